From an optimization exercise on the open Yosys and OpenROAD flow, aimed at small area and a short achievable clock period; shortcuts taken in it are not production practice.
Where RTL was checked, it was by simulation tests only, not by an equivalence proof against the original.
Order is by start time. A run may have started before the one above it ended, and the first run may already hold edits.
Some runs may be left out. An edit can pass the tests and still lose a function that they never use.
No functional check of the RTL was part of run 2.
Power figures rest on the tool's default switching activity, not on a simulated workload.

===== design/flow/config.mk =====
export PLATFORM = sky130hd
export DESIGN_NAME = riscv_ppu
export DESIGN_NICKNAME = riscv_ppu
export VERILOG_FILES = /design/flow/design.v
export SDC_FILE = /design/flow/constraint.sdc
export NUM_CORES = 4
export LEC_CHECK = 0
export CAP_MARGIN = 20
export CORE_MARGIN = 2
export CORE_UTILIZATION = 30
export PLACE_DENSITY = 0.5
export SLEW_MARGIN = 20

===== design/flow/constraint.sdc =====
create_clock -name core_clock -period 9.0 [get_ports {clk}]
set_input_delay 1.8000 -clock core_clock [delete_from_list [all_inputs] [get_ports {clk}]]
set_output_delay 1.8000 -clock core_clock [all_outputs]
set_load 0.01 [all_outputs]

===== design/flow/design.v =====
module PC (
    output reg [31:0] pc_out,
    input [31:0] pc_in,
    input clk, LE, reset
);
    always @(posedge clk) begin
        if (reset) begin
            pc_out  <= 32'b0;
        end
        else begin
            if(LE) begin
                pc_out <= pc_in;
            end
        end
    end
endmodule
module CONTROL_UNIT_MUX (
    output reg[22:0] out_id_signal,
    input[22:0] in_id_signal,
    input wire nop_signal
);
    always @(*) begin
        if (nop_signal) begin
            out_id_signal = 23'b0;
        end
        else begin
            out_id_signal = in_id_signal;
        end
    end
endmodule
module CONTROL_UNIT (
    output reg[22:0] id_signal,
    input[31:0] instruction
);
    reg[1:0] ID_source_registers; 
    reg[3:0] ID_ALU_op;
    reg ID_load_instr;
    reg ID_RF_enable;
    reg ID_S2;
    reg ID_S1;
    reg ID_S0;
    reg[2:0] ID_branchType;
    reg[1:0] ID_Size;
    reg ID_E;
    reg ID_SE;
    reg ID_RW;
    reg ID_dataMemAddressInput;
    reg ID_AUIPC;
    reg ID_JALR;
    reg ID_JAL;
    always@(instruction) begin
        ID_source_registers = 0;
        ID_ALU_op = 0;
        ID_load_instr = 0;
        ID_RF_enable = 0;
        ID_S2 = 0;
        ID_S1 = 0;
        ID_S0 = 0;
        ID_branchType = 0;
        ID_Size = 0;
        ID_E = 0;
        ID_SE = 0;
        ID_RW = 0;
        ID_dataMemAddressInput = 0;
        ID_AUIPC = 0;
        ID_JALR = 0;
        ID_JAL = 0;
        case (instruction[6:0])
            7'b0010011: begin
                            if(instruction[14:12] == 3'b000) begin
                                    ID_load_instr = 0;
                                    ID_ALU_op = 4'b0010;     
                                    ID_RF_enable = 1;        
                                    ID_S2 = 0;
                                    ID_S1 = 0;
                                    ID_S0 = 1;
                                    ID_source_registers = 2'b01;
                            end
                            else if(instruction[14:12] == 3'b010) begin
                                    ID_load_instr = 0;
                                    ID_ALU_op = 4'b1000;     
                                    ID_RF_enable = 1;        
                                    ID_S2 = 0;
                                    ID_S1 = 0;
                                    ID_S0 = 1;
                                    ID_source_registers = 2'b01;
                            end
                            else if(instruction[14:12] == 3'b011) begin
                                    ID_load_instr = 0;
                                    ID_ALU_op = 4'b1001;     
                                    ID_RF_enable = 1;        
                                    ID_S2 = 0;
                                    ID_S1 = 0;
                                    ID_S0 = 1;
                                    ID_source_registers = 2'b01;
                            end
                            else if(instruction[14:12] == 3'b111) begin
                                    ID_load_instr = 0;
                                    ID_ALU_op = 4'b1010;     
                                    ID_RF_enable = 1;        
                                    ID_S2 = 0;
                                    ID_S1 = 0;
                                    ID_S0 = 1;
                                    ID_source_registers = 2'b01;
                            end
                            else if(instruction[14:12] == 3'b110) begin
                                    ID_load_instr = 0;
                                    ID_ALU_op = 4'b1011;     
                                    ID_RF_enable = 1;        
                                    ID_S2 = 0;
                                    ID_S1 = 0;
                                    ID_S0 = 1;
                                    ID_source_registers = 2'b01;
                            end
                            else if(instruction[14:12] == 3'b100) begin
                                    ID_load_instr = 0;
                                    ID_ALU_op = 4'b1100;     
                                    ID_RF_enable = 1;        
                                    ID_S2 = 0;
                                    ID_S1 = 0;
                                    ID_S0 = 1;
                                    ID_source_registers = 2'b01;
                            end
                            else if(instruction[14:12] == 3'b100) begin
                                    ID_load_instr = 0;
                                    ID_ALU_op = 4'b0101;     
                                    ID_RF_enable = 1;        
                                    ID_S2 = 0;
                                    ID_S1 = 0;
                                    ID_S0 = 1;
                                    ID_source_registers = 2'b01;
                            end
                            else if(instruction[14:12] == 3'b101 && instruction[31:25] == 7'b0000000) begin
                                    ID_load_instr = 0;
                                    ID_ALU_op = 4'b0110;     
                                    ID_RF_enable = 1;        
                                    ID_S2 = 0;
                                    ID_S1 = 0;
                                    ID_S0 = 1;
                                    ID_source_registers = 2'b01;
                            end
                            else if(instruction[14:12] == 3'b101 && instruction[31:25] == 7'b0100000) begin
                                    ID_load_instr = 0;
                                    ID_ALU_op = 4'b0111;     
                                    ID_RF_enable = 1;        
                                    ID_S2 = 0;
                                    ID_S1 = 0;
                                    ID_S0 = 1;
                                    ID_source_registers = 2'b01;
                            end
                        end
            7'b0110111: begin
                            ID_S2 = 0;
                            ID_S1 = 1;
                            ID_S0 = 1;
                            ID_ALU_op = 4'b0000;    
                            ID_RF_enable = 1;        
                            ID_source_registers = 2'b00;
                        end
            7'b0010111: begin
                            ID_S2 = 0;
                            ID_S1 = 1;
                            ID_S0 = 1;
                            ID_ALU_op = 4'b0010;    
                            ID_RF_enable = 1;        
                            ID_source_registers = 2'b00;
                            ID_AUIPC = 1;
                        end
            7'b0110011: begin
                            if(instruction[14:12] == 3'b000 && instruction[31:25] == 7'b0000000) begin
                                ID_load_instr = 0;
                                ID_ALU_op = 4'b0010;     
                                ID_RF_enable = 1;        
                                ID_S2 = 0;
                                ID_S1 = 0;
                                ID_S0 = 0;
                                ID_source_registers = 2'b10;
                            end
                            else if(instruction[14:12] == 3'b000 && instruction[31:25] == 7'b0100000) begin
                                ID_load_instr = 0;
                                ID_ALU_op = 4'b0011;     
                                ID_RF_enable = 1;        
                                ID_S2 = 0;
                                ID_S1 = 0;
                                ID_S0 = 0;
                                ID_source_registers = 2'b10;
                            end
                            else if(instruction[14:12] == 3'b010) begin
                                ID_load_instr = 0;
                                ID_ALU_op = 4'b1000;     
                                ID_RF_enable = 1;        
                                ID_S2 = 0;
                                ID_S1 = 0;
                                ID_S0 = 0;
                                ID_source_registers = 2'b10;
                            end
                            else if(instruction[14:12] == 3'b011) begin
                                ID_load_instr = 0;
                                ID_ALU_op = 4'b1001;     
                                ID_RF_enable = 1;        
                                ID_S2 = 0;
                                ID_S1 = 0;
                                ID_S0 = 0;
                                ID_source_registers = 2'b10;
                            end
                            else if(instruction[14:12] == 3'b111) begin
                                ID_load_instr = 0;
                                ID_ALU_op = 4'b1010;     
                                ID_RF_enable = 1;        
                                ID_S2 = 0;
                                ID_S1 = 0;
                                ID_S0 = 0;
                                ID_source_registers = 2'b10;
                            end
                            else if(instruction[14:12] == 3'b110) begin
                                ID_load_instr = 0;
                                ID_ALU_op = 4'b1011;     
                                ID_RF_enable = 1;        
                                ID_S2 = 0;
                                ID_S1 = 0;
                                ID_S0 = 0;
                                ID_source_registers = 2'b10;
                            end
                            else if(instruction[14:12] == 3'b100) begin
                                ID_load_instr = 0;
                                ID_ALU_op = 4'b1100;     
                                ID_RF_enable = 1;        
                                ID_S2 = 0;
                                ID_S1 = 0;
                                ID_S0 = 0;
                                ID_source_registers = 2'b10;
                            end
                            else if(instruction[14:12] == 3'b001) begin
                                ID_load_instr = 0;
                                ID_ALU_op = 4'b0101;     
                                ID_RF_enable = 1;        
                                ID_S2 = 0;
                                ID_S1 = 0;
                                ID_S0 = 0;
                                ID_source_registers = 2'b10;
                            end
                            else if(instruction[14:12] == 3'b101 && instruction[31:25] == 7'b0000000) begin
                                ID_load_instr = 0;
                                ID_ALU_op = 4'b0110;     
                                ID_RF_enable = 1;        
                                ID_S2 = 0;
                                ID_S1 = 0;
                                ID_S0 = 0;
                                ID_source_registers = 2'b10;
                            end
                            else if(instruction[14:12] == 3'b101 && instruction[31:25] == 7'b0100000) begin
                                ID_load_instr = 0;
                                ID_ALU_op = 4'b0111;     
                                ID_RF_enable = 1;        
                                ID_S2 = 0;
                                ID_S1 = 0;
                                ID_S0 = 0;
                                ID_source_registers = 2'b10;
                            end
                        end
            7'b0000011: begin
                            if(instruction[14:12] == 3'b010) begin
                                ID_load_instr = 1;           
                                ID_RF_enable = 1;            
                                ID_Size  = 2'b10;             
                                ID_SE = 0;          
                                ID_E = 1;      
                                ID_S2 = 0;
                                ID_S1 = 0;
                                ID_S0 = 1;
                                ID_ALU_op = 4'b0010;
                                ID_source_registers = 2'b01;
                            end
                            else if(instruction[14:12] == 3'b001) begin
                                ID_load_instr = 1;           
                                ID_RF_enable = 1;            
                                ID_Size  = 2'b01;             
                                ID_SE = 1;          
                                ID_E = 1;      
                                ID_S2 = 0;
                                ID_S1 = 0;
                                ID_S0 = 1;
                                ID_ALU_op = 4'b0010;
                                ID_source_registers = 2'b01;
                            end
                            else if(instruction[14:12] == 3'b101) begin
                                ID_load_instr = 1;           
                                ID_RF_enable = 1;            
                                ID_Size  = 2'b01;             
                                ID_SE = 0;          
                                ID_E = 1;      
                                ID_S2 = 0;
                                ID_S1 = 0;
                                ID_S0 = 1;
                                ID_ALU_op = 4'b0010;
                                ID_source_registers = 2'b01;
                            end
                            else if(instruction[14:12] == 3'b000) begin
                                ID_load_instr = 1;           
                                ID_RF_enable = 1;            
                                ID_Size  = 2'b00;             
                                ID_SE = 1;          
                                ID_E = 1;      
                                ID_S2 = 0;
                                ID_S1 = 0;
                                ID_S0 = 1;
                                ID_ALU_op = 4'b0010;
                                ID_source_registers = 2'b01;
                            end
                            else if(instruction[14:12] == 3'b100) begin
                                ID_load_instr = 1;           
                                ID_RF_enable = 1;            
                                ID_Size  = 2'b00;             
                                ID_SE = 0;          
                                ID_E = 1;      
                                ID_S2 = 0;
                                ID_S1 = 0;
                                ID_S0 = 1;
                                ID_ALU_op = 4'b0010;
                                ID_source_registers = 2'b01;
                            end
                        end
            7'b0100011: begin
                            if(instruction[14:12] == 3'b010) begin
                                ID_load_instr = 0;                 
                                ID_Size = 2'b10;             
                                ID_SE = 0;         
                                ID_E = 1;      
                                ID_RW = 1;
                                ID_S2 = 0;
                                ID_S1 = 1;
                                ID_S0 = 0;
                                ID_ALU_op = 4'b0010;
                                ID_source_registers = 2'b10;
                            end
                            else if(instruction[14:12] == 3'b001) begin
                                ID_load_instr = 0;                 
                                ID_Size = 2'b01;             
                                ID_SE = 0;         
                                ID_E = 1;      
                                ID_RW = 1;
                                ID_S2 = 0;
                                ID_S1 = 1;
                                ID_S0 = 0;
                                ID_ALU_op = 4'b0010;
                                ID_source_registers = 2'b01;
                            end
                            else if(instruction[14:12] == 3'b000) begin
                                ID_load_instr = 0;                 
                                ID_Size = 2'b00;             
                                ID_SE = 0;         
                                ID_E = 1;      
                                ID_RW = 1;
                                ID_S2 = 0;
                                ID_S1 = 1;
                                ID_S0 = 0;
                                ID_ALU_op = 4'b0010;
                                ID_source_registers = 2'b10;
                            end
                        end
            7'b1100011: begin
                            if(instruction[14:12] == 3'b000) begin
                                ID_ALU_op = 4'b0011;
                                ID_RF_enable = 0;                    
                                ID_branchType = 3'b010;                
                                ID_source_registers = 2'b10;
                            end
                            else begin
                                    ID_ALU_op = 4'b0011;
                                    ID_RF_enable = 0; 
                                    ID_branchType = instruction[14:12];  
                                    ID_source_registers = 2'b10;
                                end
                        end
            7'b1101111: begin
                            ID_load_instr = 0;
                            ID_RF_enable = 1;
                            ID_JAL = 1;
                            ID_dataMemAddressInput = 1;
                            ID_source_registers = 2'b00;
                        end
            7'b1100111: begin
                            ID_ALU_op = 4'b0100;
                            ID_load_instr = 0;
                            ID_RF_enable = 1;
                            ID_JALR = 1;
                            ID_dataMemAddressInput = 1;
                            ID_source_registers = 2'b01;
                            ID_S2 = 0;
                            ID_S1 = 0;
                            ID_S0 = 1;
                        end
        endcase
        id_signal = {
                    ID_source_registers,      
                    ID_ALU_op,                  
                    ID_load_instr,                
                    ID_RF_enable,                 
                    ID_S2,                        
                    ID_S1,                        
                    ID_S0,                        
                    ID_branchType,                
                    ID_Size,                      
                    ID_E,                         
                    ID_SE,                        
                    ID_RW,                       
                    ID_dataMemAddressInput,       
                    ID_AUIPC,                     
                    ID_JALR,                      
                    ID_JAL };                     
    end
endmodule
module PC_ADDER (
    output reg[31:0] adder_out,
    input[31:0] adder_in
);
    always @(adder_in) begin
        adder_out = adder_in + 32'b100;
    end
endmodule
module ALU(
    output reg [31:0] Out,
    output reg Z,
    output reg N,
    output reg C,
    output reg V,
    input [31:0] A,
    input [31:0] B,
    input [3:0] Op
);
reg [32:0] temp;  
always @(A, B, Op)
begin
    temp = {1'b1, A} - {1'b0, B};
    Z = (temp[31:0] == 32'b0);
    N = temp[31];
    C = ~temp[32];
    V = (A[31] ^ B[31]) & (A[31] ^ temp[31]);
    Out = 32'b0;
    case (Op)
        4'b0000: Out = B;
        4'b0001: Out = B+4;
        4'b0010: Out = A+B;
        4'b0011:
        begin
            Out = A - B;
            temp = {1'b1, A} - {1'b0, B};
            Out = temp[31:0];
            if (Out == 32'b0) Z = 1;  
            else Z = 0;
            N = Out[31];  
            C = ~temp[32];
            V = (A[31] ^ B[31]) & (A[31] ^ Out[31]);
        end
        4'b0100: Out = (A + B) & 32'b11111111111111111111111111111110; 
        4'b0101: Out = A << B[4:0]; 
        4'b0110: Out = A >> B[4:0];  
        4'b0111: Out = $signed(A) >>> B[4:0];  
        4'b1000:
            begin
            temp = {1'b1, A} - {1'b0, B};
            Out = temp[31:0];
            if (Out == 32'b0) Z = 1;  
            else Z = 0;
            N = Out[31];  
            C = ~temp[32];
            V = (A[31] ^ B[31]) & (A[31] ^ Out[31]);
            if(~(N)&V) Out =1;
            else Out =0;
        end
        4'b1001:
        begin
            temp = {1'b1, A} - {1'b0, B};
            Out = temp[31:0];
            if (Out == 32'b0) Z = 1;  
            else Z = 0;
            N = Out[31];  
            C = ~temp[32];
            V = (A[31] ^ B[31]) & (A[31] ^ Out[31]);
            if(C == 1) Out =1;
            else Out =0;
        end
        4'b1010: Out = A&B;
        4'b1011: Out = A|B;
        4'b1100: Out = A ^ B;
    endcase
end
endmodule
module SecondOperandHandler(
    output reg [31:0] N, 
    input [31:0] PB, 
    input [2:0] Si,
    input [11:0] imm12_I,
    input [11:0] imm12_S,
    input [19:0] imm20,
    input [31:0] PC
);
always @(PB, Si, imm12_I, imm12_S, imm20, PC)
begin
    case(Si)
        3'b000: N = PB; 
        3'b001: N = {{20{imm12_I[11]}}, imm12_I};
        3'b010: N = {{20{imm12_S[11]}}, imm12_S};
        3'b011:  N = {imm20,  12'b0}; 
        3'b100: N = PC;
        default: N = 32'b0;
    endcase
end
endmodule
module PIPELINE_IF_ID (
    output reg [31:0] instruction_out,
    output reg [31:0] pc_out,
    output reg [31:0] id_pc_plus4,
    input[31:0] instruction, pc, if_pc_plus4,
    input reset, clk, load_enable, hazard_reset
);
    always@(posedge clk) begin
       if(reset || hazard_reset) begin
            instruction_out <= 32'b0;
            pc_out          <= 32'b0;
            id_pc_plus4     <= 32'b0;
        end
       else if (load_enable) begin
            instruction_out <= instruction;
            pc_out          <= pc;
            id_pc_plus4     <= if_pc_plus4;
       end
    end
endmodule
module PIPELINE_ID_EX (
    output reg[22:0] EX_CONTROL_SIGNAL,
    output reg[31:0] EX_INSTRUCTION,
    output reg[31:0] PA, PB,
    output reg[4:0] RW, 
    output reg[31:0] PC,  
    output reg[31:0] ex_pc_plus4,      
    output reg[31:0] TA,         
    input[22:0] ID_CONTROL_SIGNAL,
    input[31:0] ID_INSTRUCTION,
    input[31:0] PA_OUT, PB_OUT,
    input[4:0] RW_DATA,
    input[31:0] PC_DATA,
    input[31:0] id_pc_plus4,
    input[31:0] TA_DATA,
    input wire reset, clk, hazard_reset
);
    always@(posedge clk) begin
       if(reset || hazard_reset) begin
            EX_CONTROL_SIGNAL   <= 23'b0;
            EX_INSTRUCTION      <= 32'b0;
            PA                  <= 32'b0;  
            PB                  <= 32'b0;
            RW                  <= 5'b0;
            PC                  <= 32'b0;
            ex_pc_plus4         <= 32'b0;
       end
       else begin
            EX_CONTROL_SIGNAL   <= ID_CONTROL_SIGNAL;
            EX_INSTRUCTION      <= ID_INSTRUCTION;
            PA                  <= PA_OUT;
            PB                  <= PB_OUT;
            RW                  <= RW_DATA;
            PC                  <= PC_DATA;
            ex_pc_plus4         <= id_pc_plus4;
            TA                  <= TA_DATA;
       end    
    end
endmodule
module PIPELINE_EX_MEM (
    output reg[22:0] MEM_CONTROL_SIGNAL,
    output reg[31:0] PB,
    output reg[4:0] RW,
    output reg[31:0] ALU_RESULT,
    input[22:0] EX_CONTROL_SIGNAL,
    input[31:0] PB_DATA,
    input[4:0] RW_DATA,
    input[31:0] ALU_RESULT_DATA,
    input reset, clk 
);
    always@(posedge clk) begin
        if(reset) begin
            MEM_CONTROL_SIGNAL  <= 23'b0;
            PB                  <= 32'b0;
            RW                  <= 5'b0;
            ALU_RESULT          <= 32'b0;
        end
        else begin
            MEM_CONTROL_SIGNAL  <= EX_CONTROL_SIGNAL;
            PB                  <= PB_DATA;
            RW                  <= RW_DATA;
            ALU_RESULT          <= ALU_RESULT_DATA;
        end
    end
endmodule
module PIPELINE_MEM_WB (
    output reg[22:0] WB_CONTROL_SIGNAL,
    output reg[4:0] RW,
    output reg[31:0] PW,
    input[22:0] MEM_CONTROL_SIGNAL,
    input[4:0] RW_DATA,
    input[31:0] PW_DATA,
    input reset, clk
);
    always@(posedge clk) begin
        if(reset) begin
            WB_CONTROL_SIGNAL   <= 23'b0;
            RW                  <= 5'b0;
            PW                  <= 32'b0;    
        end
        else begin
            WB_CONTROL_SIGNAL   <= MEM_CONTROL_SIGNAL;
            RW                  <= RW_DATA;
            PW                  <= PW_DATA;
        end
    end
endmodule
module multiPlexer(
    output reg [31:0] P, 
    input [31:0] R0,R1,R2,R3,R4,R5,R6,R7,R8,R9,R10,R11,R12,
                R13,R14,R15,R16,R17,R18,R19,R20,R21,R22,R23,
                R24,R25,R26,R27,R28,R29,R30,R31,
    input [4:0] S
    );
always @ (*)
    begin
        case (S)
            5'b00000: P = R0;
            5'b00001: P = R1;  
            5'b00010: P = R2;
            5'b00011: P = R3;
            5'b00100: P = R4;
            5'b00101: P = R5;
            5'b00110: P = R6;
            5'b00111: P = R7;
            5'b01000: P = R8;
            5'b01001: P = R9;
            5'b01010: P = R10;
            5'b01011: P = R11;
            5'b01100: P = R12;
            5'b01101: P = R13;
            5'b01110: P = R14;
            5'b01111: P = R15;
            5'b10000: P = R16;
            5'b10001: P = R17;
            5'b10010: P = R18;
            5'b10011: P = R19;
            5'b10100: P = R20;
            5'b10101: P = R21;
            5'b10110: P = R22;
            5'b10111: P = R23;
            5'b11000: P = R24;
            5'b11001: P = R25;
            5'b11010: P = R26;
            5'b11011: P = R27;
            5'b11100: P = R28;
            5'b11101: P = R29;
            5'b11110: P = R30;
            5'b11111: P = R31;
        endcase 
    end
endmodule 
module binaryDecoder (
        output reg [31:0] O, input [4:0] D, input E
);
        always @ (*) begin 
                if(E == 0)
                        O =  32'b00000000000000000000000000000000;
                else   
                    begin
                        case (D)
                                5'b00000: O = 32'b00000000000000000000000000000001;
                                5'b00001: O = 32'b00000000000000000000000000000010;  
                                5'b00010: O = 32'b00000000000000000000000000000100;
                                5'b00011: O = 32'b00000000000000000000000000001000;
                                5'b00100: O = 32'b00000000000000000000000000010000;
                                5'b00101: O = 32'b00000000000000000000000000100000;
                                5'b00110: O = 32'b00000000000000000000000001000000;
                                5'b00111: O = 32'b00000000000000000000000010000000;
                                5'b01000: O = 32'b00000000000000000000000100000000;
                                5'b01001: O = 32'b00000000000000000000001000000000;
                                5'b01010: O = 32'b00000000000000000000010000000000;
                                5'b01011: O = 32'b00000000000000000000100000000000;
                                5'b01100: O = 32'b00000000000000000001000000000000;
                                5'b01101: O = 32'b00000000000000000010000000000000;
                                5'b01110: O = 32'b00000000000000000100000000000000;
                                5'b01111: O = 32'b00000000000000001000000000000000;
                                5'b10000: O = 32'b00000000000000010000000000000000;
                                5'b10001: O = 32'b00000000000000100000000000000000;
                                5'b10010: O = 32'b00000000000001000000000000000000;
                                5'b10011: O = 32'b00000000000010000000000000000000;
                                5'b10100: O = 32'b00000000000100000000000000000000;
                                5'b10101: O = 32'b00000000001000000000000000000000;
                                5'b10110: O = 32'b00000000010000000000000000000000;
                                5'b10111: O = 32'b00000000100000000000000000000000;
                                5'b11000: O = 32'b00000001000000000000000000000000;
                                5'b11001: O = 32'b00000010000000000000000000000000;
                                5'b11010: O = 32'b00000100000000000000000000000000;
                                5'b11011: O = 32'b00001000000000000000000000000000;
                                5'b11100: O = 32'b00010000000000000000000000000000;
                                5'b11101: O = 32'b00100000000000000000000000000000;
                                5'b11110: O = 32'b01000000000000000000000000000000;
                                5'b11111: O = 32'b10000000000000000000000000000000;
                        endcase 
                end
        end
endmodule
module register32 (
    output reg [31:0] Qs,
    input clk, Ld, 
    input [31:0] Ds
);
    reg[31:0] PW;
    always @  (posedge clk)  
        if(Ld) begin
            PW <= Ds;       
            Qs <= Ds;
        end
endmodule
module RegisterFile (output [31:0] PA, PB, input [31:0] PW, input [4:0] RA, RB, RW, input Clk, LE);
    wire [31:0] Qs0,Qs1,Qs2,Qs3,Qs4,Qs5,Qs6,Qs7,Qs8,Qs9,Qs10,Qs11,Qs12,Qs13,Qs14,Qs15,Qs16,Qs17,Qs18,Qs19,Qs20,Qs21,Qs22,Qs23,Qs24,Qs25,Qs26,Qs27,Qs28,Qs29,Qs30,Qs31;
    wire [31:0] O;
    binaryDecoder BD1 (O,RW,LE);
    register32 R0 (Qs0,Clk,O[0] ,PW);
    register32 R1 (Qs1,Clk,O[1] ,PW);
    register32 R2 (Qs2,Clk,O[2] ,PW);
    register32 R3 (Qs3,Clk,O[3] ,PW);
    register32 R4 (Qs4,Clk,O[4] ,PW);
    register32 R5 (Qs5,Clk,O[5] ,PW);
    register32 R6 (Qs6,Clk,O[6] ,PW);
    register32 R7 (Qs7,Clk,O[7] ,PW);
    register32 R8 (Qs8,Clk,O[8] ,PW);
    register32 R9 (Qs9,Clk,O[9] ,PW);
    register32 R10 (Qs10,Clk,O[10] ,PW);
    register32 R11 (Qs11,Clk,O[11] ,PW);
    register32 R12 (Qs12,Clk,O[12] ,PW);
    register32 R13 (Qs13,Clk,O[13] ,PW);
    register32 R14 (Qs14,Clk,O[14] ,PW);
    register32 R15 (Qs15,Clk,O[15] ,PW);
    register32 R16 (Qs16,Clk,O[16] ,PW);
    register32 R17 (Qs17,Clk,O[17] ,PW);
    register32 R18 (Qs18,Clk,O[18] ,PW);
    register32 R19 (Qs19,Clk,O[19] ,PW);
    register32 R20 (Qs20,Clk,O[20] ,PW);
    register32 R21 (Qs21,Clk,O[21] ,PW);
    register32 R22 (Qs22,Clk,O[22] ,PW);
    register32 R23 (Qs23,Clk,O[23] ,PW);
    register32 R24 (Qs24,Clk,O[24] ,PW);
    register32 R25 (Qs25,Clk,O[25] ,PW);
    register32 R26 (Qs26,Clk,O[26] ,PW);
    register32 R27 (Qs27,Clk,O[27] ,PW);
    register32 R28 (Qs28,Clk,O[28] ,PW);
    register32 R29 (Qs29,Clk,O[29] ,PW);
    register32 R30 (Qs30,Clk,O[30] ,PW);
    register32 R31 (Qs31,Clk,O[31] ,PW);
    multiPlexer mpPA (PA, 32'h00000000,Qs1,Qs2,Qs3,Qs4,Qs5,Qs6,Qs7,Qs8,Qs9,Qs10,Qs11,Qs12,Qs13,Qs14,Qs15,
        Qs16,Qs17,Qs18,Qs19,Qs20,Qs21,Qs22,Qs23,Qs24,Qs25,Qs26,Qs27,Qs28,Qs29,Qs30,Qs31, RA);
    multiPlexer mpPB (PB, 32'h00000000,Qs1,Qs2,Qs3,Qs4,Qs5,Qs6,Qs7,Qs8,Qs9,Qs10,Qs11,Qs12,Qs13,Qs14,Qs15,
        Qs16,Qs17,Qs18,Qs19,Qs20,Qs21,Qs22,Qs23,Qs24,Qs25,Qs26,Qs27,Qs28,Qs29,Qs30,Qs31, RB);
endmodule 
module PA_MUX(
    output reg [31:0] pa_out,
    input wire [1:0] pa_selector,
    input wire [31:0] Ex_Rd, Mem_Rd, Wb_Rd, pa_in
);
    always @(*) begin
        case (pa_selector)
            2'b00: pa_out = pa_in;
            2'b01: pa_out = Ex_Rd;
            2'b10: pa_out = Mem_Rd;
            2'b11: pa_out = Wb_Rd;
        endcase
    end
endmodule
module PB_MUX(
    output reg [31:0] pb_out,
    input wire [1:0] pb_selector,
    input wire [31:0] Ex_Rd, Mem_Rd, Wb_Rd, pb_in
);
    always @(*) begin
        case (pb_selector)
            2'b00: pb_out = pb_in;
            2'b01: pb_out = Ex_Rd;
            2'b10: pb_out = Mem_Rd;
            2'b11: pb_out = Wb_Rd;
        endcase
    end
endmodule
module Concatenate_imm12_s(
    output reg [11:0] conc_result,
    input wire [6:0] value_one,
    input wire [4:0] value_two
);
    always @(*) begin
        conc_result = {value_one, value_two};
    end
endmodule
module GEN_MUX(
    output reg[31:0] selected,
    input wire[31:0] option_one, option_two,
    input wire signal
);
    always @(*) begin
        if(signal) selected <=option_two;
        else 
        selected <=option_one;
    end
endmodule
module PW_SELECTOR(
    output reg[31:0] pw_in,
    input wire[31:0] alu_out, ram_out,
    input wire load_instr
    );
    always @(*) begin
        if (load_instr) begin
            pw_in = ram_out;
        end
        else pw_in = alu_out;
    end
endmodule
module CONDITION_HANDLER(
    output reg control_hazard,
    input Z,
    input N,
    input C,
    input V,
    input wire[2:0] branch_type
);
    always @(*) begin
        if (branch_type == 3'b000) begin
            control_hazard <= 1'b0;
        end
        else if ((branch_type == 3'b010) && (Z == 1'b1)) begin
            control_hazard <= 1'b1;
        end
        else if ((branch_type == 3'b001) && (Z == 1'b0)) begin
            control_hazard <= 1'b1;
        end
        else if ((branch_type == 3'b100) && (Z == 1'b0) && (N == 1'b1)) begin
            control_hazard <= 1'b1;
        end
        else if ((branch_type == 3'b101) && ((Z == 1'b1) || (N == 1'b0))) begin
            control_hazard <= 1'b1;
        end
        else if ((branch_type == 3'b110) && (Z == 1'b0) && (N == 1'b1)) begin
            control_hazard <= 1'b1;
        end
        else if (branch_type == 3'b111 && ((Z == 1'b1) || (N == 1'b0))) begin
                control_hazard <= 1'b1;
        end
            else control_hazard <= 1'b0;
    end 
endmodule
module LOGIC_BOX(
    output reg [2:0] decision_output,
    output reg if_id_reset, 
    output reg id_ex_reset,
    input cond_hand_out,
    input wire Jal,
    input wire JalR
    );
    always @(*) begin
        decision_output = 3'b000;
        if_id_reset = 0;
        id_ex_reset = 0;
        if (cond_hand_out) begin
            decision_output = 3'b001;  
            if_id_reset = 1;
            id_ex_reset = 1;
        end
        else if (Jal == 1'b1) begin
            decision_output = 3'b010;  
            if_id_reset = 1;
            id_ex_reset = 0;
        end
        else if (JalR == 1'b1) begin
            decision_output = 3'b011;  
            if_id_reset = 1;
            id_ex_reset = 1;
        end 
    end
endmodule
module IF_MUX(
    output reg[31:0] pc_in,
    input wire[31:0] ex_TA,
    input wire[31:0] ex_alu,
    input wire[31:0] id_TA,
    input wire[31:0] adder_out,
    input [2:0] decision_output
    );
    always @(*) begin
        if (decision_output == 3'b001) begin
            pc_in = ex_TA;
        end
        else if (decision_output == 3'b010) begin
            pc_in = id_TA;
        end
        else if (decision_output == 3'b011) begin
            pc_in = ex_alu;
        end
        else pc_in = adder_out;
    end
endmodule
module HAZARD_FORWARDING_UNIT (
    output reg[1:0] pa_selector, pb_selector,
    output reg load_enable, pc_enable, nop_signal,  
    input wire[4:0] ex_destination, mem_destination, wb_destination,
    input wire[4:0] id_rs1, id_rs2,
    input wire ex_rf_enable, mem_rf_enable, wb_rf_enable, ex_load_instruction,
    input wire[1:0] source_registers_signal
);
    reg[1:0] pa_selector_val;
    reg[1:0] pb_selector_val;
    reg load_enable_val;
    reg pc_enable_val;
    reg nop_signal_val;
    always @(*) begin
            pa_selector_val = 2'b00;
            pb_selector_val = 2'b00;
            load_enable_val = 1'b1;
            pc_enable_val = 1'b1;
            nop_signal_val = 1'b0;
        case (source_registers_signal)
        2'b00: begin  
            if (ex_load_instruction && (id_rs1 == ex_destination || id_rs2 == ex_destination)) begin
                load_enable_val = 1'b0;
                pc_enable_val = 1'b0;
                nop_signal_val = 1'b1;
            end
        end
        2'b01: begin  
            if (ex_load_instruction && (id_rs1 == ex_destination)) begin
                load_enable_val = 1'b0;
                pc_enable_val = 1'b0;
                nop_signal_val = 1'b1;
            end 
            else begin
                if (ex_rf_enable && (id_rs1 == ex_destination))
                    pa_selector_val = 2'b01;
                else if (mem_rf_enable && (id_rs1 == mem_destination))
                    pa_selector_val = 2'b10;
                else if (wb_rf_enable && (id_rs1 == wb_destination))
                    pa_selector_val = 2'b11;
                else
                    pa_selector_val = 2'b00;
            end
        end
        2'b10: begin  
            if (ex_load_instruction && (id_rs1 == ex_destination || id_rs2 == ex_destination)) begin
                load_enable_val = 1'b0;
                pc_enable_val = 1'b0;
                nop_signal_val = 1'b1;
            end 
            else begin
                if (ex_rf_enable && (id_rs1 == ex_destination))
                    pa_selector_val = 2'b01;
                else if (mem_rf_enable && (id_rs1 == mem_destination))
                    pa_selector_val = 2'b10;
                else if (wb_rf_enable && (id_rs1 == wb_destination))
                    pa_selector_val = 2'b11;
                else
                    pa_selector_val = 2'b00;
                if (ex_rf_enable && (id_rs2 == ex_destination))
                    pb_selector_val = 2'b01;
                else if (mem_rf_enable && (id_rs2 == mem_destination))
                    pb_selector_val = 2'b10;
                else if (wb_rf_enable && (id_rs2 == wb_destination))
                    pb_selector_val = 2'b11;
                else
                    pb_selector_val = 2'b00;
            end
        end
    endcase
    pa_selector <= pa_selector_val;
    pb_selector <= pb_selector_val;
    load_enable <= load_enable_val;
    pc_enable <= pc_enable_val; 
    nop_signal <= nop_signal_val;
    end
endmodule
module IMM_HANDLER(
    output reg [31:0] imm_out,
    input wire Jal,
    input wire[31:0] instr
    );
    always @(*) begin
        if (Jal) begin
            imm_out = {{12{instr[31]}}, instr[31], instr[19:12], instr[20], instr[30:21], 1'b0};
        end
        else begin
            imm_out = {{19{instr[31]}}, instr[31], instr[7], instr[30:25], instr[11:8], 1'b0};
        end
    end
endmodule
module ADDER(
    output reg [31:0] addition,
    input wire [31:0] value_one,
    input wire [31:0] value_two
);
    always @(*) begin
        addition = value_one + value_two;
    end
endmodule
module Concatenate_si(
    output reg [2:0] conc_result,
    input wire value_one,
    input wire value_two,
    input wire value_three
);
    always @(*) begin
        conc_result = {value_one, value_two, value_three};
    end
endmodule
module riscv_ppu (
    input             clk,
    input             reset,
    output [31:0]     imem_addr,
    input  [31:0]     imem_data,
    output            dmem_en,
    output            dmem_rw,
    output            dmem_se,
    output [1:0]      dmem_size,
    output [31:0]     dmem_addr,
    output [31:0]     dmem_wdata,
    input  [31:0]     dmem_rdata
);
    wire [31:0] adder_out, pc_out, if_instruction_out;
    wire [31:0] id_instruction_out;
    wire [22:0] id_control_signal, id_control_signal_mux;
    wire [22:0] ex_control_signal;
    wire [22:0] mem_control_signal;
    wire [22:0] wb_control_signal;
    wire [31:0] id_pa, id_pb, id_pa_mux, id_pb_mux;
    wire [31:0] ex_second_operand, ex_alu;
    wire Z, N, C, V;
    wire nop_signal, load_enable, pc_enable;
    wire [31:0] alu_A_input;
    wire [31:0] alu_mux_output;
    wire [1:0] pa_selector, pb_selector;
    wire [31:0] mem_pb, mem_alu;
    wire [4:0]  mem_rw;
    wire [31:0] mem_ram, mem_pw;
    wire [11:0] imm12_s;
    wire [31:0] wb_pw;
    wire [4:0]  wb_rw;
    wire if_id_reset_hazard;
    wire id_ex_reset_hazard;
    wire cond_hand_out;
    wire [2:0] decision_output;
    wire [31:0] pc_in;
    wire [31:0] id_TA, ex_TA;
    wire [31:0] imm_handler_out;
    wire [31:0] ex_instruction, ex_pa, ex_pb;
    wire [4:0]  ex_rw;
    wire [31:0] id_pc, ex_pc;
    wire [2:0]  si;
    wire [31:0] id_pc_plus4, ex_pc_plus4;
    CONTROL_UNIT my_ctrl_unit (id_control_signal, id_instruction_out);
    CONTROL_UNIT_MUX my_ctrl_mux (id_control_signal_mux, id_control_signal, nop_signal);
    HAZARD_FORWARDING_UNIT my_forwarding_unit (pa_selector, pb_selector, load_enable, pc_enable, nop_signal,
        ex_rw, mem_rw, wb_rw, id_instruction_out[19:15], id_instruction_out[24:20],
        ex_control_signal[15], mem_control_signal[15], wb_control_signal[15], ex_control_signal[16],
        id_control_signal[22:21]);
    IF_MUX my_if_mux (pc_in, ex_TA, ex_alu, id_TA, adder_out, decision_output);
    PC my_pc (pc_out, pc_in, clk, load_enable, reset);
    PC_ADDER my_pc_adder (adder_out, pc_out);
    assign imem_addr = pc_out;
    assign if_instruction_out = imem_data;
    PIPELINE_IF_ID my_if_id (id_instruction_out, id_pc, id_pc_plus4, if_instruction_out, pc_out, adder_out,
        reset, clk, load_enable, if_id_reset_hazard);
    RegisterFile my_reg_file (id_pa, id_pb, wb_pw, id_instruction_out[19:15], id_instruction_out[24:20],
        wb_rw, clk, wb_control_signal[15]);
    PA_MUX my_pa_mux (id_pa_mux, pa_selector, ex_alu, mem_pw, wb_pw, id_pa);
    PB_MUX my_pb_mux (id_pb_mux, pb_selector, ex_alu, mem_pw, wb_pw, id_pb);
    IMM_HANDLER my_imm_hanlder (imm_handler_out, id_control_signal_mux[0], id_instruction_out[31:0]);
    ADDER my_TA_adder (id_TA, imm_handler_out, id_pc);
    PIPELINE_ID_EX my_id_ex (ex_control_signal, ex_instruction, ex_pa, ex_pb, ex_rw, ex_pc, ex_pc_plus4, ex_TA,
        id_control_signal_mux, id_instruction_out, id_pa_mux, id_pb_mux, id_instruction_out[11:7], id_pc,
        id_pc_plus4, id_TA, reset, clk, id_ex_reset_hazard);
    Concatenate_imm12_s my_imm12_s_conc (imm12_s, ex_instruction[31:25], ex_instruction[11:7]);
    Concatenate_si my_si (si, ex_control_signal[14], ex_control_signal[13], ex_control_signal[12]);
    SecondOperandHandler my_second_operand (ex_second_operand, ex_pb, si, ex_instruction[31:20], imm12_s,
        ex_instruction[31:12], ex_pc);
    GEN_MUX my_alu_A_input (alu_A_input, ex_pa, ex_pc, ex_control_signal[2]);
    ALU my_alu (ex_alu, Z, N, C, V, alu_A_input, ex_second_operand, ex_control_signal[20:17]);
    CONDITION_HANDLER my_condition_handler (cond_hand_out, Z, N, C, V, ex_control_signal[11:9]);
    GEN_MUX my_alu_mux (alu_mux_output, ex_alu, ex_pc_plus4, ex_control_signal[3]);
    LOGIC_BOX my_logic_box (decision_output, if_id_reset_hazard, id_ex_reset_hazard, cond_hand_out,
        id_control_signal_mux[0], ex_control_signal[1]);
    PIPELINE_EX_MEM my_ex_mem (mem_control_signal, mem_pb, mem_rw, mem_alu, ex_control_signal, ex_pb, ex_rw,
        alu_mux_output, reset, clk);
    assign dmem_en    = mem_control_signal[6];
    assign dmem_rw    = mem_control_signal[4];
    assign dmem_se    = mem_control_signal[5];
    assign dmem_size  = mem_control_signal[8:7];
    assign dmem_addr  = mem_alu;
    assign dmem_wdata = mem_pb;
    assign mem_ram    = dmem_rdata;
    PW_SELECTOR my_mem_mux (mem_pw, mem_alu, mem_ram, mem_control_signal[16]);
    PIPELINE_MEM_WB my_mem_wb (wb_control_signal, wb_rw, wb_pw, mem_control_signal, mem_rw, mem_pw, reset, clk);
endmodule

===== design/flow/run.sh =====
#!/bin/bash
# synth_recipe.tcl (not shown) runs the flow's synth.tcl, then flattens the netlist and writes it again
# the make line also repeats each setting of config.mk as NAME=value (left out here)
make -C /OpenROAD-flow-scripts/flow DESIGN_CONFIG=/design/flow/config.mk WORK_HOME=/design/flow/orfs CLKGATE_MAP_FILE= SYNTH_SCRIPT=/design/flow/synth_recipe.tcl finish

==> reports/summary.txt, run 1 <==
Final setup vio count: 0
Placed cells: 9,573
Synth Register Bits: 1,465
Pint: 11,600 µW
Most common cell after layout, fill and taps aside: edfxtp_1
Critical path endpoint: my_id_ex.TA[14]$_DFFE_PN_
Post-CTS Setup Inserts: 0
Tot Pwr: 16,500 µW
Core ar.: 237,000 µm²
Avg WL per Cell: 40.1 µm
Gr usage total: 31.3%
Detailed placement HPWL: 251 mm
Sequential area share after synthesis: 55.4%
WS Path Type: flop to flop
Switching fraction of total power: 29.6%
H-tree depth: 4
Worst EP required: 9.50 ns
Final Non-Filler Cells: 9,877
Distinct cell type count after synthesis: 93
FMAX: 129 MHz
Worst rel slew slack: 8.53%
Hold path startpoint: my_id_ex.EX_CONTROL_SIGNAL[6]$_SDFF_PP0_
Routed WL: 397 mm
Io pins: 167
RSZ-0062 raised after global routing: no
First-pass DRT Iterations: 8
Comb pwr share: 15.3%
Initial DRC count: 11,700
RR Endpoint: my_id_ex.TA[14]$_DFFE_PN_
Cell Rows: 179
Routability Congestion: 1.02
CTS Root Cell: clkbuf_16
Slowest stage cell, crit path: mux2i_1
PortBufs: 166
Status: finished clean
Crit share post-route: 85.9%
Max VDD drop: 0.000180 V
Final #Nets: 6,769
Clock Sink Count: 1,465
GRT overflow: 0
Sequential share of power: 45.2%
Max FO, Critical Path: 72
Initial antenna violation count: 24
Vias post-DR: 65,400
Slew of the pin with the lowest slew margin: 1.36 ns
Chip width: 492 µm
Max Root-Sink Buffers: 3
TritonCTS clock tree: built
Starting Density: 30.1%
CP Capture Type: flop
Lkg Pwr: 0.0284 µW
Post-synth top flop: edfxtp_1
CTS Hold Bufs: 0
WHS: 0.441 ns
Max incr delay on CP: 0.93 ns
DP Worst Slack: 1.36 ns
Fraction of registers with async set/reset: 0%
Post-Synthesis Mean Instance Area: 11.1 µm²
Largest net degree at the start of global routing: 92
Post-Synthesis Cell Area: 71,400 µm²
Setup TNS: 0 ns
TritonCTS Buffers: 159
Clock-pin slew on the worst setup and hold paths: 0.06 ns
Post-route ant nets: 0
Number of flops mapped to enable cells by yosys: 1,024
Critical Path Start Type: flop
Max-cap violation count: 0
Dominant cells by area after synthesis: edfxtp_1, dfxtp_1, a22oi_1
Synth area leader: edfxtp_1
Fin Clk Skew: 0.0764 ns
Share of layout cells above drive strength 1: 10.8%
First-pass GRT wire length: 527 mm
Worst Setup Slack, final: 1.27 ns
Final Hold Fails: 0
Crit-path cells: buf_12 -> mux2i_1 -> inv_1 -> ha_1 -> nor2b_1 -> o21ai_0 -> o21ai_0 -> or4_1 -> a2111o_1 -> nor4_1 -> and4bb_1 -> o2111ai_1 -> nor4_4 -> o311ai_2 -> nand2_4 -> nand2_4 -> inv_4 -> buf_12
Share of the synthesized area in the top cell type: 43.1%
Yosys warns: 25
Cell Pwr Density: 199 nW/µm²
Switching power: 4890 µW
R2R depth: 18
Vias per cell: 6.62
Cells after synthesis: 6,456
Commonest non-fill, non-tap cells in the layout: edfxtp_1, nor2_1, dfxtp_1, a22oi_1, nand2_1
Reg2reg start: my_id_ex.EX_CONTROL_SIGNAL[2]$_SDFF_PP0_
Hold Path Class: flop to flop
Die H: 492 µm
CP startpoint: my_id_ex.EX_CONTROL_SIGNAL[2]$_SDFF_PP0_
Remaining DRCs: 0
Clock network power share: 39.5%
Syn Nets: 6,655
Worst reg2reg setup slack: 1.27 ns
Resized cells post-CTS: 0
Clock latency on the worst-skew pair: 0.84 ns
Final Max Tran Viols: 0
Vias in the first global route: 60,800
Minimum clock period: 7.73 ns
Synth-to-layout area growth: 16.4%
Die ar.: 242,000 µm²
Critical path arrival: 8.23 ns
==> worst min path at each step <==
stage	endpoint	slack, ns	cells after the start
floorplan	my_ex_mem.MEM_CONTROL_SIGNAL[4]$_SDFF_PP0_	0.41	1
global placement	my_ex_mem.MEM_CONTROL_SIGNAL[6]$_SDFF_PP0_	0.43	1
detailed placement	my_ex_mem.MEM_CONTROL_SIGNAL[6]$_SDFF_PP0_	0.43	1
CTS	my_ex_mem.MEM_CONTROL_SIGNAL[6]$_SDFF_PP0_	0.45	1
global route	my_ex_mem.MEM_CONTROL_SIGNAL[6]$_SDFF_PP0_	0.46	1
finish	my_ex_mem.MEM_CONTROL_SIGNAL[6]$_SDFF_PP0_	0.44	1
==> logic make-up after synthesis <==
| logic type | share of synthesized area (%) |
|---|---|
| adder cells (fa/ha/maj) | 2.34 |
| buffers and inverters | 3.42 |
| XOR/XNOR | 1.58 |
| AND/OR/NAND/NOR | 11.7 |
| AO/OA/AOI/OAI | 21.7 |
| flip-flops | 55.4 |
| multiplexers | 3.78 |
==> critical path: cells and delay by family, from the launching register on <==
family / cells / cell delay (ns)
and+or+nand+nor: 7 / 2.28
AOI/OAI and AO/OA: 5 / 1.44
adders and majority gates: 1 / 0.38
DFF: 1 / 0.78
muxes: 1 / 0.93
buffers and inverters: 4 / 1.53
==> through the flow <==
step | instance area (µm²) | utilization (%)
6_report | 83100 | 35.0
5_1_grt | 83100 | 35.0
4_1_cts | 82900 | 35.0
3_5_place_dp | 77900 | 32.8
3_3_place_gp | 77800 | 32.8
2_1_floorplan | 71400 | -
==> per-layer routing <==
layer / wire length (µm) / global-route usage [%] / vias to the layer above
li1: - / - / 25600
met1: 146000 / 39.4 / 32600
met2: 167000 / 46.3 / 5754
met3: 54100 / 11.0 / 1395
met4: 29700 / 18.3 / 18
met5: 119 / 0 / -
==> power by group through the flow <==
stage	clock network [µW]	registers [µW]	logic (µW)
6_report	6520	7460	2520
4_1_cts	6550	7450	2400
3_3_place_gp	0	7590	2400
2_1_floorplan	0	7510	1280
3_5_place_dp	0	7590	2390
5_1_grt	6810	7460	2600
==> cell usage after synthesis (80+ instances only) <==
master    count
nor3_1      127
xnor2_1      88
o21ai_0     226
and2_1      152
clkbuf_1    381
nand4_1     104
nand2_1     359
nand3_1     245
dfxtp_1     441
edfxtp_1   1024
ha_1        132
a22o_1      270
a22oi_1     415
a221oi_1    295
nor2_1      516
inv_1       133
mux2i_1     226
nor2b_1      80
a21oi_1     331
==> cell type report <==
class | instances | area, µm²
Fill cell | 23500 | 154000
Sequential cell | 1465 | 39600
Multi-Input combinational cell | 4374 | 30200
Clock buffer | 211 | 4320
Tap cell | 3167 | 3960
Timing Repair Buffer | 431 | 3710
Clock inverter | 72 | 748
Inverter | 139 | 524
Antenna cell | 18 | 45.0
==> run 2, diff against run 1 <==
==> design/flow/design.v (replaced) <==
module riscv_ppu (
    input             clk,
    input             reset,
    output [31:0]     imem_addr,
    input  [31:0]     imem_data,
    output            dmem_en,
    output            dmem_rw,
    output            dmem_se,
    output [1:0]      dmem_size,
    output [31:0]     dmem_addr,
    output [31:0]     dmem_wdata,
    input  [31:0]     dmem_rdata
);
    reg  [31:0] pc;
    reg  [31:0] id_ir;
    reg  [31:0] id_pc;
    reg  [31:0] ex_a;        
    reg  [31:0] ex_b;        
    reg  [31:0] ex_t;        
    reg  [4:0]  ex_rd;
    reg         ex_rf;       
    reg         ex_ld;       
    reg         ex_en;       
    reg         ex_st;       
    reg         ex_se;
    reg  [1:0]  ex_size;
    reg  [2:0]  ex_bt;       
    reg         ex_jalr;
    reg         ex_link;     
    reg         ex_sub;
    reg         ex_sra;
    reg  [2:0]  ex_fn;
    reg  [31:0] mem_res;
    reg  [31:0] mem_sd;
    reg  [4:0]  mem_rd;
    reg         mem_rf, mem_ld, mem_en, mem_st, mem_se;
    reg  [1:0]  mem_size;
    reg  [31:0] wb_pw;
    reg  [4:0]  wb_rd;
    reg         wb_rf;
    reg  [31:0] rf [1:31];
    wire [6:0] op  = id_ir[6:0];
    wire [2:0] f3  = id_ir[14:12];
    wire [6:0] f7  = id_ir[31:25];
    wire [4:0] rs1 = id_ir[19:15];
    wire [4:0] rs2 = id_ir[24:20];
    wire [4:0] rd  = id_ir[11:7];
    wire f7z = (f7 == 7'b0000000);
    wire f7s = (f7 == 7'b0100000);
    wire o_opimm = (op == 7'b0010011);
    wire o_op    = (op == 7'b0110011);
    wire o_lui   = (op == 7'b0110111);
    wire o_auipc = (op == 7'b0010111);
    wire o_load  = (op == 7'b0000011);
    wire o_store = (op == 7'b0100011);
    wire o_br    = (op == 7'b1100011);
    wire o_jal   = (op == 7'b1101111);
    wire o_jalr  = (op == 7'b1100111);
    wire v_opimm = o_opimm & (f3 != 3'b001) & ((f3 != 3'b101) | f7z | f7s);
    wire v_op    = o_op & (((f3 != 3'b000) & (f3 != 3'b101)) | f7z | f7s);
    wire v_load  = o_load & (f3 != 3'b011) & (f3 != 3'b110) & (f3 != 3'b111);
    wire v_store = o_store & (f3[2] == 1'b0) & (f3[1:0] != 2'b11);
    wire is_sh   = o_store & (f3 == 3'b001);
    wire src1 = v_opimm | v_load | is_sh | o_jalr;           
    wire src2 = v_op | (v_store & ~is_sh) | o_br;            
    wire id_rf = v_opimm | v_op | o_lui | o_auipc | v_load | o_jal | o_jalr;
    wire stall = ex_ld & ((rs1 == ex_rd) | (~src1 & (rs2 == ex_rd)));
    wire [31:0] imm_i = {{20{id_ir[31]}}, id_ir[31:20]};
    wire [31:0] imm_s = {{20{id_ir[31]}}, id_ir[31:25], id_ir[11:7]};
    wire [31:0] imm_u = {id_ir[31:12], 12'b0};
    wire [31:0] imm_b = {{20{id_ir[31]}}, id_ir[7], id_ir[30:25], id_ir[11:8], 1'b0};
    wire [31:0] imm_j = {{12{id_ir[31]}}, id_ir[19:12], id_ir[20], id_ir[30:21], 1'b0};
    wire [31:0] id_ta = id_pc + (o_jal ? imm_j : imm_b);
    reg [31:0] rf_a, rf_b;
    integer k;
    always @(*) begin
        rf_a = 32'b0;
        rf_b = 32'b0;
        for (k = 1; k < 32; k = k + 1) begin
            if (rs1 == k) rf_a = rf[k];
            if (rs2 == k) rf_b = rf[k];
        end
    end
    wire [31:0] ex_alu;
    wire [31:0] mem_pw = mem_ld ? dmem_rdata : mem_res;
    wire src12 = src1 | src2;
    wire a_ex  = src12 & ex_rf  & (rs1 == ex_rd);
    wire a_mem = src12 & mem_rf & (rs1 == mem_rd);
    wire a_wb  = src12 & wb_rf  & (rs1 == wb_rd);
    wire b_ex  = src2  & ex_rf  & (rs2 == ex_rd);
    wire b_mem = src2  & mem_rf & (rs2 == mem_rd);
    wire b_wb  = src2  & wb_rf  & (rs2 == wb_rd);
    wire [31:0] fwd_a = a_ex ? ex_alu : a_mem ? mem_pw : a_wb ? wb_pw : rf_a;
    wire [31:0] fwd_b = b_ex ? ex_alu : b_mem ? mem_pw : b_wb ? wb_pw : rf_b;
    wire use_imm_i = o_opimm | o_load | o_jalr;
    wire [31:0] id_a = o_auipc ? id_pc : o_lui ? 32'b0 : fwd_a;
    wire [31:0] id_b = use_imm_i ? imm_i : o_store ? imm_s : (o_lui | o_auipc) ? imm_u : fwd_b;
    wire [31:0] id_t = o_br ? id_ta : fwd_b;
    wire [31:0] b_in = ex_b ^ {32{ex_sub}};
    wire [32:0] sum  = {1'b0, ex_a} + {1'b0, b_in} + {32'b0, ex_sub};
    wire eq   = (ex_a == ex_b);
    wire neg  = sum[31];
    wire slt  = ex_a[31] & ~ex_b[31] & ~sum[31];
    wire sltu = ~sum[32];
    wire        left = (ex_fn == 3'b001);
    reg  [31:0] sh_in, sh_rev;
    integer j;
    always @(*) begin
        for (j = 0; j < 32; j = j + 1) begin
            sh_in[j] = left ? ex_a[31-j] : ex_a[j];
        end
    end
    wire        fill   = ex_sra & ex_a[31] & ~left;
    wire [63:0] sh_ext = {{32{fill}}, sh_in};
    wire [31:0] sh_out = sh_ext >> ex_b[4:0];
    always @(*) begin
        for (j = 0; j < 32; j = j + 1) begin
            sh_rev[j] = sh_out[31-j];
        end
    end
    reg [31:0] alu_r;
    always @(*) begin
        case (ex_fn)
            3'b000: alu_r = sum[31:0];
            3'b001: alu_r = sh_rev;
            3'b010: alu_r = {31'b0, slt};
            3'b011: alu_r = {31'b0, sltu};
            3'b100: alu_r = ex_a ^ ex_b;
            3'b101: alu_r = sh_out;
            3'b110: alu_r = ex_a | ex_b;
            default: alu_r = ex_a & ex_b;
        endcase
    end
    assign ex_alu = alu_r;
    wire cond = ((ex_bt == 3'b010) & eq) |
                ((ex_bt == 3'b001) & ~eq) |
                (ex_bt[2] & ~ex_bt[0] & ~eq & neg) |
                (ex_bt[2] &  ex_bt[0] & (eq | ~neg));
    wire [31:0] pc_in = cond ? ex_t :
                        o_jal ? id_ta :
                        ex_jalr ? {sum[31:1], 1'b0} :
                        pc + 32'd4;
    wire flush_if = cond | (o_jal & ~stall) | ex_jalr;
    wire flush_ex = cond | (ex_jalr & ~o_jal);
    always @(posedge clk) begin
        if (reset)
            pc <= 32'b0;
        else if (!stall)
            pc <= pc_in;
    end
    always @(posedge clk) begin
        if (reset | flush_if) begin
            id_ir[1:0]   <= 2'b0;
            id_ir[19:15] <= 5'b0;
            id_ir[24:20] <= 5'b0;
        end else if (!stall) begin
            id_ir[1:0]   <= imem_data[1:0];
            id_ir[19:15] <= imem_data[19:15];
            id_ir[24:20] <= imem_data[24:20];
        end
        if (!stall) begin
            id_ir[14:2]  <= imem_data[14:2];
            id_ir[31:25] <= imem_data[31:25];
            id_pc        <= pc;
        end
    end
    always @(posedge clk) begin
        if (reset | flush_ex | stall) begin
            ex_rf   <= 1'b0;
            ex_ld   <= 1'b0;
            ex_en   <= 1'b0;
            ex_bt   <= 3'b0;
            ex_jalr <= 1'b0;
        end else begin
            ex_rf   <= id_rf;
            ex_ld   <= v_load;
            ex_en   <= v_load | v_store;
            ex_bt   <= o_br ? ((f3 == 3'b000) ? 3'b010 : f3) : 3'b000;
            ex_jalr <= o_jalr;
        end
        ex_a    <= id_a;
        ex_b    <= id_b;
        ex_t    <= id_t;
        ex_rd   <= rd;
        ex_st   <= o_store;
        ex_se   <= ~f3[2] & ~f3[1];
        ex_size <= f3[1:0];
        ex_link <= o_jal | o_jalr;
        ex_sub  <= o_br | ((v_op | v_opimm) & (f3[2:1] == 2'b01)) | (o_op & (f3 == 3'b000) & f7s);
        ex_sra  <= f7s;
        ex_fn   <= (o_op | o_opimm) ? f3 : 3'b000;
    end
    always @(posedge clk) begin
        if (reset) begin
            mem_rf <= 1'b0;
            mem_en <= 1'b0;
        end else begin
            mem_rf <= ex_rf;
            mem_en <= ex_en;
        end
        mem_res  <= ex_link ? id_pc : ex_alu;
        mem_sd   <= ex_t;
        mem_rd   <= ex_rd;
        mem_ld   <= ex_ld;
        mem_st   <= ex_st;
        mem_se   <= ex_se;
        mem_size <= ex_size;
    end
    always @(posedge clk) begin
        if (reset)
            wb_rf <= 1'b0;
        else
            wb_rf <= mem_rf;
        wb_pw <= mem_pw;
        wb_rd <= mem_rd;
    end
    genvar g;
    generate
        for (g = 1; g < 32; g = g + 1) begin : rfw
            always @(posedge clk)
                if (wb_rf && wb_rd == g)
                    rf[g] <= wb_pw;
        end
    endgenerate
    assign imem_addr  = pc;
    assign dmem_en    = mem_en;
    assign dmem_rw    = mem_st;
    assign dmem_se    = mem_se;
    assign dmem_size  = mem_size;
    assign dmem_addr  = mem_res;
    assign dmem_wdata = mem_sd;
endmodule
==> design/flow/config.mk (replaced) <==
export PLATFORM = sky130hd
export DESIGN_NAME = riscv_ppu
export DESIGN_NICKNAME = riscv_ppu
export VERILOG_FILES = /design/flow/design.v
export SDC_FILE = /design/flow/constraint.sdc
export NUM_CORES = 4
export LEC_CHECK = 0
export ABC_CLOCK_PERIOD_IN_PS = 4000
export CAP_MARGIN = 20
export CORE_MARGIN = 2
export CORE_UTILIZATION = 40
export PLACE_DENSITY = 0.6
export SETUP_SLACK_MARGIN = 4.5
export SLEW_MARGIN = 20
==> run 2 against run 1 <==
  * Die area is 31% lower
  * Synthesized cell count down 11%
  * Critical path type unchanged
  * Via count decreased by 3.8%
  * Hold slack worse by 0.12 ns
  * Highest routed layer unchanged
==> reports/summary.txt, run 2 <==
Reg2reg start: id_ir[22]$_SDFFE_PP0N_
Clock network power share: 33.8% (-5.7 points)
Setup TNS: 0 ns (unchanged)
TritonCTS Buffers: 146 (-8.2%)
WHS Path Cells: 0 (-1)
Comb pwr share: 23.3% (+8.0 points)
Lkg Pwr: 0.0264 µW (-7.0%)
First-pass GRT wire length: 528 mm (+0.12%)
Slew of the pin with the lowest slew margin: 1.25 ns (-0.110 ns)
Dominant cells by area after synthesis: edfxtp_1, dfxtp_1, a22oi_1
Initial DRC count: 13,400 (+15%)
Tot Pwr: 18,700 µW (+13%)
Met3 usage: 20.2% (+9.2 points)
TritonCTS clock tree: built
Max incr delay on CP: 0.62 ns (-0.31 ns)
Vias in the first global route: 57,400 (-5.7%)
Routed WL: 400 mm (+0.80%)
Clock latency on the worst-skew pair: 0.85 ns (about the same)
Max VDD drop: 0.000220 V (+23%)
H-tree depth: 4 (unchanged)
Max reg flops: 992
Final setup vio count: 0 (unchanged)
Routability Congestion: 1.13 (+11%)
R2R depth: 12 (-6)
Fin Clk Skew: 0.0448 ns (-0.0316 ns)
Hold Path Class: flop to flop
Final Max Tran Viols: 0 (unchanged)
PortBufs: 166 (unchanged)
Avg WL per Cell: 48.1 µm (+20%)
Final #Nets: 6,191 (-8.5%)
Syn Nets: 5,960 (-10%)
GRT overflow: 0 (unchanged)
Share of layout cells above drive strength 1: 15.7% (+4.9 points)
Fillers: 14,700 (-37%)
Clock Sink Count: 1,320 (-9.9%)
Top reg by flops: rf
Chip width: 408 µm (-17%)
Synth Register Bits: 1,320 (-9.9%)
DP Worst Slack: 2.39 ns (+1.03 ns)
Max Root-Sink Buffers: 3 (unchanged)
Yosys warns: 2 (-92%)
CTS Root Cell: clkbuf_16
Cells after synthesis: 5,765 (-11%)
Switching fraction of total power: 34.4% (+4.8 points)
Sequential share of power: 42.9% (-2.3 points)
Minimum clock period: 4.85 ns (-2.88 ns)
Clock-pin slew on the worst setup and hold paths: 0.06 ns (about the same)
Initial antenna violation count: 42 (+75%)
First-pass DRT Iterations: 10 (+2)
Vias per cell: 7.56 (+14%)
Crit-path cells: buf_8 -> nand3b_1 -> nor2_2 -> buf_4 -> a22oi_1 -> nand4_1 -> a211oi_1 -> nor4_4 -> o21ai_0 -> a31oi_1 -> a211o_1 -> a31o_2
FMAX: 206 MHz (+59%)
Hold path startpoint: ex_size[1]$_DFF_P_
Worst reg2reg setup slack: 4.15 ns (+2.88 ns)
Worst Setup Slack, final: 4.15 ns (+2.88 ns)
Io pins: 167 (unchanged)
Most frequent cell after synthesis: edfxtp_1
Status: finished clean
Met1 Track Usage GR: 53.3% (+14 points)
Max FO, Critical Path: 34 (-53%)
Critical Path Start Type: flop
Crit share post-route: 53.9% (-32 points)
Starting Density: 40.2% (+10 points)
RR Endpoint: ex_b[22]$_DFF_P_
Cell Rows: 148 (-17%)
Fraction of registers with async set/reset: 0% (unchanged)
Distinct cell type count after synthesis: 103 (+11%)
Hold endpoint: mem_size[1]$_DFF_P_
Final Hold Fails: 0 (unchanged)
WHS: 0.321 ns (-0.120 ns)
Critical path arrival: 5.62 ns (-2.61 ns)
Die ar.: 167,000 µm² (-31%)
Post-route ant nets: 0 (unchanged)
Share of the synthesized area in the top cell type: 48.0% (+4.9 points)
Worst rel slew slack: 16.5% (+7.9 points)
Slowest stage cell, crit path: a31oi_1
Synth area leader: edfxtp_1
Gr usage total: 46.7% (+15 points)
Core ar.: 162,000 µm² (-32%)
Final Non-Filler Cells: 8,317 (-16%)
Worst EP required: 9.76 ns (+0.26 ns)
Commonest non-fill, non-tap cells in the layout: edfxtp_1, a22oi_1, nand2_1, nor2_1, buf_4
RSZ-0062 raised after global routing: yes
Global-route met2 utilization: 67.4% (+21 points)
Switching power: 6420 µW (+31%)
Number of flops mapped to enable cells by yosys: 1,044 (+2.0%)
Post-Synthesis Cell Area: 65,300 µm² (-8.5%)
CTS Hold Bufs: 0 (unchanged)
Cell Pwr Density: 242 nW/µm² (+22%)
WS Path Type: flop to flop
CP Capture Type: flop
Synth-to-layout area growth: 18.3%
Placed cells: 7,977 (-17%)
Largest net degree at the start of global routing: 53 (-42%)
Vias post-DR: 62,900 (-3.8%)
Pint: 12,200 µW (+5.5%)
Max-cap violation count: 0 (unchanged)
Die H: 408 µm (-17%)
Detailed placement HPWL: 273 mm (+8.8%)
Post-synth top flop: edfxtp_1
Most frequent cells after synthesis: edfxtp_1, a22oi_1, nand2_1
Post-Synthesis Mean Instance Area: 11.3 µm² (+2.4%)
Grt peak-use layer: met2
Most common cell after layout, fill and taps aside: edfxtp_1
Remaining DRCs: 0 (unchanged)
Sequential area share after synthesis: 56.5% (+1.0 points)
## run 2: cell count changes after synthesis, sizes merged, moves of 61 or more
cell and change:
a221oi -215, a22o -234, a22oi +79, and2 -130, clkbuf -61, dfxtp -165, mux2i -176, nand2 +71
nand3 -66, nor2 -113, o22ai +111
## run 2: kinds of logic after synthesis
| kind of cell | after synthesis | share of synthesized area [%] |
|---|---|---|
| AOI/OAI and AO/OA | 1995 | 21.6 |
| and+or+nand+nor | 1500 | 11.0 |
| DFF | 1320 | 56.5 |
| buffers and inverters | 527 | 3.17 |
| muxes | 156 | 3.50 |
| xor gates and xnor gates | 138 | 1.85 |
| adders and majority gates | 129 | 2.49 |
## run 2: how the worst max path moves through the flow
stage	start	end	slack, ns	cells past startpoint
4_1_cts	ex_b[0]$_DFF_P_	ex_b[8]$_DFF_P_	4.33	12
3_5_place_dp	id_ir[20]$_SDFFE_PP0N_	ex_b[2]$_DFF_P_	2.39	11
6_report	id_ir[22]$_SDFFE_PP0N_	ex_b[22]$_DFF_P_	4.15	12
2_1_floorplan	id_ir[5]$_DFFE_PN_	pc[24]$_SDFFE_PP0N_	4.52	19
5_1_grt	id_ir[24]$_SDFFE_PP0N_	ex_b[2]$_DFF_P_	4.45	12
3_3_place_gp	id_ir[20]$_SDFFE_PP0N_	ex_b[2]$_DFF_P_	1.96	11
## run 2: per-layer routing
layer,part of all wire [%],routed length (µm),up-vias
met2,41,164000,6651
met1,32,128000,30700
li1,-,-,23500
met3,15,60800,2009
met4,12,46700,42
met5,0.14,563,-
## run 2: critical path: cells and delay by family, from the launching register on
family | cells | cell delay (ns)
compound gates | 6 | 1.87
simple gates | 4 | 1.45
flops | 1 | 0.51
buf+inv | 2 | 0.88
## run 2: power by group through the flow
stage | logic [µW] | clock network, µW | registers (µW)
4_1_cts | 4030 | 6270 | 7980
3_5_place_dp | 3950 | 0 | 8100
3_3_place_gp | 3970 | 0 | 8110
5_1_grt | 4350 | 6490 | 8010
6_report | 4350 | 6300 | 8020
2_1_floorplan | 1450 | 0 | 8160
## run 2: metrics by stage
step / utilization [%] / cell area (µm²)
2_1_floorplan: - / 65300
3_3_place_gp: 43.6 / 70800
3_5_place_dp: 43.6 / 70800
4_1_cts: 47.1 / 76500
5_1_grt: 47.5 / 77200
6_report: 47.6 / 77300
## run 2: layout make-up
cell class,instances,area [µm²],share of cell area (%)
diodes,26,65.1,0.0842
clock buffers,179,3880,5.02
clock inverters,89,1040,1.35
inverters,119,462,0.598
multi-input cells,3918,27800,36.0
flip-flops and latches,1320,36900,47.8
well taps,2175,2720,3.52
repair buffers,491,4360,5.64
## run 2: what timing repair did
| item | 4_1_cts | 5_1_grt |
|---|---|---|
| setup buffers | 23 | 11 |
| cloned | 1 | 1 |
| pin swaps | 13 | 10 |
| setup endpoints to repair | 144 | 106 |
| resized for setup | 132 | 97 |
==> run 3, diff against run 2 <==
--- a/design/flow/design.v
+++ b/design/flow/design.v
@@ -30,6 +30,7 @@
     reg         ex_sub;
     reg         ex_sra;
     reg  [2:0]  ex_fn;
+    reg         ex_left;     
     reg  [31:0] mem_res;
     reg  [31:0] mem_sd;
     reg  [4:0]  mem_rd;
@@ -71,18 +72,20 @@
     wire [31:0] imm_b = {{20{id_ir[31]}}, id_ir[7], id_ir[30:25], id_ir[11:8], 1'b0};
     wire [31:0] imm_j = {{12{id_ir[31]}}, id_ir[19:12], id_ir[20], id_ir[30:21], 1'b0};
     wire [31:0] id_ta = id_pc + (o_jal ? imm_j : imm_b);
-    reg [31:0] rf_a, rf_b;
-    integer k;
-    always @(*) begin
-        rf_a = 32'b0;
-        rf_b = 32'b0;
-        for (k = 1; k < 32; k = k + 1) begin
-            if (rs1 == k) rf_a = rf[k];
-            if (rs2 == k) rf_b = rf[k];
-        end
-    end
+    wire [31:0] dec_a = 32'b1 << rs1;
+    wire [31:0] dec_b = 32'b1 << rs2;
+    wire [31:0] rf_a, rf_b;
+    wire [1023:0] rf_q;
+    assign rf_q[31:0] = 32'b0;
+    genvar gq;
+    generate
+        for (gq = 1; gq < 32; gq = gq + 1) begin : rfq
+            assign rf_q[32*gq +: 32] = rf[gq];
+        end
+    endgenerate
+    rf_read rda (.q(rf_q), .sel(dec_a), .y(rf_a));
+    rf_read rdb (.q(rf_q), .sel(dec_b), .y(rf_b));
     wire [31:0] ex_alu;
-    wire [31:0] mem_pw = mem_ld ? dmem_rdata : mem_res;
     wire src12 = src1 | src2;
     wire a_ex  = src12 & ex_rf  & (rs1 == ex_rd);
     wire a_mem = src12 & mem_rf & (rs1 == mem_rd);
@@ -90,29 +93,60 @@
     wire b_ex  = src2  & ex_rf  & (rs2 == ex_rd);
     wire b_mem = src2  & mem_rf & (rs2 == mem_rd);
     wire b_wb  = src2  & wb_rf  & (rs2 == wb_rd);
-    wire [31:0] fwd_a = a_ex ? ex_alu : a_mem ? mem_pw : a_wb ? wb_pw : rf_a;
-    wire [31:0] fwd_b = b_ex ? ex_alu : b_mem ? mem_pw : b_wb ? wb_pw : rf_b;
-    wire use_imm_i = o_opimm | o_load | o_jalr;
-    wire [31:0] id_a = o_auipc ? id_pc : o_lui ? 32'b0 : fwd_a;
-    wire [31:0] id_b = use_imm_i ? imm_i : o_store ? imm_s : (o_lui | o_auipc) ? imm_u : fwd_b;
-    wire [31:0] id_t = o_br ? id_ta : fwd_b;
-    wire [31:0] b_in = ex_b ^ {32{ex_sub}};
-    wire [32:0] sum  = {1'b0, ex_a} + {1'b0, b_in} + {32'b0, ex_sub};
+    wire fa_ex  = a_ex;
+    wire fa_mem = ~a_ex & a_mem;
+    wire fa_wb  = ~a_ex & ~a_mem & a_wb;
+    wire fa_rf  = ~a_ex & ~a_mem & ~a_wb;
+    wire fb_ex  = b_ex;
+    wire fb_mem = ~b_ex & b_mem;
+    wire fb_wb  = ~b_ex & ~b_mem & b_wb;
+    wire fb_rf  = ~b_ex & ~b_mem & ~b_wb;
+    wire use_imm = o_opimm | o_load | o_jalr | o_store | o_lui | o_auipc;
+    wire [31:0] imm = o_store ? imm_s : (o_lui | o_auipc) ? imm_u : imm_i;
+    wire sa_pc  = o_auipc;
+    wire sa_on  = ~o_auipc & ~o_lui;
+    wire sa_ex  = sa_on & fa_ex;
+    wire sa_mem = sa_on & fa_mem;
+    wire sa_wb  = sa_on & fa_wb;
+    wire sa_rf  = sa_on & fa_rf;
+    wire sb_imm = use_imm;
+    wire sb_ex  = ~use_imm & fb_ex;
+    wire sb_mem = ~use_imm & fb_mem;
+    wire sb_wb  = ~use_imm & fb_wb;
+    wire sb_rf  = ~use_imm & fb_rf;
+    wire st_ta  = o_br;
+    wire st_ex  = ~o_br & fb_ex;
+    wire st_mem = ~o_br & fb_mem;
+    wire st_wb  = ~o_br & fb_wb;
+    wire st_rf  = ~o_br & fb_rf;
+    wire mem_pl = mem_ld;    
+    wire [31:0] id_a = ({32{sa_ex}} & ex_alu) |
+                       ({32{sa_mem & mem_pl}} & dmem_rdata) | ({32{sa_mem & ~mem_pl}} & mem_res) |
+                       ({32{sa_wb}} & wb_pw) | ({32{sa_rf}} & rf_a) | ({32{sa_pc}} & id_pc);
+    wire [31:0] id_b = ({32{sb_ex}} & ex_alu) |
+                       ({32{sb_mem & mem_pl}} & dmem_rdata) | ({32{sb_mem & ~mem_pl}} & mem_res) |
+                       ({32{sb_wb}} & wb_pw) | ({32{sb_rf}} & rf_b) | ({32{sb_imm}} & imm);
+    wire [31:0] id_t = ({32{st_ex}} & ex_alu) |
+                       ({32{st_mem & mem_pl}} & dmem_rdata) | ({32{st_mem & ~mem_pl}} & mem_res) |
+                       ({32{st_wb}} & wb_pw) | ({32{st_rf}} & rf_b) | ({32{st_ta}} & id_ta);
+    wire [31:0] mem_pw = mem_ld ? dmem_rdata : mem_res;
+    wire [31:0] b_in  = ex_b ^ {32{ex_sub}};
+    wire [33:0] sum_x = {1'b0, ex_a, 1'b1} + {1'b0, b_in, ex_sub};
+    wire [31:0] sum   = sum_x[32:1];
     wire eq   = (ex_a == ex_b);
     wire neg  = sum[31];
     wire slt  = ex_a[31] & ~ex_b[31] & ~sum[31];
-    wire sltu = ~sum[32];
-    wire        left = (ex_fn == 3'b001);
+    wire sltu = ~sum_x[33];
     reg  [31:0] sh_in, sh_rev;
     integer j;
     always @(*) begin
         for (j = 0; j < 32; j = j + 1) begin
-            sh_in[j] = left ? ex_a[31-j] : ex_a[j];
-        end
-    end
-    wire        fill   = ex_sra & ex_a[31] & ~left;
-    wire [63:0] sh_ext = {{32{fill}}, sh_in};
-    wire [31:0] sh_out = sh_ext >> ex_b[4:0];
+            sh_in[j] = ex_left ? ex_a[31-j] : ex_a[j];
+        end
+    end
+    wire        fill   = ex_sra & ex_a[31];
+    wire [32:0] sh_x   = $signed({fill, sh_in}) >>> ex_b[4:0];
+    wire [31:0] sh_out = sh_x[31:0];
     always @(*) begin
         for (j = 0; j < 32; j = j + 1) begin
             sh_rev[j] = sh_out[31-j];
@@ -121,7 +155,7 @@
     reg [31:0] alu_r;
     always @(*) begin
         case (ex_fn)
-            3'b000: alu_r = sum[31:0];
+            3'b000: alu_r = sum;
             3'b001: alu_r = sh_rev;
             3'b010: alu_r = {31'b0, slt};
             3'b011: alu_r = {31'b0, sltu};
@@ -187,7 +221,8 @@
         ex_size <= f3[1:0];
         ex_link <= o_jal | o_jalr;
         ex_sub  <= o_br | ((v_op | v_opimm) & (f3[2:1] == 2'b01)) | (o_op & (f3 == 3'b000) & f7s);
-        ex_sra  <= f7s;
+        ex_sra  <= f7s & (f3 == 3'b101);
+        ex_left <= f3 == 3'b001;
         ex_fn   <= (o_op | o_opimm) ? f3 : 3'b000;
     end
     always @(posedge clk) begin
@@ -230,3 +265,31 @@
     assign dmem_addr  = mem_res;
     assign dmem_wdata = mem_sd;
 endmodule
+module rf_read (
+    input  [1023:0] q,
+    input  [31:0]   sel,
+    output [31:0]   y
+);
+    genvar b, k;
+    generate
+        for (b = 0; b < 32; b = b + 1) begin : bits
+            wire [10:0] n;
+            for (k = 0; k < 10; k = k + 1) begin : g
+                rf_aoi3 u (.a(q[32*(3*k+1)+b]), .sa(sel[3*k+1]),
+                           .b(q[32*(3*k+2)+b]), .sb(sel[3*k+2]),
+                           .c(q[32*(3*k+3)+b]), .sc(sel[3*k+3]), .y(n[k]));
+            end
+            rf_nand2 u31 (.a(q[32*31+b]), .b(sel[31]), .y(n[10]));
+            rf_nand11 uo (.x(n), .y(y[b]));
+        end
+    endgenerate
+endmodule
+module rf_aoi3 (input a, input sa, input b, input sb, input c, input sc, output y);
+    assign y = ~((a & sa) | (b & sb) | (c & sc));
+endmodule
+module rf_nand2 (input a, input b, output y);
+    assign y = ~(a & b);
+endmodule
+module rf_nand11 (input [10:0] x, output y);
+    assign y = ~&x;
+endmodule
--- a/design/flow/config.mk
+++ b/design/flow/config.mk
@@ -12,3 +12,4 @@
 export PLACE_DENSITY = 0.6
 export SETUP_SLACK_MARGIN = 4.5
 export SLEW_MARGIN = 20
+export SYNTH_HIERARCHICAL = 1
==> run 3 against run 2 <==
  * Clock-buffer cell count up 9
  * Maximum frequency up 4.9%
  * First-iteration DRC count down 8.1%
  * Total power down 6.6%
  * Clock skew down 0.013 ns
  * Cell count down 14%
  * Sequential share of layout area up 4.2 points
  * Critical path type unchanged
  * Critical endpoint is now ex_t[1]$_DFF_P_
  * Largest power group unchanged
==> reports/summary.txt, run 3 <==
Global-route met2 utilization: 52.4% (-15 points)
Detailed placement HPWL: 188 mm (-31%)
Final #Nets: 5,147 (-17%)
Max VDD drop: 0.000178 V (-19%)
Largest net degree at the start of global routing: 70 (+32%)
Routability Congestion: 1.03 (-8.6%)
Io pins: 167 (unchanged)
Grt peak-use layer: met2
WHS: 0.327 ns (+0.00574 ns)
GRT overflow: 0 (unchanged)
WS Path Type: flop to flop
Remaining DRCs: 0 (unchanged)
Crit share post-route: 51.4% (-2.5 points)
Crit-path cells: nand2_1 -> nor2_4 -> buf_4 -> a222oi_1 -> nand4_1 -> or3_1 -> mux2i_1 -> o22ai_1 -> a21oi_1 -> a21oi_1
Tot Pwr: 17,400 µW (-6.6%)
Chip width: 394 µm (-3.5%)
Top reg by flops: rf
H-tree depth: 4 (unchanged)
DP Worst Slack: 3.61 ns (+1.22 ns)
Die H: 394 µm (-3.5%)
Slew of the pin with the lowest slew margin: 1.20 ns (-0.0485 ns)
Fillers: 13,500 (-8.2%)
Synth-to-layout area growth: 16.8%
First-pass DRT Iterations: 13 (+3)
Worst reg2reg setup slack: 4.38 ns (+0.23 ns)
Max Root-Sink Buffers: 3 (unchanged)
Core ar.: 151,000 µm² (-6.8%)
Starting Density: 40.2% (-0.059 points)
Die ar.: 155,000 µm² (-6.9%)
Syn Nets: 4,852 (-19%)
CTS Hold Bufs: 0 (unchanged)
Reg2reg start: id_ir[23]$_SDFFE_PP0N_
Share of layout cells above drive strength 1: 13.1% (-2.7 points)
Final Max Tran Viols: 0 (unchanged)
Gr usage total: 34.8% (-12 points)
Commonest non-fill, non-tap cells in the layout: edfxtp_1, a222oi_1, nand2_1, dfxtp_1, a21oi_1
Final Hold Fails: 0 (unchanged)
Max incr delay on CP: 0.73 ns (+0.11 ns)
Initial DRC count: 12,400 (-8.1%)
Fin Clk Skew: 0.0320 ns (-0.0128 ns)
TritonCTS Buffers: 142 (-2.7%)
Post-Synthesis Mean Instance Area: 13.1 µm² (+15%)
TritonCTS clock tree: built
Critical Path Start Type: flop
Vias per cell: 7.20 (-4.7%)
Worst Path Buf+Inv: 1 (-1)
Max-cap violation count: 0 (unchanged)
Setup TNS: 0 ns (unchanged)
Vias post-DR: 51,300 (-18%)
Met3 usage: 9.73% (-10 points)
FMAX: 216 MHz (+4.9%)
Slowest stage cell, crit path: nor2_4
Pint: 11,800 µW (-3.8%)
Critical path depth in cells: 10 (-2)
Worst rel slew slack: 19.6% (+3.2 points)
Minimum clock period: 4.62 ns (-0.229 ns)
Max reg flops: 992 (unchanged)
Area after DPL: 66,100 µm² (-6.7%)
Max FO, Critical Path: 18 (-47%)
Cell Rows: 143 (-3.4%)
Post-route ant nets: 0 (unchanged)
Comb pwr share: 21.3% (-2.0 points)
RR Endpoint: ex_t[1]$_DFF_P_
Final setup vio count: 0 (unchanged)
Clock latency on the worst-skew pair: 0.80 ns (-0.05 ns)
Vias in the first global route: 47,300 (-18%)
R2R depth: 10 (-2)
Cell Pwr Density: 246 nW/µm² (+1.6%)
Critical path endpoint: ex_t[1]$_DFF_P_
RSZ-0062 raised after global routing: yes
Final Instance Area: 71,000 µm² (-8.1%)
Clock Sink Count: 1,321 (+0.076%)
Most frequent CP cell: a21oi_1
Yosys warns: 8 (+6)
Clock-pin slew on the worst setup and hold paths: 0.06 ns (about the same)
Avg WL per Cell: 39.4 µm (-18%)
Worst Setup Slack, final: 4.38 ns (+0.229 ns)
Sequential share of power: 45.3% (+2.4 points)
Lkg Pwr: 0.0246 µW (-7.0%)
Most common cell after layout, fill and taps aside: edfxtp_1
Routed WL: 281 mm (-30%)
First-pass GRT wire length: 382 mm (-28%)
Switching power: 5650 µW (-12%)
Met1 Track Usage GR: 44.7% (-8.6 points)
CTS Root Cell: clkbuf_16
Clock network power share: 33.3% (-0.5 points)
Worst EP required: 9.59 ns (-0.17 ns)
CP startpoint: id_ir[23]$_SDFFE_PP0N_
Critical path arrival: 5.22 ns (-0.40 ns)
Status: finished clean
Switching fraction of total power: 32.4% (-2.0 points)
Initial antenna violation count: 30 (-29%)
Hold Path Class: flop to flop
Post-Synthesis Cell Area: 60,800 µm² (-6.9%)
Cell family with most CP delay: simple AND/OR/NAND/NOR gates
CP Capture Type: flop
Cells after synthesis: 4,656 (-19%)
PortBufs: 166 (unchanged)
-- run 3: changes by cell type in the layout (fill, tap and decap cells not counted), sizes merged, moves of 43 or more --
cell	previous run	this run
a222oi	56	642
nand4	76	148
buf	321	182
a21oi	295	187
nand2	433	288
nor2	403	272
mux2i	50	99
a221oi	80	20
nor3	89	25
nand3	179	115
a22oi	494	56
or3	28	71
o22ai	156	40
o21ai	279	189
-- run 3: repair_timing --
item                                    in CTS  in global routing
gates resized for setup                     23                 34
pin swaps                                    4                  8
setup buffers                                1                  5
endpoints found under the setup margin      98                 98
-- run 3: worst register-to-register path: stages (launching register included) --
cell and delay (ns):
dfxtp_1 0.66, nand2_1 0.57, nor2_4 0.74, buf_4 0.45, a222oi_1 0.21, nand4_1 0.38
or3_1 0.27, mux2i_1 0.20, o22ai_1 0.20, a21oi_1 0.07, a21oi_1 0.69
-- run 3: worst min path at each step --
stage / start / endpoint / slack [ns] / cells past startpoint
after floorplan: ex_se$_DFF_P_ / mem_se$_DFF_P_ / 0.31 / 0
after detailed placement: ex_se$_DFF_P_ / mem_se$_DFF_P_ / 0.31 / 0
after global routing: ex_se$_DFF_P_ / mem_se$_DFF_P_ / 0.33 / 0
after global placement: ex_size[1]$_DFF_P_ / mem_size[1]$_DFF_P_ / 0.31 / 0
final: ex_se$_DFF_P_ / mem_se$_DFF_P_ / 0.33 / 0
after CTS: ex_se$_DFF_P_ / mem_se$_DFF_P_ / 0.33 / 0
-- run 3: final cells by class --
class,instances,area (µm²),area share [%]
clock inverter,70,623,0.878
multi-input combinational,3015,23400,32.9
inverter,123,463,0.652
tap,2030,2540,3.58
clock buffer,188,3960,5.58
sequential,1321,36900,52.0
antenna,22,55.1,0.0775
timing repair buffer,348,3080,4.34
-- run 3: per-layer routing --
metal	part of all wire, %	wire, µm	vias up
met4	7.3	20400	20
met2	43	121000	4593
met5	0.052	145	-
met1	35	99200	25300
li1	-	-	20500
met3	14	39500	858
-- run 3: power groups by stage --
stage                     clock network [µW]  logic, µW  registers, µW
final                                   5810       3720           7910
after detailed placement                   0       3480           8000
after global placement                     0       3460           8000
after floorplan                            0       1300           8120
after CTS                               5840       3500           7870
after global routing                    6080       3780           7900
-- run 3: stage by stage --
step	cells	util [%]
floorplan	4656	-
global placement	6831	43.6
detailed placement	6831	43.6
CTS	7090	46.7
global route	7096	46.9
finish	7117	46.9
==> run 4, diff against run 3 <==
--- a/design/flow/design.v
+++ b/design/flow/design.v
@@ -14,6 +14,7 @@
     reg  [31:0] pc;
     reg  [31:0] id_ir;
     reg  [31:0] id_pc;
+    reg         id_v;        
     reg  [31:0] ex_a;        
     reg  [31:0] ex_b;        
     reg  [31:0] ex_t;        
@@ -48,15 +49,15 @@
     wire [4:0] rd  = id_ir[11:7];
     wire f7z = (f7 == 7'b0000000);
     wire f7s = (f7 == 7'b0100000);
-    wire o_opimm = (op == 7'b0010011);
-    wire o_op    = (op == 7'b0110011);
-    wire o_lui   = (op == 7'b0110111);
-    wire o_auipc = (op == 7'b0010111);
-    wire o_load  = (op == 7'b0000011);
-    wire o_store = (op == 7'b0100011);
-    wire o_br    = (op == 7'b1100011);
-    wire o_jal   = (op == 7'b1101111);
-    wire o_jalr  = (op == 7'b1100111);
+    wire o_opimm = id_v & (op == 7'b0010011);
+    wire o_op    = id_v & (op == 7'b0110011);
+    wire o_lui   = id_v & (op == 7'b0110111);
+    wire o_auipc = id_v & (op == 7'b0010111);
+    wire o_load  = id_v & (op == 7'b0000011);
+    wire o_store = id_v & (op == 7'b0100011);
+    wire o_br    = id_v & (op == 7'b1100011);
+    wire o_jal   = id_v & (op == 7'b1101111);
+    wire o_jalr  = id_v & (op == 7'b1100111);
     wire v_opimm = o_opimm & (f3 != 3'b001) & ((f3 != 3'b101) | f7z | f7s);
     wire v_op    = o_op & (((f3 != 3'b000) & (f3 != 3'b101)) | f7z | f7s);
     wire v_load  = o_load & (f3 != 3'b011) & (f3 != 3'b110) & (f3 != 3'b111);
@@ -65,13 +66,14 @@
     wire src1 = v_opimm | v_load | is_sh | o_jalr;           
     wire src2 = v_op | (v_store & ~is_sh) | o_br;            
     wire id_rf = v_opimm | v_op | o_lui | o_auipc | v_load | o_jal | o_jalr;
-    wire stall = ex_ld & ((rs1 == ex_rd) | (~src1 & (rs2 == ex_rd)));
+    wire stall = ex_ld & (id_v ? ((rs1 == ex_rd) | (~src1 & (rs2 == ex_rd)))
+                               : (ex_rd == 5'd0));
     wire [31:0] imm_i = {{20{id_ir[31]}}, id_ir[31:20]};
     wire [31:0] imm_s = {{20{id_ir[31]}}, id_ir[31:25], id_ir[11:7]};
     wire [31:0] imm_u = {id_ir[31:12], 12'b0};
     wire [31:0] imm_b = {{20{id_ir[31]}}, id_ir[7], id_ir[30:25], id_ir[11:8], 1'b0};
     wire [31:0] imm_j = {{12{id_ir[31]}}, id_ir[19:12], id_ir[20], id_ir[30:21], 1'b0};
-    wire [31:0] id_ta = id_pc + (o_jal ? imm_j : imm_b);
+    wire [31:0] id_ta = id_pc + (id_ir[3] ? imm_j : imm_b);
     wire [31:0] dec_a = 32'b1 << rs1;
     wire [31:0] dec_b = 32'b1 << rs2;
     wire [31:0] rf_a, rf_b;
@@ -101,10 +103,13 @@
     wire fb_mem = ~b_ex & b_mem;
     wire fb_wb  = ~b_ex & ~b_mem & b_wb;
     wire fb_rf  = ~b_ex & ~b_mem & ~b_wb;
-    wire use_imm = o_opimm | o_load | o_jalr | o_store | o_lui | o_auipc;
-    wire [31:0] imm = o_store ? imm_s : (o_lui | o_auipc) ? imm_u : imm_i;
-    wire sa_pc  = o_auipc;
-    wire sa_on  = ~o_auipc & ~o_lui;
+    wire use_rs2 = id_ir[5] & ~id_ir[2] & (id_ir[4] | id_ir[6]);
+    wire use_imm = ~use_rs2;
+    wire is_u    = id_ir[2] & ~id_ir[6];            
+    wire [31:0] imm = id_ir[2] ? (id_ir[6] ? imm_i : imm_u) : (id_ir[5] ? imm_s : imm_i);
+    wire id_sub = o_br | ((v_op | v_opimm) & (f3[2:1] == 2'b01)) | (o_op & (f3 == 3'b000) & f7s);
+    wire sa_pc  = is_u & ~id_ir[5];
+    wire sa_on  = ~is_u;
     wire sa_ex  = sa_on & fa_ex;
     wire sa_mem = sa_on & fa_mem;
     wire sa_wb  = sa_on & fa_wb;
@@ -123,19 +128,19 @@
     wire [31:0] id_a = ({32{sa_ex}} & ex_alu) |
                        ({32{sa_mem & mem_pl}} & dmem_rdata) | ({32{sa_mem & ~mem_pl}} & mem_res) |
                        ({32{sa_wb}} & wb_pw) | ({32{sa_rf}} & rf_a) | ({32{sa_pc}} & id_pc);
-    wire [31:0] id_b = ({32{sb_ex}} & ex_alu) |
-                       ({32{sb_mem & mem_pl}} & dmem_rdata) | ({32{sb_mem & ~mem_pl}} & mem_res) |
-                       ({32{sb_wb}} & wb_pw) | ({32{sb_rf}} & rf_b) | ({32{sb_imm}} & imm);
+    wire [31:0] b_oth = ({32{sb_mem & mem_pl}} & dmem_rdata) | ({32{sb_mem & ~mem_pl}} & mem_res) |
+                        ({32{sb_wb}} & wb_pw) | ({32{sb_rf}} & rf_b) | ({32{sb_imm}} & imm);
+    wire [31:0] id_b = ({32{sb_ex & ~id_sub}} & ex_alu) | ({32{sb_ex & id_sub}} & ~ex_alu) |
+                       ({32{~sb_ex}} & (b_oth ^ {32{id_sub}}));
     wire [31:0] id_t = ({32{st_ex}} & ex_alu) |
                        ({32{st_mem & mem_pl}} & dmem_rdata) | ({32{st_mem & ~mem_pl}} & mem_res) |
                        ({32{st_wb}} & wb_pw) | ({32{st_rf}} & rf_b) | ({32{st_ta}} & id_ta);
     wire [31:0] mem_pw = mem_ld ? dmem_rdata : mem_res;
-    wire [31:0] b_in  = ex_b ^ {32{ex_sub}};
-    wire [33:0] sum_x = {1'b0, ex_a, 1'b1} + {1'b0, b_in, ex_sub};
+    wire [33:0] sum_x = {1'b0, ex_a, 1'b1} + {1'b0, ex_b, ex_sub};
     wire [31:0] sum   = sum_x[32:1];
-    wire eq   = (ex_a == ex_b);
+    wire eq   = &(ex_a ^ ex_b);           
     wire neg  = sum[31];
-    wire slt  = ex_a[31] & ~ex_b[31] & ~sum[31];
+    wire slt  = ex_a[31] & ex_b[31] & ~sum[31];
     wire sltu = ~sum_x[33];
     reg  [31:0] sh_in, sh_rev;
     integer j;
@@ -170,10 +175,8 @@
                 ((ex_bt == 3'b001) & ~eq) |
                 (ex_bt[2] & ~ex_bt[0] & ~eq & neg) |
                 (ex_bt[2] &  ex_bt[0] & (eq | ~neg));
-    wire [31:0] pc_in = cond ? ex_t :
-                        o_jal ? id_ta :
-                        ex_jalr ? {sum[31:1], 1'b0} :
-                        pc + 32'd4;
+    wire [31:0] pc_nb = o_jal ? id_ta : ex_jalr ? {sum[31:1], 1'b0} : pc + 32'd4;
+    wire [31:0] pc_in = cond ? ex_t : pc_nb;
     wire flush_if = cond | (o_jal & ~stall) | ex_jalr;
     wire flush_ex = cond | (ex_jalr & ~o_jal);
     always @(posedge clk) begin
@@ -183,19 +186,13 @@
             pc <= pc_in;
     end
     always @(posedge clk) begin
-        if (reset | flush_if) begin
-            id_ir[1:0]   <= 2'b0;
-            id_ir[19:15] <= 5'b0;
-            id_ir[24:20] <= 5'b0;
-        end else if (!stall) begin
-            id_ir[1:0]   <= imem_data[1:0];
-            id_ir[19:15] <= imem_data[19:15];
-            id_ir[24:20] <= imem_data[24:20];
-        end
+        if (reset | flush_if)
+            id_v <= 1'b0;
+        else if (!stall)
+            id_v <= 1'b1;
         if (!stall) begin
-            id_ir[14:2]  <= imem_data[14:2];
-            id_ir[31:25] <= imem_data[31:25];
-            id_pc        <= pc;
+            id_ir <= imem_data;
+            id_pc <= pc;
         end
     end
     always @(posedge clk) begin
@@ -220,7 +217,7 @@
         ex_se   <= ~f3[2] & ~f3[1];
         ex_size <= f3[1:0];
         ex_link <= o_jal | o_jalr;
-        ex_sub  <= o_br | ((v_op | v_opimm) & (f3[2:1] == 2'b01)) | (o_op & (f3 == 3'b000) & f7s);
+        ex_sub  <= id_sub;
         ex_sra  <= f7s & (f3 == 3'b101);
         ex_left <= f3 == 3'b001;
         ex_fn   <= (o_op | o_opimm) ? f3 : 3'b000;
==> design/flow/config.mk (replaced) <==
export PLATFORM = sky130hd
export DESIGN_NAME = riscv_ppu
export DESIGN_NICKNAME = riscv_ppu
export VERILOG_FILES = /design/flow/design.v
export SDC_FILE = /design/flow/constraint.sdc
export NUM_CORES = 4
export LEC_CHECK = 0
export ABC_CLOCK_PERIOD_IN_PS = 3000
export CAP_MARGIN = 20
export CORE_MARGIN = 2
export CORE_UTILIZATION = 40
export PLACE_DENSITY = 0.6
export SETUP_SLACK_MARGIN = 5
export SLEW_MARGIN = 20
export SYNTH_HIERARCHICAL = 1
==> run 4 against run 3 <==
  * Largest power group unchanged
  * Routed wire length rose by 2.5%
  * Critical endpoint is now ex_t[5]$_DFF_P_
  * Combinational power is 5% lower
  * Largest cell class unchanged
  * Sequential share of layout area decreased by 0.48 points
  * Via count is 1.0% higher
  * Non-clock buffer count grew 50
  * Clock power down 2%
  * Hold slack got worse by 0.0016 ns
  * First-iteration DRC count shrank 4.3%
==> reports/summary.txt, run 4 <==
Status: finished clean
Max Root-Sink Buffers: 3 (unchanged)
Worst Setup Slack, final: 4.85 ns (+0.474 ns)
Gr usage total: 35.5% (+0.75 points)
Detailed placement HPWL: 190 mm (+0.92%)
Cells after synthesis: 4,746 (+1.9%)
Worst rel slew slack: 29.3% (+9.7 points)
Core ar.: 152,000 µm² (+0.24%)
Die ar.: 156,000 µm² (+0.36%)
CP Capture Type: flop
Cell Pwr Density: 235 nW/µm² (-4.2%)
CP startpoint: ex_left$_DFF_P_
Final Hold Fails: 0 (unchanged)
Avg WL per Cell: 39.8 µm (+1.0%)
Tot Pwr: 16,900 µW (-2.9%)
Syn Nets: 4,909 (+1.2%)
Hold Path Class: flop to flop
RR Endpoint: ex_t[5]$_DFF_P_
Share of layout cells above drive strength 1: 15.1% (+2.0 points)
Final setup vio count: 0 (unchanged)
Synth-to-layout area growth: 18.0%
TritonCTS clock tree: built
Most common cell after layout, fill and taps aside: edfxtp_1
Vias post-DR: 51,800 (+1.0%)
Clock latency on the worst-skew pair: 0.82 ns (+0.02 ns)
Critical path endpoint: ex_t[5]$_DFF_P_
Final #Nets: 5,240 (+1.8%)
H-tree depth: 4 (unchanged)
GRT overflow: 0 (unchanged)
Max FO, Critical Path: 43 (+25)
Critical Path Start Type: flop
FMAX: 241 MHz (+11%)
Chip width: 395 µm (+0.18%)
Slew of the pin with the lowest slew margin: 1.05 ns (-0.150 ns)
Max VDD drop: 0.000178 V (about the same)
Post-Synthesis Mean Instance Area: 12.9 µm² (-1.5%)
Die H: 395 µm (+0.18%)
DP Worst Slack: 3.50 ns (-0.104 ns)
Top reg by flops: rf
PortBufs: 166 (unchanged)
CTS Root Cell: clkbuf_16
Routed WL: 288 mm (+2.5%)
Post-route ant nets: 0 (unchanged)
Largest net degree at the start of global routing: 56 (-20%)
Worst EP required: 9.64 ns (+0.05 ns)
Vias per cell: 7.17 (-0.46%)
Post-Synthesis Cell Area: 61,000 µm² (+0.37%)
Commonest non-fill, non-tap cells in the layout: edfxtp_1, a222oi_1, nand2_1, dfxtp_1, buf_4
Max-cap violation count: 0 (unchanged)
First-pass GRT wire length: 388 mm (+1.8%)
Setup TNS: 0 ns (unchanged)
Remaining DRCs: 0 (unchanged)
WS Path Type: flop to flop
Io pins: 167 (unchanged)
CTS Hold Bufs: 0 (unchanged)
RSZ-0062 raised after global routing: yes
Clock-pin slew on the worst setup and hold paths: 0.06 ns (about the same)
Worst reg2reg setup slack: 4.85 ns (+0.47 ns)
Critical path arrival: 4.79 ns (-0.43 ns)
Max reg flops: 992 (unchanged)
First-pass DRT Iterations: 14 (+1)
Routability Congestion: 1.04 (+0.95%)
WHS: 0.326 ns (-0.00159 ns)
Clock Sink Count: 1,322 (+0.076%)
Yosys warns: 8 (unchanged)
Vias in the first global route: 47,700 (+0.79%)
R2R depth: 10 (unchanged)
Final Max Tran Viols: 0 (unchanged)
Fin Clk Skew: 0.0405 ns (+0.00854 ns)
Minimum clock period: 4.15 ns (-0.474 ns)
Cell Rows: 143 (unchanged)
Initial antenna violation count: 28 (-6.7%)
Starting Density: 40.2% (+0.052 points)
Lkg Pwr: 0.0242 µW (-1.5%)
Reg2reg start: ex_left$_DFF_P_
Crit share post-route: 46.1% (-5.3 points)
TritonCTS Buffers: 144 (+1.4%)
Initial DRC count: 11,800 (-4.3%)
run 4: report_power, final:
group	internal (µW)	total [µW]	switching (µW)
Clock	3160	5690	2540
Sequential	7390	7710	316
Combinational	987	3530	2540
Total	11500	16900	5400
run 4: worst min path at each step:
stage	slack [ns]	end	cells past startpoint	start
global route	0.33	mem_size[1]$_DFF_P_	0	ex_size[1]$_DFF_P_
CTS	0.33	mem_size[1]$_DFF_P_	0	ex_size[1]$_DFF_P_
floorplan	0.31	mem_se$_DFF_P_	0	ex_se$_DFF_P_
detailed placement	0.31	mem_size[1]$_DFF_P_	0	ex_size[1]$_DFF_P_
global placement	0.31	mem_size[1]$_DFF_P_	0	ex_size[1]$_DFF_P_
finish	0.33	mem_size[1]$_DFF_P_	0	ex_size[1]$_DFF_P_
run 4: critical path, stage by stage (launching register included):
cell	delay (ns)
dfxtp_1	0.31
buf_4	0.42
nand2b_1	0.19
a31oi_1	0.38
a21oi_1	0.21
o21ai_0	0.43
mux2i_1	0.14
o22ai_1	0.62
o221ai_1	0.63
a21oi_2	0.54
a21oi_1	0.12
run 4: final cells by class:
type | count | area [µm²]
inverters | 114 | 457
clock inverters | 75 | 529
fillers | 13600 | 79700
clock buffers | 181 | 3890
repair buffers | 398 | 3570
repair inverters | 1 | 5.00
well taps | 2030 | 2540
multi-input cells | 3096 | 23900
flip-flops and latches | 1322 | 37100
diodes | 5 | 12.5
run 4: what timing repair did:
item	in CTS	in global routing
resized for setup	96	74
setup buffers	17	22
pin swaps	3	15
endpoints found under the setup margin	202	103
endpoints found under the hold margin	0	0
cloned	1	1
run 4: per-stage QoR:
step,cells,area [µm²],utilization (%)
6_report,7222,72000,47.5
5_1_grt,7218,72000,47.4
4_1_cts,7193,71400,47.1
3_5_place_dp,6919,66400,43.8
3_3_place_gp,6919,66400,43.8
2_1_floorplan,4746,61000,-
run 4: per-layer routing:
layer / wire [µm] / global-route usage [%]
met3: 38900 / 9.41
met2: 124000 / 52.9
met5: 191 / 0
met1: 101000 / 45.4
met4: 23500 / 23.9
==> run 5, diff against run 4 <==
--- a/design/flow/design.v
+++ b/design/flow/design.v
@@ -85,8 +85,11 @@
             assign rf_q[32*gq +: 32] = rf[gq];
         end
     endgenerate
-    rf_read rda (.q(rf_q), .sel(dec_a), .y(rf_a));
-    rf_read rdb (.q(rf_q), .sel(dec_b), .y(rf_b));
+    wire [31:0] rf_a_n, rf_b_n;
+    rf_read rda (.q(rf_q), .sel(dec_a), .y_n(rf_a_n));
+    rf_read rdb (.q(rf_q), .sel(dec_b), .y_n(rf_b_n));
+    assign rf_a = ~rf_a_n;
+    assign rf_b = ~rf_b_n;
     wire [31:0] ex_alu;
     wire src12 = src1 | src2;
     wire a_ex  = src12 & ex_rf  & (rs1 == ex_rd);
@@ -265,7 +268,7 @@
 module rf_read (
     input  [1023:0] q,
     input  [31:0]   sel,
-    output [31:0]   y
+    output [31:0]   y_n      
 );
     genvar b, k;
     generate
@@ -277,7 +280,11 @@
                            .c(q[32*(3*k+3)+b]), .sc(sel[3*k+3]), .y(n[k]));
             end
             rf_nand2 u31 (.a(q[32*31+b]), .b(sel[31]), .y(n[10]));
-            rf_nand11 uo (.x(n), .y(y[b]));
+            wire [2:0] m;
+            rf_nand4 uo0 (.a(n[0]), .b(n[1]), .c(n[2]), .d(n[3]), .y(m[0]));
+            rf_nand4 uo1 (.a(n[4]), .b(n[5]), .c(n[6]), .d(n[7]), .y(m[1]));
+            rf_nand3 uo2 (.a(n[8]), .b(n[9]), .c(n[10]), .y(m[2]));
+            rf_nor3  uo3 (.a(m[0]), .b(m[1]), .c(m[2]), .y(y_n[b]));
         end
     endgenerate
 endmodule
@@ -287,6 +294,12 @@
 module rf_nand2 (input a, input b, output y);
     assign y = ~(a & b);
 endmodule
-module rf_nand11 (input [10:0] x, output y);
-    assign y = ~&x;
-endmodule
+module rf_nand4 (input a, input b, input c, input d, output y);
+    assign y = ~(a & b & c & d);
+endmodule
+module rf_nand3 (input a, input b, input c, output y);
+    assign y = ~(a & b & c);
+endmodule
+module rf_nor3 (input a, input b, input c, output y);
+    assign y = ~(a | b | c);
+endmodule
==> design/flow/flow/run.sh (new file) <==
#!/bin/bash
# Own layout flow: the standard ORFS flow (standard.sh, with the standard
# synthesis unchanged) with two resizer settings changed:
#  - ports buffered with buf_2 instead of the default delay-cell buffer.
# The clock period and I/O constraints are the design's (constraint.sdc is
# not touched). The flow's output goes to standard_flow.log; ORFS writes each
# step's log under orfs/logs/.
set -euo pipefail
MARGIN=6.0
bash standard.sh SETUP_SLACK_MARGIN=$MARGIN \
    "BUFFER_PORTS_ARGS=-buffer_cell sky130_fd_sc_hd__buf_2" \
    finish > standard_flow.log 2>&1
==> design/flow/standard.sh (new file) <==
#!/bin/bash
# synth_recipe.tcl (not shown) runs the flow's synth.tcl, then flattens the netlist and writes it again
# the make line also repeats each setting of config.mk as NAME=value (left out here)
make -C /OpenROAD-flow-scripts/flow DESIGN_CONFIG=/design/flow/config.mk WORK_HOME=/design/flow/orfs CLKGATE_MAP_FILE= SYNTH_SCRIPT=/design/flow/synth_recipe.tcl "${@:-finish}"
--- a/design/flow/config.mk
+++ b/design/flow/config.mk
@@ -9,7 +9,8 @@
 export CAP_MARGIN = 20
 export CORE_MARGIN = 2
 export CORE_UTILIZATION = 40
+export CTS_CLUSTER_DIAMETER = 100
+export CTS_CLUSTER_SIZE = 20
 export PLACE_DENSITY = 0.6
-export SETUP_SLACK_MARGIN = 5
 export SLEW_MARGIN = 20
 export SYNTH_HIERARCHICAL = 1
removed: design/flow/run.sh
==> run 5 against run 4 <==
  * Synthesized cell count fell by 0.29%
  * Largest power group unchanged
  * Highest routed layer unchanged
  * Total power down 6.0%
  * Area after synthesis rose by 0.35%
  * Utilization is 4.1 points higher
  * Critical endpoint unchanged
  * Still clean on timing, DRC and antenna
  * Non-clock buffer count up 426
  * First-iteration DRC count up 11%
  * Sequential power about the same
==> reports/summary.txt, run 5 <==
Cell Pwr Density: 203 nW/µm² (-13%)
First-pass DRT Iterations: 13 (-1)
Most common cell after layout, fill and taps aside: edfxtp_1
Critical path arrival: 4.40 ns (-0.39 ns)
Seq. cell area: 37,400 µm² (+0.78%)
Worst rel slew slack: 17.5% (-12 points)
Post-Synthesis Mean Instance Area: 12.9 µm² (+0.65%)
WHS: 0.331 ns (+0.00545 ns)
TritonCTS Buffers: 76 (-47%)
Avg WL per Cell: 40.0 µm (+0.33%)
H-tree depth: 3 (-1)
Yosys warns: 8 (unchanged)
Lkg Pwr: 0.0266 µW (+9.7%)
WS Path Type: flop to flop
FMAX: 258 MHz (+7.1%)
Minimum clock period: 3.87 ns (-0.276 ns)
Fillers: 12,900 (-5.2%)
Post-Synthesis Cell Area: 61,200 µm² (+0.35%)
Post-route ant nets: 0 (unchanged)
Detailed placement HPWL: 188 mm (-1.1%)
Synth-to-layout area growth: 27.8%
Vias post-DR: 54,700 (+5.7%)
Clock-pin slew on the worst setup and hold paths: 0.10 ns (+0.04 ns)
Final Hold Fails: 0 (unchanged)
PortBufs: 166 (unchanged)
Vias per cell: 7.29 (+1.7%)
Multi-input gate area: 27,300 µm² (+14%)
Vias in the first global route: 49,500 (+3.7%)
Worst Path Buf+Inv: 5 (+4)
TritonCTS clock tree: built
Max-cap violation count: 0 (unchanged)
Status: finished clean
Final #Nets: 5,590 (+6.7%)
Chip width: 395 µm (+0.17%)
Setup TNS: 0 ns (unchanged)
Starting Density: 40.3% (+0.095 points)
Clock Sink Count: 1,322 (unchanged)
Fin Clk Skew: 0.0443 ns (+0.00374 ns)
Most frequent CP cell: buf_6
Slowest stage cell, crit path: a222oi_1
GRT overflow: 0 (unchanged)
Final Max Tran Viols: 0 (unchanged)
Gr usage total: 35.9% (+0.35 points)
Top reg by flops: rf
Crit share post-route: 43.0% (-3.1 points)
Syn Nets: 4,895 (-0.29%)
Initial DRC count: 13,100 (+11%)
Clock latency on the worst-skew pair: 0.72 ns (-0.10 ns)
Remaining DRCs: 0 (unchanged)
Crit-path cells: buf_6 -> buf_6 -> buf_6 -> nand3b_1 -> buf_4 -> nor2_4 -> buf_12 -> a222oi_1 -> nand4_1 -> nor3_2 -> a21oi_2 -> a222oi_1 -> a21oi_1
Worst EP required: 9.53 ns (-0.11 ns)
Share of layout cells above drive strength 1: 33.4% (+18 points)
Final setup vio count: 0 (unchanged)
Die ar.: 156,000 µm² (+0.35%)
First-pass GRT wire length: 395 mm (+1.8%)
Hold Path Class: flop to flop
Die H: 395 µm (+0.17%)
Max VDD drop: 0.000208 V (+17%)
Routed WL: 300 mm (+4.2%)
Io pins: 167 (unchanged)
Largest net degree at the start of global routing: 67 (+20%)
Cell Rows: 143 (unchanged)
Core ar.: 152,000 µm² (+0.12%)
Cells after synthesis: 4,732 (-0.29%)
Max Root-Sink Buffers: 3 (unchanged)
CTS Hold Bufs: 0 (unchanged)
Commonest non-fill, non-tap cells in the layout: edfxtp_1, a222oi_1, buf_4, nand2_1, nor2_1
Critical Path Start Type: flop
CP Capture Type: flop
RSZ-0062 raised after global routing: yes
Slew of the pin with the lowest slew margin: 1.23 ns (+0.181 ns)
CTS Root Cell: clkbuf_16
Max FO, Critical Path: 8 (-81%)
Max incr delay on CP: 0.92 ns (+0.29 ns)
Initial antenna violation count: 21 (-25%)
Max reg flops: 992 (unchanged)
Routability Congestion: 1.02 (-1.8%)
Cell family with most CP delay: compound AO/OA/AOI/OAI gates
## run 5: final cells by class
class / instances / area share (%)
timing repair buffer: 824 / 10.5
clock inverter: 6 / 0.0863
antenna: 14 / 0.0448
tap: 2030 / 3.25
clock buffer: 102 / 2.66
multi-input combinational: 3073 / 34.9
sequential: 1322 / 47.8
inverter: 130 / 0.727
## run 5: worst reg2reg max path, cell delays in order (launching register included)
cell      delay [ns]
edfxtp_1        0.39
buf_6           0.15
buf_6           0.12
buf_6           0.10
nand3b_1        0.17
buf_4           0.16
nor2_4          0.06
buf_12          0.15
a222oi_1        0.44
nand4_1         0.39
nor3_2          0.32
a21oi_2         0.11
a222oi_1        0.92
a21oi_1         0.21
## run 5: per-stage QoR
step	util (%)	cells	instance area, µm²	total power [µW]	setup WS, ns
6_report	51.5	7501	78300	15900	5.13
5_1_grt	51.5	7487	78200	16100	5.30
4_1_cts	49.1	7275	74500	15200	5.53
3_5_place_dp	43.3	6888	65800	11000	3.90
3_3_place_gp	43.3	6884	65800	11000	3.93
2_1_floorplan	-	4732	61700	9190	5.76
## run 5: worst paths after layout
kind / depth (start not counted) / end / start / slack, ns
worst max-delay path: 13 / ex_t[5]$_DFF_P_ / id_ir[24]$_DFFE_PN_ / 5.13
worst min-delay path: 0 / mem_size[0]$_DFF_P_ / ex_size[0]$_DFF_P_ / 0.33
worst max register to register: 13 / ex_t[5]$_DFF_P_ / id_ir[24]$_DFFE_PN_ / 5.13
worst min register to register: 0 / mem_size[0]$_DFF_P_ / ex_size[0]$_DFF_P_ / 0.33
## run 5: report_power, final
part / switching, µW / leakage, µW / total [µW] / internal, µW
Clock: 2020 / 0.00105 / 3650 / 1630
Sequential: 339 / 0.0119 / 7730 / 7390
Combinational: 2980 / 0.0136 / 4540 / 1550
Total: 5340 / 0.0266 / 15900 / 10600
## run 5: timing repair
item,4_1_cts,5_1_grt
resized for setup,883,374
setup endpoints to repair,295,244
gates cloned,26,17
pin swaps,265,245
setup buffers,253,195
## run 5: per-layer routing
| metal | routed length [µm] | track usage (%) | share of wire [%] | vias to the layer above |
|---|---|---|---|---|
| met2 | 126000 | 52.7 | 42 | 4917 |
| li1 | - | - | - | 21500 |
| met3 | 48400 | 13.2 | 16 | 938 |
| met5 | 72 | 0 | 0.024 | - |
| met4 | 20000 | 17.6 | 6.7 | 12 |
| met1 | 106000 | 46.7 | 35 | 27300 |
==> run 6, diff against run 5 <==
--- a/design/flow/flow/run.sh
+++ b/design/flow/flow/run.sh
@@ -6,7 +6,7 @@
 # not touched). The flow's output goes to standard_flow.log; ORFS writes each
 # step's log under orfs/logs/.
 set -euo pipefail
-MARGIN=6.0
+MARGIN=5.5
 bash standard.sh SETUP_SLACK_MARGIN=$MARGIN \
     "BUFFER_PORTS_ARGS=-buffer_cell sky130_fd_sc_hd__buf_2" \
     finish > standard_flow.log 2>&1
==> run 6 against run 5 <==
  * Still clean on timing, DRC and antenna
  * Maximum frequency shrank 2.3%
  * Global-route usage shrank 1.2 points
  * Non-clock buffer count fell by 307
  * Setup slack got worse by 0.091 ns
  * Hold slack better by 0.00091 ns
  * Critical path depth down 3
  * Clock skew is 0.0029 ns higher
  * First-iteration DRC count down 1.8%
  * Cell count down 4.2%
  * Cell area is 8.2% lower
  * Die area is the same
  * Critical path type unchanged
  * Highest routed layer unchanged
==> reports/summary.txt, run 6 <==
Final Non-Filler Cells: 7,184 (-4.2%)
Initial DRC count: 12,900 (-1.8%)
Clock latency on the worst-skew pair: 0.74 ns (+0.02 ns)
RSZ-0062 raised after global routing: yes
R2R depth: 10 (-3)
Chip width: 395 µm (unchanged)
Post-Synthesis Cell Area: 61,200 µm² (unchanged)
Share of layout cells above drive strength 1: 23.2% (-10 points)
Max Root-Sink Buffers: 3 (unchanged)
CTS Root Cell: clkbuf_16
GRT overflow: 0 (unchanged)
Lkg Pwr: 0.0240 µW (-9.8%)
Max-cap violation count: 0 (unchanged)
Switching fraction of total power: 33.4% (-0.18 points)
Critical path arrival: 4.52 ns (+0.12 ns)
Final #Nets: 5,280 (-5.5%)
Vias in the first global route: 47,000 (-5.0%)
Max FO, Critical Path: 32 (+24)
Tot Pwr: 15,100 µW (-5.0%)
Remaining DRCs: 0 (unchanged)
Cell Rows: 143 (unchanged)
Placed cells: 6,897 (+0.13%)
H-tree depth: 3 (unchanged)
Commonest non-fill, non-tap cells in the layout: edfxtp_1, a222oi_1, nand2_1, buf_4, dfxtp_1
Global-route met2 utilization: 49.7% (-3.0 points)
Met1 Track Usage GR: 46.5% (-0.25 points)
Setup TNS: 0 ns (unchanged)
TritonCTS clock tree: built
Sequential share of power: 51.4% (+2.8 points)
Core ar.: 152,000 µm² (unchanged)
Minimum clock period: 3.96 ns (+0.0912 ns)
Worst EP required: 9.56 ns (+0.03 ns)
Detailed placement HPWL: 187 mm (-0.47%)
Initial antenna violation count: 16 (-24%)
WHS: 0.332 ns (+0.000914 ns)
Gr usage total: 34.7% (-1.2 points)
Hold Path Class: flop to flop
Worst rel slew slack: 24.8% (+7.3 points)
Die ar.: 156,000 µm² (unchanged)
Status: finished clean
Max VDD drop: 0.000248 V (+19%)
Final Max Tran Viols: 0 (unchanged)
Pint: 10,100 µW (-4.8%)
Routability Congestion: 1.05 (+2.7%)
Most common cell after layout, fill and taps aside: edfxtp_1
Top reg by flops: rf
Clock Sink Count: 1,322 (unchanged)
Die H: 395 µm (unchanged)
Fillers: 13,500 (+4.9%)
Routed WL: 286 mm (-4.6%)
Final Hold Fails: 0 (unchanged)
Worst Setup Slack, final: 5.04 ns (-0.0912 ns)
Switching power: 5040 µW (-5.6%)
WHS Path Cells: 0 (unchanged)
FMAX: 252 MHz (-2.3%)
First-pass GRT wire length: 382 mm (-3.5%)
Starting Density: 40.3% (unchanged)
WS Path Type: flop to flop
TritonCTS Buffers: 78 (+2.6%)
CP Capture Type: flop
Slew of the pin with the lowest slew margin: 1.13 ns (-0.105 ns)
Crit share post-route: 44.0% (+1.0 points)
Cell Pwr Density: 211 nW/µm² (+3.5%)
Avg WL per Cell: 39.8 µm (-0.42%)
Final setup vio count: 0 (unchanged)
Vias per cell: 7.33 (+0.54%)
PortBufs: 166 (unchanged)
Vias post-DR: 52,700 (-3.7%)
Synth-to-layout area growth: 17.3%
Syn Nets: 4,895 (unchanged)
Comb pwr share: 24.1% (-4.4 points)
Post-Synthesis Mean Instance Area: 12.9 µm² (unchanged)
Post-route ant nets: 0 (unchanged)
Fin Clk Skew: 0.0472 ns (+0.00292 ns)
Grt peak-use layer: met2
Clock network power share: 24.5% (+1.6 points)
Cells after synthesis: 4,732 (unchanged)
DP Worst Slack: 3.41 ns (-0.490 ns)
First-pass DRT Iterations: 13 (unchanged)
Yosys warns: 8 (unchanged)
Largest net degree at the start of global routing: 55 (-18%)
Max reg flops: 992 (unchanged)
Met3 usage: 11.8% (-1.4 points)
Critical Path Start Type: flop
Clock-pin slew on the worst setup and hold paths: 0.08 ns (-0.02 ns)
CTS Hold Bufs: 0 (unchanged)
Io pins: 167 (unchanged)
-- run 6: timing repair --
item | 4_1_cts | 5_1_grt
resized for setup | 269 | 245
setup buffers | 60 | 93
pin swaps | 48 | 85
setup endpoints to repair | 214 | 193
gates cloned | 6 | 11
-- run 6: through the flow --
step	utilization [%]	instance area [µm²]
after floorplan	-	61300
after global placement	43.3	65700
after detailed placement	43.3	65700
after CTS	45.9	69700
after global routing	47.3	71800
final	47.3	71800
-- run 6: path summary, 6_finish.rpt --
| path | slack [ns] | start | endpoint |
|---|---|---|---|
| worst max-delay path | 5.04 | id_ir[24]$_DFFE_PN_ | ex_t[23]$_DFF_P_ |
| worst min-delay path | 0.33 | ex_size[0]$_DFF_P_ | mem_size[0]$_DFF_P_ |
| worst max register to register | 5.04 | id_ir[24]$_DFFE_PN_ | ex_t[23]$_DFF_P_ |
| worst min register to register | 0.33 | ex_size[0]$_DFF_P_ | mem_size[0]$_DFF_P_ |
-- run 6: per-layer routing --
metal  wire length, µm  vias up
li1                  -    20900
met1            103000    26200
met2            119000     4809
met3             46300      806
met4             18200       22
met5               368        -
-- run 6: power groups by stage --
stage                     clock (µW)  sequential (µW)  combinational (µW)
after floorplan                    0             7950                1200
after global placement             0             7880                3020
after detailed placement           0             7880                3030
after CTS                       3710             7740                3220
after global routing            3910             7770                3670
final                           3710             7770                3640
-- run 6: final cells by class --
| class | instances | area [µm²] | area share, % |
|---|---|---|---|
| Sequential cell | 1322 | 37200 | 51.8 |
| Multi-Input combinational cell | 3067 | 25100 | 34.9 |
| Timing Repair Buffer | 517 | 4280 | 5.96 |
| Tap cell | 2030 | 2540 | 3.54 |
| Clock buffer | 103 | 2090 | 2.91 |
| Inverter | 130 | 526 | 0.732 |
| Clock inverter | 10 | 110 | 0.153 |
| Antenna cell | 4 | 10.0 | 0.0139 |
| Timing Repair inverter | 1 | 5.00 | 0.00697 |
-- run 6: worst max-delay path, cell delays in order (launching register included) --
cell	delay, ns
edfxtp_1	0.42
buf_12	0.18
or3b_4	0.31
nor2_4	0.06
buf_8	0.19
a222oi_1	0.42
nand4_1	0.51
nor3_2	0.40
a21oi_2	0.15
a222oi_1	0.96
o21ai_1	0.16
==> run 7, diff against run 6 <==
--- a/design/flow/design.v
+++ b/design/flow/design.v
@@ -30,7 +30,9 @@
     reg         ex_link;     
     reg         ex_sub;
     reg         ex_sra;
-    reg  [2:0]  ex_fn;
+    reg         ex_s_sum, ex_s_sll, ex_s_slt, ex_s_sltu;    
+    reg         ex_s_xor, ex_s_sr, ex_s_or, ex_s_and;
+    reg         ex_tfwd;     
     reg         ex_left;     
     reg  [31:0] mem_res;
     reg  [31:0] mem_sd;
@@ -85,11 +87,11 @@
             assign rf_q[32*gq +: 32] = rf[gq];
         end
     endgenerate
-    wire [31:0] rf_a_n, rf_b_n;
-    rf_read rda (.q(rf_q), .sel(dec_a), .y_n(rf_a_n));
-    rf_read rdb (.q(rf_q), .sel(dec_b), .y_n(rf_b_n));
-    assign rf_a = ~rf_a_n;
-    assign rf_b = ~rf_b_n;
+    wire [95:0] rf_a_p, rf_b_p;
+    rf_read rda (.q(rf_q), .sel(dec_a), .p(rf_a_p));
+    rf_read rdb (.q(rf_q), .sel(dec_b), .p(rf_b_p));
+    assign rf_a = rf_a_p[31:0] | rf_a_p[63:32] | rf_a_p[95:64];
+    assign rf_b = rf_b_p[31:0] | rf_b_p[63:32] | rf_b_p[95:64];
     wire [31:0] ex_alu;
     wire src12 = src1 | src2;
     wire a_ex  = src12 & ex_rf  & (rs1 == ex_rd);
@@ -135,8 +137,7 @@
                         ({32{sb_wb}} & wb_pw) | ({32{sb_rf}} & rf_b) | ({32{sb_imm}} & imm);
     wire [31:0] id_b = ({32{sb_ex & ~id_sub}} & ex_alu) | ({32{sb_ex & id_sub}} & ~ex_alu) |
                        ({32{~sb_ex}} & (b_oth ^ {32{id_sub}}));
-    wire [31:0] id_t = ({32{st_ex}} & ex_alu) |
-                       ({32{st_mem & mem_pl}} & dmem_rdata) | ({32{st_mem & ~mem_pl}} & mem_res) |
+    wire [31:0] id_t = ({32{st_mem & mem_pl}} & dmem_rdata) | ({32{st_mem & ~mem_pl}} & mem_res) |
                        ({32{st_wb}} & wb_pw) | ({32{st_rf}} & rf_b) | ({32{st_ta}} & id_ta);
     wire [31:0] mem_pw = mem_ld ? dmem_rdata : mem_res;
     wire [33:0] sum_x = {1'b0, ex_a, 1'b1} + {1'b0, ex_b, ex_sub};
@@ -160,20 +161,13 @@
             sh_rev[j] = sh_out[31-j];
         end
     end
-    reg [31:0] alu_r;
-    always @(*) begin
-        case (ex_fn)
-            3'b000: alu_r = sum;
-            3'b001: alu_r = sh_rev;
-            3'b010: alu_r = {31'b0, slt};
-            3'b011: alu_r = {31'b0, sltu};
-            3'b100: alu_r = ex_a ^ ex_b;
-            3'b101: alu_r = sh_out;
-            3'b110: alu_r = ex_a | ex_b;
-            default: alu_r = ex_a & ex_b;
-        endcase
-    end
-    assign ex_alu = alu_r;
+    assign ex_alu = ({32{ex_s_sum}} & sum) |
+                    ({32{ex_s_sll}} & sh_rev) |
+                    ({32{ex_s_sr}}  & sh_out) |
+                    ({32{ex_s_xor}} & (ex_a ^ ex_b)) |
+                    ({32{ex_s_or}}  & (ex_a | ex_b)) |
+                    ({32{ex_s_and}} & (ex_a & ex_b)) |
+                    {31'b0, (ex_s_slt & slt) | (ex_s_sltu & sltu)};
     wire cond = ((ex_bt == 3'b010) & eq) |
                 ((ex_bt == 3'b001) & ~eq) |
                 (ex_bt[2] & ~ex_bt[0] & ~eq & neg) |
@@ -186,7 +180,7 @@
         if (reset)
             pc <= 32'b0;
         else if (!stall)
-            pc <= pc_in;
+            pc <= {pc_in[31:1], 1'b0};    
     end
     always @(posedge clk) begin
         if (reset | flush_if)
@@ -223,7 +217,15 @@
         ex_sub  <= id_sub;
         ex_sra  <= f7s & (f3 == 3'b101);
         ex_left <= f3 == 3'b001;
-        ex_fn   <= (o_op | o_opimm) ? f3 : 3'b000;
+        ex_s_sum  <= ~(o_op | o_opimm) | (f3 == 3'b000);
+        ex_s_sll  <= (o_op | o_opimm) & (f3 == 3'b001);
+        ex_s_slt  <= (o_op | o_opimm) & (f3 == 3'b010);
+        ex_s_sltu <= (o_op | o_opimm) & (f3 == 3'b011);
+        ex_s_xor  <= (o_op | o_opimm) & (f3 == 3'b100);
+        ex_s_sr   <= (o_op | o_opimm) & (f3 == 3'b101);
+        ex_s_or   <= (o_op | o_opimm) & (f3 == 3'b110);
+        ex_s_and  <= (o_op | o_opimm) & (f3 == 3'b111);
+        ex_tfwd   <= st_ex;
     end
     always @(posedge clk) begin
         if (reset) begin
@@ -234,7 +236,7 @@
             mem_en <= ex_en;
         end
         mem_res  <= ex_link ? id_pc : ex_alu;
-        mem_sd   <= ex_t;
+        mem_sd   <= ex_tfwd ? mem_res : ex_t;
         mem_rd   <= ex_rd;
         mem_ld   <= ex_ld;
         mem_st   <= ex_st;
@@ -268,7 +270,7 @@
 module rf_read (
     input  [1023:0] q,
     input  [31:0]   sel,
-    output [31:0]   y_n      
+    output [95:0]   p        
 );
     genvar b, k;
     generate
@@ -280,11 +282,9 @@
                            .c(q[32*(3*k+3)+b]), .sc(sel[3*k+3]), .y(n[k]));
             end
             rf_nand2 u31 (.a(q[32*31+b]), .b(sel[31]), .y(n[10]));
-            wire [2:0] m;
-            rf_nand4 uo0 (.a(n[0]), .b(n[1]), .c(n[2]), .d(n[3]), .y(m[0]));
-            rf_nand4 uo1 (.a(n[4]), .b(n[5]), .c(n[6]), .d(n[7]), .y(m[1]));
-            rf_nand3 uo2 (.a(n[8]), .b(n[9]), .c(n[10]), .y(m[2]));
-            rf_nor3  uo3 (.a(m[0]), .b(m[1]), .c(m[2]), .y(y_n[b]));
+            rf_nand4 uo0 (.a(n[0]), .b(n[1]), .c(n[2]), .d(n[3]), .y(p[b]));
+            rf_nand4 uo1 (.a(n[4]), .b(n[5]), .c(n[6]), .d(n[7]), .y(p[32+b]));
+            rf_nand3 uo2 (.a(n[8]), .b(n[9]), .c(n[10]), .y(p[64+b]));
         end
     endgenerate
 endmodule
@@ -300,6 +300,3 @@
 module rf_nand3 (input a, input b, input c, output y);
     assign y = ~(a & b & c);
 endmodule
-module rf_nor3 (input a, input b, input c, output y);
-    assign y = ~(a | b | c);
-endmodule
==> run 7 against run 6 <==
  * Hold slack worse by 0.032 ns
  * Global-route usage down 0.21 points
  * Flip-flop and latch count up 4
  * Via count down 1.9%
  * Combinational power down 2%
  * Sequential share of layout area down 0.62 points
  * Critical path depth up 4
  * Clock skew up 0.012 ns
  * Register-to-register slack better by 0.29 ns
  * Critical endpoint is now ex_b[30]$_DFF_P_
==> reports/summary.txt, run 7 <==
Worst rel slew slack: 12.4% (-12 points)
Post-Synthesis Mean Instance Area: 13.1 µm² (+0.99%)
Final Non-Filler Cells: 7,234 (+0.70%)
Fin Clk Skew: 0.0592 ns (+0.0120 ns)
Avg WL per Cell: 39.3 µm (-1.4%)
Worst EP required: 9.62 ns (+0.06 ns)
Die H: 395 µm (-0.10%)
Tot Pwr: 15,300 µW (+1.0%)
Syn Nets: 4,839 (-1.1%)
Post-route ant nets: 0 (unchanged)
Detailed placement HPWL: 185 mm (-1.1%)
Max-cap violation count: 0 (unchanged)
Routability Congestion: 1.03 (-2.0%)
Slew of the pin with the lowest slew margin: 1.30 ns (+0.176 ns)
Chip width: 395 µm (-0.10%)
Clock latency on the worst-skew pair: 0.76 ns (+0.02 ns)
Core ar.: 152,000 µm² (-0.12%)
Top reg by flops: rf
Critical path arrival: 4.29 ns (-0.23 ns)
Placed cells: 6,856 (-0.59%)
Critical Path Start Type: flop
Clock-pin slew on the worst setup and hold paths: 0.09 ns (about the same)
Reg2reg start: id_ir[24]$_DFFE_PN_
RSZ-0062 raised after global routing: yes
Max incr delay on CP: 0.47 ns (-0.49 ns)
Vias post-DR: 51,700 (-1.9%)
Minimum clock period: 3.67 ns (-0.295 ns)
Hold Path Class: flop to flop
Synth-to-layout area growth: 19.1%
Final Hold Fails: 0 (unchanged)
TritonCTS Buffers: 78 (unchanged)
Vias per cell: 7.14 (-2.6%)
Crit-path cells: buf_12 -> nand2b_4 -> buf_4 -> nor2_2 -> buf_6 -> a222oi_1 -> nand4_1 -> nor3_2 -> nor3_1 -> a21oi_1 -> o31ai_2 -> a211oi_2 -> a31oi_1 -> xor2_1
Slowest stage cell, crit path: nand4_1
Max reg flops: 992 (unchanged)
Cells after synthesis: 4,676 (-1.2%)
Final Max Tran Viols: 0 (unchanged)
Status: finished clean
WHS Path Cells: 0 (unchanged)
PortBufs: 165 (-0.60%)
Initial DRC count: 11,300 (-13%)
Hold path startpoint: ex_size[0]$_DFF_P_
Clock Sink Count: 1,326 (+0.30%)
TritonCTS clock tree: built
Die ar.: 156,000 µm² (-0.20%)
CTS Root Cell: clkbuf_16
Hold endpoint: mem_size[0]$_DFF_P_
Final setup vio count: 0 (unchanged)
Gr usage total: 34.4% (-0.21 points)
Cell Pwr Density: 210 nW/µm² (-0.28%)
Remaining DRCs: 0 (unchanged)
Starting Density: 40.3% (about the same)
Commonest non-fill, non-tap cells in the layout: edfxtp_1, a222oi_1, buf_4, nand2_1, dfxtp_1
Final #Nets: 5,324 (+0.83%)
CP Capture Type: flop
Max VDD drop: 0.000198 V (-20%)
Initial antenna violation count: 18 (+2)
WHS: 0.300 ns (-0.0317 ns)
Max FO, Critical Path: 32 (unchanged)
Largest net degree at the start of global routing: 68 (+24%)
First-pass DRT Iterations: 17 (+4)
Setup TNS: 0 ns (unchanged)
Worst reg2reg setup slack: 5.33 ns (+0.29 ns)
Io pins: 167 (unchanged)
FMAX: 273 MHz (+8.0%)
Worst Setup Slack, final: 5.33 ns (+0.295 ns)
Yosys warns: 8 (unchanged)
Vias in the first global route: 47,600 (+1.3%)
CTS Hold Bufs: 0 (unchanged)
R2R depth: 14 (+4)
Routed WL: 284 mm (-0.67%)
Crit share post-route: 40.8% (-3.3 points)
DP Worst Slack: 4.00 ns (+0.593 ns)
Cell Rows: 143 (unchanged)
Post-Synthesis Cell Area: 61,100 µm² (-0.20%)
RR Endpoint: ex_b[30]$_DFF_P_
WS Path Type: flop to flop
GRT overflow: 0 (unchanged)
Lkg Pwr: 0.0246 µW (+2.5%)
Max Root-Sink Buffers: 3 (unchanged)
Share of layout cells above drive strength 1: 24.5% (+1.2 points)
First-pass GRT wire length: 380 mm (-0.38%)
H-tree depth: 3 (unchanged)
Most common cell after layout, fill and taps aside: edfxtp_1
run 7: changes by cell type in the layout (fill, tap and decap cells not counted), moves of 14 or more:
cell	previous run	this run
nor3_1	39	76
nand3_1	115	130
xor2_1	43	68
buf_4	279	340
a21oi_1	206	123
a222oi_1	680	650
nor3_2	61	24
nand2_1	308	279
xnor2_1	77	63
o31ai_1	4	26
buf_6	18	38
a221oi_1	23	41
run 7: what timing repair did:
item                                    4_1_cts  5_1_grt
pin swaps                                    62       95
setup buffers                               115      122
endpoints found under the setup margin      221      133
resized for setup                           314      272
gates cloned                                  7       11
run 7: metrics by stage:
stage	util [%]	instance area, µm²
final	48.0	72800
after global routing	47.9	72700
after CTS	46.4	70400
after detailed placement	43.3	65700
after global placement	43.3	65700
after floorplan	-	61100
run 7: cell type report:
| type | count | area (µm²) |
|---|---|---|
| tap | 2030 | 2540 |
| clock inverter | 8 | 91.3 |
| sequential | 1326 | 37200 |
| timing repair buffer | 601 | 5040 |
| timing repair inverter | 1 | 11.3 |
| clock buffer | 110 | 2200 |
| multi-input combinational | 3012 | 25100 |
| inverter | 141 | 576 |
| fill | 13400 | 79000 |
| antenna | 5 | 12.5 |
run 7: layer usage:
layer  track usage (%)  share of wire, %  vias up
met4              17.6               6.7       20
met5                 0             0.044        -
li1                  -                 -    20800
met3              10.1                14      768
met1              44.8                36    25900
met2              52.1                43     4130
run 7: worst max path at each step:
stage | startpoint | to | slack (ns)
floorplan | id_ir[3]$_DFFE_PN_ | pc[20]$_SDFFE_PP0N_ | 5.51
global placement | ex_b[4]$_DFF_P_ | pc[23]$_SDFFE_PP0N_ | 4.02
detailed placement | ex_b[4]$_DFF_P_ | pc[23]$_SDFFE_PP0N_ | 4.00
CTS | id_ir[3]$_DFFE_PN_ | pc[20]$_SDFFE_PP0N_ | 5.43
global route | id_ir[20]$_DFFE_PN_ | ex_b[30]$_DFF_P_ | 5.36
finish | id_ir[24]$_DFFE_PN_ | ex_b[30]$_DFF_P_ | 5.33
run 7: worst max-delay path: cells and delay by family (launching register included):
family	cells	cell delay (ns)
buf+inv	3	0.51
simple gates	5	1.12
compound gates	5	1.29
flops	1	0.38
xor+xnor	1	0.19
run 7: power breakdown:
group / switching [µW] / internal [µW] / total, µW
sequential: 499 / 7400 / 7900
clock: 2090 / 1720 / 3810
combinational: 2470 / 1090 / 3570
total: 5060 / 10200 / 15300
==> run 8, diff against run 7 <==
--- a/design/flow/design.v
+++ b/design/flow/design.v
@@ -15,6 +15,8 @@
     reg  [31:0] id_ir;
     reg  [31:0] id_pc;
     reg         id_v;        
+    reg  [31:1] id_dec_a;    
+    reg  [31:1] id_dec_b;    
     reg  [31:0] ex_a;        
     reg  [31:0] ex_b;        
     reg  [31:0] ex_t;        
@@ -76,8 +78,8 @@
     wire [31:0] imm_b = {{20{id_ir[31]}}, id_ir[7], id_ir[30:25], id_ir[11:8], 1'b0};
     wire [31:0] imm_j = {{12{id_ir[31]}}, id_ir[19:12], id_ir[20], id_ir[30:21], 1'b0};
     wire [31:0] id_ta = id_pc + (id_ir[3] ? imm_j : imm_b);
-    wire [31:0] dec_a = 32'b1 << rs1;
-    wire [31:0] dec_b = 32'b1 << rs2;
+    wire [31:0] dec_a = {id_dec_a, 1'b0};
+    wire [31:0] dec_b = {id_dec_b, 1'b0};
     wire [31:0] rf_a, rf_b;
     wire [1023:0] rf_q;
     assign rf_q[31:0] = 32'b0;
@@ -176,6 +178,8 @@
     wire [31:0] pc_in = cond ? ex_t : pc_nb;
     wire flush_if = cond | (o_jal & ~stall) | ex_jalr;
     wire flush_ex = cond | (ex_jalr & ~o_jal);
+    wire [31:0] if_dec_a = 32'b1 << imem_data[19:15];
+    wire [31:0] if_dec_b = 32'b1 << imem_data[24:20];
     always @(posedge clk) begin
         if (reset)
             pc <= 32'b0;
@@ -188,8 +192,10 @@
         else if (!stall)
             id_v <= 1'b1;
         if (!stall) begin
-            id_ir <= imem_data;
-            id_pc <= pc;
+            id_ir    <= imem_data;
+            id_pc    <= pc;
+            id_dec_a <= if_dec_a[31:1];
+            id_dec_b <= if_dec_b[31:1];
         end
     end
     always @(posedge clk) begin
==> run 8 against run 7 <==
  * Non-clock buffer count is 157 lower
  * First-iteration DRC count increased by 11%
  * Global-route usage is 0.33 points lower
  * Maximum frequency increased by 0.70%
  * Critical path depth shrank 5
  * Total power up 1.0%
  * Setup slack better by 0.025 ns
  * Combinational power is 3% lower
  * Sequential power up 2%
  * Area after synthesis is 1.4% higher
  * Register-to-register slack better by 0.03 ns
  * Critical path type unchanged
  * Critical endpoint is now ex_b[16]$_DFF_P_
  * Largest power group unchanged
==> reports/summary.txt, run 8 <==
Slew of the pin with the lowest slew margin: 1.30 ns (-0.00737 ns)
Clock Sink Count: 1,388 (+4.7%)
Synth-to-layout area growth: 14.8%
Syn Nets: 4,807 (-0.66%)
Post-Synthesis Mean Instance Area: 13.3 µm² (+2.1%)
Post-route ant nets: 0 (unchanged)
Worst reg2reg setup slack: 5.36 ns (+0.03 ns)
Tot Pwr: 15,400 µW (+1.0%)
Worst Path Buf+Inv: 1 (-2)
Remaining DRCs: 0 (unchanged)
GRT overflow: 0 (unchanged)
Placed cells: 6,833 (-0.34%)
Final Non-Filler Cells: 7,062 (-2.4%)
WHS Path Cells: 0 (unchanged)
Worst EP required: 9.57 ns (-0.05 ns)
RR Endpoint: ex_b[16]$_DFF_P_
Minimum clock period: 3.64 ns (-0.0255 ns)
Vias post-DR: 51,300 (-0.73%)
Most frequent cells after synthesis: edfxtp_1, a222oi_1, nand2_1
Number of flops mapped to enable cells by yosys: 1,117
Commonest non-fill, non-tap cells in the layout: edfxtp_1, a222oi_1, nand2_1, buf_4, dfxtp_1
Hold Path Class: flop to flop
Cell Rows: 144 (+0.70%)
Vias per cell: 7.26 (+1.7%)
First-pass GRT wire length: 380 mm (-0.20%)
WS Path Type: flop to flop
Sequential area share after synthesis: 62.9%
DP Worst Slack: 3.85 ns (-0.155 ns)
Initial DRC count: 12,500 (+11%)
Final setup vio count: 0 (unchanged)
Max-cap violation count: 0 (unchanged)
TritonCTS clock tree: built
Die ar.: 158,000 µm² (+1.4%)
CTS Hold Bufs: 0 (unchanged)
Final #Nets: 5,138 (-3.5%)
Critical Path Start Type: flop
Starting Density: 40.3% (about the same)
Reg2reg start: id_dec_b[10]$_SDFFCE_PP0N_
Max reg flops: 992 (unchanged)
Most frequent CP cell: o21ai_0
Cells after synthesis: 4,644 (-0.68%)
Fraction of registers with async set/reset: 0%
Cell family with most CP delay: simple AND/OR/NAND/NOR gates
Critical path arrival: 4.22 ns (-0.07 ns)
Die H: 398 µm (+0.68%)
FMAX: 274 MHz (+0.70%)
R2R depth: 9 (-5)
Top reg by flops: rf
Initial antenna violation count: 29 (+11)
Setup TNS: 0 ns (unchanged)
Io pins: 167 (unchanged)
Met1 WL: 99.4 mm (-3.2%)
WHS: 0.335 ns (+0.0348 ns)
Cell Pwr Density: 217 nW/µm² (+3.4%)
Avg WL per Cell: 39.9 µm (+1.5%)
Worst rel slew slack: 12.8% (+0.38 points)
Crit-path cells: buf_4 -> a222oi_1 -> nand4_1 -> nor3_1 -> nand2_1 -> o21ai_0 -> o21ai_0 -> o21ai_0 -> xnor2_1
Slowest stage cell, crit path: nor3_1
Critical path endpoint: ex_b[16]$_DFF_P_
Detailed placement HPWL: 182 mm (-1.5%)
Post-Synthesis Cell Area: 61,900 µm² (+1.4%)
Post-synth top flop: edfxtp_1
Worst Setup Slack, final: 5.36 ns (+0.0255 ns)
Crit share post-route: 40.5% (-0.28 points)
First-pass DRT Iterations: 14 (-3)
RSZ-0062 raised after global routing: yes
Synth Register Bits: 1,388
CP Capture Type: flop
Critical path depth in cells: 9 (-5)
Chip width: 398 µm (+0.68%)
Max VDD drop: 0.000203 V (+2.7%)
Clock-pin slew on the worst setup and hold paths: 0.09 ns (about the same)
Vias in the first global route: 46,800 (-1.6%)
Lkg Pwr: 0.0240 µW (-2.2%)
Max FO, Critical Path: 31 (-3.1%)
Distinct cell type count after synthesis: 86
PortBufs: 165 (unchanged)
TritonCTS Buffers: 81 (+3.8%)
Most common cell after layout, fill and taps aside: edfxtp_1
H-tree depth: 3 (unchanged)
Routability Congestion: 1.03 (+0.24%)
Most frequent cell after synthesis: edfxtp_1
CP startpoint: id_dec_b[10]$_SDFFCE_PP0N_
Max Root-Sink Buffers: 3 (unchanged)
Metal2 WL: 119 mm (-3.6%)
Synth area leader: edfxtp_1
Max incr delay on CP: 1.00 ns (+0.53 ns)
Yosys warns: 8 (unchanged)
Largest net degree at the start of global routing: 79 (+16%)
Dominant cells by area after synthesis: edfxtp_1, a222oi_1, dfxtp_1
CTS Root Cell: clkbuf_16
Clock latency on the worst-skew pair: 0.73 ns (-0.03 ns)
Share of the synthesized area in the top cell type: 54.2%
Status: finished clean
Final Max Tran Viols: 0 (unchanged)
DR WL met3: 45.2 mm (+17%)
Core ar.: 154,000 µm² (+1.4%)
Share of layout cells above drive strength 1: 19.0% (-5.5 points)
Highest routed layer: met5
Routed WL: 281 mm (-0.90%)
Gr usage total: 34.1% (-0.33 points)
Fin Clk Skew: 0.0489 ns (-0.0103 ns)
Final Hold Fails: 0 (unchanged)
run 8: where the power goes:
group	switching [µW]	internal, µW	total (µW)
logic	2510	964	3470
clock network	2180	1710	3880
registers	329	7750	8080
total	5010	10400	15400
run 8: cell families (layout without fill, tap and decap cells):
family	Yosys count	after routing	synth area share, %
AOI/OAI and AO/OA	1400	1400	18.6
xor gates and xnor gates	150	150	2.12
adders and majority gates	97	97	1.98
buffers and inverters	320	685	2.03
DFF	1388	1388	62.9
muxes	193	193	4.12
other	1	10	0.00605
and+or+nand+nor	1095	1095	8.27
run 8: modules after synthesis, one instance, submodules excluded, excerpt:
module,cells inside,flops+latches,area (µm²)
rf_nand4,1,0,6.26
rf_nand3,1,0,5.00
rf_nand2,1,0,3.75
riscv_ppu,3748,1388,54200
rf_aoi3,1,0,10.0
run 8: worst min path at each step:
stage                                   from                  end  slack, ns
after detailed placement  ex_size[1]$_DFF_P_  mem_size[1]$_DFF_P_       0.32
after floorplan                ex_se$_DFF_P_       mem_se$_DFF_P_       0.31
after global placement    ex_size[0]$_DFF_P_  mem_size[0]$_DFF_P_       0.31
final                     ex_size[1]$_DFF_P_  mem_size[1]$_DFF_P_       0.34
after CTS                 ex_size[1]$_DFF_P_  mem_size[1]$_DFF_P_       0.34
after global routing      ex_size[1]$_DFF_P_  mem_size[1]$_DFF_P_       0.35
run 8: per-stage QoR:
| step | instance area, µm² | utilization [%] |
|---|---|---|
| floorplan | 62000 | - |
| finish | 71100 | 46.2 |
| detailed placement | 66200 | 43.0 |
| CTS | 69600 | 45.2 |
| global placement | 66200 | 43.0 |
| global route | 71100 | 46.2 |
run 8: area by class of cell:
cell class                      count  area, µm²
Inverter                          123        495
Tap cell                         2044       2560
Sequential cell                  1388      39100
Clock buffer                      108       2170
Timing Repair inverter              1       7.51
Timing Repair Buffer              444       3270
Antenna cell                        9       22.5
Clock inverter                      9       90.1
Fill cell                       13700      82800
Multi-Input combinational cell   2936      23400
run 8: routing by layer:
layer	track usage, %	vias up
met5	0.696	-
met4	17.9	30
met3	12.2	837
met2	49.5	4697
met1	44.6	25400
li1	-	20300
run 8: what timing repair did:
action / in CTS / in global routing
gates cloned: 3 / 6
endpoints found under the setup margin: 289 / 194
resized for setup: 180 / 182
pin swaps: 15 / 52
setup buffers: 36 / 58
==> run 9, diff against run 8 <==
--- a/design/flow/flow/run.sh
+++ b/design/flow/flow/run.sh
@@ -6,7 +6,7 @@
 # not touched). The flow's output goes to standard_flow.log; ORFS writes each
 # step's log under orfs/logs/.
 set -euo pipefail
-MARGIN=5.5
+MARGIN=5.7
 bash standard.sh SETUP_SLACK_MARGIN=$MARGIN \
     "BUFFER_PORTS_ARGS=-buffer_cell sky130_fd_sc_hd__buf_2" \
     finish > standard_flow.log 2>&1
--- a/design/flow/config.mk
+++ b/design/flow/config.mk
@@ -10,7 +10,7 @@
 export CORE_MARGIN = 2
 export CORE_UTILIZATION = 40
 export CTS_CLUSTER_DIAMETER = 100
-export CTS_CLUSTER_SIZE = 20
+export CTS_CLUSTER_SIZE = 24
 export PLACE_DENSITY = 0.6
 export SLEW_MARGIN = 20
 export SYNTH_HIERARCHICAL = 1
==> run 9 against run 8 <==
  * Critical path depth stayed put
  * Non-clock buffer count is 69 higher
  * Clock power is 5% lower
  * Cell count is 0.82% higher
  * Via count is 0.71% higher
  * First-iteration DRC count is 0.71% lower
  * Routed wire length is 1.6% lower
  * Cell area is 1.8% higher
  * Utilization is 0.82 points higher
  * Total power is 0.54% higher
  * Flip-flop and latch count stayed put
  * Sequential share of layout area is 0.95 points lower
==> reports/summary.txt, run 9 <==
Critical path arrival: 4.02 ns (-0.20 ns)
Most frequent cell after synthesis: edfxtp_1
Post-route ant nets: 0 (unchanged)
Synth Register Bits: 1,388 (unchanged)
Cell Pwr Density: 214 nW/µm² (-1.2%)
Final Non-Filler Cells: 7,120 (+0.82%)
Minimum clock period: 3.47 ns (-0.176 ns)
Share of layout cells above drive strength 1: 22.9% (+3.9 points)
CTS Root Cell: clkbuf_16
Vias per cell: 7.26 (-0.11%)
Core ar.: 154,000 µm² (unchanged)
Vias in the first global route: 46,600 (-0.45%)
Final Max Tran Viols: 0 (unchanged)
Gr usage total: 33.5% (-0.63 points)
Vias post-DR: 51,700 (+0.71%)
Most frequent cells after synthesis: edfxtp_1, a222oi_1, nand2_1
Lkg Pwr: 0.0245 µW (+2.0%)
Worst Setup Slack, final: 5.53 ns (+0.176 ns)
Distinct cell type count after synthesis: 86 (unchanged)
Dominant cells by area after synthesis: edfxtp_1, a222oi_1, dfxtp_1
Cell Rows: 144 (unchanged)
Hold Path Class: flop to flop
Post-Synthesis Mean Instance Area: 13.3 µm² (unchanged)
Sequential area share after synthesis: 62.9% (unchanged)
Synth area leader: edfxtp_1
Post-synth top flop: edfxtp_1
Largest net degree at the start of global routing: 76 (-3.8%)
Worst reg2reg setup slack: 5.53 ns (+0.18 ns)
Slew of the pin with the lowest slew margin: 1.30 ns (-0.000867 ns)
Worst rel slew slack: 12.9% (+0.058 points)
Share of the synthesized area in the top cell type: 54.2% (unchanged)
Avg WL per Cell: 38.9 µm (-2.4%)
TritonCTS Buffers: 71 (-12%)
Yosys warns: 8 (unchanged)
GRT overflow: 0 (unchanged)
Max VDD drop: 0.000209 V (+2.6%)
Detailed placement HPWL: 180 mm (-1.1%)
Synth-to-layout area growth: 16.8%
Number of flops mapped to enable cells by yosys: 1,117 (unchanged)
Routability Congestion: 1.06 (+2.3%)
Layout Utilization: 47.0% (+0.82 points)
WS Path Type: flop to flop
Cells after synthesis: 4,644 (unchanged)
Starting Density: 40.3% (unchanged)
Max reg flops: 992 (unchanged)
Max FO, Critical Path: 32 (+3.2%)
First-pass GRT wire length: 374 mm (-1.6%)
Placed cells: 6,826 (-0.10%)
Routed WL: 277 mm (-1.6%)
Status: finished clean
Fraction of registers with async set/reset: 0% (unchanged)
Initial antenna violation count: 21 (-28%)
Most common cell after layout, fill and taps aside: edfxtp_1
RSZ-0062 raised after global routing: yes
Final Hold Fails: 0 (unchanged)
Die H: 398 µm (unchanged)
TritonCTS clock tree: built
Crit share post-route: 38.5% (-2.0 points)
Setup TNS: 0 ns (unchanged)
Final setup vio count: 0 (unchanged)
Die ar.: 158,000 µm² (unchanged)
CP Capture Type: flop
Post-Synthesis Cell Area: 61,900 µm² (unchanged)
Initial DRC count: 12,400 (-0.71%)
Fillers: 13,700 (-0.088%)
H-tree depth: 3 (unchanged)
Syn Nets: 4,807 (unchanged)
Final Instance Area: 72,400 µm² (+1.8%)
Max Root-Sink Buffers: 3 (unchanged)
Area after DPL: 66,100 µm² (about the same)
Clock-pin slew on the worst setup and hold paths: 0.10 ns (about the same)
FMAX: 288 MHz (+5.1%)
Top reg by flops: rf
Clock Sink Count: 1,388 (unchanged)
Fin Clk Skew: 0.0537 ns (+0.00481 ns)
DP Worst Slack: 4.17 ns (+0.325 ns)
Commonest non-fill, non-tap cells in the layout: edfxtp_1, a222oi_1, nand2_1, buf_4, dfxtp_1
First-pass DRT Iterations: 14 (unchanged)
Max-cap violation count: 0 (unchanged)
Worst EP required: 9.55 ns (-0.02 ns)
Final #Nets: 5,197 (+1.1%)
Clock latency on the worst-skew pair: 0.74 ns (about the same)
Io pins: 167 (unchanged)
Remaining DRCs: 0 (unchanged)
PortBufs: 165 (unchanged)
Chip width: 398 µm (unchanged)
Critical Path Start Type: flop
==> run 9: cell count changes in the layout (fill, tap and decap cells not counted), moves of 9 or more <==
cell | previous run | this run
buf_4 | 252 | 306
xnor2_1 | 74 | 63
o21ai_1 | 27 | 39
nand2_1 | 343 | 334
nor2_1 | 205 | 196
clkbuf_16 | 89 | 76
dfxtp_2 | 13 | 32
xnor2_2 | 13 | 26
o21ai_0 | 173 | 152
nand2_2 | 6 | 15
dfxtp_1 | 232 | 217
==> run 9: final timing paths <==
kind / startpoint / to / depth (start not counted)
worst min register to register: ex_size[0]$_DFF_P_ / mem_size[0]$_DFF_P_ / 0
worst min-delay path: ex_size[0]$_DFF_P_ / mem_size[0]$_DFF_P_ / 0
worst max-delay path: id_ir[14]$_DFFE_PN_ / ex_a[2]$_DFF_P_ / 9
worst max register to register: id_ir[14]$_DFFE_PN_ / ex_a[2]$_DFF_P_ / 9
==> run 9: cell type report <==
class / count / area, µm² / area share (%)
sequential: 1388 / 39100 / 54.0
tap: 2044 / 2560 / 3.53
inverter: 123 / 498 / 0.688
antenna: 8 / 20.0 / 0.0277
timing repair buffer: 513 / 3920 / 5.41
clock buffer: 92 / 1880 / 2.59
multi-input combinational: 2937 / 24200 / 33.4
clock inverter: 15 / 209 / 0.289
==> run 9: per-layer routing <==
metal | GRT usage [%] | up-vias | wire (µm)
li1 | - | 20500 | -
met1 | 43.8 | 25700 | 98800
met2 | 49.0 | 4613 | 117000
met3 | 12.3 | 816 | 44400
met4 | 16.4 | 20 | 16800
met5 | 0 | - | 130
==> run 9: kinds of logic (layout without fill, tap and decap cells) <==
| kind of cell | Yosys count | count (layout) | synth area share [%] |
|---|---|---|---|
| adders and majority gates | 97 | 97 | 1.98 |
| and+or+nand+nor | 1095 | 1096 | 8.27 |
| xor gates and xnor gates | 150 | 150 | 2.12 |
| DFF | 1388 | 1388 | 62.9 |
| muxes | 193 | 193 | 4.12 |
| other | 1 | 9 | 0.00605 |
| buffers and inverters | 320 | 743 | 2.03 |
| AOI/OAI and AO/OA | 1400 | 1400 | 18.6 |
==> run 9: what timing repair did <==
item,4_1_cts,5_1_grt
setup buffers,107,59
pin swaps,77,101
setup endpoints to repair,293,245
hold buffers,0,0
cloned,7,6
resized for setup,371,217
==> run 9: modules after synthesis, one instance, submodules excluded, a selection <==
module	cell area (µm²)	cells inside
rf_aoi3	10.0	1
rf_nand2	3.75	1
rf_nand3	5.00	1
rf_nand4	6.26	1
riscv_ppu	54200	3748
==> run 9: metrics by stage <==
| step | total power (µW) | hold WS (ns) |
|---|---|---|
| floorplan | 9490 | 0.310 |
| global placement | 11200 | 0.313 |
| detailed placement | 11200 | 0.318 |
| CTS | 15100 | 0.332 |
| global route | 15700 | 0.338 |
| finish | 15500 | 0.329 |
==> run 9: critical path, stage by stage (launching register included) <==
cell and delay [ns]:
edfxtp_1 0.60, nand2_1 0.27, a211oi_1 0.37, o41ai_2 0.11
a22oi_2 0.26, nand2_2 0.13, and4_1 0.18, buf_4 0.26
a222oi_1 0.81, nand3_1 0.29
==> run 9: report_power, final <==
part           total, µW  leakage, µW  switching [µW]  internal, µW
sequential          8030       0.0127             284          7750
clock               3700      0.00101            2170          1520
combinational       3790       0.0108            2680          1100
total              15500       0.0245            5140         10400
==> run 10, diff against run 9 <==
--- a/design/flow/flow/run.sh
+++ b/design/flow/flow/run.sh
@@ -6,7 +6,7 @@
 # not touched). The flow's output goes to standard_flow.log; ORFS writes each
 # step's log under orfs/logs/.
 set -euo pipefail
-MARGIN=5.7
+MARGIN=5.5
 bash standard.sh SETUP_SLACK_MARGIN=$MARGIN \
     "BUFFER_PORTS_ARGS=-buffer_cell sky130_fd_sc_hd__buf_2" \
     finish > standard_flow.log 2>&1
==> run 10 against run 9 <==
  * Still clean on timing, DRC and antenna
  * Sequential power rose by 0.5%
  * Clock-buffer cell count decreased by 2
  * Maximum frequency down 6.0%
  * Cell area fell by 2.2%
  * Flip-flop and latch count did not move
  * Largest cell class unchanged
  * Largest power group unchanged
==> reports/summary.txt, run 10 <==
Worst rel slew slack: 13.1% (+0.25 points)
Max reg flops: 992 (unchanged)
First-pass DRT Iterations: 13 (-1)
WHS Path Cells: 0 (unchanged)
Most frequent cells after synthesis: edfxtp_1, a222oi_1, nand2_1
Status: finished clean
Met1 WL: 98.8 mm (about the same)
Post-Synthesis Mean Instance Area: 13.3 µm² (unchanged)
Avg WL per Cell: 39.8 µm (+2.4%)
Remaining DRCs: 0 (unchanged)
Number of flops mapped to enable cells by yosys: 1,117 (unchanged)
Final Hold Fails: 0 (unchanged)
Multi-input gate area: 23,400 µm² (-3.5%)
Crit share post-route: 41.0% (+2.4 points)
Vias per cell: 7.27 (+0.15%)
RSZ-0062 raised after global routing: yes
Routed WL: 280 mm (+1.3%)
Initial antenna violation count: 31 (+48%)
CTS Root Cell: clkbuf_16
Post-route ant nets: 0 (unchanged)
Cell Rows: 144 (unchanged)
Largest net degree at the start of global routing: 79 (+3.9%)
Seq. cell area: 39,100 µm² (about the same)
Core ar.: 154,000 µm² (unchanged)
Final Max Tran Viols: 0 (unchanged)
Hold Path Class: flop to flop
Synth-to-layout area growth: 14.2%
First-pass GRT wire length: 379 mm (+1.4%)
Die H: 398 µm (unchanged)
Syn Nets: 4,807 (unchanged)
Worst EP required: 9.59 ns (+0.04 ns)
Max Root-Sink Buffers: 3 (unchanged)
Max FO, Critical Path: 31 (-3.1%)
Gr usage total: 34.1% (+0.58 points)
Distinct cell type count after synthesis: 86 (unchanged)
Commonest non-fill, non-tap cells in the layout: edfxtp_1, a222oi_1, nand2_1, buf_4, dfxtp_1
Final setup vio count: 0 (unchanged)
Synth Register Bits: 1,388 (unchanged)
Final #Nets: 5,123 (-1.4%)
Sequential area share after synthesis: 62.9% (unchanged)
Fillers: 13,700 (+0.44%)
R2R depth: 9 (unchanged)
Initial DRC count: 12,900 (+3.6%)
FMAX: 271 MHz (-6.0%)
Highest routed layer: met5
Post-Synthesis Cell Area: 61,900 µm² (unchanged)
WS Path Type: flop to flop
Clock Sink Count: 1,388 (unchanged)
Fin Clk Skew: 0.0369 ns (-0.0169 ns)
Setup TNS: 0 ns (unchanged)
Hold endpoint: mem_size[1]$_DFF_P_
Vias in the first global route: 46,700 (+0.094%)
Share of layout cells above drive strength 1: 19.0% (-3.9 points)
Synth area leader: edfxtp_1
Detailed placement HPWL: 182 mm (+1.2%)
Post-synth top flop: edfxtp_1
Minimum clock period: 3.69 ns (+0.220 ns)
Lkg Pwr: 0.0238 µW (-2.7%)
CP Capture Type: flop
PortBufs: 165 (unchanged)
GRT overflow: 0 (unchanged)
Most frequent cell after synthesis: edfxtp_1
Top reg by flops: rf
Chip width: 398 µm (unchanged)
Io pins: 167 (unchanged)
Reg2reg start: id_dec_b[10]$_SDFFCE_PP0N_
DR WL met3: 45.4 mm (+2.4%)
WHS: 0.340 ns (+0.0113 ns)
Hold path startpoint: ex_size[1]$_DFF_P_
Starting Density: 40.3% (unchanged)
H-tree depth: 3 (unchanged)
Max-cap violation count: 0 (unchanged)
Slew of the pin with the lowest slew margin: 1.30 ns (+0.00256 ns)
Vias post-DR: 51,200 (-0.99%)
Die ar.: 158,000 µm² (unchanged)
Routability Congestion: 1.03 (-2.2%)
Most common cell after layout, fill and taps aside: edfxtp_1
Share of the synthesized area in the top cell type: 54.2% (unchanged)
Fraction of registers with async set/reset: 0% (unchanged)
Cell Pwr Density: 215 nW/µm² (about the same)
Critical path arrival: 4.28 ns (+0.26 ns)
TritonCTS Buffers: 70 (-1.4%)
Dominant cells by area after synthesis: edfxtp_1, a222oi_1, dfxtp_1
Cells after synthesis: 4,644 (unchanged)
Worst reg2reg setup slack: 5.31 ns (-0.22 ns)
Max VDD drop: 0.000175 V (-16%)
Critical Path Start Type: flop
Yosys warns: 8 (unchanged)
TritonCTS clock tree: built
RR Endpoint: ex_b[17]$_DFF_P_
Clock latency on the worst-skew pair: 0.73 ns (about the same)
Metal2 WL: 120 mm (+2.5%)
Clock-pin slew on the worst setup and hold paths: 0.11 ns (about the same)
## run 10: cell counts after synthesis
No cell type changed its count.
## run 10: repair_timing
action / 4_1_cts / 5_1_grt
gates resized for setup: 195 / 179
hold buffers: 0 / 0
pin swaps: 20 / 47
endpoints found under the setup margin: 290 / 195
buffers inserted: 46 / 46
cloned: 5 / 2
## run 10: metrics by stage
step                area [µm²]  util [%]  worst slack [ns]  total power, µW  instances
floorplan                62000         -              5.50             9480       4644
global placement         66200      43.0              3.99            11200       6833
detailed placement       66200      43.0              3.85            11200       6833
CTS                      69500      45.2              5.39            14800       6983
global route             70700      46.0              5.38            15400       7034
finish                   70800      46.0              5.31            15200       7039
## run 10: worst max-delay path by stage
stage / startpoint / slack [ns] / endpoint / cells after the start
2_1_floorplan: ex_b[4]$_DFF_P_ / 5.50 / ex_b[30]$_DFF_P_ / 15
3_3_place_gp: ex_b[2]$_DFF_P_ / 3.99 / pc[31]$_SDFFE_PP0N_ / 13
3_5_place_dp: ex_b[2]$_DFF_P_ / 3.85 / pc[14]$_SDFFE_PP0N_ / 13
4_1_cts: ex_b[2]$_DFF_P_ / 5.39 / pc[17]$_SDFFE_PP0N_ / 13
5_1_grt: id_ir[3]$_DFFE_PN_ / 5.38 / pc[28]$_SDFFE_PP0N_ / 15
6_report: id_dec_b[10]$_SDFFCE_PP0N_ / 5.31 / ex_b[17]$_DFF_P_ / 9
## run 10: worst max-delay path, stage by stage (launching register included)
cell,delay (ns)
edfxtp_1,0.51
buf_4,0.37
a222oi_1,0.55
nand4_1,0.44
nor3_1,0.84
nand2_1,0.10
o21ai_0,0.29
o21ai_0,0.23
o21ai_1,0.14
xnor2_1,0.08
## run 10: Yosys stat by module, one instance, submodules excluded, a selection
module	cell area, µm²	times used
rf_nand4	6.26	128
rf_nand3	5.00	64
rf_aoi3	10.0	640
riscv_ppu	54200	1
rf_nand2	3.75	64
## run 10: layout make-up
class,count,area share (%)
diodes,8,0.0283
clock inverters,9,0.210
inverters,123,0.697
repair inverters,1,0.0106
multi-input cells,2936,33.0
flip-flops and latches,1388,55.2
repair buffers,440,4.59
clock buffers,90,2.61
well taps,2044,3.61
## run 10: where the power goes
| group | leakage, µW | internal, µW | total [µW] | switching, µW |
|---|---|---|---|---|
| combinational | 0.0102 | 960 | 3480 | 2510 |
| sequential | 0.0127 | 7750 | 8070 | 323 |
| clock | 0.000962 | 1490 | 3640 | 2150 |
## run 10: layer usage
layer,up-vias,track usage (%)
li1,20300,-
met1,25400,44.3
met2,4678,50.2
met3,766,12.5
met4,26,16.3
met5,-,0
## run 10: kinds of logic after synthesis
kind of cell,Yosys count,share of synthesized area [%]
AOI/OAI and AO/OA,1400,18.6
DFF,1388,62.9
and+or+nand+nor,1095,8.27
buffers and inverters,320,2.03
muxes,193,4.12
xor gates and xnor gates,150,2.12
adders and majority gates,97,1.98
other,1,0.00605
==> run 11, diff against run 10 <==
--- a/design/flow/flow/run.sh
+++ b/design/flow/flow/run.sh
@@ -6,7 +6,7 @@
 # not touched). The flow's output goes to standard_flow.log; ORFS writes each
 # step's log under orfs/logs/.
 set -euo pipefail
-MARGIN=5.5
+MARGIN=5.9
 bash standard.sh SETUP_SLACK_MARGIN=$MARGIN \
     "BUFFER_PORTS_ARGS=-buffer_cell sky130_fd_sc_hd__buf_2" \
     finish > standard_flow.log 2>&1
--- a/design/flow/config.mk
+++ b/design/flow/config.mk
@@ -10,7 +10,7 @@
 export CORE_MARGIN = 2
 export CORE_UTILIZATION = 40
 export CTS_CLUSTER_DIAMETER = 100
-export CTS_CLUSTER_SIZE = 24
+export CTS_CLUSTER_SIZE = 20
 export PLACE_DENSITY = 0.6
 export SLEW_MARGIN = 20
 export SYNTH_HIERARCHICAL = 1
==> run 11 against run 10 <==
  * Highest routed layer unchanged
  * Area after synthesis unchanged
  * Utilization increased by 2.6 points
  * Non-clock buffer count rose by 156
  * Clock-buffer cell count up 19
  * Still clean on timing, DRC and antenna
  * Clock skew up 0.017 ns
  * Sequential power is essentially flat
  * Global-route usage increased by 0.74 points
  * Clock power increased by 8.5%
==> reports/summary.txt, run 11 <==
Dominant cells by area after synthesis: edfxtp_1, a222oi_1, dfxtp_1
Post-Synth Simple-Gate Area: 8.27% (unchanged)
Post-Synthesis Cell Area: 61,900 µm² (unchanged)
DR WL met3: 47.9 mm (+5.4%)
Largest net degree at the start of global routing: 82 (+3.8%)
Final Instance Area: 74,700 µm² (+5.6%)
First-pass GRT wire length: 387 mm (+2.1%)
Distinct cell type count after synthesis: 86 (unchanged)
Routability Congestion: 1.04 (+0.88%)
Sequential area share after synthesis: 62.9% (unchanged)
Metal2 WL: 120 mm (about the same)
Vias per cell: 7.34 (+1.0%)
Area after DPL: 66,200 µm² (about the same)
CP Capture Type: flop
Lkg Pwr: 0.0254 µW (+6.5%)
Synth Area in Adders: 1.98% (unchanged)
Initial DRC count: 13,100 (+1.9%)
Cell Pwr Density: 215 nW/µm² (about the same)
Max reg flops: 992 (unchanged)
Core ar.: 154,000 µm² (unchanged)
Fin Clk Skew: 0.0542 ns (+0.0174 ns)
FMAX: 289 MHz (+6.5%)
Synth Area in Compound Gates: 18.6% (unchanged)
Vias post-DR: 53,000 (+3.6%)
Crit-path cells: ha_2 -> nand2_1 -> o21ai_0 -> a21oi_2 -> a211o_1 -> nand2_2 -> and2_4 -> o221ai_4 -> xnor2_4 -> o2bb2ai_1 -> a211o_1
Post-synth top flop: edfxtp_1
Worst EP required: 9.64 ns (+0.05 ns)
Minimum clock period: 3.46 ns (-0.225 ns)
Hold Path Class: flop to flop
Commonest non-fill, non-tap cells in the layout: edfxtp_1, a222oi_1, buf_4, nand2_1, nor2_1
Die ar.: 158,000 µm² (unchanged)
Slowest stage cell, crit path: edfxtp_1
Largest family of logic cells by synthesized area: compound AO/OA/AOI/OAI gates
Starting Density: 40.3% (unchanged)
Yosys warns: 8 (unchanged)
Most frequent cells after synthesis: edfxtp_1, a222oi_1, nand2_1
WS Path Type: flop to flop
Avg WL per Cell: 39.8 µm (about the same)
Most common cell after layout, fill and taps aside: edfxtp_1
Critical Path Start Type: flop
Max FO, Critical Path: 7 (-77%)
Synth Register Bits: 1,388 (unchanged)
Die H: 398 µm (unchanged)
Setup TNS: 0 ns (unchanged)
Share of layout cells above drive strength 1: 27.2% (+8.2 points)
Post-Synthesis Mean Instance Area: 13.3 µm² (unchanged)
Gr usage total: 34.8% (+0.74 points)
Seq. cell area: 39,300 µm² (+0.50%)
Remaining DRCs: 0 (unchanged)
TritonCTS clock tree: built
Multiplexer area fraction after synthesis: 4.12% (unchanged)
Cell family with most CP delay: compound AO/OA/AOI/OAI gates
Crit share post-route: 38.5% (-2.5 points)
Detailed placement HPWL: 181 mm (-0.64%)
PortBufs: 165 (unchanged)
Cells after synthesis: 4,644 (unchanged)
Post-Synth XOR/XNOR Area: 2.12% (unchanged)
CTS Root Cell: clkbuf_16
RSZ-0062 raised after global routing: yes
Syn Nets: 4,807 (unchanged)
Final setup vio count: 0 (unchanged)
Share of the synthesized area in the top cell type: 54.2% (unchanged)
Clock-pin slew on the worst setup and hold paths: 0.10 ns (about the same)
Synth-to-layout area growth: 20.6%
WHS: 0.336 ns (-0.00394 ns)
H-tree depth: 3 (unchanged)
Tot Pwr: 16,000 µW (+5.5%)
Number of flops mapped to enable cells by yosys: 1,117 (unchanged)
Worst rel slew slack: 10.2% (-2.9 points)
Routed WL: 287 mm (+2.5%)
Chip width: 398 µm (unchanged)
Met1 WL: 98.8 mm (about the same)
Io pins: 167 (unchanged)
Worst Path Buf+Inv: 0 (-1)
Synth area leader: edfxtp_1
Reg2reg start: id_pc[9]$_DFFE_PN_
Final Max Tran Viols: 0 (unchanged)
Most frequent CP cell: a211o_1
Slew of the pin with the lowest slew margin: 1.34 ns (+0.0387 ns)
First-pass DRT Iterations: 15 (+2)
Most frequent cell after synthesis: edfxtp_1
Cell Rows: 144 (unchanged)
Post-route ant nets: 0 (unchanged)
Status: finished clean
Multi-input gate area: 25,100 µm² (+7.5%)
GRT overflow: 0 (unchanged)
Final #Nets: 5,294 (+3.3%)
Max-cap violation count: 0 (unchanged)
Clock Sink Count: 1,388 (unchanged)
Max Root-Sink Buffers: 3 (unchanged)
CTS Hold Bufs: 0 (unchanged)
Critical path arrival: 4.10 ns (-0.18 ns)
Hold path startpoint: ex_st$_DFF_P_
Top reg by flops: rf
Max incr delay on CP: 0.62 ns (-0.22 ns)
Fillers: 13,400 (-2.2%)
CP startpoint: id_pc[9]$_DFFE_PN_
Final Hold Fails: 0 (unchanged)
Vias in the first global route: 47,900 (+2.7%)
Max VDD drop: 0.000184 V (+5.3%)
Clock latency on the worst-skew pair: 0.75 ns (+0.02 ns)
Highest routed layer: met5
TritonCTS Buffers: 82 (+17%)
Initial antenna violation count: 22 (-29%)
Fraction of registers with async set/reset: 0% (unchanged)
run 11: cell counts after synthesis:
No cell type changed its count.
run 11: stage by stage:
step                      utilization, %  instances  setup WS, ns
after floorplan                        -       4644          5.87
after global placement              43.0       6824          3.90
after detailed placement            43.0       6824          3.81
after CTS                           47.2       7137          5.63
after global routing                48.5       7210          5.54
final                               48.5       7218          5.54
run 11: path summary, 6_finish.rpt:
check | slack (ns) | depth (start not counted) | endpoint
max reg2reg | 5.54 | 11 | pc[28]$_SDFFE_PP0N_
min | 0.34 | 0 | mem_st$_DFF_P_
max | 5.54 | 11 | pc[28]$_SDFFE_PP0N_
min reg2reg | 0.34 | 0 | mem_st$_DFF_P_
run 11: logic make-up after synthesis:
group | after synthesis
simple gates | 1095
xor+xnor | 150
other cells | 1
fa+ha+maj | 97
flops | 1388
buf+inv | 320
mux | 193
compound gates | 1400
run 11: final cells by class:
cell class / count / share of cell area (%)
Clock buffer: 109 / 2.97
Clock inverter: 8 / 0.137
Multi-Input combinational cell: 2939 / 33.6
Timing Repair inverter: 1 / 0.0101
Timing Repair Buffer: 596 / 6.55
Antenna cell: 10 / 0.0335
Tap cell: 2044 / 3.42
Inverter: 123 / 0.694
Sequential cell: 1388 / 52.6
run 11: where the power goes:
group / switching, µW / internal, µW
clock network: 2200 / 1750
logic: 2750 / 1270
registers: 299 / 7760
run 11: per-module statistics from Yosys, one instance, submodules excluded, excerpt:
| module | flip-flops and latches | cells |
|---|---|---|
| rf_nand2 | 0 | 1 |
| rf_nand3 | 0 | 1 |
| rf_aoi3 | 0 | 1 |
| riscv_ppu | 1388 | 3748 |
| rf_nand4 | 0 | 1 |
run 11: repair_timing:
item,in CTS,in global routing
cloned,18,2
setup buffers,178,69
gates resized for setup,585,336
setup endpoints to repair,323,244
pin swaps,114,142
run 11: per-layer routing:
| metal | global-route usage [%] | vias up |
|---|---|---|
| li1 | - | 20700 |
| met3 | 13.9 | 1007 |
| met4 | 19.1 | 18 |
| met1 | 44.7 | 26200 |
| met2 | 50.0 | 5060 |
| met5 | 0.696 | - |
==> run 12, diff against run 11 <==
--- a/design/flow/flow/run.sh
+++ b/design/flow/flow/run.sh
@@ -6,7 +6,7 @@
 # not touched). The flow's output goes to standard_flow.log; ORFS writes each
 # step's log under orfs/logs/.
 set -euo pipefail
-MARGIN=5.9
+MARGIN=5.7
 bash standard.sh SETUP_SLACK_MARGIN=$MARGIN \
     "BUFFER_PORTS_ARGS=-buffer_cell sky130_fd_sc_hd__buf_2" \
     finish > standard_flow.log 2>&1
--- a/design/flow/config.mk
+++ b/design/flow/config.mk
@@ -10,7 +10,7 @@
 export CORE_MARGIN = 2
 export CORE_UTILIZATION = 40
 export CTS_CLUSTER_DIAMETER = 100
-export CTS_CLUSTER_SIZE = 20
+export CTS_CLUSTER_SIZE = 22
 export PLACE_DENSITY = 0.6
 export SLEW_MARGIN = 20
 export SYNTH_HIERARCHICAL = 1
==> run 12 against run 11 <==
  * Area after synthesis did not move
  * Register-to-register slack got worse by 0.08 ns
  * Synthesized cell count did not move
  * Flip-flop and latch count did not move
  * Combinational power fell by 7.2%
  * Clock skew rose by 0.0030 ns
  * Total power fell by 3.3%
  * Cell area fell by 3.1%
  * Sequential power barely moved
  * Via count fell by 2.1%
  * Global-route usage fell by 1.5 points
  * Utilization fell by 1.5 points
  * Critical endpoint is now ex_b[19]$_DFF_P_
  * Largest power group unchanged
  * Highest routed layer unchanged
==> reports/summary.txt, run 12 <==
Distinct cell type count after synthesis: 86 (unchanged)
Cell Pwr Density: 214 nW/µm² (-0.28%)
Remaining DRCs: 0 (unchanged)
Post-synth top flop: edfxtp_1
Slowest stage cell, crit path: nand4_1
Setup TNS: 0 ns (unchanged)
Avg WL per Cell: 38.8 µm (-2.5%)
Critical Path Start Type: flop
CTS Hold Bufs: 0 (unchanged)
Multi-input gate area: 24,200 µm² (-3.6%)
Final setup vio count: 0 (unchanged)
Share of the synthesized area in the top cell type: 54.2% (unchanged)
Minimum clock period: 3.54 ns (+0.0764 ns)
Final Instance Area: 72,400 µm² (-3.1%)
Critical path endpoint: ex_b[19]$_DFF_P_
Hold Path Class: flop to flop
Most frequent cells after synthesis: edfxtp_1, a222oi_1, nand2_1
Synth area leader: edfxtp_1
R2R depth: 9 (-2)
Largest net degree at the start of global routing: 76 (-7.3%)
Routability Congestion: 1.06 (+1.4%)
Yosys warns: 8 (unchanged)
Top reg by flops: rf
Max VDD drop: 0.000220 V (+19%)
Initial antenna violation count: 22 (unchanged)
Critical path depth in cells: 9 (-2)
Seq. cell area: 39,100 µm² (-0.48%)
Post-Synthesis Cell Area: 61,900 µm² (unchanged)
RSZ-0062 raised after global routing: yes
FMAX: 283 MHz (-2.2%)
Number of flops mapped to enable cells by yosys: 1,117 (unchanged)
CP Capture Type: flop
Sequential area share after synthesis: 62.9% (unchanged)
Core ar.: 154,000 µm² (unchanged)
Max FO, Critical Path: 24 (+17)
Status: finished clean
Initial DRC count: 12,400 (-5.8%)
Worst EP required: 9.61 ns (-0.03 ns)
Slew of the pin with the lowest slew margin: 1.27 ns (-0.0632 ns)
Lkg Pwr: 0.0245 µW (-3.5%)
Critical path arrival: 4.15 ns (+0.05 ns)
Clock Sink Count: 1,388 (unchanged)
Final Max Tran Viols: 0 (unchanged)
Chip width: 398 µm (unchanged)
Final Hold Fails: 0 (unchanged)
Area after DPL: 66,100 µm² (-0.15%)
Placed cells: 6,826 (+0.029%)
Post-route ant nets: 0 (unchanged)
H-tree depth: 3 (unchanged)
GRT overflow: 0 (unchanged)
Io pins: 167 (unchanged)
Most frequent cell after synthesis: edfxtp_1
Max incr delay on CP: 0.66 ns (+0.04 ns)
Die ar.: 158,000 µm² (unchanged)
Detailed placement HPWL: 180 mm (-0.51%)
Starting Density: 40.3% (unchanged)
Commonest non-fill, non-tap cells in the layout: edfxtp_1, a222oi_1, nand2_1, buf_4, dfxtp_1
Syn Nets: 4,807 (unchanged)
Worst Setup Slack, final: 5.46 ns (-0.0764 ns)
Final Non-Filler Cells: 7,127 (-1.3%)
Crit share post-route: 39.3% (+0.85 points)
CTS Root Cell: clkbuf_16
PortBufs: 165 (unchanged)
Max reg flops: 992 (unchanged)
First-pass GRT wire length: 372 mm (-3.8%)
Clock-pin slew on the worst setup and hold paths: 0.11 ns (about the same)
Cells after synthesis: 4,644 (unchanged)
Final #Nets: 5,197 (-1.8%)
DP Worst Slack: 4.17 ns (+0.363 ns)
Max-cap violation count: 0 (unchanged)
Vias in the first global route: 46,500 (-2.9%)
Fraction of registers with async set/reset: 0% (unchanged)
Reg2reg start: id_dec_b[18]$_SDFFCE_PN0N_
Synth Register Bits: 1,388 (unchanged)
Die H: 398 µm (unchanged)
Cell family with most CP delay: simple AND/OR/NAND/NOR gates
TritonCTS Buffers: 75 (-8.5%)
Vias post-DR: 51,900 (-2.1%)
Gr usage total: 33.3% (-1.5 points)
RR Endpoint: ex_b[19]$_DFF_P_
TritonCTS clock tree: built
Cell Rows: 144 (unchanged)
Vias per cell: 7.28 (-0.89%)
Routed WL: 277 mm (-3.7%)
Share of layout cells above drive strength 1: 22.7% (-4.6 points)
Max Root-Sink Buffers: 3 (unchanged)
WS Path Type: flop to flop
Worst Path Buf+Inv: 1 (+1)
Worst rel slew slack: 14.5% (+4.3 points)
Clock latency on the worst-skew pair: 0.74 ns (about the same)
Crit-path cells: buf_4 -> a222oi_1 -> nand4_1 -> nor3_1 -> nand2_1 -> o21ai_1 -> o21ai_0 -> o21ai_1 -> xnor2_1
Fillers: 13,700 (+1.9%)
First-pass DRT Iterations: 14 (-1)
Most common cell after layout, fill and taps aside: edfxtp_1
Synth-to-layout area growth: 16.9%
Most frequent CP cell: o21ai_1
Dominant cells by area after synthesis: edfxtp_1, a222oi_1, dfxtp_1
CP startpoint: id_dec_b[18]$_SDFFCE_PN0N_
Tot Pwr: 15,500 µW (-3.3%)
Post-Synthesis Mean Instance Area: 13.3 µm² (unchanged)
Fin Clk Skew: 0.0572 ns (+0.00301 ns)
Worst reg2reg setup slack: 5.46 ns (-0.08 ns)
-- run 12: cell counts after synthesis --
Identical to the previous run, type by type.
-- run 12: kinds of logic after synthesis --
group | after synthesis | share of synthesized area [%]
compound gates | 1400 | 18.6
xor+xnor | 150 | 2.12
fa+ha+maj | 97 | 1.98
buf+inv | 320 | 2.03
flops | 1388 | 62.9
mux | 193 | 4.12
other cells | 1 | 0.00605
simple gates | 1095 | 8.27
-- run 12: per-module statistics from Yosys (local to each module, per instance), excerpt --
module | cell area [µm²] | copies in the design | flip-flops and latches
rf_nand2 | 3.75 | 64 | 0
rf_nand4 | 6.26 | 128 | 0
rf_nand3 | 5.00 | 64 | 0
rf_aoi3 | 10.0 | 640 | 0
riscv_ppu | 54200 | 1 | 1388
-- run 12: per-layer routing --
metal | up-vias | GRT usage [%] | share of wire, %
met3 | 814 | 11.5 | 16
met4 | 12 | 16.4 | 6.2
met5 | - | 0.151 | 0.027
met1 | 25900 | 43.9 | 35
li1 | 20500 | - | -
met2 | 4714 | 48.9 | 42
-- run 12: final cells by class --
cell class	instances	share of cell area, %
tap	2044	3.53
sequential	1388	54.0
multi-input combinational	2937	33.4
timing repair buffer	509	5.38
inverter	123	0.688
clock inverter	11	0.197
antenna	15	0.0519
clock buffer	100	2.75
-- run 12: power breakdown --
part	internal, µW	switching (µW)
Combinational	1070	2660
Sequential	7750	286
Clock	1590	2140
-- run 12: how the worst min path moves through the flow --
stage                                   from                   to  cells past startpoint
after floorplan                ex_se$_DFF_P_       mem_se$_DFF_P_                      0
after global placement    ex_size[1]$_DFF_P_  mem_size[1]$_DFF_P_                      0
after detailed placement       ex_st$_DFF_P_       mem_st$_DFF_P_                      0
after CTS                      ex_st$_DFF_P_       mem_st$_DFF_P_                      0
after global routing           ex_st$_DFF_P_       mem_st$_DFF_P_                      0
final                          ex_st$_DFF_P_       mem_st$_DFF_P_                      0
-- run 12: through the flow --
| step | hold WS (ns) | util, % |
|---|---|---|
| 2_1_floorplan | 0.310 | - |
| 3_3_place_gp | 0.313 | 43.0 |
| 3_5_place_dp | 0.318 | 43.0 |
| 4_1_cts | 0.326 | 45.8 |
| 5_1_grt | 0.332 | 47.0 |
| 6_report | 0.325 | 47.0 |
-- run 12: worst reg2reg max path: cells and delay by family (launching register included) --
kind	cells	cell delay [ns]
XOR/XNOR	1	0.25
flip-flops	1	0.50
AND/OR/NAND/NOR	3	1.18
buffers and inverters	1	0.34
AO/OA/AOI/OAI	4	1.19
-- run 12: repair_timing --
| item | 4_1_cts | 5_1_grt |
|---|---|---|
| pin swaps | 49 | 122 |
| gates resized for setup | 347 | 236 |
| gates cloned | 6 | 8 |
| setup endpoints to repair | 292 | 243 |
| setup buffers | 77 | 84 |

==> afterwards: timing with drivers on the ports <==
The results above use ideal ports. As a check the final layouts listed here were re-extracted and re-timed, cells and wires unchanged.
Step 1 (the two cells are an assumption about what drives the block):
set clk [get_ports {clk}]
set_driving_cell -lib_cell sky130_fd_sc_hd__clkbuf_16 $clk
set_driving_cell -lib_cell sky130_fd_sc_hd__buf_2 [delete_from_list [all_inputs] $clk]
Step 2 also shifts input and output timing later by t, the mid clock arrival at the registers, as if the neighbouring blocks saw the same clock.
Slacks: ideal ports / drivers / drivers and shift; pairs: ideal ports / drivers.
run	shift t [ns]	setup slack, ns	worst data-port slew with drivers (ns)
run 1	0.897	1.270 / 1.270 / 1.270	0.07
run 2	0.913	4.149 / 4.149 / 4.149	0.08
run 3	0.853	4.378 / 4.378 / 4.378	0.05
run 4	0.877	4.851 / 4.851 / 4.851	0.06
run 5	0.776	5.127 / 5.127 / 5.127	0.09
run 6	0.788	5.036 / 5.036 / 5.036	0.08
run 7	0.798	5.331 / 5.331 / 5.064	0.06
run 8	0.788	5.356 / 5.356 / 5.106	0.15
run 9	0.806	5.532 / 5.532 / 4.985	0.08
run 10	0.791	5.312 / 5.312 / 5.074	0.15
run 11	0.807	5.537 / 5.537 / 5.089	0.09
run 12	0.797	5.461 / 5.461 / 4.883	0.08
After both steps setup and hold are still met in every run listed. The setup slack of run 12, which loses most, moves by 0.000 ns with the drivers and by -0.578 ns with both steps.
